This design comes from an exercise in tuning for small area on the open sky130 flow, not from production work. RTL that was checked went through simulation tests only; none was proved equivalent to the original. Order is by start time. A run may have started before the one above it ended, and the first run may already hold edits. Some runs may be left out. An edit can pass the tests and still lose a function that they never use. No functional check of the RTL was part of runs 1 and 13. The clock port is modelled as an ideal driver, which makes a skipped or thinned clock tree look cheaper than it is; a real chip needs a root buffer or a tree. Power and IR drop assume default switching activity.

### design/flow/design.v
module baud_rate_generation(baud_rise,sysclk,reset); 
input sysclk,reset;
output baud_rise;
reg baud;
reg [17:0] s;
wire toggle=(s==18'd326)||(s==18'd651)||(s==18'd977)||(s==18'd1302)||
            (s==18'd1628)||(s==18'd1953)||(s==18'd2279)||(s==18'd2604);
assign baud_rise=toggle&&~baud;
always @(posedge sysclk)
begin
if (reset)
begin
s<=1;
baud<=0;
end
else
begin
s<=s+1;
if(s==18'd326)
baud<=~baud;
else if(s==18'd651)
baud<=~baud;
else if(s==18'd977)
baud<=~baud;
else if(s==18'd1302)
baud<=~baud;
else if(s==18'd1628)
baud<=~baud;
else if (s==18'd1953)
baud<=~baud;
else if(s==18'd2279)
baud<=~baud;
else if (s==18'd2604)
begin
baud<=~baud;
s<=1;
end
end
end
endmodule
module receiver(rx_data,rx_status,baud,rxd,reset,sysclk);
output reg [7:0] rx_data;
reg [7:0] new_rx_data;
output reg rx_status;
input baud,rxd,reset,sysclk;
reg started;
reg [7:0] count;
always @(posedge sysclk)
begin
if (reset)
begin
started<=0;
rx_data<=8'b0;
new_rx_data<=8'b0;
rx_status<=0;
count<=0;
end
else if (baud)
begin
if (~rxd && ~started)
started<=1;
if (started)
count<=count+1;
if (count==8'd160)
begin
count<=0;
started<=0;
end
if (count==8'd24) 
new_rx_data[0]<=rxd;
else if (count==8'd40) 
new_rx_data[1]<=rxd;
else if (count==8'd56) 
new_rx_data[2]<=rxd;
else if (count==8'd72) 
new_rx_data[3]<=rxd;
else if (count==8'd88) 
new_rx_data[4]<=rxd;
else if (count==8'd104) 
new_rx_data[5]<=rxd;
else if (count==8'd120) 
new_rx_data[6]<=rxd;
else if (count==8'd136) 
new_rx_data[7]<=rxd;
else if (count==8'd152) 
begin
rx_data<=new_rx_data;
rx_status<=1;
end
else if (count==8'd154)
rx_status<=0;
end
end
endmodule
module controller(tx_data,tx_en,baud,tx_status,rx_status,rx_data,reset,sysclk);
input [7:0] rx_data;
reg [7:0] data;
reg ready,ready2,rx_high,rx_negedge,rx_negedge2;
input rx_status,tx_status,baud,sysclk;
input reset;
output reg tx_en;
output reg [7:0] tx_data;
always @(posedge sysclk)
begin
if (reset)
begin
rx_high<=0;
rx_negedge<=0;
rx_negedge2<=0;
end
else if (baud)
begin
if (rx_status)
rx_high<=1;
else if(rx_negedge2)
begin
rx_negedge2<=0;
rx_negedge<=0;
end
else if(rx_negedge)
begin
rx_negedge2<=1;
end
else if(~rx_status && rx_high)
begin
rx_negedge<=1;
rx_high<=0;
end
end
end
always @(posedge sysclk)
begin
if (reset)
data<=8'b0;
else if (rx_negedge)
begin
if (rx_data[7]==1)
data<=~rx_data;
else
data<=rx_data;
end
end
always @(posedge sysclk)
begin
if (reset)
begin
tx_en<=0;
tx_data<=8'b0;
ready<=0;
ready2<=0;
end
else if (baud)
begin
if (ready && tx_status)
begin
tx_en<=1;
ready2<=1;
end
else if (ready2)
begin
ready2<=0;
ready<=0;
end
else if (~ready)
begin
tx_en<=0;
end
if (rx_negedge)
begin
ready<=1;
tx_data<=data;
end
end
end
endmodule
module sender(txd,tx_status,tx_en,tx_data,reset,baud,sysclk);
output reg txd;
output reg tx_status;
input tx_en,reset,baud,sysclk;
input [7:0] tx_data;
reg [7:0] data;
reg [7:0] count;
reg enabled,stop,started;
always @(posedge sysclk) 
begin
if (reset)
tx_status<=1;
else if (stop)
begin
tx_status<=1;
end
else if (tx_en)
begin
tx_status<=0;
end
end
always @(posedge sysclk)
begin
if (reset)
begin
txd<=1;
enabled<=0;
stop<=0;
started<=0;
data<=8'b0;
count<=0;
end
else if (baud)
begin
if (tx_en)
enabled<=1;
else if (~tx_en && enabled)
begin
enabled<=0;
started<=1;
data<=tx_data;
end
if (started)
begin
count<=count+1;
if (count==8'd160)
begin
stop<=1;
end
else if (count==8'd161)
begin
count<=0;
stop<=0;
started<=0;
end
if (count==8'd0) 
txd<=0;
else if (count==8'd16) 
txd<=data[0];
else if (count==8'd32) 
txd<=data[1];
else if (count==8'd48) 
txd<=data[2];
else if (count==8'd64) 
txd<=data[3];
else if (count==8'd80) 
txd<=data[4];
else if (count==8'd96) 
txd<=data[5];
else if (count==8'd112) 
txd<=data[6];
else if (count==8'd128) 
txd<=data[7];
else if (count==8'd144) 
begin
txd<=1;
end
end
end
end
endmodule
module uart(txd,rxd,sysclk,reset);
output txd;
input rxd;
input sysclk,reset;
wire [7:0] tx_data,rx_data;
baud_rate_generation baud_gen(.baud_rise(baud),.sysclk(sysclk),.reset(reset));
receiver recv(.rx_data(rx_data),.rx_status(rx_status),.baud(baud),.rxd(rxd),.reset(reset),.sysclk(sysclk));
controller cont(.tx_data(tx_data),.tx_en(tx_en),.baud(baud),.tx_status(tx_status),.rx_status(rx_status),.rx_data(rx_data),.reset(reset),.sysclk(sysclk));
sender send(.txd(txd),.tx_status(tx_status),.tx_en(tx_en),.tx_data(tx_data),.reset(reset),.baud(baud),.sysclk(sysclk));
endmodule
### design/flow/run.sh
#!/bin/bash
# synth_recipe.tcl (not shown) runs the flow's synth.tcl, then flattens the netlist and writes it again
# the make line also repeats each setting of config.mk as NAME=value (left out here)
make -C /OpenROAD-flow-scripts/flow DESIGN_CONFIG=/design/flow/config.mk WORK_HOME=/design/flow/orfs CLKGATE_MAP_FILE= SYNTH_SCRIPT=/design/flow/synth_recipe.tcl finish
### design/flow/config.mk
export PLATFORM = sky130hd
export DESIGN_NAME = uart
export DESIGN_NICKNAME = uart
export VERILOG_FILES = /design/flow/design.v
export SDC_FILE = /design/flow/constraint.sdc
export NUM_CORES = 4
export LEC_CHECK = 0
export CAP_MARGIN = 20
export CORE_MARGIN = 2
export CORE_UTILIZATION = 40
export SLEW_MARGIN = 20
### design/flow/constraint.sdc
create_clock -name core_clock -period 10.0 [get_ports {sysclk}]
set_input_delay 2.0000 -clock core_clock [delete_from_list [all_inputs] [get_ports {sysclk}]]
set_output_delay 2.0000 -clock core_clock [all_outputs]
set_load 0.01 [all_outputs]
==> results of run 1 <==
==> report_power, final <==
part           total [mW]  internal [mW]  leakage [nW]  switching, mW
Combinational      0.0159        0.00532         0.739         0.0106
Clock               0.239          0.113         0.100          0.127
Sequential          0.343          0.340         0.685        0.00294
==> routing by layer <==
metal / GRT usage, % / up-vias
li1: - / 1669
met1: 21.74 / 1515
met2: 26.13 / 38
met3: 3.463 / 13
met4: 7.613 / 0
met5: 0 / -
==> layout make-up <==
type	instances	area (um^2)	share of cell area, %
multi-input combinational	347	2222	50.76
sequential	85	1702	38.87
tap	136	170.2	3.887
clock buffer	13	168.9	3.858
inverter	15	56.30	1.286
timing repair buffer	4	32.53	0.7431
clock inverter	3	26.28	0.6002
==> critical path: cells and delay by family <==
family                 cells  cell delay [ns]
buffers and inverters      3             0.97
AND/OR/NAND/NOR            2             0.59
==> path summary, 6_finish.rpt <==
path         depth (start not counted)                      endpoint  slack (ns)
min reg2reg                          2  cont.tx_data[5]$_SDFFE_PP0P_        0.46
max reg2reg                          6    send.count[4]$_SDFFE_PP0P_        7.21
min                                  2  cont.tx_data[5]$_SDFFE_PP0P_        0.46
max                                  5     baud_gen.s[15]$_SDFF_PP0_        6.64
==> sequential cells by signal (all words and copies together) (netlist names), 7 cells and up <==
| register | count |
|---|---|
| baud_gen.s | 18 |
| recv.count | 8 |
| recv.new_rx_data | 8 |
| recv.rx_data | 8 |
| send.count | 8 |
| cont.data | 7 |
| cont.tx_data | 7 |
| send.data | 7 |
==> synth_stat cells, types with 3 or more instances <==
cell type,number
inv_1,15
ha_1,10
or4_1,6
nor4_1,8
mux2i_1,22
clkbuf_1,17
buf_2,9
a21oi_1,33
o2111ai_1,5
nand2_1,43
or3_1,3
nand4_1,8
nor4b_1,3
o31ai_1,3
nor2_1,65
buf_4,3
a211oi_1,8
xnor2_1,13
nor3_1,5
and3_1,3
o21ai_0,22
o21a_1,4
xor2_1,10
dfxtp_1,85
nand3_1,28
==> cells by family after synthesis <==
kind of cell | Yosys count | share of synthesized area (%)
AND/OR/NAND/NOR | 199 | 24.80
XOR/XNOR | 23 | 4.876
flip-flops | 85 | 41.19
AO/OA/AOI/OAI | 92 | 15.05
adder cells (fa/ha/maj) | 10 | 3.028
multiplexers | 23 | 5.875
buffers and inverters | 47 | 5.178
==> results.sh, run 1 <==
export IMPL_final_fill_count=1065
export IMPL_syn_to_final_growth_pct=5.966
export IMPL_io_pins=4
export IMPL_core_area_um2=10180
export IMPL_cts_buffers=9
export IMPL_fin_area_um2=4378
export IMPL_async_flop_share_pct=0
export IMPL_min_period_over_period_pct=33.57
export IMPL_wl_met1_um=4115
export IMPL_drt_vias_per_instance=5.365
export IMPL_status="finished clean"
export IMPL_p_leak_nw=1.524
export IMPL_ys_ff_latch=85
export IMPL_yosys_warnings=8
export IMPL_tightest_slew_ns=0.7947
export IMPL_first_pass_iters=4
export IMPL_synth_area_um2=4131
export IMPL_drive_above_1_share_pct=5.996
export IMPL_maxCapViolations=0
export IMPL_reg2reg_from="baud_gen.s[4]$_SDFF_PP0_"
export IMPL_dieArea_um2=11160
export IMPL_wl_per_cell_um=14.08
export IMPL_cp_required_ns=10.23
export IMPL_grt_overflow=0
export IMPL_netlist_cell_type_count=60
export IMPL_skew_ns=0.01059
export IMPL_hold_ws_ns=0.4599
export IMPL_peakVddDrop_mv=0.07896
export IMPL_synth_main_ff_cell="dfxtp_1"
export IMPL_route_detailed_drc=0
export IMPL_total_power_uw=598.0
export IMPL_clock_sinks=85
export IMPL_fin_ws_ns=6.643
export IMPL_fmax_mhz=297.9
export IMPL_post_cts_buffers=0
export IMPL_finalWirelength_um=8493
export IMPL_rsz0062_at_grt="no"
export IMPL_yosysTopAreaCell="dfxtp_1"
export IMPL_die_x_um=105.6
export IMPL_port_buffers=3
export IMPL_grt_usage_pct=16.56
export IMPL_routed_wl_met3_um=241
export IMPL_fin_util_pct=42.99
export IMPL_fp_dieH_um=105.6
export IMPL_dp_cells=587
export IMPL_pre_cts_ws_ns=6.259
export IMPL_grt_max_degree=60
export IMPL_hold_start="cont.tx_data[5]$_SDFFE_PP0P_"
export IMPL_cp_max_fo=59
export IMPL_detail_route_antenna_nets=0
export IMPL_hold_buffers=0
export IMPL_maxSlewViolCount=0
export IMPL_layout_commonest_cell="dfxtp_1"
export IMPL_synth_area_per_cell_um2=8.625
export IMPL_place_gp_congestion=0.8484
export IMPL_worstPathArrival_ns=3.58
export IMPL_dp_hpwl_um=5632
export IMPL_crit_slowest_cell="buf_4"
export IMPL_max_stage_delay_ns=0.50
export IMPL_setup_viol=0
export IMPL_antenna_found_initial=0
export IMPL_cts_root_buffer="clkbuf_8"
export IMPL_synth_edff_count=0
export IMPL_tns_ns=0
export IMPL_htreeDepth=3
export IMPL_placed_cell_area_um2=4177
export IMPL_met2_length_um=3990
export IMPL_final_cells=603
export IMPL_hold_class="flop to flop"
export IMPL_synth_top_area_share_pct=41.19
export IMPL_num_vias=3235
export IMPL_pwr_density_cell_nw_per_um2=136.6
export IMPL_cp_start_kind="primary input"
export IMPL_post_cts_resize_count=0
export IMPL_cts_reportedPaths_clkPinSlew_ns=0.09
export IMPL_fin_nets=475
export IMPL_synth_nets=492
export IMPL_path_class="primary input to flop"
export IMPL_cts_buffer_depth=2
export IMPL_rows=37
export IMPL_clock_latency_ns=0.36
export IMPL_syn_inst=479
export IMPL_grt_pass1_vias=3114
export IMPL_cts_tree="done"
export IMPL_synthTopCellsByArea="dfxtp_1 (41%), nor2_1 (5.9%), mux2i_1 (5.3%)"
export IMPL_grt_pass1_wl_um=14960
export IMPL_hold_violations=0
export IMPL_end_kind="flop"
export IMPL_slew_headroom_pct=46.95
export IMPL_yosysSeqAreaShare_pct=41.19
export IMPL_cp_startpoint="reset"
export IMPL_cp_cell_sequence="buf_2 > buf_4 > inv_1 > nand2_1 > nor2_1"
export IMPL_period_needed_ns=3.357
export IMPL_diodes=0
export IMPL_layout_common_cells="dfxtp_1 (85), nor2_1 (65), nand2_1 (43), a21oi_1 (33), nand3_1 (28)"
export IMPL_initial_core_util_pct=40.57
export IMPL_highest_layer="met4"
export IMPL_drt_initial_drc_count=127
==> run 2, diff against run 1 <==
==> design/flow/design.v (replaced) <==
module uart(txd,rxd,sysclk,reset);
output reg txd;
input rxd;
input sysclk,reset;
reg [9:0] bc;
wire tick = (bc == 10'd0);
always @(posedge sysclk)
  if (reset) bc <= 10'd325;
  else if (tick) bc <= 10'd650;
  else bc <= bc - 10'd1;
reg [7:0] rc;
reg [7:0] rx;
always @(posedge sysclk)
  if (reset) rc <= 8'd0;
  else if (tick) begin
    if (rc == 8'd0) begin
      if (~rxd) rc <= 8'd161;
    end else
      rc <= rc - 8'd1;
  end
always @(posedge sysclk)
  if (tick && rc[3:0] == 4'd9 && rc[7:4] != 4'd0)
    rx <= {rxd, rx[7:1]};
wire rxn = (rc[7:1] == 7'd2);    
reg [6:0] tb;    
always @(posedge sysclk)
  if (tick && rc == 8'd5)
    tb <= rx[6:0] ^ {7{rx[7]}};
reg [7:0] sp;
reg ready;
reg [6:0] sd;
always @(posedge sysclk)
  if (reset) begin
    sp <= 8'd0;
    ready <= 1'b0;
  end else if (tick) begin
    if (ready && sp[7:1] == 7'd0) sp <= 8'd165;
    else if (sp == 8'd165 && rxn) sp <= 8'd166;
    else if (sp != 8'd0 && sp != 8'd166) sp <= sp - 8'd1;
    if (rxn) ready <= 1'b1;
    else if (sp == 8'd165) ready <= 1'b0;
  end
always @(posedge sysclk)
  if (tick && sp == 8'd163)
    sd <= tb;
reg bitv;
always @(*)
  case (sp[7:4])
    4'd10: bitv = 1'b0;
    4'd9:  bitv = sd[0];
    4'd8:  bitv = sd[1];
    4'd7:  bitv = sd[2];
    4'd6:  bitv = sd[3];
    4'd5:  bitv = sd[4];
    4'd4:  bitv = sd[5];
    4'd3:  bitv = sd[6];
    4'd2:  bitv = 1'b0;
    default: bitv = 1'b1;
  endcase
always @(posedge sysclk)
  if (reset) txd <= 1'b1;
  else if (tick && sp[3:0] == 4'd2 && sp[7:4] != 4'd0)
    txd <= bitv;
endmodule
==> run 2 against run 1 <==
Net effect:
- worst hold slack worse by 0.032 ns
- still clean
- combinational power is about 30% lower
- global-route usage down 2.7 points
- non-clock buffer count is the same
- synthesized cell count shrank 53%
- register-to-register slack improved by 0.35 ns
- final cell count down 50%
==> results.sh, run 2 <==
export IMPL_status="finished clean"
export IMPL_highest_layer="met4"
export IMPL_diodes=0
export IMPL_final_fill_count=558
export IMPL_largest_reg_flops=10
export IMPL_grt_pass1_vias=1509
export IMPL_yosysSeqAreaShare_pct=51.86
export IMPL_p_switching_uw=76.20
export IMPL_synth_main_ff_cell="dfxtp_1"
export IMPL_end_kind="flop"
export IMPL_antenna_found_initial=0
export IMPL_cts_reportedPaths_clkPinSlew_ns=0.09
export IMPL_post_cts_buffers=0
export IMPL_finalWirelength_um=3938
export IMPL_dp_hpwl_um=2723
export IMPL_post_cts_resize_count=0
export IMPL_cts_buffer_depth=2
export IMPL_critical_path_buf_inv_count=1
export IMPL_synth_area_um2=2355
export IMPL_first_pass_iters=4
export IMPL_grt_max_degree=28
export IMPL_maxCapViolations=0
export IMPL_path_class="primary input to flop"
export IMPL_period_needed_ns=3.299
export IMPL_netlist_cell_type_count=47
export IMPL_cts_root_buffer="clkbuf_8"
export IMPL_rrSetupSlack_ns=7.56
export IMPL_clock_sinks=50
export IMPL_htreeDepth=2
export IMPL_synth_nets=237
export IMPL_fmax_mhz=303.1
export IMPL_rsz0062_at_grt="no"
export IMPL_drt_initial_drc_count=83
export IMPL_cts_buffers=5
export IMPL_syn_inst=225
export IMPL_crit_slowest_cell="clkdlybuf4s50_1"
export IMPL_synth_most_common_cell="dfxtp_1"
export IMPL_dieArea_um2=6517
export IMPL_synth_top_area_share_pct=28.06
export IMPL_tightest_slew_ns=1.016
export IMPL_clock_latency_ns=0.31
export IMPL_p_leak_nw=0.8637
export IMPL_route_detailed_drc=0
export IMPL_skew_ns=0.007631
export IMPL_top_register="bc"
export IMPL_die_x_um=80.73
export IMPL_min_to="sd[1]$_DFFE_PP_"
export IMPL_pwr_share_comb_pct=3.2
export IMPL_p_int_uw=267.5
export IMPL_rows=27
export IMPL_dp_cells=291
export IMPL_hold_class="flop to flop"
export IMPL_cp_max_fo=27
export IMPL_port_buffers=3
export IMPL_maxSlewViolCount=0
export IMPL_layout_commonest_cell="dfxtp_1"
export IMPL_synth_edff_count=22
export IMPL_place_gp_congestion=0.8196
export IMPL_routed_wl_met3_um=95
export IMPL_final_cells=299
export IMPL_grt_usage_pct=13.85
export IMPL_max_stage_delay_ns=1.13
export IMPL_peakVddDrop_mv=0.05527
export IMPL_io_pins=4
export IMPL_cp_top_family="buffers and inverters"
export IMPL_whs_path_depth=0
export IMPL_rr_worst_depth=7
export IMPL_initial_core_util_pct=41.99
export IMPL_min_period_over_period_pct=32.99
export IMPL_hold_ws_ns=0.4275
export IMPL_tns_ns=0
export IMPL_core_area_um2=5608
export IMPL_seq_power_share_pct=62.8
export IMPL_syn_to_final_growth_pct=7.704
export IMPL_hold_start="tb[1]$_DFFE_PP_"
export IMPL_yosysTopAreaCell="edfxtp_1"
export IMPL_wl_met1_um=2061
export IMPL_layout_common_cells="dfxtp_1 (28), nor2_1 (24), edfxtp_1 (22), a21oi_1 (12), nand2_1 (12)"
export IMPL_cp_cell_sequence="clkdlybuf4s50_1 > o21bai_1 > nor2_1"
export IMPL_grt_pass1_wl_um=7003
export IMPL_fp_dieH_um=80.73
export IMPL_drt_vias_per_instance=5.385
export IMPL_met2_length_um=1716
export IMPL_synthTopCellsByArea="edfxtp_1 (28%), dfxtp_1 (24%), ha_1 (4.8%)"
export IMPL_grt_overflow=0
export IMPL_cp_required_ns=10.19
export IMPL_async_flop_share_pct=0
export IMPL_drive_above_1_share_pct=7.048
export IMPL_cp_start_kind="primary input"
export IMPL_cts_tree="done"
export IMPL_setup_viol=0
export IMPL_detail_route_antenna_nets=0
export IMPL_fin_nets=238
export IMPL_slew_headroom_pct=32.05
export IMPL_reg2reg_from="bc[2]$_SDFF_PP1_"
export IMPL_yosys_warnings=1
export IMPL_pwr_share_clk_pct=34.0
export IMPL_switching_share_pct=22.17
export IMPL_r2r_end="sp[6]$_SDFFE_PP0P_"
export IMPL_num_vias=1610
export IMPL_pwr_density_cell_nw_per_um2=135.5
export IMPL_synth_area_per_cell_um2=10.47
export IMPL_wl_per_cell_um=13.17
export IMPL_hold_violations=0
export IMPL_hold_buffers=0
export IMPL_worstPathArrival_ns=3.49
export IMPL_synth_top_cells_by_count="dfxtp_1 (28), nor2_1 (24), edfxtp_1 (22), a21oi_1 (12), nand2_1 (12)"
export IMPL_ys_ff_latch=50
run 2: cell count changes after synthesis, moves of 7 or more:
cell,delta
nand2_1,-31
clkbuf_1,-11
nor2_1,-41
dfxtp_1,-57
nand3_1,-24
a21oi_1,-21
xnor2_1,-7
o21ai_0,-18
mux2i_1,-21
edfxtp_1,+22
run 2: cell type report:
class / count / area, um^2 / share of cell area [%]
flip-flops and latches: 50 / 1221 / 48.15
inverters: 9 / 33.78 / 1.332
repair buffers: 4 / 37.54 / 1.480
multi-input cells: 156 / 1064 / 41.93
well taps: 72 / 90.09 / 3.552
clock buffers: 5 / 68.82 / 2.713
clock inverters: 3 / 21.27 / 0.8387
run 2: worst max-delay path by stage:
stage | startpoint | end | slack, ns | depth (start not counted)
4_1_cts | reset | sp[4]$_SDFFE_PP0P_ | 6.66 | 3
5_1_grt | reset | sp[1]$_SDFFE_PP0P_ | 6.55 | 2
3_5_place_dp | reset | sp[4]$_SDFFE_PP0P_ | 6.35 | 3
3_3_place_gp | reset | sp[3]$_SDFFE_PP0P_ | 6.37 | 3
6_report | reset | sp[3]$_SDFFE_PP0P_ | 6.70 | 3
2_1_floorplan | rxd | rc[7]$_SDFFE_PP0P_ | 7.24 | 5
run 2: power by group through the flow:
| stage | combinational [mW] | sequential [mW] | clock, mW |
|---|---|---|---|
| after global placement | 0.0112 | 0.220 | 0 |
| after detailed placement | 0.0113 | 0.221 | 0 |
| final | 0.0111 | 0.216 | 0.117 |
| after floorplan | 0.00865 | 0.220 | 0 |
| after CTS | 0.0114 | 0.216 | 0.121 |
| after global routing | 0.0128 | 0.216 | 0.127 |
run 2: cells by family (layout without fill, tap and decap cells):
family | count (synthesis) | in the layout | share of synthesized area, %
AND/OR/NAND/NOR | 83 | 83 | 19.55
flip-flops | 50 | 50 | 51.86
AO/OA/AOI/OAI | 46 | 46 | 13.87
buffers and inverters | 19 | 21 | 3.188
XOR/XNOR | 17 | 17 | 6.323
adder cells (fa/ha/maj) | 9 | 9 | 4.782
multiplexers | 1 | 1 | 0.4251
run 2: metrics by stage:
stage / power [mW] / instance area, um^2 / utilization (%) / worst slack (ns)
detailed placement: 0.2318 / 2446 / 43.62 / 6.353
floorplan: 0.2286 / 2355 / - / 7.242
finish: 0.3437 / 2536 / 45.23 / 6.701
global placement: 0.2316 / 2446 / 43.62 / 6.368
CTS: 0.3485 / 2536 / 45.23 / 6.660
global route: 0.3563 / 2536 / 45.23 / 6.545
run 2: per-layer routing:
metal,global-route usage (%),vias up
met3,3.371,6
met2,21.50,11
li1,-,832
met4,5.085,0
met1,18.79,761
met5,0,-
==> run 3, diff against run 2 <==
==> design/flow/design.v (replaced) <==
module uart(txd,rxd,sysclk,reset);
output reg txd;
input rxd;
input sysclk,reset;
reg [1:0] ba; reg [2:0] bb; reg [4:0] bk;
always @(posedge sysclk)
  if (reset) begin ba <= 2'd0; bb <= 3'd0; bk <= 5'd0; end
  else begin
    ba <= {~ba[0], ba[1]^ba[0]};
    bb <= {~bb[1:0], bb[2]^bb[0]};
    bk <= {~bk[3:0], bk[4]^bk[1]};
  end
wire tick = (ba == 2'd2) && (bb == 3'd1) && (bk == 5'd9);
reg [7:0] rc;
always @(posedge sysclk)
  if (reset) rc <= 8'd0;
  else if (tick) begin
    if (rc == 8'd0) begin
      if (~rxd) rc <= 8'd161;
    end else
      rc <= rc - 8'd1;
  end
reg [7:0] rx;
integer i;
always @(posedge sysclk)
  for (i = 0; i < 8; i = i + 1)
    if (tick && rc[3:0] == 4'd9 && rc[7:4] == 8 - i)
      rx[i] <= rxd;
wire rxn = (rc[7:1] == 7'd2);    
wire rxdone = (rc == 8'd5);
reg [7:0] sp;
reg ready;
always @(posedge sysclk)
  if (reset) begin
    sp <= 8'd0;
    ready <= 1'b0;
  end else if (tick) begin
    if (ready && (sp == 8'd0 || sp == 8'd177)) sp <= 8'd13;
    else if (sp == 8'd13 && rxn) sp <= 8'd12;
    else if (sp == 8'd177) sp <= 8'd0;
    else if (sp != 8'd0 && sp != 8'd12) sp <= sp + 8'd1;
    if (rxn) ready <= 1'b1;
    else if (sp == 8'd13) ready <= 1'b0;
  end
reg [6:0] tb;
always @(posedge sysclk)
  for (i = 0; i < 7; i = i + 1)
    if (tick && ((rxdone && !(sp >= 8'd15 && sp <= 31 + 16*i)) || sp == 32 + 16*i))
      tb[i] <= rx[i] ^ rx[7];
reg bitv;
always @(*)
  case (sp[7:4])
    4'd1:  bitv = 1'b0;
    4'd2:  bitv = tb[0];
    4'd3:  bitv = tb[1];
    4'd4:  bitv = tb[2];
    4'd5:  bitv = tb[3];
    4'd6:  bitv = tb[4];
    4'd7:  bitv = tb[5];
    4'd8:  bitv = tb[6];
    4'd9:  bitv = 1'b0;
    default: bitv = 1'b1;
  endcase
always @(posedge sysclk)
  if (reset) txd <= 1'b1;
  else if (tick && sp[3:0] == 4'd0 && sp[7:4] != 4'd0 && sp[7:4] <= 4'd10)
    txd <= bitv;
endmodule
==> run 3 against run 2 <==
Net effect:
- non-clock buffer count down 1
- synthesized area fell by 4.2%
- design area fell by 4.5%
- register-to-register slack got worse by 0.06 ns
- via count rose by 7.4%
==> results.sh, run 3 <==
export IMPL_status="finished clean"
export IMPL_synth_nets=260
export IMPL_synth_area_per_cell_um2=9.060
export IMPL_fmax_mhz=294.6
export IMPL_netlist_cell_type_count=48
export IMPL_met2_length_um=2033
export IMPL_p_leak_nw=0.7957
export IMPL_final_fill_count=553
export IMPL_wl_per_cell_um=13.86
export IMPL_drt_initial_drc_count=98
export IMPL_cts_buffer_depth=2
export IMPL_grt_max_degree=30
export IMPL_ys_ff_latch=43
export IMPL_synth_main_ff_cell="dfxtp_1"
export IMPL_maxSlewViolCount=0
export IMPL_grt_pass1_wl_um=7721
export IMPL_skew_ns=0.005470
export IMPL_hold_class="flop to flop"
export IMPL_clock_latency_ns=0.30
export IMPL_yosysSeqAreaShare_pct=44.81
export IMPL_hold_buffers=0
export IMPL_synthTopCellsByArea="dfxtp_1 (25%), edfxtp_1 (20%), nor2_1 (5.3%)"
export IMPL_tns_ns=0
export IMPL_async_flop_share_pct=0
export IMPL_cp_max_fo=10
export IMPL_register_area_um2=1011
export IMPL_grt_usage_pct=15.53
export IMPL_cp_start_kind="primary input"
export IMPL_rows=27
export IMPL_grt_overflow=0
export IMPL_core_area_um2=5473
export IMPL_min_period_over_period_pct=33.94
export IMPL_dieArea_um2=6257
export IMPL_place_gp_congestion=0.8687
export IMPL_layout_commonest_cell="nor2_1"
export IMPL_period_needed_ns=3.394
export IMPL_layout_common_cells="nor2_1 (32), dfxtp_1 (28), a21oi_1 (17), edfxtp_1 (15), nor3_1 (14)"
export IMPL_slew_headroom_pct=61.31
export IMPL_cp_cell_sequence="clkdlybuf4s50_1 > nand3_1 > and4_1 > a211oi_1 > a311oi_1"
export IMPL_initial_core_util_pct=41.22
export IMPL_antenna_found_initial=0
export IMPL_largestRegisters="rc: 8 flops, rx: 8 flops, sp: 8 flops"
export IMPL_critical_path_buf_inv_count=1
export IMPL_drt_vias_per_instance=5.506
export IMPL_routed_wl_met3_um=106
export IMPL_first_pass_iters=4
export IMPL_synth_top_area_share_pct=24.85
export IMPL_peakVddDrop_mv=0.06666
export IMPL_post_cts_buffers=0
export IMPL_yosys_warnings=1
export IMPL_io_pins=4
export IMPL_multi_input_area_um2=1139
export IMPL_fin_nets=252
export IMPL_hold_violations=0
export IMPL_cts_root_buffer="clkbuf_8"
export IMPL_grt_pass1_vias=1637
export IMPL_htreeDepth=2
export IMPL_fin_area_um2=2422
export IMPL_yosysTopAreaCell="dfxtp_1"
export IMPL_synth_top_cells_by_count="nor2_1 (32), dfxtp_1 (28), a21oi_1 (17), clkbuf_1 (15), edfxtp_1 (15)"
export IMPL_cts_buffers=5
export IMPL_synth_area_um2=2256
export IMPL_synth_most_common_cell="nor2_1"
export IMPL_detail_route_antenna_nets=0
export IMPL_dp_hpwl_um=2951
export IMPL_post_cts_resize_count=0
export IMPL_cts_reportedPaths_clkPinSlew_ns=0.08
export IMPL_synth_edff_count=15
export IMPL_worstPathArrival_ns=3.55
export IMPL_die_x_um=79.10
export IMPL_finalWirelength_um=4353
export IMPL_placed_cell_area_um2=2300
export IMPL_route_detailed_drc=0
export IMPL_cp_required_ns=10.16
export IMPL_syn_inst=249
export IMPL_cp_top_family="buffers and inverters"
export IMPL_cts_tree="done"
export IMPL_pwr_density_cell_nw_per_um2=143.5
export IMPL_end_kind="flop"
export IMPL_total_power_uw=347.7
export IMPL_maxCapViolations=0
export IMPL_syn_to_final_growth_pct=7.376
export IMPL_port_buffers=3
export IMPL_wl_met1_um=2160
export IMPL_setup_viol=0
export IMPL_rsz0062_at_grt="no"
export IMPL_clock_sinks=43
export IMPL_drive_above_1_share_pct=4.959
export IMPL_crit_slowest_cell="clkdlybuf4s50_1"
export IMPL_num_vias=1729
export IMPL_fp_dieH_um=79.10
export IMPL_diodes=0
export IMPL_highest_layer="met4"
export IMPL_path_class="primary input to flop"
export IMPL_max_stage_delay_ns=0.67
export IMPL_tightest_slew_ns=0.5787
run 3: logic make-up after synthesis:
kind of cell	count (synthesis)	share of synthesized area [%]
XOR/XNOR	12	4.659
flip-flops	43	44.81
AO/OA/AOI/OAI	54	15.31
buffers and inverters	26	4.714
AND/OR/NAND/NOR	102	24.29
multiplexers	4	1.775
adder cells (fa/ha/maj)	8	4.437
run 3: worst paths after layout:
| path | from | end | slack (ns) | cells past startpoint |
|---|---|---|---|---|
| min reg2reg | bk[3]$_SDFF_PP0_ | bk[4]$_SDFF_PP0_ | 0.41 | 1 |
| min | bk[3]$_SDFF_PP0_ | bk[4]$_SDFF_PP0_ | 0.41 | 1 |
| max reg2reg | bk[1]$_SDFF_PP0_ | rx[0]$_DFFE_PP_ | 7.50 | 5 |
| max | rxd | rc[5]$_SDFFE_PP0P_ | 6.61 | 5 |
run 3: metal layers:
metal / track usage [%] / up-vias
met4: 5.172 / 0
met2: 24.24 / 19
li1: - / 890
met5: 0 / -
met1: 21.57 / 816
met3: 3.068 / 4
run 3: stage by stage:
stage,utilization (%),setup WS (ns),hold WS [ns],std cells
after detailed placement,42.02,6.288,0.3990,306
after CTS,44.35,6.608,0.4093,314
after global routing,44.26,6.497,0.4372,314
final,44.26,6.606,0.4084,314
after global placement,42.02,6.361,0.3967,306
after floorplan,-,7.106,0.3840,249
run 3: area by class of cell:
class	instances	share of cell area, %
tap	72	3.719
multi-input combinational	180	47.00
sequential	43	41.74
clock inverter	1	1.240
clock buffer	7	4.029
timing repair buffer	3	1.033
inverter	8	1.240
run 3: where the power goes:
part	total (mW)	internal, mW	switching (mW)
registers	0.186	0.184	0.00236
logic	0.00820	0.00346	0.00474
clock network	0.153	0.0899	0.0632
total	0.348	0.277	0.0703
==> run 4, diff against run 3 <==
--- a/design/flow/config.mk
+++ b/design/flow/config.mk
@@ -9,3 +9,5 @@
 export CORE_MARGIN = 2
 export CORE_UTILIZATION = 40
+export CTS_CLUSTER_DIAMETER = 200
+export CTS_CLUSTER_SIZE = 60
 export SLEW_MARGIN = 20
==> run 4 against run 3 <==
Net effect:
- via count is the same
- final cell count unchanged
- maximum frequency unchanged
- design area unchanged
- still clean
- combinational power hardly changed
- critical path type unchanged
- non-clock buffer count unchanged
- clock-buffer cell count unchanged
- worst hold slack is the same
- flip-flop and latch count is the same
- largest power group unchanged
- die area unchanged
- register-to-register slack hardly changed
- critical path depth did not move
==> results.sh, run 4 <==
export IMPL_yosysSeqAreaShare_pct=44.81
export IMPL_synth_area_um2=2256
export IMPL_pwr_density_cell_nw_per_um2=143.5
export IMPL_cts_reportedPaths_clkPinSlew_ns=0.08
export IMPL_max_stage_delay_ns=0.67
export IMPL_htreeDepth=2
export IMPL_drt_vias_per_instance=5.506
export IMPL_slew_headroom_pct=61.31
export IMPL_min_period_over_period_pct=33.94
export IMPL_post_cts_resize_count=0
export IMPL_clock_sinks=43
export IMPL_synth_top_cells_by_count="nor2_1 (32), dfxtp_1 (28), a21oi_1 (17), clkbuf_1 (15), edfxtp_1 (15)"
export IMPL_cts_root_buffer="clkbuf_8"
export IMPL_end_kind="flop"
export IMPL_grt_max_degree=30
export IMPL_path_class="primary input to flop"
export IMPL_cts_buffer_depth=2
export IMPL_synth_area_per_cell_um2=9.060
export IMPL_synth_main_ff_cell="dfxtp_1"
export IMPL_dp_cells=306
export IMPL_antenna_found_initial=0
export IMPL_fin_nets=252
export IMPL_io_pins=4
export IMPL_p_leak_nw=0.7957
export IMPL_cp_cell_sequence="clkdlybuf4s50_1 > nand3_1 > and4_1 > a211oi_1 > a311oi_1"
export IMPL_synth_nets=260
export IMPL_fin_ws_ns=6.606
export IMPL_yosysTopAreaCell="dfxtp_1"
export IMPL_critical_path_buf_inv_count=1
export IMPL_cp_start_kind="primary input"
export IMPL_status="finished clean"
export IMPL_setup_viol=0
export IMPL_skew_ns=0.005470
export IMPL_async_flop_share_pct=0
export IMPL_detail_route_antenna_nets=0
export IMPL_maxCapViolations=0
export IMPL_grt_overflow=0
export IMPL_final_cells=314
export IMPL_diodes=0
export IMPL_syn_to_final_growth_pct=7.376
export IMPL_post_cts_buffers=0
export IMPL_die_x_um=79.10
export IMPL_synth_top_area_share_pct=24.85
export IMPL_initial_core_util_pct=41.22
export IMPL_grt_pass1_wl_um=7721
export IMPL_cp_required_ns=10.16
export IMPL_multi_input_area_um2=1139
export IMPL_syn_inst=249
export IMPL_final_fill_count=553
export IMPL_largestRegisters="rc: 8 flops, rx: 8 flops, sp: 8 flops"
export IMPL_worstPathArrival_ns=3.55
export IMPL_register_area_um2=1011
export IMPL_grt_pass1_vias=1637
export IMPL_core_area_um2=5473
export IMPL_cts_tree="done"
export IMPL_synthTopCellsByArea="dfxtp_1 (25%), edfxtp_1 (20%), nor2_1 (5.3%)"
export IMPL_tightest_slew_ns=0.5787
export IMPL_peakVddDrop_mv=0.06666
export IMPL_hold_violations=0
export IMPL_grt_usage_pct=15.53
export IMPL_fin_util_pct=44.26
export IMPL_ys_ff_latch=43
export IMPL_route_detailed_drc=0
export IMPL_first_pass_iters=4
export IMPL_rsz0062_at_grt="no"
export IMPL_synth_edff_count=15
export IMPL_cts_buffers=5
export IMPL_dp_hpwl_um=2951
export IMPL_yosys_warnings=1
export IMPL_netlist_cell_type_count=48
export IMPL_layout_commonest_cell="nor2_1"
export IMPL_hold_class="flop to flop"
export IMPL_maxSlewViolCount=0
export IMPL_wl_per_cell_um=13.86
export IMPL_hold_buffers=0
export IMPL_crit_slowest_cell="clkdlybuf4s50_1"
export IMPL_synth_most_common_cell="nor2_1"
export IMPL_fp_dieH_um=79.10
export IMPL_rows=27
export IMPL_dieArea_um2=6257
export IMPL_fmax_mhz=294.6
export IMPL_drt_initial_drc_count=98
export IMPL_hold_ws_ns=0.4084
export IMPL_port_buffers=3
export IMPL_finalWirelength_um=4353
export IMPL_period_needed_ns=3.394
export IMPL_clock_latency_ns=0.30
export IMPL_pre_cts_ws_ns=6.288
export IMPL_drive_above_1_share_pct=4.959
export IMPL_layout_common_cells="nor2_1 (32), dfxtp_1 (28), a21oi_1 (17), edfxtp_1 (15), nor3_1 (14)"
export IMPL_place_gp_congestion=0.8687
export IMPL_num_vias=1729
export IMPL_tns_ns=0
export IMPL_cp_max_fo=10
export IMPL_cp_top_family="buffers and inverters"
## run 4: cell counts after synthesis
Identical to the previous run, type by type.
## run 4: final cells by class
| type | count | area share [%] |
|---|---|---|
| flip-flops and latches | 43 | 41.74 |
| clock inverters | 1 | 1.240 |
| clock buffers | 7 | 4.029 |
| repair buffers | 3 | 1.033 |
| well taps | 72 | 3.719 |
| inverters | 8 | 1.240 |
| multi-input cells | 180 | 47.00 |
## run 4: report_power, final
group	switching, mW	internal [mW]
combinational	0.00474	0.00346
sequential	0.00236	0.184
clock	0.0632	0.0899
## run 4: per-layer routing
layer / GRT usage, % / routed length, um / part of all wire (%) / up-vias
li1: - / - / - / 890
met1: 21.57 / 2160 / 50 / 816
met2: 24.24 / 2033 / 47 / 19
met3: 3.068 / 106 / 2.4 / 4
met4: 5.172 / 54 / 1.2 / 0
met5: 0 / 0 / 0 / -
## run 4: cell families after synthesis
kind of cell | Yosys count | synth area share [%]
AO/OA/AOI/OAI | 54 | 15.31
XOR/XNOR | 12 | 4.659
multiplexers | 4 | 1.775
flip-flops | 43 | 44.81
adder cells (fa/ha/maj) | 8 | 4.437
AND/OR/NAND/NOR | 102 | 24.29
buffers and inverters | 26 | 4.714
## run 4: worst paths after layout
path                         start            endpoint  slack, ns  cells past startpoint
hold reg to reg   bk[3]$_SDFF_PP0_    bk[4]$_SDFF_PP0_       0.41                      1
setup / recovery               rxd  rc[5]$_SDFFE_PP0P_       6.61                      5
setup reg to reg  bk[1]$_SDFF_PP0_     rx[0]$_DFFE_PP_       7.50                      5
hold / removal    bk[3]$_SDFF_PP0_    bk[4]$_SDFF_PP0_       0.41                      1
## run 4: worst register-to-register path: cells and delay by family (launching register included)
kind             cells  cell delay [ns]
DFF                  1             0.34
and+or+nand+nor      5             1.86
## run 4: through the flow
| step | cell area (um^2) | total power [mW] |
|---|---|---|
| 2_1_floorplan | 2256 | 0.1963 |
| 3_3_place_gp | 2300 | 0.1990 |
| 3_5_place_dp | 2300 | 0.1992 |
| 4_1_cts | 2427 | 0.3502 |
| 5_1_grt | 2422 | 0.3580 |
| 6_report | 2422 | 0.3477 |
==> run 5, diff against run 4 <==
==> design/flow/flow/run.sh (new file) <==
#!/bin/bash
set -euo pipefail
W=$(pwd)
F=$W/flow
R=$W/orfs/results/$FLOW_PLATFORM/uart/base
LIB=$FLOW_HOME/platforms/$FLOW_PLATFORM/lib/sky130_fd_sc_hd__tt_025C_1v80.lib

bash standard.sh synth > synth.log 2>&1
cp $R/1_2_yosys.v $W/std_netlist.v
REMAP_LIB=$LIB REMAP_IN=$W/std_netlist.v REMAP_OUT=$W/remap_netlist.v REMAP_TOP=$FLOW_TOP \
  REMAP_SCRIPT=$F/area.script yosys -c $F/remap.tcl > remap.log 2>&1
mkdir -p $W/eq
cp $W/std_netlist.v $W/eq/gold.v
sed -E 's/\b_([0-9]+)_\b/_g\1_/g' $W/remap_netlist.v > $W/eq/gate.v
sed -e "s#LIB#$LIB#" -e "s#TOP#$FLOW_TOP#" $F/equiv.ys > $W/eq/equiv.ys
if (cd $W/eq && yosys -q equiv.ys) > equiv.log 2>&1; then
  echo "re-mapped netlist proven equivalent; using it" >> equiv.log
  cp $W/remap_netlist.v $R/1_2_yosys.v
  bash standard.sh synth > synth_odb.log 2>&1
else
  echo "equivalence not proven; keeping the standard netlist" >> equiv.log
fi

export BUFFER_PORTS_ARGS="-buffer_cell sky130_fd_sc_hd__buf_1"
export CTS_ARGS="-sink_clustering_enable -repair_clock_nets -dont_use_dummy_load"
export FLOW_CLOCK_PORT=sysclk
export POST_CTS_TCL=$F/post_cts.tcl
bash standard.sh > layout.log 2>&1
==> design/flow/flow/area.script (new file) <==
&get -n
&st
&dch
&nf -R 1000
&put
==> design/flow/flow/equiv.ys (new file) <==
# Prove the re-mapped netlist (gate.v) equivalent to the standard one (gold.v).
read_liberty -lib LIB
read_verilog gold.v
rename TOP gold
read_verilog gate.v
rename TOP gate
read_liberty -overwrite -ignore_miss_func LIB
hierarchy -check
flatten
opt_clean
equiv_make gold gate eq
hierarchy -top eq
equiv_simple
equiv_induct
equiv_status -assert
==> design/flow/flow/post_cts.tcl (new file) <==
set block [ord::get_db_block]
foreach port_net [list [$block findNet $::env(FLOW_CLOCK_PORT)]] {
  set its [$port_net getITerms]
  if { [llength $its] != 1 } { continue }
  set root [[lindex $its 0] getInst]
  if { ![string match sky130_fd_sc_hd__clkbuf_* [[$root getMaster] getName]] } { continue }
  set out_net ""
  foreach it [$root getITerms] {
    if { [$it isOutputSignal] } { set out_net [$it getNet] }
  }
  if { $out_net == "" } { continue }
  set loads [$out_net getITerms]
  set ok [expr {[llength $loads] >= 2 && [llength $loads] <= 5}]
  foreach it $loads {
    if { $it == [lindex [$root getITerms] 0] } { continue }
    set inst [$it getInst]
    if { $inst == $root } { continue }
    if { ![string match sky130_fd_sc_hd__clkbuf_* [[$inst getMaster] getName]] } { set ok 0 }
  }
  if { !$ok } { puts "post_cts: root buffer kept"; continue }
  set moved 0
  foreach it $loads {
    if { [$it getInst] == $root } { continue }
    $it disconnect
    $it connect $port_net
    incr moved
  }
  if { $moved > 4 } { error "post_cts: clock port would drive $moved cells" }
  odb::dbInst_destroy $root
  if { [llength [$out_net getITerms]] == 0 } { odb::dbNet_destroy $out_net }
  puts "post_cts: removed root clock buffer, port drives $moved leaf buffers"
}
==> design/flow/flow/remap.tcl (new file) <==
# Re-map the combinational logic of the standard synthesis netlist with an
# area-oriented ABC script. Flip-flops stay exactly as the standard synthesis
# made them (same instances, names and cell types); only the gates between
# them change.
set lib $::env(REMAP_LIB)
yosys read_liberty -lib $lib
yosys read_verilog -defer $::env(REMAP_IN)
yosys hierarchy -top $::env(REMAP_TOP)
# Give the combinational cells their logic functions; keep sequential cells whole.
yosys read_liberty -overwrite -ignore_miss_func $lib
yosys hierarchy -top $::env(REMAP_TOP)
yosys setattr -mod -set keep_hierarchy 1 sky130_fd_sc_hd__*df* sky130_fd_sc_hd__*dl* sky130_fd_sc_hd__conb_1
yosys flatten
yosys opt_clean -purge
yosys abc -liberty $lib -script $::env(REMAP_SCRIPT) -dont_use sky130_fd_sc_hd__probe_p_8 -dont_use sky130_fd_sc_hd__probec_p_8 -dont_use sky130_fd_sc_hd__lpflow_*
yosys opt_clean -purge
yosys splitnets
yosys opt_clean -purge
yosys hilomap -singleton -hicell sky130_fd_sc_hd__conb_1 HI -locell sky130_fd_sc_hd__conb_1 LO
yosys select $::env(REMAP_TOP)
yosys tee -o $::env(REMAP_OUT).stat stat -liberty $lib
yosys write_verilog -noattr -nohex -nodec -selected $::env(REMAP_OUT)
==> design/flow/standard.sh (new file) <==
#!/bin/bash
# synth_recipe.tcl (not shown) runs the flow's synth.tcl, then flattens the netlist and writes it again
# the make line also repeats each setting of config.mk as NAME=value (left out here)
make -C /OpenROAD-flow-scripts/flow DESIGN_CONFIG=/design/flow/config.mk WORK_HOME=/design/flow/orfs CLKGATE_MAP_FILE= SYNTH_SCRIPT=/design/flow/synth_recipe.tcl "${@:-finish}"
--- a/design/flow/config.mk
+++ b/design/flow/config.mk
@@ -9,5 +9,3 @@
 export CORE_MARGIN = 2
 export CORE_UTILIZATION = 40
-export CTS_CLUSTER_DIAMETER = 200
-export CTS_CLUSTER_SIZE = 60
 export SLEW_MARGIN = 20
removed: design/flow/run.sh
==> run 5 against run 4 <==
Net effect:
- synthesized cell count is 8.4% lower
- routed wire length is 13% lower
- maximum frequency is 1.2% lower
- setup slack worse by 0.042 ns
- flip-flop and latch count stayed put
- design area is 8.9% lower
- still clean
- sequential power hardly changed
- critical path type unchanged
- global-route usage is 0.92 points lower
- clock skew is 0.0017 ns higher
- register-to-register slack worse by 0.54 ns
==> results.sh, run 5 <==
export IMPL_status="finished clean"
export IMPL_end_kind="flop"
export IMPL_use_met1_pct=21.09
export IMPL_finalWirelength_um=3789
export IMPL_syn_inst=228
export IMPL_diodes=0
export IMPL_use_met2_pct=22.71
export IMPL_r2r_end="sp[6]$_SDFFE_PP0P_"
export IMPL_grt_busiest_layer="met2"
export IMPL_dieArea_um2=5699
export IMPL_cp_required_ns=10.05
export IMPL_register_area_um2=1011
export IMPL_layout_commonest_cell="nor2_1"
export IMPL_p_leak_nw=0.7329
export IMPL_rrSetupSlack_ns=6.96
export IMPL_hold_ws_ns=0.4242
export IMPL_port_buffers=3
export IMPL_skew_ns=0.007145
export IMPL_grt_max_degree=27
export IMPL_hold_class="flop to flop"
export IMPL_cp_max_fo=11
export IMPL_reg2reg_from="sp[6]$_SDFFE_PP0P_"
export IMPL_synth_area_per_cell_um2=8.967
export IMPL_wl_per_cell_um=12.38
export IMPL_grt_pass1_wl_um=6534
export IMPL_largestRegisters="rc: 8 flops, rx: 8 flops, sp: 8 flops"
export IMPL_fin_area_um2=2206
export IMPL_final_fill_count=534
export IMPL_peakVddDrop_mv=0.06659
export IMPL_grt_overflow=0
export IMPL_period_needed_ns=3.436
export IMPL_layout_common_cells="nor2_1 (50), dfxtp_1 (28), a21oi_1 (15), edfxtp_1 (15), nand2_1 (14)"
export IMPL_first_pass_iters=4
export IMPL_rr_worst_depth=9
export IMPL_num_vias=1603
export IMPL_syn_to_final_growth_pct=7.895
export IMPL_drt_initial_drc_count=93
export IMPL_slew_headroom_pct=56.70
export IMPL_rsz0062_at_grt="no"
export IMPL_cp_cell_sequence="buf_1 > a2111o_1 > or3_1 > nor3_1 > nor2_1 > a211oi_1"
export IMPL_detail_route_antenna_nets=0
export IMPL_placed_cell_area_um2=2151
export IMPL_io_pins=4
export IMPL_whs_path_depth=1
export IMPL_synth_area_um2=2044
export IMPL_path_class="primary input to flop"
export IMPL_drive_above_1_share_pct=2.119
export IMPL_place_gp_congestion=0.8262
export IMPL_setup_viol=0
export IMPL_synth_nets=231
export IMPL_fp_dieH_um=75.49
export IMPL_drt_vias_per_instance=5.239
export IMPL_cts_reportedPaths_clkPinSlew_ns=0.07
export IMPL_clock_latency_ns=0.14
export IMPL_grt_pass1_vias=1419
export IMPL_maxSlewViolCount=0
export IMPL_final_cells=306
export IMPL_multi_input_area_um2=1015
export IMPL_core_area_um2=5010
export IMPL_grt_usage_pct=14.61
export IMPL_dp_cells=302
export IMPL_crit_slowest_cell="a2111o_1"
export IMPL_tns_ns=0
export IMPL_die_x_um=75.49
export IMPL_total_power_uw=274.1
export IMPL_pre_cts_ws_ns=6.423
export IMPL_clock_sinks=43
export IMPL_yosys_warnings=1
export IMPL_worstPathArrival_ns=3.49
export IMPL_min_to="bk[3]$_SDFF_PP0_"
export IMPL_hold_start="bk[2]$_SDFF_PP0_"
export IMPL_antenna_found_initial=0
export IMPL_rows=26
export IMPL_fmax_mhz=291.0
export IMPL_dp_hpwl_um=2720
export IMPL_route_detailed_drc=0
export IMPL_initial_core_util_pct=40.81
export IMPL_pwr_density_cell_nw_per_um2=124.3
export IMPL_hold_violations=0
export IMPL_cp_start_kind="primary input"
export IMPL_maxCapViolations=0
export IMPL_min_period_over_period_pct=34.36
export IMPL_max_stage_delay_ns=0.46
export IMPL_fin_ws_ns=6.564
export IMPL_fin_util_pct=44.03
export IMPL_tightest_slew_ns=0.6332
export IMPL_fin_nets=241
export IMPL_grtUsageMet3_pct=3.175
run 5: critical path, delay by kind of cell:
kind,cells,cell delay (ns)
buf+inv,1,0.19
compound gates,2,0.65
simple gates,3,0.65
run 5: power breakdown:
part	total, mW	switching, mW	internal, mW
Combinational	0.00822	0.00476	0.00346
Clock	0.0793	0.0428	0.0365
Sequential	0.187	0.00303	0.184
Total	0.274	0.0506	0.224
run 5: how the worst max path moves through the flow:
| stage | from | to |
|---|---|---|
| after floorplan | rxd | rc[7]$_SDFFE_PP0P_ |
| after global placement | rxd | rc[7]$_SDFFE_PP0P_ |
| after detailed placement | rxd | rc[7]$_SDFFE_PP0P_ |
| after global routing | rxd | rc[7]$_SDFFE_PP0P_ |
| final | rxd | rc[7]$_SDFFE_PP0P_ |
run 5: layout make-up:
cell class                      count  share of cell area [%]
Tap cell                           70                   3.970
Multi-Input combinational cell    180                   46.00
Timing Repair Buffer                4                  0.8508
Clock buffer                        4                   2.496
Inverter                            5                  0.8508
Sequential cell                    43                   45.83
run 5: per-layer routing:
layer / share of wire [%] / up-vias
met4: 0.71 / 0
met5: 0 / -
met2: 45 / 11
met3: 2.2 / 2
met1: 52 / 744
li1: - / 846
==> run 6, diff against run 5 <==
==> design/flow/design.v (replaced) <==
module uart(txd,rxd,sysclk,reset);
output reg txd;
input rxd;
input sysclk,reset;
reg [1:0] ba; reg [2:0] bb; reg [4:0] bk;
always @(posedge sysclk)
  if (reset) begin ba <= 2'd0; bb <= 3'd0; bk <= 5'd0; end
  else begin
    ba <= {~ba[0], ba[1]^ba[0]};
    bb <= {~bb[1:0], bb[2]^bb[0]};
    bk <= {~bk[3:0], bk[4]^bk[1]};
  end
wire tick = (ba == 2'd2) && (bb == 3'd1) && (bk == 5'd9);
reg [3:0] rh, rl;
wire ridle = (rh == 4'd15);
always @(posedge sysclk)
  if (tick) rl <= (ridle && ~rxd) ? 4'd0 : rl + 4'd1;
always @(posedge sysclk)
  if (reset) rh <= 4'd15;
  else if (tick) begin
    if (ridle) begin
      if (~rxd) rh <= 4'd0;
    end else if (rh == 4'd10) rh <= 4'd15;    
    else if (rl == 4'd15) rh <= rh + 4'd1;
  end
reg [7:0] rx;
integer i;
always @(posedge sysclk)
  for (i = 0; i < 8; i = i + 1)
    if (tick && rl == 4'd8 && rh == i + 1)
      rx[i] <= rxd;
wire rxn = (rh == 4'd9) && (rl[3:1] == 3'd6);    
wire rxdone = (rh == 4'd9) && (rl == 4'd12);
reg [7:0] sp;
reg ready;
wire [3:0] sh = sp[7:4];
wire [3:0] sl = sp[3:0];
always @(posedge sysclk)
  if (reset) begin
    sp <= 8'ha1;
    ready <= 1'b0;
  end else if (tick) begin
    if (sp == 8'ha1) begin
      if (ready) sp <= 8'hfd;
    end else if (sp == 8'hfd && rxn) sp <= 8'hfc;
    else if (sp != 8'hfc) sp <= sp + 8'd1;
    if (rxn) ready <= 1'b1;
    else if (sp == 8'hfd) ready <= 1'b0;
  end
reg [6:0] tb;
always @(posedge sysclk)
  for (i = 0; i < 7; i = i + 1)
    if (tick && ((rxdone && !(sp == 8'hff || sh <= i)) || (sl == 4'd0 && sh == i + 1)))
      tb[i] <= rx[i] ^ rx[7];
reg bitv;
always @(*)
  case (sh)
    4'd0:  bitv = 1'b0;
    4'd1:  bitv = tb[0];
    4'd2:  bitv = tb[1];
    4'd3:  bitv = tb[2];
    4'd4:  bitv = tb[3];
    4'd5:  bitv = tb[4];
    4'd6:  bitv = tb[5];
    4'd7:  bitv = tb[6];
    4'd8:  bitv = 1'b0;
    default: bitv = 1'b1;
  endcase
always @(posedge sysclk)
  if (reset) txd <= 1'b1;
  else if (tick && sl == 4'd0 && sh <= 4'd9)
    txd <= bitv;
endmodule
==> run 6 against run 5 <==
Net effect:
- maximum frequency up 2.5%
- global-route usage down 0.057 points
- combinational power down 6.3%
- flip-flop and latch count unchanged
- critical path depth unchanged
- critical path type unchanged
- highest routed layer unchanged
==> results.sh, run 6 <==
export IMPL_status="finished clean"
export IMPL_io_pins=4
export IMPL_layout_common_cells="nor2_1 (41), dfxtp_1 (24), a21oi_1 (19), edfxtp_1 (19), nand2_1 (14)"
export IMPL_rr_worst_depth=9
export IMPL_whs_path_depth=1
export IMPL_critical_path_buf_inv_count=1
export IMPL_setup_viol=0
export IMPL_final_fill_count=458
export IMPL_grt_usage_pct=14.55
export IMPL_initial_core_util_pct=41.33
export IMPL_drive_above_1_share_pct=2.304
export IMPL_cp_required_ns=10.07
export IMPL_grt_max_degree=25
export IMPL_layout_commonest_cell="nor2_1"
export IMPL_clock_latency_ns=0.15
export IMPL_detail_route_antenna_nets=0
export IMPL_port_buffers=3
export IMPL_tns_ns=0
export IMPL_worstPathArrival_ns=3.42
export IMPL_rrSetupSlack_ns=7.29
export IMPL_cp_top_family="simple AND/OR/NAND/NOR gates"
export IMPL_worst_path_most_repeated_cell="o21ai_0"
export IMPL_pwr_share_comb_pct=2.8
export IMPL_p_int_uw=226.1
export IMPL_die_x_um=73.63
export IMPL_cp_cell_sequence="buf_1 > nor3_1 > o21ai_0 > nor2_1 > a21oi_1 > o21ai_0"
export IMPL_grtUsageMet3_pct=3.155
export IMPL_tightest_slew_ns=1.019
export IMPL_rsz0062_at_grt="no"
export IMPL_end_kind="flop"
export IMPL_synth_nets=212
export IMPL_seq_power_share_pct=68.3
export IMPL_p_switching_uw=50.86
export IMPL_core_area_um2=4692
export IMPL_dp_hpwl_um=2521
export IMPL_hold_class="flop to flop"
export IMPL_first_pass_iters=4
export IMPL_p_leak_nw=0.6819
export IMPL_pwr_density_cell_nw_per_um2=133.1
export IMPL_cp_start_kind="primary input"
export IMPL_maxCapViolations=0
export IMPL_syn_to_final_growth_pct=7.291
export IMPL_multi_input_area_um2=858.3
export IMPL_cp_max_fo=9
export IMPL_fmax_mhz=298.2
export IMPL_min_to="bk[1]$_SDFF_PP0_"
export IMPL_place_gp_congestion=0.7792
export IMPL_clock_sinks=43
export IMPL_use_met1_pct=21.94
export IMPL_reg2reg_from="sp[5]$_SDFFE_PP1P_"
export IMPL_diodes=0
export IMPL_switching_share_pct=18.36
export IMPL_maxSlewViolCount=0
export IMPL_crit_slowest_cell="nor3_1"
export IMPL_register_area_um2=1051
export IMPL_fin_nets=222
export IMPL_use_met2_pct=20.83
export IMPL_slew_headroom_pct=32.04
export IMPL_skew_ns=0.02092
export IMPL_pwr_share_clk_pct=28.9
export IMPL_r2r_end="sp[5]$_SDFFE_PP1P_"
export IMPL_syn_inst=209
export IMPL_period_needed_ns=3.354
export IMPL_hold_start="bk[0]$_SDFF_PP0_"
export IMPL_synth_area_per_cell_um2=9.279
export IMPL_max_stage_delay_ns=0.47
export IMPL_dieArea_um2=5421
export IMPL_total_power_uw=276.9
export IMPL_cts_reportedPaths_clkPinSlew_ns=0.09
export IMPL_yosys_warnings=1
export IMPL_drt_initial_drc_count=165
export IMPL_grt_overflow=0
export IMPL_synth_area_um2=1939
export IMPL_antenna_found_initial=0
export IMPL_peakVddDrop_mv=0.09449
export IMPL_grt_pass1_wl_um=6237
export IMPL_fp_dieH_um=73.63
export IMPL_hold_violations=0
export IMPL_path_class="primary input to flop"
export IMPL_num_vias=1520
export IMPL_fin_util_pct=44.35
export IMPL_largestRegisters="rx: 8 flops, sp: 8 flops, tb: 7 flops"
export IMPL_drt_vias_per_instance=5.609
export IMPL_grt_busiest_layer="met1"
export IMPL_rows=25
export IMPL_finalWirelength_um=3583
export IMPL_min_period_over_period_pct=33.54
export IMPL_route_detailed_drc=0
export IMPL_grt_pass1_vias=1351
export IMPL_wl_per_cell_um=13.22
-- run 6: routing by layer --
metal / routed length (um) / up-vias
met5: 0 / -
met4: 44 / 0
met3: 92 / 5
met2: 1567 / 17
met1: 1879 / 717
li1: - / 781
-- run 6: power groups by stage --
stage | Sequential [mW] | Clock [mW] | Combinational [mW]
finish | 0.189 | 0.0801 | 0.00770
global route | 0.190 | 0.0897 | 0.00898
detailed placement | 0.193 | 0 | 0.00783
global placement | 0.193 | 0 | 0.00759
floorplan | 0.192 | 0 | 0.00495
-- run 6: final cells by class --
cell class / count / area share, %
clock buffer: 4 / 2.646
sequential: 43 / 50.51
timing repair buffer: 4 / 0.9020
multi-input combinational: 158 / 41.25
tap: 54 / 3.247
inverter: 8 / 1.443
-- run 6: worst max path at each step --
stage	end	from	depth (start not counted)	slack (ns)
2_1_floorplan	rh[1]$_SDFFE_PP1P_	rxd	3	6.90
5_1_grt	rh[3]$_SDFFE_PP1P_	rxd	6	6.36
3_3_place_gp	rh[3]$_SDFFE_PP1P_	rxd	6	6.55
6_report	rh[3]$_SDFFE_PP1P_	rxd	6	6.65
3_5_place_dp	rh[3]$_SDFFE_PP1P_	rxd	6	6.47
-- run 6: through the flow --
| step | instance area (um^2) | instances | setup slack (ns) | hold slack (ns) |
|---|---|---|---|---|
| final | 2081 | 271 | 6.646 | 0.4301 |
| after global placement | 2026 | 267 | 6.549 | 0.4046 |
| after global routing | 2081 | 271 | 6.357 | 0.4515 |
| after floorplan | 1939 | 209 | 6.902 | 0.3925 |
| after detailed placement | 2026 | 267 | 6.472 | 0.4103 |
==> run 7, diff against run 6 <==
==> design/flow/flow/area.script (replaced) <==
&get -n
&st
&dch -f
&nf -R 1000
&st
&dch -f
&nf -R 1000
&put
==> run 7 against run 6 <==
Net effect:
- largest cell class unchanged
- critical path type unchanged
- via count is 7.6% lower
- still clean on timing, DRC and antenna
- largest power group unchanged
- total power is 0.24% lower
- final cell count is 3.7% lower
- critical endpoint unchanged
- sequential share of layout area is 1.1 points higher
==> results.sh, run 7 <==
export IMPL_grt_overflow=0
export IMPL_clock_latency_ns=0.14
export IMPL_wl_per_cell_um=12.54
export IMPL_pwr_density_cell_nw_per_um2=135.5
export IMPL_pre_cts_ws_ns=6.612
export IMPL_synth_area_per_cell_um2=9.532
export IMPL_hold_class="flop to flop"
export IMPL_dieArea_um2=5309
export IMPL_grt_pass1_wl_um=5582
export IMPL_core_area_um2=4661
export IMPL_grt_pass1_vias=1278
export IMPL_syn_to_final_growth_pct=7.454
export IMPL_use_met2_pct=21.11
export IMPL_initial_core_util_pct=40.70
export IMPL_skew_ns=0.01627
export IMPL_whs_path_depth=1
export IMPL_largestRegisters="rx: 8 flops, sp: 8 flops, tb: 7 flops"
export IMPL_cp_max_fo=10
export IMPL_rows=25
export IMPL_grt_max_degree=25
export IMPL_first_pass_iters=4
export IMPL_place_gp_congestion=0.8041
export IMPL_maxSlewViolCount=0
export IMPL_die_x_um=72.86
export IMPL_synth_nets=202
export IMPL_io_pins=4
export IMPL_fmax_mhz=310.9
export IMPL_cts_reportedPaths_clkPinSlew_ns=0.08
export IMPL_crit_slowest_cell="nor2b_1"
export IMPL_cp_start_kind="primary input"
export IMPL_use_met1_pct=17.81
export IMPL_port_buffers=3
export IMPL_min_period_over_period_pct=32.17
export IMPL_route_detailed_drc=0
export IMPL_max_stage_delay_ns=0.28
export IMPL_end_kind="flop"
export IMPL_antenna_found_initial=0
export IMPL_grt_usage_pct=13.37
export IMPL_grt_busiest_layer="met2"
export IMPL_hold_violations=0
export IMPL_finalWirelength_um=3272
export IMPL_worstPathArrival_ns=3.25
export IMPL_peakVddDrop_mv=0.07758
export IMPL_clock_sinks=43
export IMPL_fin_nets=212
export IMPL_yosys_warnings=1
export IMPL_path_class="primary input to flop"
export IMPL_drt_vias_per_instance=5.379
export IMPL_maxCapViolations=0
export IMPL_cp_required_ns=10.03
export IMPL_grtUsageMet3_pct=4.144
export IMPL_setup_viol=0
export IMPL_synth_area_um2=1897
export IMPL_period_needed_ns=3.217
export IMPL_tns_ns=0
export IMPL_layout_commonest_cell="nor2_1"
export IMPL_fp_dieH_um=72.86
export IMPL_status="finished clean"
export IMPL_drive_above_1_share_pct=2.415
export IMPL_slew_headroom_pct=36.86
export IMPL_drt_initial_drc_count=74
export IMPL_rsz0062_at_grt="no"
export IMPL_final_fill_count=454
export IMPL_detail_route_antenna_nets=0
export IMPL_num_vias=1404
export IMPL_syn_inst=199
export IMPL_rr_worst_depth=8
export IMPL_dp_hpwl_um=2293
export IMPL_fin_ws_ns=6.783
export IMPL_tightest_slew_ns=0.9472
export IMPL_layout_common_cells="nor2_1 (39), dfxtp_1 (24), edfxtp_1 (19), nand2_1 (18), a21oi_1 (18)"
export IMPL_diodes=0
export IMPL_p_leak_nw=0.6984
export IMPL_cp_cell_sequence="buf_1 > nor2_1 > a21oi_1 > nor2b_1 > and4_1 > xnor2_1 > nand2b_1"
==> run 7: stage by stage <==
| stage | util (%) | cell area [um^2] | std cells | hold WS, ns | total power [mW] |
|---|---|---|---|---|---|
| floorplan | - | 1897 | 199 | 0.3849 | 0.1975 |
| detailed placement | 42.55 | 1983 | 257 | 0.4002 | 0.2007 |
| global route | 43.73 | 2038 | 261 | 0.4301 | 0.2872 |
| global placement | 42.55 | 1983 | 257 | 0.3953 | 0.2006 |
| finish | 43.73 | 2038 | 261 | 0.4115 | 0.2763 |
==> run 7: final timing paths <==
| check | start | to | slack (ns) |
|---|---|---|---|
| hold reg to reg | bk[2]$_SDFF_PP0_ | bk[3]$_SDFF_PP0_ | 0.41 |
| hold / removal | bk[2]$_SDFF_PP0_ | bk[3]$_SDFF_PP0_ | 0.41 |
| setup / recovery | rxd | rh[3]$_SDFFE_PP1P_ | 6.78 |
| setup reg to reg | sp[5]$_SDFFE_PP1P_ | sp[2]$_SDFFE_PP0P_ | 7.21 |
==> run 7: routing by layer <==
layer  up-vias  routed length [um]  part of all wire [%]
met5         -                   0                     0
met4         0                  19                  0.58
met3         2                  77                   2.4
met2        15                1477                    45
met1       646                1698                    52
li1        741                   -                     -
==> run 7: power breakdown <==
group / switching, mW / internal [mW] / total (mW)
combinational: 0.00395 / 0.00359 / 0.00754
sequential: 0.00253 / 0.186 / 0.189
clock: 0.0433 / 0.0365 / 0.0798
==> run 7: critical path: cells and delay by family <==
family	cells	cell delay [ns]
AO/OA/AOI/OAI	1	0.07
AND/OR/NAND/NOR	4	0.88
XOR/XNOR	1	0.12
buffers and inverters	1	0.17
==> run 7: layout make-up <==
cell class / count / area, um^2 / share of cell area (%)
clock buffer: 4 / 55.05 / 2.701
inverter: 5 / 18.77 / 0.9208
multi-input combinational: 151 / 827.0 / 40.58
sequential: 43 / 1051 / 51.57
tap: 54 / 67.56 / 3.315
timing repair buffer: 4 / 18.77 / 0.9208
==> run 8, diff against run 7 <==
--- a/design/flow/flow/post_cts.tcl
+++ b/design/flow/flow/post_cts.tcl
@@ -1,2 +1,3 @@
+set block [ord::get_db_block]
 set block [ord::get_db_block]
 foreach port_net [list [$block findNet $::env(FLOW_CLOCK_PORT)]] {
@@ -31,2 +32,34 @@
   puts "post_cts: removed root clock buffer, port drives $moved leaf buffers"
 }
+
+proc my_leaf_slew { inst } {
+  set mx 0
+  foreach it [$inst getITerms] {
+    if { ![$it isOutputSignal] } { continue }
+    foreach s [[$it getNet] getITerms] {
+      if { [$s getInst] == $inst } { continue }
+      set pin [get_pins [[$s getInst] getName]/[[$s getMTerm] getName]]
+      foreach k {slew_max_rise slew_max_fall} {
+        set v [get_property $pin $k]
+        if { $v > $mx } { set mx $v }
+      }
+    }
+  }
+  return $mx
+}
+estimate_parasitics -placement
+foreach it [[$block findNet $::env(FLOW_CLOCK_PORT)] getITerms] {
+  set inst [$it getInst]
+  set old [[$inst getMaster] getName]
+  if { $old != "sky130_fd_sc_hd__clkbuf_8" } { continue }
+  replace_cell [$inst getName] sky130_fd_sc_hd__clkbuf_4
+  estimate_parasitics -placement
+  set s [my_leaf_slew $inst]
+  if { $s > 0.100 } {
+    replace_cell [$inst getName] $old
+    estimate_parasitics -placement
+    puts "post_cts: [$inst getName] kept $old (clkbuf_4 slew $s)"
+  } else {
+    puts "post_cts: [$inst getName] now clkbuf_4 (slew $s)"
+  }
+}
==> run 8 against run 7 <==
Net effect:
- total power is 1.3% lower
- core utilization is 0.13 points lower
- largest power group unchanged
- design area is 0.31% lower
- sequential share of layout area is 0.16 points higher
- register-to-register slack hardly changed
- sequential power hardly changed
- critical path depth stayed put
- still clean
- via count is 0.57% lower
- clock-buffer cell count stayed put
- global-route usage is 0.087 points higher
- maximum frequency hardly changed
==> results.sh, run 8 <==
export IMPL_status="finished clean"
export IMPL_diodes=0
export IMPL_grt_pass1_vias=1274
export IMPL_port_buffers=3
export IMPL_reg2reg_from="sp[5]$_SDFFE_PP1P_"
export IMPL_num_vias=1396
export IMPL_end_kind="flop"
export IMPL_pwr_density_cell_nw_per_um2=134.2
export IMPL_clock_sinks=43
export IMPL_grt_usage_pct=13.46
export IMPL_cp_max_fo=10
export IMPL_core_area_um2=4661
export IMPL_drt_vias_per_instance=5.349
export IMPL_die_x_um=72.86
export IMPL_maxCapViolations=0
export IMPL_fp_dieH_um=72.86
export IMPL_hold_start="bk[2]$_SDFF_PP0_"
export IMPL_min_to="bk[3]$_SDFF_PP0_"
export IMPL_dp_hpwl_um=2293
export IMPL_dieArea_um2=5309
export IMPL_rows=25
export IMPL_finalWirelength_um=3282
export IMPL_cts_reportedPaths_clkPinSlew_ns=0.08
export IMPL_tns_ns=0
export IMPL_maxSlewViolCount=0
export IMPL_synth_area_per_cell_um2=9.532
export IMPL_slew_headroom_pct=36.76
export IMPL_clock_latency_ns=0.16
export IMPL_syn_inst=199
export IMPL_fin_nets=212
export IMPL_largestRegisters="rx: 8 flops, sp: 8 flops, tb: 7 flops"
export IMPL_p_leak_nw=0.6958
export IMPL_setup_viol=0
export IMPL_syn_to_final_growth_pct=7.124
export IMPL_hold_ws_ns=0.4115
export IMPL_drive_above_1_share_pct=2.415
export IMPL_total_power_uw=272.7
export IMPL_rrSetupSlack_ns=7.22
export IMPL_tightest_slew_ns=0.9485
export IMPL_grt_pass1_wl_um=5595
export IMPL_hold_violations=0
export IMPL_hold_class="flop to flop"
export IMPL_grt_overflow=0
export IMPL_synth_area_um2=1897
export IMPL_antenna_found_initial=0
export IMPL_fmax_mhz=310.8
export IMPL_rsz0062_at_grt="no"
export IMPL_rr_worst_depth=8
export IMPL_yosys_warnings=1
export IMPL_r2r_end="sp[2]$_SDFFE_PP0P_"
export IMPL_worstPathArrival_ns=3.25
export IMPL_synth_nets=202
export IMPL_first_pass_iters=4
export IMPL_place_gp_congestion=0.8041
export IMPL_whs_path_depth=1
export IMPL_cp_required_ns=10.03
export IMPL_detail_route_antenna_nets=0
export IMPL_skew_ns=0.02626
export IMPL_min_period_over_period_pct=32.18
export IMPL_layout_common_cells="nor2_1 (39), dfxtp_1 (24), edfxtp_1 (19), nand2_1 (18), a21oi_1 (18)"
export IMPL_initial_core_util_pct=40.70
export IMPL_layout_commonest_cell="nor2_1"
export IMPL_peakVddDrop_mv=0.07747
export IMPL_period_needed_ns=3.218
export IMPL_route_detailed_drc=0
export IMPL_grt_max_degree=25
export IMPL_drt_initial_drc_count=77
export IMPL_io_pins=4
export IMPL_wl_per_cell_um=12.57
export IMPL_path_class="primary input to flop"
export IMPL_cp_start_kind="primary input"
## run 8: layout make-up
type	instances	area (um^2)
Inverter	5	18.77
Timing Repair Buffer	4	18.77
Clock buffer	4	48.80
Sequential cell	43	1051
Fill cell	456	2629
Tap cell	54	67.56
Multi-Input combinational cell	151	827.0
## run 8: per-layer routing
metal | wire, um | track usage (%) | part of all wire [%]
met2 | 1472 | 21.11 | 45
met1 | 1708 | 17.81 | 52
met5 | 0 | 0 | 0
met4 | 17 | 3.704 | 0.52
met3 | 84 | 4.558 | 2.6
## run 8: how the worst max path moves through the flow
stage               slack, ns            endpoint  start  cells past startpoint
floorplan                6.99  rh[3]$_SDFFE_PP1P_    rxd                      6
global route             6.64  rh[3]$_SDFFE_PP1P_    rxd                      7
detailed placement       6.61  rh[3]$_SDFFE_PP1P_    rxd                      7
finish                   6.78  rh[3]$_SDFFE_PP1P_    rxd                      7
global placement         6.67  rh[3]$_SDFFE_PP1P_    rxd                      7
## run 8: power by group
group	internal [mW]	leakage, nW	switching (mW)
sequential	0.186	0.368	0.00253
clock	0.0322	0.0262	0.0440
combinational	0.00359	0.302	0.00395
total	0.222	0.696	0.0505
## run 8: metrics by stage
step / std cells / util, % / setup slack (ns) / area, um^2
floorplan: 199 / - / 6.985 / 1897
global route: 261 / 43.60 / 6.637 / 2032
detailed placement: 257 / 42.55 / 6.612 / 1983
global placement: 257 / 42.55 / 6.670 / 1983
finish: 261 / 43.60 / 6.782 / 2032
## run 8: worst max-delay path: stages
cell and delay, ns:
buf_1 0.17, nor2_1 0.27, a21oi_1 0.07, nor2b_1 0.28
and4_1 0.27, xnor2_1 0.12, nand2b_1 0.06
==> run 9, diff against run 8 <==
==> design/flow/flow/run.sh (replaced) <==
#!/bin/bash
# Layout flow: the standard flow, with these changes:
#  1. the combinational logic of the standard synthesis is re-mapped with
#     several area-oriented ABC scripts (some with SAT-based AIG resynthesis,
#     &deepsyn), in parallel; the smallest result that is proven equivalent
#     to the standard netlist is used (flip-flops untouched: same instances,
#     names and cell types);
#  3. everything else is standard.sh unchanged.
# Each tool's output goes to a log file of its own in this folder.
set -euo pipefail
W=$(pwd)
F=$W/flow
R=$W/orfs/results/$FLOW_PLATFORM/uart/base
LIB=$FLOW_HOME/platforms/$FLOW_PLATFORM/lib/sky130_fd_sc_hd__tt_025C_1v80.lib
JOBS=${NUM_CORES:-4}

bash standard.sh synth > synth.log 2>&1
cp $R/1_2_yosys.v $W/std_netlist.v

mkdir -p $W/remap
run_remap() {
  local name=$1 scripts=$2
  mkdir -p $W/remap/$name.d
  (cd $W/remap/$name.d && REMAP_LIB=$LIB REMAP_IN=$W/std_netlist.v REMAP_OUT=$W/remap/$name.v \
    REMAP_TOP=$FLOW_TOP REMAP_SCRIPTS=$scripts timeout 900 yosys -c $F/remap.tcl > $W/remap/$name.log 2>&1) || true
}
run_remap classic $F/t5.script,$F/u4.script,$F/w3.script,$F/w4.script,$F/s1.script,$F/t10.script,$F/a2.script &
n=1
for s in $F/ds*.script; do
  run_remap $(basename $s .script) $s &
  n=$((n + 1))
  if [ $n -ge $JOBS ]; then wait -n || true; n=$((n - 1)); fi
done
wait

# Candidates from smallest to largest area; use the first one proven equivalent.
for st in $(ls $W/remap/*.v.stat 2> /dev/null); do
  a=$(awk '/Chip area for module/ {print $NF}' $st)
  [ -n "$a" ] && echo "$a ${st%.stat}"
done | sort -n > $W/remap/candidates.txt
cat $W/remap/candidates.txt > remap.log
used=std
mkdir -p $W/eq
while read -r a v; do
  cp $W/std_netlist.v $W/eq/gold.v
  sed -E 's/\b_([0-9]+)_\b/_g\1_/g' $v > $W/eq/gate.v
  sed -e "s#LIB#$LIB#" -e "s#TOP#$FLOW_TOP#" $F/equiv.ys > $W/eq/equiv.ys
  if (cd $W/eq && timeout 900 yosys -q equiv.ys) >> equiv.log 2>&1; then
    echo "$v ($a) proven equivalent; using it" >> equiv.log
    cp $v $R/1_2_yosys.v
    used=$v
    break
  else
    echo "$v ($a) not proven equivalent" >> equiv.log
  fi
done < $W/remap/candidates.txt
echo "netlist used: $used" >> equiv.log
if [ "$used" != std ]; then
  bash standard.sh synth > synth_odb.log 2>&1
fi

export BUFFER_PORTS_ARGS="-buffer_cell sky130_fd_sc_hd__buf_1"
export CTS_ARGS="-sink_clustering_enable -repair_clock_nets -dont_use_dummy_load"
export FLOW_CLOCK_PORT=sysclk
export POST_CTS_TCL=$F/post_cts.tcl
bash standard.sh > layout.log 2>&1
==> design/flow/flow/a2.script (new file) <==
&get -n
&st
&dch
&nf -R 1000
&put
==> design/flow/flow/ds1.script (new file) <==
&get -n
&st
&deepsyn -T 120 -S 1
&dch -f
&nf -R 1000
&st
&dch -f
&nf -R 1000
&put
==> design/flow/flow/ds2.script (new file) <==
&get -n
&st
&deepsyn -T 120 -S 2
&dch -f
&nf -R 1000
&st
&dch -f
&nf -R 1000
&put
==> design/flow/flow/ds3.script (new file) <==
&get -n
&st
&deepsyn -T 120 -S 3
&dch -f
&nf -R 1000
&st
&dch -f
&nf -R 1000
&put
==> design/flow/flow/ds4.script (new file) <==
&get -n
&st
&deepsyn -T 120 -S 4
&dch -f
&nf -R 1000
&st
&dch -f
&nf -R 1000
&put
==> design/flow/flow/ds5.script (new file) <==
&get -n
&st
&deepsyn -T 120 -S 5
&dch -f
&nf -R 1000
&st
&dch -f
&nf -R 1000
&put
==> design/flow/flow/ds6.script (new file) <==
&get -n
&st
&deepsyn -T 120 -S 6
&dch -f
&nf -R 1000
&st
&dch -f
&nf -R 1000
&put
==> design/flow/flow/ds7.script (new file) <==
&get -n
&st
&deepsyn -T 120 -S 7
&dch -f
&nf -R 1000
&st
&dch -f
&nf -R 1000
&put
==> design/flow/flow/remap.tcl (replaced) <==
# Re-map the combinational logic of the standard synthesis netlist with
# area-oriented ABC scripts and keep the smallest result. Flip-flops stay
# exactly as the standard synthesis made them (same instances, names and
# cell types); only the gates between them change.
set lib $::env(REMAP_LIB)
set top $::env(REMAP_TOP)
yosys read_liberty -lib $lib
yosys read_verilog -defer $::env(REMAP_IN)
yosys hierarchy -top $top
# Give the combinational cells their logic functions; keep sequential cells whole.
yosys read_liberty -overwrite -ignore_miss_func $lib
yosys hierarchy -top $top
yosys setattr -mod -set keep_hierarchy 1 sky130_fd_sc_hd__*df* sky130_fd_sc_hd__conb_1
yosys flatten
yosys opt_clean -purge
yosys design -save base
set abc_dont_use {-dont_use sky130_fd_sc_hd__probe_p_8 -dont_use sky130_fd_sc_hd__probec_p_8 -dont_use sky130_fd_sc_hd__lpflow_*}
proc area_of {lib top} {
  yosys select $top
  yosys tee -q -o area.tmp stat -liberty $lib
  yosys select -clear
  set f [open area.tmp]; set t [read $f]; close $f
  if { [regexp {Chip area for module '\\[^']*': ([0-9.]+)} $t -> a] } { return $a }
  return 1e9
}
set best ""
set best_area 1e9
foreach s [split $::env(REMAP_SCRIPTS) ","] {
  yosys design -load base
  if { [catch { yosys abc -liberty $lib -script $s {*}$abc_dont_use $top } err] } { puts "REMAP $s failed: $err"; continue }
  yosys opt_clean -purge
  set a [area_of $lib $top]
  puts "REMAP $s area $a"
  if { $a < $best_area } { set best_area $a; set best $s }
}
puts "REMAP best $best area $best_area"
yosys design -load base
yosys abc -liberty $lib -script $best {*}$abc_dont_use $top
yosys opt_clean -purge
yosys splitnets
yosys opt_clean -purge
yosys hilomap -singleton -hicell sky130_fd_sc_hd__conb_1 HI -locell sky130_fd_sc_hd__conb_1 LO
yosys select $top
yosys tee -o $::env(REMAP_OUT).stat stat -liberty $lib
yosys write_verilog -noattr -nohex -nodec -selected $::env(REMAP_OUT)
==> design/flow/flow/s1.script (new file) <==
&get -n
&st
&dch
&nf -R 1000
&st
&dch
&nf -R 1000
&put
==> design/flow/flow/t10.script (new file) <==
&get -n
&st
&dch -f
&nf -p -R 1000
&st
&dch -f
&nf -p -R 1000
&put
==> design/flow/flow/t5.script (new file) <==
&get -n
&st
&dch -f
&nf -R 1000
&st
&dch -f
&nf -R 1000
&put
==> design/flow/flow/u4.script (new file) <==
&get -n
&st
&dch -f
&nf -R 1000 -D 8000 -F 40 -A 40
&st
&dch -f
&nf -R 1000 -D 8000 -F 40 -A 40
&put
==> design/flow/flow/w3.script (new file) <==
&get -n
&st
&syn3
&dch -f
&nf -R 1000
&st
&dch -f
&nf -R 1000
&put
==> design/flow/flow/w4.script (new file) <==
strash
dc2
drw
drf
dc2
&get -n
&st
&dch -f
&nf -R 1000
&st
&dch -f
&nf -R 1000
&put
removed: design/flow/flow/area.script
==> run 9 against run 8 <==
Net effect:
- still clean on timing, DRC and antenna
- design area down 4.1%
- synthesized area decreased by 3.9%
- routed wire length fell by 4.2%
- non-clock buffer count down 1
- global-route usage is 0.43 points higher
- sequential power about the same
- synthesized cell count shrank 8.0%
==> results.sh, run 9 <==
export IMPL_status="finished clean"
export IMPL_antenna_found_initial=0
export IMPL_grt_busiest_layer="met2"
export IMPL_wl_per_cell_um=12.99
export IMPL_io_pins=4
export IMPL_tns_ns=0
export IMPL_finalWirelength_um=3144
export IMPL_synth_nets=186
export IMPL_slew_headroom_pct=34.81
export IMPL_drt_vias_per_instance=5.620
export IMPL_peakVddDrop_mv=0.07764
export IMPL_initial_core_util_pct=41.58
export IMPL_detail_route_antenna_nets=0
export IMPL_rows=24
export IMPL_switching_share_pct=17.97
export IMPL_syn_to_final_growth_pct=6.864
export IMPL_cp_startpoint="rxd"
export IMPL_largestRegisters="rx: 8 flops, sp: 8 flops, tb: 7 flops"
export IMPL_total_power_uw=270.9
export IMPL_diodes=0
export IMPL_path_class="primary input to flop"
export IMPL_skew_ns=0.02034
export IMPL_p_leak_nw=0.6663
export IMPL_yosys_warnings=1
export IMPL_place_gp_congestion=0.7884
export IMPL_cp_start_kind="primary input"
export IMPL_fp_dieH_um=71.51
export IMPL_grt_overflow=0
export IMPL_rrSetupSlack_ns=7.05
export IMPL_clock_sinks=43
export IMPL_end_kind="flop"
export IMPL_min_period_over_period_pct=33.19
export IMPL_port_buffers=3
export IMPL_num_vias=1360
export IMPL_reg2reg_from="ba[1]$_SDFF_PP0_"
export IMPL_hold_violations=0
export IMPL_maxSlewViolCount=0
export IMPL_seq_power_share_pct=69.8
export IMPL_grt_usage_pct=13.89
export IMPL_pwr_share_comb_pct=2.9
export IMPL_hold_class="flop to flop"
export IMPL_worstPathArrival_ns=3.35
export IMPL_cts_reportedPaths_clkPinSlew_ns=0.07
export IMPL_use_met1_pct=17.41
export IMPL_core_area_um2=4384
export IMPL_p_int_uw=222.2
export IMPL_multi_input_area_um2=753.2
export IMPL_fmax_mhz=301.3
export IMPL_maxCapViolations=0
export IMPL_first_pass_iters=4
export IMPL_clock_latency_ns=0.15
export IMPL_grt_max_degree=25
export IMPL_dp_hpwl_um=2358
export IMPL_layout_commonest_cell="nor2_1"
export IMPL_period_needed_ns=3.319
export IMPL_drive_above_1_share_pct=2.105
export IMPL_cp_max_fo=9
export IMPL_syn_inst=183
export IMPL_route_detailed_drc=0
export IMPL_synth_area_per_cell_um2=9.962
export IMPL_p_switching_uw=48.68
export IMPL_grt_pass1_vias=1276
export IMPL_pwr_share_clk_pct=27.2
export IMPL_final_fill_count=444
export IMPL_dieArea_um2=5114
export IMPL_pwr_density_cell_nw_per_um2=139.0
export IMPL_layout_common_cells="nor2_1 (32), dfxtp_1 (24), edfxtp_1 (19)"
export IMPL_cp_required_ns=10.04
export IMPL_tightest_slew_ns=0.9779
export IMPL_fin_nets=195
export IMPL_register_area_um2=1051
export IMPL_setup_viol=0
export IMPL_hold_start="bk[3]$_SDFF_PP0_"
export IMPL_grtUsageMet3_pct=4.079
export IMPL_die_x_um=71.51
export IMPL_grt_pass1_wl_um=5630
export IMPL_synth_area_um2=1823
export IMPL_drt_initial_drc_count=59
export IMPL_use_met2_pct=22.53
export IMPL_rsz0062_at_grt="no"
## run 9: cell types whose count changed in the layout (fill, tap and decap cells not counted), sizes merged, moves of 3 or more
| cell | before | now |
|---|---|---|
| and2 | 0 | 3 |
| nand2 | 18 | 11 |
| a21oi | 18 | 11 |
| nor2 | 39 | 32 |
| nor3 | 5 | 11 |
| o22ai | 2 | 7 |
## run 9: through the flow
step	util, %	hold WS, ns	setup slack [ns]	instance area, um^2	std cells
floorplan	-	0.3849	6.934	1823	183
detailed placement	43.32	0.4017	6.520	1899	238
global route	44.43	0.4363	6.527	1948	242
finish	44.43	0.4141	6.681	1948	242
global placement	43.32	0.3912	6.614	1899	238
## run 9: layer usage
| metal | share of wire, % | wire [um] | vias up |
|---|---|---|---|
| met5 | 0 | 0 | - |
| met4 | 1.7 | 55 | 0 |
| met3 | 4.8 | 152 | 7 |
| met2 | 49 | 1535 | 28 |
| met1 | 45 | 1400 | 646 |
| li1 | - | - | 679 |
## run 9: power groups by stage
stage	Clock [mW]	Combinational, mW	Sequential, mW
6_report	0.0738	0.00799	0.189
5_1_grt	0.0839	0.00898	0.190
3_5_place_dp	0	0.00816	0.193
3_3_place_gp	0	0.00751	0.193
2_1_floorplan	0	0.00517	0.193
## run 9: layout make-up
cell class / count / share of cell area, %
clock buffer: 4 / 2.505
inverter: 5 / 0.9634
multi-input combinational: 135 / 38.66
sequential: 43 / 53.95
tap: 52 / 3.340
timing repair buffer: 3 / 0.5780
## run 9: critical path: stages
cell      delay [ns]
buf_1           0.16
nor3b_1         0.54
and2_0          0.23
a21oi_1         0.07
nand2b_1        0.17
a21o_1          0.18
## run 9: final timing paths
| path | cells past startpoint | end |
|---|---|---|
| setup reg to reg | 9 | tb[0]$_DFFE_PP_ |
| setup / recovery | 6 | rh[2]$_SDFFE_PP1P_ |
| hold reg to reg | 1 | bk[4]$_SDFF_PP0_ |
| hold / removal | 1 | bk[4]$_SDFF_PP0_ |
==> run 10, diff against run 9 <==
==> design/flow/flow/ds1.script (replaced) <==
&get -n
&st
&deepsyn -T 90 -S 1
&dch -f
&nf -R 1000
&st
&dch -f
&nf -R 1000
&put
==> design/flow/flow/ds10.script (new file) <==
&get -n
&st
&deepsyn -T 90 -S 10
&dch -f
&nf -R 1000
&st
&dch -f
&nf -R 1000
&put
==> design/flow/flow/ds11.script (new file) <==
&get -n
&st
&deepsyn -T 90 -S 11
&dch -f
&nf -R 1000
&st
&dch -f
&nf -R 1000
&put
==> design/flow/flow/ds2.script (replaced) <==
&get -n
&st
&deepsyn -T 90 -S 2
&dch -f
&nf -R 1000
&st
&dch -f
&nf -R 1000
&put
==> design/flow/flow/ds3.script (replaced) <==
&get -n
&st
&deepsyn -T 90 -S 3
&dch -f
&nf -R 1000
&st
&dch -f
&nf -R 1000
&put
==> design/flow/flow/ds4.script (replaced) <==
&get -n
&st
&deepsyn -T 90 -S 4
&dch -f
&nf -R 1000
&st
&dch -f
&nf -R 1000
&put
==> design/flow/flow/ds5.script (replaced) <==
&get -n
&st
&deepsyn -T 90 -S 5
&dch -f
&nf -R 1000
&st
&dch -f
&nf -R 1000
&put
==> design/flow/flow/ds6.script (replaced) <==
&get -n
&st
&deepsyn -T 90 -S 6
&dch -f
&nf -R 1000
&st
&dch -f
&nf -R 1000
&put
==> design/flow/flow/ds7.script (replaced) <==
&get -n
&st
&deepsyn -T 90 -S 7
&dch -f
&nf -R 1000
&st
&dch -f
&nf -R 1000
&put
==> design/flow/flow/ds8.script (new file) <==
&get -n
&st
&deepsyn -T 90 -S 8
&dch -f
&nf -R 1000
&st
&dch -f
&nf -R 1000
&put
==> design/flow/flow/ds9.script (new file) <==
&get -n
&st
&deepsyn -T 90 -S 9
&dch -f
&nf -R 1000
&st
&dch -f
&nf -R 1000
&put
--- a/design/flow/flow/remap.tcl
+++ b/design/flow/flow/remap.tcl
@@ -32,10 +32,9 @@
   set a [area_of $lib $top]
   puts "REMAP $s area $a"
-  if { $a < $best_area } { set best_area $a; set best $s }
+  if { $a < $best_area } { set best_area $a; set best $s; yosys design -save best }
 }
 puts "REMAP best $best area $best_area"
-yosys design -load base
-yosys abc -liberty $lib -script $best {*}$abc_dont_use $top
-yosys opt_clean -purge
+if { $best == "" } { error "no re-mapping succeeded" }
+yosys design -load best
 yosys splitnets
 yosys opt_clean -purge
==> run 10 against run 9 <==
Net effect:
- still clean
- worst hold slack is the same
- setup slack stayed put
- first-iteration DRC count stayed put
- synthesized area is the same
- maximum frequency unchanged
- combinational power about the same
- routed wire length unchanged
- clock-buffer cell count unchanged
- global-route usage unchanged
- core utilization unchanged
- register-to-register slack about the same
- die area unchanged
- critical endpoint unchanged
- largest power group unchanged
- highest routed layer unchanged
==> results.sh, run 10 <==
export IMPL_final_fill_count=444
export IMPL_io_pins=4
export IMPL_maxCapViolations=0
export IMPL_cp_required_ns=10.04
export IMPL_core_area_um2=4384
export IMPL_setup_viol=0
export IMPL_worstPathArrival_ns=3.35
export IMPL_dp_hpwl_um=2358
export IMPL_finalWirelength_um=3144
export IMPL_peakVddDrop_mv=0.07764
export IMPL_fin_ws_ns=6.681
export IMPL_layout_commonest_cell="nor2_1"
export IMPL_hold_class="flop to flop"
export IMPL_layout_common_cells="nor2_1 (32), dfxtp_1 (24), edfxtp_1 (19)"
export IMPL_min_period_over_period_pct=33.19
export IMPL_hold_violations=0
export IMPL_grt_max_degree=25
export IMPL_fin_util_pct=44.43
export IMPL_end_kind="flop"
export IMPL_synth_nets=186
export IMPL_grt_pass1_vias=1276
export IMPL_rsz0062_at_grt="no"
export IMPL_detail_route_antenna_nets=0
export IMPL_fmax_mhz=301.3
export IMPL_port_buffers=3
export IMPL_die_x_um=71.51
export IMPL_final_cells=242
export IMPL_grt_pass1_wl_um=5630
export IMPL_largestRegisters="rx: 8 flops, sp: 8 flops, tb: 7 flops"
export IMPL_place_gp_congestion=0.7884
export IMPL_num_vias=1360
export IMPL_grt_overflow=0
export IMPL_dieArea_um2=5114
export IMPL_grt_usage_pct=13.89
export IMPL_slew_headroom_pct=34.81
export IMPL_dp_cells=238
export IMPL_synth_area_per_cell_um2=9.962
export IMPL_drt_initial_drc_count=59
export IMPL_rr_worst_depth=9
export IMPL_initial_core_util_pct=41.58
export IMPL_clock_sinks=43
export IMPL_cts_reportedPaths_clkPinSlew_ns=0.07
export IMPL_r2r_end="tb[0]$_DFFE_PP_"
export IMPL_timing_critical_path_to="rh[2]$_SDFFE_PP1P_"
export IMPL_cp_startpoint="rxd"
export IMPL_yosys_warnings=1
export IMPL_synth_area_um2=1823
export IMPL_diodes=0
export IMPL_rows=24
export IMPL_cp_max_fo=9
export IMPL_period_needed_ns=3.319
export IMPL_antenna_found_initial=0
export IMPL_pwr_density_cell_nw_per_um2=139.0
export IMPL_drt_vias_per_instance=5.620
export IMPL_fp_dieH_um=71.51
export IMPL_multi_input_area_um2=753.2
export IMPL_register_area_um2=1051
export IMPL_reg2reg_from="ba[1]$_SDFF_PP0_"
export IMPL_hold_ws_ns=0.4141
export IMPL_path_class="primary input to flop"
export IMPL_wl_per_cell_um=12.99
export IMPL_tightest_slew_ns=0.9779
export IMPL_drive_above_1_share_pct=2.105
export IMPL_maxSlewViolCount=0
export IMPL_cp_start_kind="primary input"
export IMPL_route_detailed_drc=0
export IMPL_pre_cts_ws_ns=6.520
export IMPL_first_pass_iters=4
export IMPL_status="finished clean"
export IMPL_syn_inst=183
export IMPL_clock_latency_ns=0.15
export IMPL_syn_to_final_growth_pct=6.864
export IMPL_rrSetupSlack_ns=7.05
export IMPL_fin_nets=195
export IMPL_tns_ns=0
export IMPL_skew_ns=0.02034
export IMPL_p_leak_nw=0.6663
==> run 10: how the worst min path moves through the flow <==
stage / start / to / cells past startpoint
3_5_place_dp: bk[2]$_SDFF_PP0_ / bk[3]$_SDFF_PP0_ / 1
3_3_place_gp: bk[3]$_SDFF_PP0_ / bk[4]$_SDFF_PP0_ / 1
6_report: bk[3]$_SDFF_PP0_ / bk[4]$_SDFF_PP0_ / 1
2_1_floorplan: bk[3]$_SDFF_PP0_ / bk[4]$_SDFF_PP0_ / 1
5_1_grt: bk[2]$_SDFF_PP0_ / bk[3]$_SDFF_PP0_ / 1
==> run 10: critical path, cell delays in order <==
cell and delay, ns:
buf_1 0.16, nor3b_1 0.54, and2_0 0.23, a21oi_1 0.07, nand2b_1 0.17, a21o_1 0.18
==> run 10: through the flow <==
step	power [mW]	instance area, um^2
after floorplan	0.1977	1823
after global placement	0.2003	1899
after detailed placement	0.2013	1899
after global routing	0.2826	1948
final	0.2709	1948
==> run 10: power breakdown <==
group | internal (mW) | leakage (nW) | total, mW | switching [mW]
Combinational | 0.00358 | 0.272 | 0.00799 | 0.00441
Clock | 0.0322 | 0.0262 | 0.0738 | 0.0416
Sequential | 0.186 | 0.368 | 0.189 | 0.00268
==> run 10: layout make-up <==
type | count | area share [%]
flip-flops and latches | 43 | 53.95
multi-input cells | 135 | 38.66
well taps | 52 | 3.340
clock buffers | 4 | 2.505
inverters | 5 | 0.9634
repair buffers | 3 | 0.5780
==> run 10: metal layers <==
| layer | share of wire, % | vias to the layer above | global-route usage (%) |
|---|---|---|---|
| met5 | 0 | - | 0 |
| met4 | 1.7 | 0 | 5.660 |
| met3 | 4.8 | 7 | 4.079 |
| met2 | 49 | 28 | 22.53 |
| met1 | 45 | 646 | 17.41 |
| li1 | - | 679 | - |
==> run 11, diff against run 10 <==
--- a/design/flow/flow/run.sh
+++ b/design/flow/flow/run.sh
@@ -3,7 +3,8 @@
 #  1. the combinational logic of the standard synthesis is re-mapped with
 #     several area-oriented ABC scripts (some with SAT-based AIG resynthesis,
-#     &deepsyn), in parallel; the smallest result that is proven equivalent
-#     to the standard netlist is used (flip-flops untouched: same instances,
-#     names and cell types);
+#     &deepsyn), in parallel, starting both from the standard netlist and
+#     from the same synthesis run with ORFS's area-oriented ABC script; the
+#     smallest result proven equivalent to the standard netlist is used
+#     (flip-flops untouched: same instances, names and cell types);
 #  3. everything else is standard.sh unchanged.
 # Each tool's output goes to a log file of its own in this folder.
@@ -18,15 +19,29 @@
 cp $R/1_2_yosys.v $W/std_netlist.v
 
+# The same synthesis with ORFS's area-oriented ABC script, in a folder of its own.
+sed -e "s#WORK_HOME=$W/orfs #WORK_HOME=$W/orfs_area ABC_AREA=1 #" standard.sh > standard_area.sh
+if bash standard_area.sh synth > synth_area.log 2>&1; then
+  cp $W/orfs_area/results/$FLOW_PLATFORM/uart/base/1_2_yosys.v $W/area_netlist.v
+else
+  cp $W/std_netlist.v $W/area_netlist.v
+fi
+
 mkdir -p $W/remap
 run_remap() {
-  local name=$1 scripts=$2
+  local name=$1 in=$2 scripts=$3
   mkdir -p $W/remap/$name.d
-  (cd $W/remap/$name.d && REMAP_LIB=$LIB REMAP_IN=$W/std_netlist.v REMAP_OUT=$W/remap/$name.v \
+  (cd $W/remap/$name.d && REMAP_LIB=$LIB REMAP_IN=$in REMAP_OUT=$W/remap/$name.v \
     REMAP_TOP=$FLOW_TOP REMAP_SCRIPTS=$scripts timeout 900 yosys -c $F/remap.tcl > $W/remap/$name.log 2>&1) || true
 }
-run_remap classic $F/t5.script,$F/u4.script,$F/w3.script,$F/w4.script,$F/s1.script,$F/t10.script,$F/a2.script &
-n=1
+classic=$F/t5.script,$F/u4.script,$F/w3.script,$F/w4.script,$F/s1.script,$F/t10.script,$F/a2.script
+jobs=("classic_std|$W/std_netlist.v|$classic" "classic_area|$W/area_netlist.v|$classic")
 for s in $F/ds*.script; do
-  run_remap $(basename $s .script) $s &
+  b=$(basename $s .script)
+  jobs+=("${b}_std|$W/std_netlist.v|$s" "${b}_area|$W/area_netlist.v|$s")
+done
+n=0
+for job in "${jobs[@]}"; do
+  IFS='|' read -r name in scripts <<< "$job"
+  run_remap $name $in $scripts &
   n=$((n + 1))
   if [ $n -ge $JOBS ]; then wait -n || true; n=$((n - 1)); fi
==> design/flow/flow/ds1.script (replaced) <==
&get -n
&st
&deepsyn -T 60 -S 1
&dch -f
&nf -R 1000
&st
&dch -f
&nf -R 1000
&put
==> design/flow/flow/ds2.script (replaced) <==
&get -n
&st
&deepsyn -T 60 -S 2
&dch -f
&nf -R 1000
&st
&dch -f
&nf -R 1000
&put
==> design/flow/flow/ds3.script (replaced) <==
&get -n
&st
&deepsyn -T 60 -S 3
&dch -f
&nf -R 1000
&st
&dch -f
&nf -R 1000
&put
==> design/flow/flow/ds4.script (replaced) <==
&get -n
&st
&deepsyn -T 60 -S 4
&dch -f
&nf -R 1000
&st
&dch -f
&nf -R 1000
&put
==> design/flow/flow/ds5.script (replaced) <==
&get -n
&st
&deepsyn -T 60 -S 5
&dch -f
&nf -R 1000
&st
&dch -f
&nf -R 1000
&put
==> design/flow/flow/ds6.script (replaced) <==
&get -n
&st
&deepsyn -T 60 -S 6
&dch -f
&nf -R 1000
&st
&dch -f
&nf -R 1000
&put
==> design/flow/flow/ds7.script (replaced) <==
&get -n
&st
&deepsyn -T 60 -S 7
&dch -f
&nf -R 1000
&st
&dch -f
&nf -R 1000
&put
==> design/flow/flow/ds8.script (replaced) <==
&get -n
&st
&deepsyn -T 60 -S 8
&dch -f
&nf -R 1000
&st
&dch -f
&nf -R 1000
&put
removed: design/flow/flow/ds10.script
removed: design/flow/flow/ds11.script
removed: design/flow/flow/ds9.script
==> run 11 against run 10 <==
Net effect:
- still clean
- setup slack gained 0.30 ns
- first-iteration DRC count is 41% lower
- worst hold slack got worse by 0.0065 ns
- critical path type is now flop to flop
==> results.sh, run 11 <==
export IMPL_diodes=0
export IMPL_skew_ns=0.03315
export IMPL_final_fill_count=414
export IMPL_wl_per_cell_um=12.97
export IMPL_drt_vias_per_instance=5.553
export IMPL_worst_path_most_repeated_cell="nand2_1"
export IMPL_fin_nets=190
export IMPL_syn_to_final_growth_pct=7.330
export IMPL_status="finished clean"
export IMPL_fp_dieH_um=71.26
export IMPL_cp_max_fo=12
export IMPL_cp_required_ns=9.88
export IMPL_route_detailed_drc=0
export IMPL_rsz0062_at_grt="no"
export IMPL_whs_path_depth=1
export IMPL_first_pass_iters=5
export IMPL_cp_start_kind="flop"
export IMPL_setup_viol=0
export IMPL_min_to="bk[4]$_SDFF_PP0_"
export IMPL_grt_max_degree=25
export IMPL_antenna_found_initial=0
export IMPL_core_area_um2=4354
export IMPL_grt_usage_pct=13.61
export IMPL_fmax_mhz=331.2
export IMPL_clock_latency_ns=0.16
export IMPL_grt_pass1_vias=1233
export IMPL_clock_sinks=43
export IMPL_period_needed_ns=3.019
export IMPL_maxSlewViolCount=0
export IMPL_num_vias=1316
export IMPL_hold_violations=0
export IMPL_dp_hpwl_um=2201
export IMPL_r2r_end="tb[1]$_DFFE_PP_"
export IMPL_dieArea_um2=5077
export IMPL_tightest_slew_ns=0.9706
export IMPL_hold_start="bk[3]$_SDFF_PP0_"
export IMPL_grt_pass1_wl_um=5499
export IMPL_rows=24
export IMPL_slew_headroom_pct=35.30
export IMPL_worstPathArrival_ns=2.90
export IMPL_cts_reportedPaths_clkPinSlew_ns=0.08
export IMPL_layout_commonest_cell="nor2_1"
export IMPL_path_class="flop to flop"
export IMPL_drive_above_1_share_pct=3.243
export IMPL_rrSetupSlack_ns=6.98
export IMPL_syn_inst=177
export IMPL_cp_cell_sequence="nor4bb_1 > nand2_1 > nor4_1 > buf_4 > and3_1 > and2_0 > nand2_1 > o21ai_0 > a21boi_0 > nor2_1"
export IMPL_synth_area_um2=1809
export IMPL_peakVddDrop_mv=0.06672
export IMPL_min_period_over_period_pct=30.19
export IMPL_layout_common_cells="nor2_1 (37), dfxtp_1 (24), edfxtp_1 (19), a21oi_1 (13), nand2_1 (12)"
export IMPL_end_kind="flop"
export IMPL_maxCapViolations=0
export IMPL_port_buffers=3
export IMPL_multi_input_area_um2=754.5
export IMPL_drt_initial_drc_count=35
export IMPL_hold_class="flop to flop"
export IMPL_register_area_um2=1051
export IMPL_crit_slowest_cell="a21boi_0"
export IMPL_io_pins=4
export IMPL_synth_nets=180
export IMPL_rr_worst_depth=10
export IMPL_place_gp_congestion=0.7931
export IMPL_yosys_warnings=1
export IMPL_max_stage_delay_ns=0.39
export IMPL_initial_core_util_pct=41.55
export IMPL_synth_area_per_cell_um2=10.22
export IMPL_total_power_uw=271.1
export IMPL_p_leak_nw=0.6777
export IMPL_finalWirelength_um=3074
export IMPL_die_x_um=71.26
export IMPL_grt_overflow=0
export IMPL_reg2reg_from="bb[0]$_SDFF_PP0_"
export IMPL_largestRegisters="rx: 8 flops, sp: 8 flops, tb: 7 flops"
export IMPL_pwr_density_cell_nw_per_um2=139.6
export IMPL_detail_route_antenna_nets=0
export IMPL_tns_ns=0
run 11: layer usage:
layer  share of wire (%)  track usage, %
met1                  46           17.00
met2                  49           22.84
met3                 3.1           3.797
met4                 1.6           4.403
met5                   0               0
run 11: where the power goes:
group / internal [mW] / leakage (nW) / switching [mW] / total, mW
Sequential: 0.186 / 0.368 / 0.00278 / 0.189
Combinational: 0.00355 / 0.283 / 0.00408 / 0.00762
Clock: 0.0322 / 0.0262 / 0.0421 / 0.0742
Total: 0.222 / 0.678 / 0.0489 / 0.271
run 11: how the worst max path moves through the flow:
stage	startpoint	slack (ns)	to	depth (start not counted)
final	bb[0]$_SDFF_PP0_	6.98	tb[1]$_DFFE_PP_	10
after global routing	bb[0]$_SDFF_PP0_	6.71	tb[0]$_DFFE_PP_	10
after detailed placement	rxd	6.86	rh[3]$_SDFFE_PP1P_	5
after global placement	rxd	6.91	rh[3]$_SDFFE_PP1P_	5
after floorplan	bb[0]$_SDFF_PP0_	6.81	tb[0]$_DFFE_PP_	9
run 11: metrics by stage:
stage          utilization [%]  worst slack [ns]  area [um^2]  cells  hold slack (ns)
2_1_floorplan                -             6.806         1809    177           0.3849
3_3_place_gp             43.48             6.906         1893    233           0.3925
3_5_place_dp             43.48             6.864         1893    233           0.3986
5_1_grt                  44.60             6.712         1942    237           0.4217
6_report                 44.60             6.981         1942    237           0.4076
run 11: layout make-up:
cell class                      count  share of cell area, %
Inverter                            1                 0.1933
Clock buffer                        4                  2.513
Multi-Input combinational cell    133                  38.85
Timing Repair Buffer                4                 0.9665
Tap cell                           52                  3.351
Sequential cell                    43                  54.12
run 11: critical path: cells and delay by family (launching register included):
kind	cells	cell delay, ns
AO/OA/AOI/OAI	2	0.75
flip-flops	1	0.36
buffers and inverters	1	0.24
AND/OR/NAND/NOR	7	1.41
==> run 12, diff against run 11 <==
--- a/design/flow/design.v
+++ b/design/flow/design.v
@@ -41,15 +41,14 @@
     ready <= 1'b0;
   end else if (tick) begin
-    if (sp == 8'ha1) begin
-      if (ready) sp <= 8'hfd;
-    end else if (sp == 8'hfd && rxn) sp <= 8'hfc;
-    else if (sp != 8'hfc) sp <= sp + 8'd1;
+    if (sp == 8'ha4) sp <= 8'h00;
+    else if (sp == 8'ha2 && rxn) sp <= 8'ha6;
+    else if (!(sp == 8'ha6 || (sp == 8'ha1 && !ready))) sp <= sp + 8'd1;
     if (rxn) ready <= 1'b1;
-    else if (sp == 8'hfd) ready <= 1'b0;
+    else if (sp == 8'ha2) ready <= 1'b0;
   end
 reg [6:0] tb;
 always @(posedge sysclk)
   for (i = 0; i < 7; i = i + 1)
-    if (tick && ((rxdone && !(sp == 8'hff || sh <= i)) || (sl == 4'd0 && sh == i + 1)))
+    if (tick && ((rxdone && !(sp == 8'ha4 || sh <= i)) || (sl == 4'd0 && sh == i + 1)))
       tb[i] <= rx[i] ^ rx[7];
 reg bitv;
==> run 12 against run 11 <==
Net effect:
- still clean on timing, DRC and antenna
- critical path depth decreased by 4
- maximum frequency shrank 15%
- flip-flop and latch count is the same
- via count grew 0.46%
- core utilization down 0.49 points
- first-iteration DRC count increased by 100%
- setup slack worse by 0.54 ns
- final cell count rose by 1.7%
- non-clock buffer count decreased by 1
- sequential share of layout area rose by 0.60 points
- critical path type is now primary input to flop
- critical endpoint is now rh[2]$_SDFFE_PP1P_
- largest power group unchanged
==> results.sh, run 12 <==
export IMPL_tns_ns=0
export IMPL_hold_violations=0
export IMPL_peakVddDrop_mv=0.04428
export IMPL_detail_route_antenna_nets=0
export IMPL_final_fill_count=424
export IMPL_cp_start_kind="primary input"
export IMPL_fin_ws_ns=6.442
export IMPL_drive_above_1_share_pct=2.646
export IMPL_setup_viol=0
export IMPL_seq_power_share_pct=70.3
export IMPL_final_cells=241
export IMPL_layout_commonest_cell="nor2_1"
export IMPL_synth_area_per_cell_um2=9.900
export IMPL_pwr_share_clk_pct=26.6
export IMPL_tightest_slew_ns=0.7633
export IMPL_grt_usage_pct=13.52
export IMPL_place_gp_congestion=0.7907
export IMPL_port_buffers=3
export IMPL_synth_nets=185
export IMPL_cp_required_ns=10.02
export IMPL_die_x_um=71.12
export IMPL_finalWirelength_um=3232
export IMPL_dieArea_um2=5057
export IMPL_fmax_mhz=281.1
export IMPL_maxCapViolations=0
export IMPL_maxSlewViolCount=0
export IMPL_skew_ns=0.02220
export IMPL_diodes=0
export IMPL_grt_max_degree=18
export IMPL_layout_common_cells="nor2_1 (36), dfxtp_1 (24), edfxtp_1 (19), a21oi_1 (13)"
export IMPL_core_area_um2=4354
export IMPL_end_kind="flop"
export IMPL_p_int_uw=217.9
export IMPL_p_switching_uw=51.04
export IMPL_rsz0062_at_grt="no"
export IMPL_dp_cells=237
export IMPL_total_power_uw=268.9
export IMPL_path_class="primary input to flop"
export IMPL_dp_hpwl_um=2369
export IMPL_syn_to_final_growth_pct=6.597
export IMPL_largestRegisters="rx: 8 flops, sp: 8 flops, tb: 7 flops"
export IMPL_pre_cts_ws_ns=6.293
export IMPL_period_needed_ns=3.558
export IMPL_cts_reportedPaths_clkPinSlew_ns=0.10
export IMPL_cp_max_fo=10
export IMPL_grt_pass1_vias=1298
export IMPL_wl_per_cell_um=13.41
export IMPL_fin_nets=194
export IMPL_p_leak_nw=0.6519
export IMPL_hold_class="flop to flop"
export IMPL_fp_dieH_um=71.12
export IMPL_pwr_density_cell_nw_per_um2=140.0
export IMPL_synth_area_um2=1802
export IMPL_initial_core_util_pct=41.38
export IMPL_grt_overflow=0
export IMPL_clock_latency_ns=0.16
export IMPL_drt_vias_per_instance=5.485
export IMPL_clock_sinks=43
export IMPL_drt_initial_drc_count=70
export IMPL_status="finished clean"
export IMPL_io_pins=4
export IMPL_antenna_found_initial=0
export IMPL_num_vias=1322
export IMPL_yosys_warnings=1
export IMPL_rows=24
export IMPL_worstPathArrival_ns=3.57
export IMPL_syn_inst=182
export IMPL_grt_pass1_wl_um=5540
export IMPL_min_period_over_period_pct=35.58
export IMPL_slew_headroom_pct=49.11
export IMPL_switching_share_pct=18.98
export IMPL_route_detailed_drc=0
export IMPL_first_pass_iters=4
export IMPL_pwr_share_comb_pct=3.2
[run 12: critical path, stage by stage]
cell and delay, ns:
buf_1 0.18, nor4bb_1 0.69, a21o_1 0.18, and4_1 0.29, and3_1 0.17, o21ai_0 0.06
[run 12: power by group through the flow]
stage	registers [mW]	logic, mW	clock network, mW
final	0.189	0.00851	0.0715
after detailed placement	0.193	0.00858	0
after global placement	0.193	0.00820	0
after global routing	0.190	0.00957	0.0769
after floorplan	0.193	0.00558	0
[run 12: worst paths after layout]
check                   startpoint            endpoint  slack [ns]  cells past startpoint
hold / removal    bk[3]$_SDFF_PP0_    bk[4]$_SDFF_PP0_        0.40                      1
hold reg to reg   bk[3]$_SDFF_PP0_    bk[4]$_SDFF_PP0_        0.40                      1
setup / recovery               rxd  rh[2]$_SDFFE_PP1P_        6.44                      6
setup reg to reg  bk[0]$_SDFF_PP0_     tb[4]$_DFFE_PP_        7.35                      9
[run 12: routing by layer]
| layer | wire [um] | vias up | track usage, % | part of all wire, % |
|---|---|---|---|---|
| met5 | 0 | - | 0 | 0 |
| met2 | 1514 | 18 | 22.22 | 47 |
| li1 | - | 670 | - | - |
| met3 | 117 | 4 | 3.561 | 3.6 |
| met4 | 47 | 0 | 4.403 | 1.5 |
| met1 | 1553 | 630 | 17.43 | 48 |
[run 12: layout make-up]
class | instances | area (um^2) | area share [%]
clock buffer | 4 | 42.54 | 2.215
tap | 52 | 65.06 | 3.388
inverter | 5 | 18.77 | 0.9772
sequential | 43 | 1051 | 54.72
multi-input combinational | 134 | 732.0 | 38.11
timing repair buffer | 3 | 11.26 | 0.5863
[run 12: metrics by stage]
step | utilization (%) | hold WS, ns | instance area [um^2]
after detailed placement | 43.13 | 0.4051 | 1878
after global placement | 43.13 | 0.3976 | 1878
after floorplan | - | 0.3849 | 1802
after global routing | 44.11 | 0.4174 | 1921
final | 44.11 | 0.4016 | 1921
==> run 13, diff against run 12 <==
--- a/design/flow/design.v
+++ b/design/flow/design.v
@@ -13,14 +13,13 @@
 wire tick = (ba == 2'd2) && (bb == 3'd1) && (bk == 5'd9);
 reg [3:0] rh, rl;
-wire ridle = (rh == 4'd15);
+wire ridle = (rh == 4'd11);
 always @(posedge sysclk)
-  if (tick) rl <= (ridle && ~rxd) ? 4'd0 : rl + 4'd1;
+  if (tick) rl <= (ridle && ~rxd) ? 4'd15 : rl + 4'd1;
 always @(posedge sysclk)
-  if (reset) rh <= 4'd15;
+  if (reset) rh <= 4'd11;
   else if (tick) begin
     if (ridle) begin
       if (~rxd) rh <= 4'd0;
-    end else if (rh == 4'd10) rh <= 4'd15;    
-    else if (rl == 4'd15) rh <= rh + 4'd1;
+    end else if (rl == 4'd15) rh <= rh + 4'd1;
   end
 reg [7:0] rx;
@@ -28,8 +27,8 @@
 always @(posedge sysclk)
   for (i = 0; i < 8; i = i + 1)
-    if (tick && rl == 4'd8 && rh == i + 1)
+    if (tick && rl == 4'd7 && rh == i + 2)
       rx[i] <= rxd;
-wire rxn = (rh == 4'd9) && (rl[3:1] == 3'd6);    
-wire rxdone = (rh == 4'd9) && (rl == 4'd12);
+wire rxn = (rh == 4'd10) && (rl == 4'd11 || rl == 4'd12);    
+wire rxdone = (rh == 4'd10) && (rl == 4'd11);
 reg [7:0] sp;
 reg ready;
@@ -41,14 +40,15 @@
     ready <= 1'b0;
   end else if (tick) begin
-    if (sp == 8'ha4) sp <= 8'h00;
-    else if (sp == 8'ha2 && rxn) sp <= 8'ha6;
-    else if (!(sp == 8'ha6 || (sp == 8'ha1 && !ready))) sp <= sp + 8'd1;
+    if (sp == 8'ha1) begin
+      if (ready) sp <= 8'hfd;
+    end else if (sp == 8'hfd && rxn) sp <= 8'hfc;
+    else if (sp != 8'hfc) sp <= sp + 8'd1;
     if (rxn) ready <= 1'b1;
-    else if (sp == 8'ha2) ready <= 1'b0;
+    else if (sp == 8'hfd) ready <= 1'b0;
   end
 reg [6:0] tb;
 always @(posedge sysclk)
   for (i = 0; i < 7; i = i + 1)
-    if (tick && ((rxdone && !(sp == 8'ha4 || sh <= i)) || (sl == 4'd0 && sh == i + 1)))
+    if (tick && ((rxdone && !(sp == 8'hff || sh <= i)) || (sl == 4'd0 && sh == i + 1)))
       tb[i] <= rx[i] ^ rx[7];
 reg bitv;
==> run 13 against run 12 <==
Net effect:
- sequential power barely moved
- largest power group unchanged
- highest routed layer unchanged
- critical path type unchanged
- largest cell class unchanged
- first-iteration DRC count up 33%
- combinational power down 15%
==> results.sh, run 13 <==
export IMPL_hold_class="flop to flop"
export IMPL_slew_headroom_pct=33.98
export IMPL_end_kind="flop"
export IMPL_rsz0062_at_grt="no"
export IMPL_period_needed_ns=3.309
export IMPL_status="finished clean"
export IMPL_peakVddDrop_mv=0.08668
export IMPL_total_power_uw=269.6
export IMPL_yosys_warnings=1
export IMPL_route_detailed_drc=0
export IMPL_fin_ws_ns=6.691
export IMPL_io_pins=4
export IMPL_tightest_slew_ns=0.9903
export IMPL_hold_violations=0
export IMPL_setup_viol=0
export IMPL_path_class="primary input to flop"
export IMPL_synth_area_per_cell_um2=10.23
export IMPL_cp_max_fo=9
export IMPL_fmax_mhz=302.2
export IMPL_grt_pass1_vias=1339
export IMPL_wl_per_cell_um=13.74
export IMPL_max_stage_delay_ns=0.49
export IMPL_register_area_um2=1051
export IMPL_syn_inst=178
export IMPL_tns_ns=0
export IMPL_synth_area_um2=1822
export IMPL_grt_overflow=0
export IMPL_pwr_share_comb_pct=2.7
export IMPL_rows=24
export IMPL_p_int_uw=221.9
export IMPL_p_leak_nw=0.6670
export IMPL_grt_usage_pct=14.18
export IMPL_largestRegisters="rx: 8 flops, sp: 8 flops, tb: 7 flops"
export IMPL_cp_required_ns=10.02
export IMPL_grt_max_degree=25
export IMPL_p_switching_uw=47.75
export IMPL_pwr_share_clk_pct=27.1
export IMPL_pwr_density_cell_nw_per_um2=137.5
export IMPL_min_period_over_period_pct=33.09
export IMPL_seq_power_share_pct=70.2
export IMPL_die_x_um=71.49
export IMPL_grt_pass1_wl_um=5740
export IMPL_place_gp_congestion=0.7483
export IMPL_switching_share_pct=17.71
export IMPL_dp_hpwl_um=2351
export IMPL_hold_ws_ns=0.4195
export IMPL_cp_cell_sequence="buf_1 > or3b_1 > o22ai_1 > nand2_1 > a21oi_1 > o21ai_0"
export IMPL_antenna_found_initial=0
export IMPL_layout_commonest_cell="nor2_1"
export IMPL_final_fill_count=418
export IMPL_core_area_um2=4384
export IMPL_initial_core_util_pct=41.55
export IMPL_layout_common_cells="nor2_1 (26), dfxtp_1 (24), edfxtp_1 (19), nand2_1 (15), a21oi_1 (11)"
export IMPL_maxSlewViolCount=0
export IMPL_first_pass_iters=4
export IMPL_pre_cts_ws_ns=6.542
export IMPL_finalWirelength_um=3270
export IMPL_fp_dieH_um=71.49
export IMPL_cts_reportedPaths_clkPinSlew_ns=0.08
export IMPL_skew_ns=0.02444
export IMPL_port_buffers=3
export IMPL_cp_start_kind="primary input"
export IMPL_drt_initial_drc_count=93
export IMPL_clock_latency_ns=0.15
export IMPL_multi_input_area_um2=754.5
export IMPL_num_vias=1307
export IMPL_crit_slowest_cell="or3b_1"
export IMPL_syn_to_final_growth_pct=7.624
export IMPL_diodes=0
export IMPL_worstPathArrival_ns=3.33
export IMPL_fin_nets=191
export IMPL_clock_sinks=43
export IMPL_drive_above_1_share_pct=3.226
export IMPL_dieArea_um2=5110
export IMPL_drt_vias_per_instance=5.492
export IMPL_maxCapViolations=0
export IMPL_detail_route_antenna_nets=0
export IMPL_synth_nets=181
## run 13: critical path: cells and delay by family
family          cells  cell delay, ns
buf+inv             1            0.16
simple gates        2            0.64
compound gates      3            0.54
## run 13: metrics by stage
step	cell area, um^2	utilization [%]	cells
6_report	1961	44.72	238
5_1_grt	1961	44.72	238
3_5_place_dp	1912	43.61	234
3_3_place_gp	1912	43.61	234
2_1_floorplan	1822	-	178
## run 13: cell type report
class	count	area share (%)
Sequential cell	43	53.61
Multi-Input combinational cell	129	38.48
Tap cell	52	3.318
Clock buffer	4	2.489
Inverter	6	1.149
Timing Repair Buffer	4	0.9572
## run 13: per-layer routing
metal  GRT usage [%]  vias to the layer above  part of all wire [%]
met1           18.44                      613                    47
met2           22.53                       25                    48
met4           6.080                        0                   1.7
li1                -                      664                     -
met5               0                        -                     0
met3           3.516                        5                   3.3
## run 13: final timing paths
path / startpoint / endpoint / slack, ns / cells past startpoint
max: rxd / rh[3]$_SDFFE_PP1P_ / 6.69 / 6
min: bb[1]$_SDFF_PP0_ / bb[2]$_SDFF_PP0_ / 0.42 / 1
max reg2reg: rl[0]$_SDFFCE_PP1P_ / tb[3]$_DFFE_PP_ / 7.47 / 8
min reg2reg: bb[1]$_SDFF_PP0_ / bb[2]$_SDFF_PP0_ / 0.42 / 1
## run 13: power groups by stage
stage                     combinational [mW]  clock (mW)  sequential, mW
after floorplan                      0.00455           0           0.193
after global placement               0.00675           0           0.193
final                                0.00726      0.0730           0.189
after global routing                 0.00831      0.0828           0.190
after detailed placement             0.00746           0           0.193
==> run 14, diff against run 13 <==
--- a/design/flow/design.v
+++ b/design/flow/design.v
@@ -13,13 +13,14 @@
 wire tick = (ba == 2'd2) && (bb == 3'd1) && (bk == 5'd9);
 reg [3:0] rh, rl;
-wire ridle = (rh == 4'd11);
+wire ridle = (rh == 4'd15);
 always @(posedge sysclk)
-  if (tick) rl <= (ridle && ~rxd) ? 4'd15 : rl + 4'd1;
+  if (tick) rl <= (ridle && ~rxd) ? 4'd0 : rl + 4'd1;
 always @(posedge sysclk)
-  if (reset) rh <= 4'd11;
+  if (reset) rh <= 4'd15;
   else if (tick) begin
     if (ridle) begin
       if (~rxd) rh <= 4'd0;
-    end else if (rl == 4'd15) rh <= rh + 4'd1;
+    end else if (rh == 4'd10) rh <= 4'd15;    
+    else if (rl == 4'd15) rh <= rh + 4'd1;
   end
 reg [7:0] rx;
@@ -27,8 +28,8 @@
 always @(posedge sysclk)
   for (i = 0; i < 8; i = i + 1)
-    if (tick && rl == 4'd7 && rh == i + 2)
+    if (tick && rl == 4'd8 && rh == i + 1)
       rx[i] <= rxd;
-wire rxn = (rh == 4'd10) && (rl == 4'd11 || rl == 4'd12);    
-wire rxdone = (rh == 4'd10) && (rl == 4'd11);
+wire rxn = (rh == 4'd9) && (rl[3:1] == 3'd6);    
+wire rxdone = (rh == 4'd9) && (rl == 4'd12);
 reg [7:0] sp;
 reg ready;
--- a/design/flow/flow/post_cts.tcl
+++ b/design/flow/flow/post_cts.tcl
@@ -56,5 +56,5 @@
   estimate_parasitics -placement
   set s [my_leaf_slew $inst]
-  if { $s > 0.100 } {
+  if { $s > 0.112 } {
     replace_cell [$inst getName] $old
     estimate_parasitics -placement
--- a/design/flow/config.mk
+++ b/design/flow/config.mk
@@ -6,5 +6,5 @@
 export NUM_CORES = 4
 export LEC_CHECK = 0
-export CAP_MARGIN = 20
+export CAP_MARGIN = 0
 export CORE_MARGIN = 2
 export CORE_UTILIZATION = 40
==> run 14 against run 13 <==
Net effect:
- routed wire length is 6.1% lower
- synthesized area is 0.69% lower
- design area is 1.3% lower
- still clean
- critical path depth is 1 lower
- maximum frequency is 11% higher
- total power is 1.1% lower
- critical path type unchanged
- worst hold slack worse by 0.012 ns
- clock-buffer cell count stayed put
- global-route usage is 0.57 points lower
- core utilization is 0.27 points lower
- sequential power hardly changed
- setup slack better by 0.32 ns
==> results.sh, run 14 <==
export IMPL_diodes=0
export IMPL_place_gp_congestion=0.7931
export IMPL_tightest_slew_ns=0.9701
export IMPL_wl_per_cell_um=12.96
export IMPL_rr_worst_depth=10
export IMPL_grt_usage_pct=13.61
export IMPL_cp_required_ns=10.03
export IMPL_synth_nets=180
export IMPL_dieArea_um2=5077
export IMPL_syn_inst=177
export IMPL_maxSlewViolCount=0
export IMPL_drive_above_1_share_pct=3.243
export IMPL_hold_start="bk[3]$_SDFF_PP0_"
export IMPL_maxCapViolations=0
export IMPL_layout_commonest_cell="nor2_1"
export IMPL_register_area_um2=1051
export IMPL_port_buffers=3
export IMPL_core_area_um2=4354
export IMPL_rows=24
export IMPL_slew_headroom_pct=35.33
export IMPL_worstPathArrival_ns=3.02
export IMPL_syn_to_final_growth_pct=6.985
export IMPL_period_needed_ns=2.988
export IMPL_clock_sinks=43
export IMPL_grt_overflow=0
export IMPL_rsz0062_at_grt="no"
export IMPL_grtUsageMet3_pct=3.797
export IMPL_min_period_over_period_pct=29.88
export IMPL_largestRegisters="rx: 8 flops, sp: 8 flops, tb: 7 flops"
export IMPL_antenna_found_initial=0
export IMPL_detail_route_antenna_nets=0
export IMPL_cp_start_kind="primary input"
export IMPL_fmax_mhz=334.6
export IMPL_end_kind="flop"
export IMPL_grt_pass1_wl_um=5499
export IMPL_die_x_um=71.26
export IMPL_min_to="bk[4]$_SDFF_PP0_"
export IMPL_fin_ws_ns=7.012
export IMPL_final_fill_count=413
export IMPL_route_detailed_drc=0
export IMPL_grt_max_degree=25
export IMPL_multi_input_area_um2=754.5
export IMPL_hold_class="flop to flop"
export IMPL_use_met2_pct=22.84
export IMPL_clock_latency_ns=0.16
export IMPL_pre_cts_ws_ns=6.864
export IMPL_layout_common_cells="nor2_1 (37), dfxtp_1 (24), edfxtp_1 (19), a21oi_1 (13), nand2_1 (12)"
export IMPL_tns_ns=0
export IMPL_setup_viol=0
export IMPL_rrSetupSlack_ns=7.02
export IMPL_hold_violations=0
export IMPL_synth_area_per_cell_um2=10.22
export IMPL_fin_nets=190
export IMPL_first_pass_iters=5
export IMPL_num_vias=1317
export IMPL_io_pins=4
export IMPL_initial_core_util_pct=41.55
export IMPL_drt_vias_per_instance=5.557
export IMPL_finalWirelength_um=3071
export IMPL_fp_dieH_um=71.26
export IMPL_whs_path_depth=1
export IMPL_path_class="primary input to flop"
export IMPL_cts_reportedPaths_clkPinSlew_ns=0.08
export IMPL_drt_initial_drc_count=44
export IMPL_dp_hpwl_um=2201
export IMPL_peakVddDrop_mv=0.06655
export IMPL_grt_pass1_vias=1233
export IMPL_pwr_density_cell_nw_per_um2=137.8
export IMPL_synth_area_um2=1809
export IMPL_r2r_end="tb[1]$_DFFE_PP_"
export IMPL_reg2reg_from="bb[0]$_SDFF_PP0_"
export IMPL_status="finished clean"
export IMPL_p_leak_nw=0.6751
export IMPL_use_met1_pct=17.00
export IMPL_skew_ns=0.02693
export IMPL_yosys_warnings=1
export IMPL_grt_busiest_layer="met2"
export IMPL_cp_max_fo=9
-- run 14: final cells by class --
| type | instances | share of cell area [%] |
|---|---|---|
| multi-input cells | 133 | 38.98 |
| inverters | 1 | 0.1939 |
| repair buffers | 4 | 0.9696 |
| well taps | 52 | 3.361 |
| clock buffers | 4 | 2.198 |
| flip-flops and latches | 43 | 54.30 |
-- run 14: power breakdown --
part,internal (mW),switching (mW),total (mW)
clock,0.0279,0.0420,0.0699
sequential,0.186,0.00278,0.189
combinational,0.00355,0.00408,0.00762
total,0.218,0.0489,0.267
-- run 14: worst max path at each step --
stage	startpoint	end	slack, ns
2_1_floorplan	bb[0]$_SDFF_PP0_	tb[0]$_DFFE_PP_	6.81
3_3_place_gp	rxd	rh[3]$_SDFFE_PP1P_	6.91
3_5_place_dp	rxd	rh[3]$_SDFFE_PP1P_	6.86
5_1_grt	bb[0]$_SDFF_PP0_	tb[0]$_DFFE_PP_	6.75
6_report	rxd	rh[3]$_SDFFE_PP1P_	7.01
-- run 14: worst max-delay path: stages --
cell and delay, ns:
buf_1 0.16, a31oi_1 0.28, and3_1 0.29, a21oi_1 0.09
or2_0 0.20
-- run 14: metal layers --
layer / share of wire, % / wire length (um) / vias to the layer above
met3: 3.1 / 95 / 5
met4: 1.6 / 49 / 0
li1: - / - / 657
met1: 46 / 1420 / 634
met5: 0 / 0 / -
met2: 49 / 1504 / 21
-- run 14: through the flow --
step	util (%)	hold slack (ns)	total power [mW]	cell area, um^2	instances
floorplan	-	0.3849	0.1975	1809	177
global placement	43.48	0.3925	0.2001	1893	233
finish	44.45	0.4076	0.2667	1936	237
global route	44.45	0.4217	0.2768	1936	237
detailed placement	43.48	0.3986	0.2009	1893	233
==> run 15, diff against run 14 <==
--- a/design/flow/design.v
+++ b/design/flow/design.v
@@ -41,15 +41,14 @@
     ready <= 1'b0;
   end else if (tick) begin
-    if (sp == 8'ha1) begin
-      if (ready) sp <= 8'hfd;
-    end else if (sp == 8'hfd && rxn) sp <= 8'hfc;
-    else if (sp != 8'hfc) sp <= sp + 8'd1;
+    if (sp == 8'ha4) sp <= 8'h00;
+    else if (sp == 8'ha2 && rxn) sp <= 8'ha6;
+    else if (!(sp == 8'ha6 || (sp == 8'ha1 && !ready))) sp <= sp + 8'd1;
     if (rxn) ready <= 1'b1;
-    else if (sp == 8'hfd) ready <= 1'b0;
+    else if (sp == 8'ha2) ready <= 1'b0;
   end
 reg [6:0] tb;
 always @(posedge sysclk)
   for (i = 0; i < 7; i = i + 1)
-    if (tick && ((rxdone && !(sp == 8'hff || sh <= i)) || (sl == 4'd0 && sh == i + 1)))
+    if (tick && ((rxdone && !(sp == 8'ha4 || sh <= i)) || (sl == 4'd0 && sh == i + 1)))
       tb[i] <= rx[i] ^ rx[7];
 reg bitv;
--- a/design/flow/config.mk
+++ b/design/flow/config.mk
@@ -6,5 +6,5 @@
 export NUM_CORES = 4
 export LEC_CHECK = 0
-export CAP_MARGIN = 0
+export CAP_MARGIN = 20
 export CORE_MARGIN = 2
 export CORE_UTILIZATION = 40
==> run 15 against run 14 <==
Net effect:
- still clean on timing, DRC and antenna
- synthesized area shrank 0.41%
- routed wire length grew 5.2%
- critical path depth grew 1
- critical endpoint is now rh[2]$_SDFFE_PP1P_
- largest cell class unchanged
==> results.sh, run 15 <==
export IMPL_worstPathArrival_ns=3.57
export IMPL_final_fill_count=424
export IMPL_die_x_um=71.12
export IMPL_switching_share_pct=18.98
export IMPL_pwr_share_comb_pct=3.2
export IMPL_port_buffers=3
export IMPL_grt_pass1_wl_um=5540
export IMPL_max_stage_delay_ns=0.69
export IMPL_rows=24
export IMPL_fp_dieH_um=71.12
export IMPL_rsz0062_at_grt="no"
export IMPL_status="finished clean"
export IMPL_drt_vias_per_instance=5.485
export IMPL_synth_area_um2=1802
export IMPL_total_power_uw=268.9
export IMPL_layout_commonest_cell="nor2_1"
export IMPL_tightest_slew_ns=0.7633
export IMPL_layout_common_cells="nor2_1 (36), dfxtp_1 (24), edfxtp_1 (19), a21oi_1 (13)"
export IMPL_io_pins=4
export IMPL_maxSlewViolCount=0
export IMPL_grt_overflow=0
export IMPL_pwr_share_clk_pct=26.6
export IMPL_grt_pass1_vias=1298
export IMPL_wl_per_cell_um=13.41
export IMPL_hold_start="bk[3]$_SDFF_PP0_"
export IMPL_cp_start_kind="primary input"
export IMPL_cts_reportedPaths_clkPinSlew_ns=0.10
export IMPL_path_class="primary input to flop"
export IMPL_p_leak_nw=0.6519
export IMPL_detail_route_antenna_nets=0
export IMPL_skew_ns=0.02220
export IMPL_end_kind="flop"
export IMPL_cp_required_ns=10.02
export IMPL_seq_power_share_pct=70.3
export IMPL_core_area_um2=4354
export IMPL_cp_max_fo=10
export IMPL_clock_latency_ns=0.16
export IMPL_cp_cell_sequence="buf_1 > nor4bb_1 > a21o_1 > and4_1 > and3_1 > o21ai_0"
export IMPL_final_cells=241
export IMPL_dieArea_um2=5057
export IMPL_p_int_uw=217.9
export IMPL_diodes=0
export IMPL_fmax_mhz=281.1
export IMPL_peakVddDrop_mv=0.04428
export IMPL_antenna_found_initial=0
export IMPL_num_vias=1322
export IMPL_setup_viol=0
export IMPL_clock_sinks=43
export IMPL_grt_usage_pct=13.52
export IMPL_syn_inst=182
export IMPL_crit_slowest_cell="nor4bb_1"
export IMPL_grt_max_degree=18
export IMPL_yosys_warnings=1
export IMPL_period_needed_ns=3.558
export IMPL_dp_cells=237
export IMPL_pwr_density_cell_nw_per_um2=140.0
export IMPL_maxCapViolations=0
export IMPL_initial_core_util_pct=41.38
export IMPL_hold_violations=0
export IMPL_p_switching_uw=51.04
export IMPL_drt_initial_drc_count=70
export IMPL_fin_nets=194
export IMPL_cp_startpoint="rxd"
export IMPL_first_pass_iters=4
export IMPL_tns_ns=0
export IMPL_synth_area_per_cell_um2=9.900
export IMPL_route_detailed_drc=0
export IMPL_finalWirelength_um=3232
export IMPL_dp_hpwl_um=2369
export IMPL_min_period_over_period_pct=35.58
export IMPL_reg2reg_from="bk[0]$_SDFF_PP0_"
export IMPL_place_gp_congestion=0.7907
export IMPL_syn_to_final_growth_pct=6.597
export IMPL_slew_headroom_pct=49.11
export IMPL_largestRegisters="rx: 8 flops, sp: 8 flops, tb: 7 flops"
export IMPL_drive_above_1_share_pct=2.646
export IMPL_synth_nets=185
export IMPL_hold_class="flop to flop"
## run 15: metal layers
| metal | track usage [%] | vias up | part of all wire [%] |
|---|---|---|---|
| met2 | 22.22 | 18 | 47 |
| met5 | 0 | - | 0 |
| met1 | 17.43 | 630 | 48 |
| li1 | - | 670 | - |
| met4 | 4.403 | 0 | 1.5 |
| met3 | 3.561 | 4 | 3.6 |
## run 15: area by class of cell
class | instances | area, um^2 | share of cell area, %
multi-input combinational | 134 | 732.0 | 38.11
timing repair buffer | 3 | 11.26 | 0.5863
clock buffer | 4 | 42.54 | 2.215
tap | 52 | 65.06 | 3.388
inverter | 5 | 18.77 | 0.9772
sequential | 43 | 1051 | 54.72
## run 15: path summary, 6_finish.rpt
kind | to | slack, ns | cells past startpoint
setup / recovery | rh[2]$_SDFFE_PP1P_ | 6.44 | 6
setup reg to reg | tb[4]$_DFFE_PP_ | 7.35 | 9
hold / removal | bk[4]$_SDFF_PP0_ | 0.40 | 1
hold reg to reg | bk[4]$_SDFF_PP0_ | 0.40 | 1
## run 15: power groups by stage
| stage | combinational [mW] | sequential, mW | clock [mW] |
|---|---|---|---|
| 2_1_floorplan | 0.00558 | 0.193 | 0 |
| 3_3_place_gp | 0.00820 | 0.193 | 0 |
| 3_5_place_dp | 0.00858 | 0.193 | 0 |
| 5_1_grt | 0.00957 | 0.190 | 0.0769 |
| 6_report | 0.00851 | 0.189 | 0.0715 |
## run 15: through the flow
step | setup WS, ns | area [um^2] | hold slack (ns) | utilization [%]
finish | 6.442 | 1921 | 0.4016 | 44.11
global route | 6.251 | 1921 | 0.4174 | 44.11
detailed placement | 6.293 | 1878 | 0.4051 | 43.13
global placement | 6.390 | 1878 | 0.3976 | 43.13
floorplan | 6.736 | 1802 | 0.3849 | -
## run 15: worst max-delay path: cells and delay by family
family,cells,cell delay [ns]
simple gates,3,1.15
compound gates,2,0.24
buf+inv,1,0.18
==> run 16, diff against run 15 <==
--- a/design/flow/flow/run.sh
+++ b/design/flow/flow/run.sh
@@ -2,5 +2,5 @@
 # Layout flow: the standard flow, with these changes:
 #  1. the combinational logic of the standard synthesis is re-mapped with
-#     several area-oriented ABC scripts (some with SAT-based AIG resynthesis,
+#     several area-oriented ABC scripts (most with SAT-based AIG resynthesis,
 #     &deepsyn), in parallel, starting both from the standard netlist and
 #     from the same synthesis run with ORFS's area-oriented ABC script; the
==> design/flow/flow/ds1.script (replaced) <==
&get -n
&st
&deepsyn -T 45 -S 1
&dch -f
&nf -R 1000
&st
&dch -f
&nf -R 1000
&put
==> design/flow/flow/ds10.script (new file) <==
&get -n
&st
&deepsyn -T 45 -S 10
&dch -f
&nf -R 1000
&st
&dch -f
&nf -R 1000
&put
==> design/flow/flow/ds11.script (new file) <==
&get -n
&st
&deepsyn -T 45 -S 11
&put
dch -f
amap
==> design/flow/flow/ds12.script (new file) <==
&get -n
&st
&deepsyn -T 45 -S 12
&dch -f
&nf -R 1000 -F 40 -A 40
&st
&dch -f
&nf -R 1000 -F 40 -A 40
&put
==> design/flow/flow/ds13.script (new file) <==
&get -n
&st
&deepsyn -T 45 -S 13
&dch -f
&nf -R 1000
&st
&dch -f
&nf -R 1000
&put
==> design/flow/flow/ds14.script (new file) <==
&get -n
&st
&deepsyn -T 45 -S 14
&put
dch -f
amap
==> design/flow/flow/ds2.script (replaced) <==
&get -n
&st
&deepsyn -T 45 -S 2
&put
dch -f
amap
==> design/flow/flow/ds3.script (replaced) <==
&get -n
&st
&deepsyn -T 45 -S 3
&dch -f
&nf -R 1000 -F 40 -A 40
&st
&dch -f
&nf -R 1000 -F 40 -A 40
&put
==> design/flow/flow/ds4.script (replaced) <==
&get -n
&st
&deepsyn -T 45 -S 4
&dch -f
&nf -R 1000
&st
&dch -f
&nf -R 1000
&put
==> design/flow/flow/ds5.script (replaced) <==
&get -n
&st
&deepsyn -T 45 -S 5
&put
dch -f
amap
==> design/flow/flow/ds6.script (replaced) <==
&get -n
&st
&deepsyn -T 45 -S 6
&dch -f
&nf -R 1000 -F 40 -A 40
&st
&dch -f
&nf -R 1000 -F 40 -A 40
&put
==> design/flow/flow/ds7.script (replaced) <==
&get -n
&st
&deepsyn -T 45 -S 7
&dch -f
&nf -R 1000
&st
&dch -f
&nf -R 1000
&put
==> design/flow/flow/ds8.script (replaced) <==
&get -n
&st
&deepsyn -T 45 -S 8
&put
dch -f
amap
==> design/flow/flow/ds9.script (new file) <==
&get -n
&st
&deepsyn -T 45 -S 9
&dch -f
&nf -R 1000 -F 40 -A 40
&st
&dch -f
&nf -R 1000 -F 40 -A 40
&put
==> run 16 against run 15 <==
Net effect:
- still clean on timing, DRC and antenna
- critical path depth shrank 2
- routed wire length down 3.2%
- clock power fell by 2%
- sequential share of layout area down 0.49 points
- flip-flop and latch count stayed put
- sequential power about the same
- total power is 0.67% lower
- synthesized area increased by 0.21%
- critical path type unchanged
- highest routed layer unchanged
==> results.sh, run 16 <==
export IMPL_cp_required_ns=10.02
export IMPL_diodes=0
export IMPL_port_buffers=3
export IMPL_final_fill_count=414
export IMPL_cp_top_family="buffers and inverters"
export IMPL_fin_util_pct=44.51
export IMPL_multi_input_area_um2=738.2
export IMPL_syn_to_final_growth_pct=7.346
export IMPL_maxSlewViolCount=0
export IMPL_initial_core_util_pct=41.47
export IMPL_critical_path_buf_inv_count=2
export IMPL_dieArea_um2=5067
export IMPL_hold_violations=0
export IMPL_synth_nets=186
export IMPL_yosys_warnings=1
export IMPL_drive_above_1_share_pct=3.141
export IMPL_pre_cts_ws_ns=6.734
export IMPL_pwr_density_cell_nw_per_um2=137.8
export IMPL_hold_start="bk[3]$_SDFF_PP0_"
export IMPL_fin_area_um2=1938
export IMPL_core_area_um2=4354
export IMPL_r2r_end="tb[1]$_DFFE_PP_"
export IMPL_clock_latency_ns=0.16
export IMPL_rows=24
export IMPL_final_cells=243
export IMPL_die_x_um=71.19
export IMPL_register_area_um2=1051
export IMPL_drt_vias_per_instance=5.407
export IMPL_route_detailed_drc=0
export IMPL_status="finished clean"
export IMPL_first_pass_iters=4
export IMPL_dp_hpwl_um=2319
export IMPL_skew_ns=0.03162
export IMPL_grt_pass1_vias=1297
export IMPL_period_needed_ns=3.104
export IMPL_grt_pass1_wl_um=5568
export IMPL_worstPathArrival_ns=3.12
export IMPL_max_stage_delay_ns=0.64
export IMPL_crit_slowest_cell="buf_1"
export IMPL_min_period_over_period_pct=31.04
export IMPL_syn_inst=183
export IMPL_wl_per_cell_um=12.88
export IMPL_reg2reg_from="bb[0]$_SDFF_PP0_"
export IMPL_synth_area_per_cell_um2=9.866
export IMPL_hold_class="flop to flop"
export IMPL_cp_cell_sequence="buf_1 > clkinv_1 > o21ai_0 > a21oi_1"
export IMPL_cp_max_fo=21
export IMPL_end_kind="flop"
export IMPL_dp_cells=239
export IMPL_placed_cell_area_um2=1896
export IMPL_rrSetupSlack_ns=7.34
export IMPL_fin_nets=196
export IMPL_grt_usage_pct=13.94
export IMPL_tightest_slew_ns=0.8732
export IMPL_io_pins=4
export IMPL_layout_commonest_cell="nor2_1"
export IMPL_layout_common_cells="nor2_1 (28), dfxtp_1 (24), o21ai_0 (21), edfxtp_1 (19), nand2_1 (13)"
export IMPL_p_leak_nw=0.6706
export IMPL_path_class="primary input to flop"
export IMPL_maxCapViolations=0
export IMPL_finalWirelength_um=3130
export IMPL_whs_path_depth=1
export IMPL_grt_max_degree=22
export IMPL_slew_headroom_pct=41.79
export IMPL_grt_overflow=0
export IMPL_largestRegisters="rx: 8 flops, sp: 8 flops, tb: 7 flops"
export IMPL_drt_initial_drc_count=78
export IMPL_detail_route_antenna_nets=0
export IMPL_min_to="bk[4]$_SDFF_PP0_"
export IMPL_setup_viol=0
export IMPL_cts_reportedPaths_clkPinSlew_ns=0.08
export IMPL_antenna_found_initial=0
export IMPL_place_gp_congestion=0.8129
export IMPL_num_vias=1314
export IMPL_peakVddDrop_mv=0.08334
export IMPL_fin_ws_ns=6.896
export IMPL_tns_ns=0
export IMPL_clock_sinks=43
export IMPL_fmax_mhz=322.2
export IMPL_cp_start_kind="primary input"
export IMPL_rr_worst_depth=8
export IMPL_synth_area_um2=1805
export IMPL_rsz0062_at_grt="no"
export IMPL_fp_dieH_um=71.19
[run 16: per-stage QoR]
step | hold WS [ns] | total power [mW]
final | 0.4122 | 0.2671
after global routing | 0.4403 | 0.2777
after detailed placement | 0.4084 | 0.2009
after global placement | 0.3964 | 0.2003
after floorplan | 0.3849 | 0.1974
[run 16: worst register-to-register path: stages (launching register included)]
cell      delay, ns
dfxtp_1        0.37
nor4bb_1       0.35
nand2_1        0.11
nor4_2         0.14
buf_4          0.24
nand2b_1       0.12
or4_1          0.47
or3_1          0.37
o21ai_0        0.23
[run 16: layout make-up]
cell class                      instances  share of cell area [%]
Sequential cell                        43                   54.23
Multi-Input combinational cell        134                   38.09
Tap cell                               52                   3.357
Clock buffer                            4                   2.195
Inverter                                6                   1.162
Timing Repair Buffer                    4                  0.9684
[run 16: power breakdown]
group | switching [mW] | internal, mW
combinational | 0.00424 | 0.00335
sequential | 0.00291 | 0.186
clock | 0.0424 | 0.0279
total | 0.0495 | 0.218
[run 16: worst max path at each step]
stage,startpoint,endpoint,slack (ns),cells after the start
after floorplan,bb[0]$_SDFF_PP0_,tb[3]$_DFFE_PP_,6.85,7
after detailed placement,reset,sp[4]$_SDFFE_PP0P_,6.73,4
after global routing,reset,sp[4]$_SDFFE_PP0P_,6.72,4
final,reset,sp[4]$_SDFFE_PP0P_,6.90,4
after global placement,reset,sp[4]$_SDFFE_PP0P_,6.81,4
[run 16: per-layer routing]
layer	vias up	GRT usage (%)	wire [um]
met5	-	0	0
met4	0	6.080	53
met3	6	2.707	122
met2	25	23.77	1484
met1	608	17.09	1469
li1	675	-	-
==> run 17, diff against run 16 <==
--- a/design/flow/flow/run.sh
+++ b/design/flow/flow/run.sh
@@ -2,5 +2,5 @@
 # Layout flow: the standard flow, with these changes:
 #  1. the combinational logic of the standard synthesis is re-mapped with
-#     several area-oriented ABC scripts (most with SAT-based AIG resynthesis,
+#     several area-oriented ABC scripts (some with SAT-based AIG resynthesis,
 #     &deepsyn), in parallel, starting both from the standard netlist and
 #     from the same synthesis run with ORFS's area-oriented ABC script; the
==> design/flow/flow/ds1.script (replaced) <==
&get -n
&st
&deepsyn -T 60 -S 1
&dch -f
&nf -R 1000
&st
&dch -f
&nf -R 1000
&put
==> design/flow/flow/ds2.script (replaced) <==
&get -n
&st
&deepsyn -T 60 -S 2
&dch -f
&nf -R 1000
&st
&dch -f
&nf -R 1000
&put
==> design/flow/flow/ds3.script (replaced) <==
&get -n
&st
&deepsyn -T 60 -S 3
&dch -f
&nf -R 1000
&st
&dch -f
&nf -R 1000
&put
==> design/flow/flow/ds4.script (replaced) <==
&get -n
&st
&deepsyn -T 60 -S 4
&dch -f
&nf -R 1000
&st
&dch -f
&nf -R 1000
&put
==> design/flow/flow/ds5.script (replaced) <==
&get -n
&st
&deepsyn -T 60 -S 5
&dch -f
&nf -R 1000
&st
&dch -f
&nf -R 1000
&put
==> design/flow/flow/ds6.script (replaced) <==
&get -n
&st
&deepsyn -T 60 -S 6
&dch -f
&nf -R 1000
&st
&dch -f
&nf -R 1000
&put
==> design/flow/flow/ds7.script (replaced) <==
&get -n
&st
&deepsyn -T 60 -S 7
&dch -f
&nf -R 1000
&st
&dch -f
&nf -R 1000
&put
==> design/flow/flow/ds8.script (replaced) <==
&get -n
&st
&deepsyn -T 60 -S 8
&dch -f
&nf -R 1000
&st
&dch -f
&nf -R 1000
&put
--- a/design/flow/flow/post_cts.tcl
+++ b/design/flow/flow/post_cts.tcl
@@ -52,14 +52,13 @@
   set inst [$it getInst]
   set old [[$inst getMaster] getName]
-  if { $old != "sky130_fd_sc_hd__clkbuf_8" } { continue }
-  replace_cell [$inst getName] sky130_fd_sc_hd__clkbuf_4
-  estimate_parasitics -placement
-  set s [my_leaf_slew $inst]
-  if { $s > 0.112 } {
-    replace_cell [$inst getName] $old
+  if { ![string match sky130_fd_sc_hd__clkbuf_* $old] } { continue }
+  set chosen ""
+  foreach m {sky130_fd_sc_hd__clkbuf_4 sky130_fd_sc_hd__clkbuf_8 sky130_fd_sc_hd__clkbuf_16} {
+    if { [[$inst getMaster] getName] != $m } { replace_cell [$inst getName] $m }
     estimate_parasitics -placement
-    puts "post_cts: [$inst getName] kept $old (clkbuf_4 slew $s)"
-  } else {
-    puts "post_cts: [$inst getName] now clkbuf_4 (slew $s)"
+    set s [my_leaf_slew $inst]
+    if { $s <= 0.105 } { set chosen $m; break }
   }
+  if { $chosen == "" } { set chosen sky130_fd_sc_hd__clkbuf_16 }
+  puts "post_cts: [$inst getName] $old -> $chosen (slew $s)"
 }
--- a/design/flow/config.mk
+++ b/design/flow/config.mk
@@ -8,4 +8,4 @@
 export CAP_MARGIN = 20
 export CORE_MARGIN = 2
-export CORE_UTILIZATION = 40
+export CORE_UTILIZATION = 60
 export SLEW_MARGIN = 20
removed: design/flow/flow/ds10.script
removed: design/flow/flow/ds11.script
removed: design/flow/flow/ds12.script
removed: design/flow/flow/ds13.script
removed: design/flow/flow/ds14.script
removed: design/flow/flow/ds9.script
==> run 17 against run 16 <==
Net effect:
- global-route usage up 7.6 points
- flip-flop and latch count unchanged
- critical path depth up 2
- clock skew down 0.0033 ns
- largest power group unchanged
- routed wire length up 6.1%
- synthesized cell count down 0.55%
- worst hold slack about the same
- non-clock buffer count down 1
- combinational power up 11%
- design area down 2.3%
- maximum frequency down 11%
- via count up 3.6%
==> results.sh, run 17 <==
export IMPL_pre_cts_ws_ns=6.360
export IMPL_syn_inst=182
export IMPL_grt_pass1_vias=1327
export IMPL_setup_viol=0
export IMPL_cp_start_kind="primary input"
export IMPL_cp_max_fo=10
export IMPL_layout_commonest_cell="nor2_1"
export IMPL_dp_cells=216
export IMPL_maxCapViolations=0
export IMPL_finalWirelength_um=3321
export IMPL_detail_route_antenna_nets=0
export IMPL_layout_common_cells="nor2_1 (36), dfxtp_1 (24), edfxtp_1 (19), a21oi_1 (13)"
export IMPL_placed_cell_area_um2=1852
export IMPL_cp_required_ns=10.04
export IMPL_synth_area_per_cell_um2=9.900
export IMPL_tightest_slew_ns=0.7138
export IMPL_drt_initial_drc_count=58
export IMPL_hold_class="flop to flop"
export IMPL_fin_area_um2=1894
export IMPL_diodes=0
export IMPL_tns_ns=0
export IMPL_wl_per_cell_um=15.10
export IMPL_status="finished clean"
export IMPL_io_pins=4
export IMPL_maxSlewViolCount=0
export IMPL_port_buffers=3
export IMPL_fin_util_pct=67.53
export IMPL_yosys_warnings=1
export IMPL_peakVddDrop_mv=0.1377
export IMPL_drt_vias_per_instance=6.186
export IMPL_register_area_um2=1051
export IMPL_path_class="primary input to flop"
export IMPL_fin_nets=194
export IMPL_fin_ws_ns=6.530
export IMPL_skew_ns=0.02833
export IMPL_synth_area_um2=1802
export IMPL_period_needed_ns=3.470
export IMPL_grt_usage_pct=21.56
export IMPL_total_power_uw=267.2
export IMPL_multi_input_area_um2=732.0
export IMPL_fp_dieH_um=58.80
export IMPL_fmax_mhz=288.2
export IMPL_grt_max_degree=18
export IMPL_hold_violations=0
export IMPL_pwr_density_cell_nw_per_um2=141.1
export IMPL_die_x_um=58.80
export IMPL_clock_latency_ns=0.16
export IMPL_cts_reportedPaths_clkPinSlew_ns=0.10
export IMPL_dp_hpwl_um=2404
export IMPL_min_period_over_period_pct=34.70
export IMPL_syn_to_final_growth_pct=5.139
export IMPL_grt_overflow=0
export IMPL_final_cells=220
export IMPL_clock_sinks=43
export IMPL_synth_nets=185
export IMPL_rsz0062_at_grt="no"
export IMPL_route_detailed_drc=0
export IMPL_final_fill_count=218
export IMPL_antenna_found_initial=0
export IMPL_dieArea_um2=3457
export IMPL_rows=19
export IMPL_initial_core_util_pct=64.23
export IMPL_drive_above_1_share_pct=2.646
export IMPL_num_vias=1361
export IMPL_hold_ws_ns=0.4118
export IMPL_worstPathArrival_ns=3.51
export IMPL_core_area_um2=2805
export IMPL_end_kind="flop"
export IMPL_first_pass_iters=16
export IMPL_place_gp_congestion=0.8661
export IMPL_slew_headroom_pct=52.41
export IMPL_p_leak_nw=0.6519
export IMPL_largestRegisters="rx: 8 flops, sp: 8 flops, tb: 7 flops"
export IMPL_grt_pass1_wl_um=5589
-- run 17: path summary, 6_finish.rpt --
kind,to,cells after the start,slack [ns],from
setup / recovery,rh[2]$_SDFFE_PP1P_,6,6.53,rxd
hold / removal,bk[3]$_SDFF_PP0_,1,0.41,bk[2]$_SDFF_PP0_
setup reg to reg,tb[4]$_DFFE_PP_,9,7.34,bk[0]$_SDFF_PP0_
hold reg to reg,bk[3]$_SDFF_PP0_,1,0.41,bk[2]$_SDFF_PP0_
-- run 17: report_power, final --
part	switching [mW]	internal, mW
Sequential	0.00272	0.186
Clock	0.0418	0.0279
Combinational	0.00484	0.00357
Total	0.0494	0.218
-- run 17: worst max-delay path, stage by stage --
cell and delay, ns:
buf_1 0.18, nor4bb_1 0.65, a21o_1 0.17, and4_1 0.28, and3_1 0.16, o21ai_0 0.06
-- run 17: layout make-up --
type	instances	area share, %
Inverter	5	0.9908
Sequential cell	43	55.48
Multi-Input combinational cell	134	38.64
Timing Repair Buffer	3	0.5945
Clock buffer	4	2.246
Tap cell	31	2.048
-- run 17: layer usage --
metal | GRT usage [%] | share of wire, % | wire (um)
met2 | 38.25 | 50 | 1674
met5 | 0 | 0 | 0
met3 | 5.934 | 5.3 | 177
met1 | 24.60 | 43 | 1425
met4 | 8.117 | 1.3 | 43
==> run 18, diff against run 17 <==
==> design/flow/flow/ds10.script (new file) <==
&get -n
&st
&deepsyn -T 60 -S 10
&dch -f
&nf -R 1000
&st
&dch -f
&nf -R 1000
&put
==> design/flow/flow/ds11.script (new file) <==
&get -n
&st
&deepsyn -T 60 -S 11
&dch -f
&nf -R 1000
&st
&dch -f
&nf -R 1000
&put
==> design/flow/flow/ds12.script (new file) <==
&get -n
&st
&deepsyn -T 60 -S 12
&dch -f
&nf -R 1000
&st
&dch -f
&nf -R 1000
&put
==> design/flow/flow/ds13.script (new file) <==
&get -n
&st
&deepsyn -T 60 -S 13
&dch -f
&nf -R 1000
&st
&dch -f
&nf -R 1000
&put
==> design/flow/flow/ds14.script (new file) <==
&get -n
&st
&deepsyn -T 60 -S 14
&dch -f
&nf -R 1000
&st
&dch -f
&nf -R 1000
&put
==> design/flow/flow/ds15.script (new file) <==
&get -n
&st
&deepsyn -T 60 -S 15
&dch -f
&nf -R 1000
&st
&dch -f
&nf -R 1000
&put
==> design/flow/flow/ds16.script (new file) <==
&get -n
&st
&deepsyn -T 60 -S 16
&dch -f
&nf -R 1000
&st
&dch -f
&nf -R 1000
&put
==> design/flow/flow/ds17.script (new file) <==
&get -n
&st
&deepsyn -T 60 -S 17
&dch -f
&nf -R 1000
&st
&dch -f
&nf -R 1000
&put
==> design/flow/flow/ds18.script (new file) <==
&get -n
&st
&deepsyn -T 60 -S 18
&dch -f
&nf -R 1000
&st
&dch -f
&nf -R 1000
&put
==> design/flow/flow/ds19.script (new file) <==
&get -n
&st
&deepsyn -T 60 -S 19
&dch -f
&nf -R 1000
&st
&dch -f
&nf -R 1000
&put
==> design/flow/flow/ds20.script (new file) <==
&get -n
&st
&deepsyn -T 60 -S 20
&dch -f
&nf -R 1000
&st
&dch -f
&nf -R 1000
&put
==> design/flow/flow/ds9.script (new file) <==
&get -n
&st
&deepsyn -T 60 -S 9
&dch -f
&nf -R 1000
&st
&dch -f
&nf -R 1000
&put
--- a/design/flow/config.mk
+++ b/design/flow/config.mk
@@ -8,4 +8,4 @@
 export CAP_MARGIN = 20
 export CORE_MARGIN = 2
-export CORE_UTILIZATION = 60
+export CORE_UTILIZATION = 40
 export SLEW_MARGIN = 20
==> run 18 against run 17 <==
Net effect:
- die area grew 46%
- register-to-register slack about the same
- global-route usage is 8.0 points lower
- synthesized area unchanged
- worst hold slack got worse by 0.010 ns
- critical endpoint unchanged
- largest cell class unchanged
- highest routed layer unchanged
==> results.sh, run 18 <==
export IMPL_skew_ns=0.02220
export IMPL_period_needed_ns=3.558
export IMPL_synth_area_per_cell_um2=9.900
export IMPL_dp_hpwl_um=2369
export IMPL_place_gp_congestion=0.7907
export IMPL_layout_commonest_cell="nor2_1"
export IMPL_tightest_slew_ns=0.7633
export IMPL_cp_max_fo=10
export IMPL_fp_dieH_um=71.12
export IMPL_min_period_over_period_pct=35.58
export IMPL_cp_top_family="simple AND/OR/NAND/NOR gates"
export IMPL_num_vias=1322
export IMPL_drt_vias_per_instance=5.485
export IMPL_clock_sinks=43
export IMPL_grt_pass1_vias=1298
export IMPL_rsz0062_at_grt="no"
export IMPL_yosys_warnings=1
export IMPL_fin_nets=194
export IMPL_worstPathArrival_ns=3.57
export IMPL_die_x_um=71.12
export IMPL_diodes=0
export IMPL_maxCapViolations=0
export IMPL_fin_util_pct=44.11
export IMPL_pwr_density_cell_nw_per_um2=140.0
export IMPL_grt_usage_pct=13.52
export IMPL_route_detailed_drc=0
export IMPL_finalWirelength_um=3232
export IMPL_grt_overflow=0
export IMPL_wl_per_cell_um=13.41
export IMPL_grt_max_degree=18
export IMPL_drt_initial_drc_count=70
export IMPL_clock_latency_ns=0.16
export IMPL_cp_required_ns=10.02
export IMPL_synth_nets=185
export IMPL_pre_cts_ws_ns=6.293
export IMPL_fin_ws_ns=6.442
export IMPL_hold_class="flop to flop"
export IMPL_synth_area_um2=1802
export IMPL_initial_core_util_pct=41.38
export IMPL_rr_worst_depth=9
export IMPL_crit_cells=6
export IMPL_whs_path_depth=1
export IMPL_largestRegisters="rx: 8 flops, sp: 8 flops, tb: 7 flops"
export IMPL_core_area_um2=4354
export IMPL_detail_route_antenna_nets=0
export IMPL_peakVddDrop_mv=0.04428
export IMPL_first_pass_iters=4
export IMPL_syn_to_final_growth_pct=6.597
export IMPL_placed_cell_area_um2=1878
export IMPL_grt_pass1_wl_um=5540
export IMPL_setup_viol=0
export IMPL_fin_area_um2=1921
export IMPL_rows=24
export IMPL_maxSlewViolCount=0
export IMPL_end_kind="flop"
export IMPL_slew_headroom_pct=49.11
export IMPL_total_power_uw=268.9
export IMPL_dieArea_um2=5057
export IMPL_max_stage_delay_ns=0.69
export IMPL_cts_reportedPaths_clkPinSlew_ns=0.10
export IMPL_tns_ns=0
export IMPL_port_buffers=3
export IMPL_layout_common_cells="nor2_1 (36), dfxtp_1 (24), edfxtp_1 (19), a21oi_1 (13)"
export IMPL_drive_above_1_share_pct=2.646
export IMPL_io_pins=4
export IMPL_critical_path_buf_inv_count=1
export IMPL_cp_cell_sequence="buf_1 > nor4bb_1 > a21o_1 > and4_1 > and3_1 > o21ai_0"
export IMPL_p_leak_nw=0.6519
export IMPL_crit_slowest_cell="nor4bb_1"
export IMPL_antenna_found_initial=0
export IMPL_status="finished clean"
export IMPL_syn_inst=182
export IMPL_cp_start_kind="primary input"
export IMPL_hold_violations=0
export IMPL_path_class="primary input to flop"
export IMPL_fmax_mhz=281.1
==> run 18: path summary, 6_finish.rpt <==
check,startpoint,end,slack (ns)
hold reg to reg,bk[3]$_SDFF_PP0_,bk[4]$_SDFF_PP0_,0.40
hold / removal,bk[3]$_SDFF_PP0_,bk[4]$_SDFF_PP0_,0.40
setup / recovery,rxd,rh[2]$_SDFFE_PP1P_,6.44
setup reg to reg,bk[0]$_SDFF_PP0_,tb[4]$_DFFE_PP_,7.35
==> run 18: cell type report <==
cell class,count,area (um^2)
inverters,5,18.77
clock buffers,4,42.54
fillers,424,2434
repair buffers,3,11.26
well taps,52,65.06
flip-flops and latches,43,1051
multi-input cells,134,732.0
==> run 18: through the flow <==
step,instances,hold WS [ns]
3_3_place_gp,237,0.3976
3_5_place_dp,237,0.4051
5_1_grt,241,0.4174
2_1_floorplan,182,0.3849
6_report,241,0.4016
==> run 18: layer usage <==
layer	part of all wire, %	routed length (um)	GRT usage, %	vias to the layer above
li1	-	-	-	670
met1	48	1553	17.43	630
met2	47	1514	22.22	18
met3	3.6	117	3.561	4
met4	1.5	47	4.403	0
met5	0	0	0	-
==> run 18: power by group <==
group | switching, mW | total [mW] | internal [mW]
clock | 0.0435 | 0.0715 | 0.0279
sequential | 0.00259 | 0.189 | 0.186
combinational | 0.00493 | 0.00851 | 0.00358
==> run 18: worst register-to-register path, cell delays in order (launching register included) <==
cell	delay, ns
dfxtp_1	0.34
nand2_1	0.05
nor3_1	0.13
nand4_1	0.22
clkinv_1	0.27
nand3_1	0.12
or3_1	0.41
nor3_1	0.31
o22ai_1	0.20
a221oi_1	0.29

[what the ideal ports hide]
The results above use ideal ports. As a check the final layouts listed here were re-extracted and re-timed, cells and wires unchanged.
Step 1 sets driving cells, clkbuf_16 on the clock port and buf_2 on the other inputs (assumed; they add their load-dependent delay and slew).
Step 2, shift: input delay + t, output delay - t, t = (earliest + latest rising clock arrival at the registers) / 2. This alone moves slack from input paths to output paths.
Three values: no drivers, after step 1, after step 2; two values: the first two.
run | t (ns) | setup slack, ns | hold WS [ns] | worst setup path after step 2
run 1 | 0.385 | 6.643 / 6.654 / 6.269 | 0.460 / 0.460 / 0.460 | input to register
run 2 | 0.331 | 6.701 / 6.706 / 6.376 | 0.427 / 0.427 / 0.427 | input to register
run 3 | 0.321 | 6.606 / 6.611 / 6.291 | 0.408 / 0.408 / 0.408 | input to register
run 4 | 0.321 | 6.606 / 6.611 / 6.291 | 0.408 / 0.408 / 0.408 | input to register
run 5 | 0.185 | 6.564 / 6.595 / 6.410 | 0.424 / 0.424 / 0.424 | input to register
run 6 | 0.185 | 6.646 / 6.674 / 6.489 | 0.430 / 0.430 / 0.430 | input to register
run 7 | 0.186 | 6.783 / 6.815 / 6.629 | 0.412 / 0.411 / 0.411 | input to register
run 8 | 0.197 | 6.782 / 6.814 / 6.617 | 0.411 / 0.411 / 0.411 | input to register
run 9 | 0.193 | 6.681 / 6.708 / 6.515 | 0.414 / 0.414 / 0.414 | input to register
run 10 | 0.193 | 6.681 / 6.708 / 6.515 | 0.414 / 0.414 / 0.414 | input to register
run 11 | 0.195 | 6.981 / 6.981 / 6.847 | 0.408 / 0.408 / 0.408 | input to register
run 12 | 0.193 | 6.442 / 6.463 / 6.270 | 0.402 / 0.401 / 0.401 | input to register
run 13 | 0.191 | 6.691 / 6.722 / 6.532 | 0.419 / 0.419 / 0.419 | input to register
run 14 | 0.196 | 7.012 / 7.018 / 6.843 | 0.408 / 0.408 / 0.408 | input to register
run 15 | 0.193 | 6.442 / 6.463 / 6.270 | 0.402 / 0.401 / 0.401 | input to register
run 16 | 0.196 | 6.896 / 6.917 / 6.721 | 0.412 / 0.412 / 0.412 | input to register
run 17 | 0.197 | 6.530 / 6.559 / 6.362 | 0.412 / 0.412 / 0.412 | input to register
run 18 | 0.193 | 6.442 / 6.463 / 6.270 | 0.402 / 0.401 / 0.401 | input to register
After both steps every run listed still meets setup and hold. The setup slack of run 1, which loses most, moves by +0.011 ns with the drivers and by -0.374 ns with both steps.
